From an optimization exercise on the open Yosys and OpenROAD flow, aimed at small area and a short achievable clock period; shortcuts taken in it are not production practice.
Where RTL was checked, it was by simulation tests only, not by an equivalence proof against the original.
Runs are listed by start time; runs that overlapped did not see each other's results, and the first one shown may already differ from the original design.
The series may have gaps, and a smaller design here may also do less where the tests do not look.
The RTL of runs 2 and 3 was laid out without a check of its function.
No driver is modelled on the clock port, so clocking that relies on it looks cheaper here than on a real chip.
No activity file was given, so power comes from the tool's default toggle rates.

==> design/flow/design.v <==
module rv32i_sc (
	input  logic        clk, rst_n,
	output logic [31:0] imem_addr,
	input  logic [31:0] imem_rdata,
	output logic [31:0] dmem_addr,
	output logic [31:0] dmem_wdata,
	output logic        dmem_we,
	input  logic [31:0] dmem_rdata,
	input  logic        SW_Src,
	input  logic [7:0]  io,
	output logic [31:0] out_read
);
logic [31:0] ins;
assign ins = imem_rdata;
logic [4:0] rs1, rs2, rd;
logic [2:0] f3;
assign rs1 = ins[19:15];
assign rs2 = ins[24:20];
assign rd  = ins[11:7];
assign f3  = ins[14:12];
logic b6, b5, b4, b3, b2;
assign {b6, b5, b4, b3, b2} = ins[6:2];
logic is_store, is_load, is_branch, is_jal, is_jalr, is_op;
assign is_store  = ~b6 &  b5 & ~b4;
assign is_load   = ~b6 & ~b5 & ~b4;
assign is_branch =  b6 & ~b2;
assign is_jal    =  b6 &  b2 &  b3;
assign is_jalr   =  b6 &  b2 & ~b3;
assign is_op     = ~b6 &  b5 &  b4 & ~b2;
logic reg_we;
assign reg_we = ~(is_store | is_branch);
logic [31:0] imm_i, imm_b, imm_j, imm_u, imm_agu, imm_pc;
assign imm_i   = {{20{ins[31]}}, ins[31:20]};
assign imm_b   = {{20{ins[31]}}, ins[7], ins[30:25], ins[11:8], 1'b0};
assign imm_j   = {{12{ins[31]}}, ins[19:12], ins[20], ins[30:21], 1'b0};
assign imm_u   = {ins[31:12], 12'h000};
assign imm_agu = {imm_i[31:5], (~b6 & b5) ? ins[11:7] : ins[24:20]};
assign imm_pc  = ~b6 ? imm_u : (b2 ? imm_j : imm_b);
logic [31:0] pc;
logic [31:0] regs [1:31];
logic [31:1] valid;
logic [31:0] wd;
logic [31:1] wsel, sel1, sel2;
always_ff @(posedge clk or negedge rst_n)
	if (~rst_n) valid <= '0;
	else        valid <= valid | wsel;
genvar gi;
generate
	for (gi = 1; gi < 32; gi++) begin : g_rf
		assign wsel[gi] = reg_we & (rd == gi);
		assign sel1[gi] = valid[gi] & (rs1 == gi);
		assign sel2[gi] = valid[gi] & (rs2 == gi);
		always_ff @(posedge clk)
			if (wsel[gi]) regs[gi] <= wd;
	end
endgenerate
logic [31:0] rd1, rd2;
always_comb begin
	rd1 = '0;
	rd2 = '0;
	for (int i = 1; i < 32; i++) begin
		rd1 = rd1 | ({32{sel1[i]}} & regs[i]);
		rd2 = rd2 | ({32{sel2[i]}} & regs[i]);
	end
end
logic [31:0] agu;
assign agu = rd1 + imm_agu;
assign dmem_addr  = SW_Src ? {24'h0, io} : agu;
assign dmem_we    = is_store;
assign dmem_wdata = f3[1] ? rd2 : (f3[0] ? {{16{rd2[15]}}, rd2[15:0]} : {{24{rd2[7]}}, rd2[7:0]});
logic [31:0] opb;
logic        sub;
assign opb = (b5 & ~b2) ? rd2 : imm_i;         
assign sub = b6 | (~f3[2] & (f3[1] | (b5 & ins[30])));
logic [32:0] diff;
assign diff = {1'b0, rd1} + {1'b0, opb ^ {32{sub}}} + {32'b0, sub};
logic ltu, lt, eq;
assign ltu = ~diff[32];
assign lt  = (rd1[31] ^ opb[31]) ? rd1[31] : diff[31];
assign eq  = (rd1 == opb);
logic [31:0] sh_in, sh_r, sh_out;
logic        fill;
logic [4:0]  shamt;
logic [31:0] t1, t2, t4, t8;
assign shamt = opb[4:0];
always_comb
	for (int i = 0; i < 32; i++) sh_in[i] = f3[2] ? rd1[i] : rd1[31 - i];
assign fill = ins[30] & f3[2] & sh_in[31];
assign t1   = shamt[0] ? {fill, sh_in[31:1]} : sh_in;
assign t2   = shamt[1] ? {{2{fill}}, t1[31:2]} : t1;
assign t4   = shamt[2] ? {{4{fill}}, t2[31:4]} : t2;
assign t8   = shamt[3] ? {{8{fill}}, t4[31:8]} : t4;
assign sh_r = shamt[4] ? {{16{fill}}, t8[31:16]} : t8;
always_comb
	for (int i = 0; i < 32; i++) sh_out[i] = f3[2] ? sh_r[i] : sh_r[31 - i];
logic [31:0] alu;
always_comb
	case (f3)
		3'b000: alu = diff[31:0];
		3'b001: alu = sh_out;
		3'b010: alu = {31'b0, lt};
		3'b011: alu = {31'b0, ltu};
		3'b100: alu = rd1 ^ opb;
		3'b101: alu = sh_out;
		3'b110: alu = rd1 | opb;
		default: alu = rd1 & opb;
	endcase
logic [31:0] pc4, pct;
assign pc4 = {pc[31:2] + 30'd1, pc[1:0]};
assign pct = pc + imm_pc;
logic taken;
assign taken = ((f3[2] ? (f3[1] ? ltu : lt) : eq) ^ f3[0]);
logic [31:0] pc_next;
always_comb
	if (is_jalr)                          pc_next = {agu[31:1], 1'b0};
	else if (is_jal | (is_branch & taken)) pc_next = pct;
	else                                   pc_next = pc4;
always_ff @(posedge clk or negedge rst_n)
	if (~rst_n) pc <= '0;
	else        pc <= pc_next;
assign imem_addr = pc;
logic [31:0] ld;
always_comb
	case (f3[1:0])
		2'b00:   ld = {{24{dmem_rdata[7] & ~f3[2]}}, dmem_rdata[7:0]};
		2'b01:   ld = {{16{dmem_rdata[15] & ~f3[2]}}, dmem_rdata[15:0]};
		default: ld = dmem_rdata;
	endcase
always_comb
	if (b6)            wd = pc4;
	else if (~b4)      wd = ld;
	else if (~b2)      wd = alu;
	else if (~b5)      wd = pct;
	else               wd = imm_u;
always_ff @(posedge clk or negedge rst_n)
	if (~rst_n)      out_read <= '0;
	else if (SW_Src) out_read <= dmem_rdata;
endmodule
==> design/flow/run.sh <==
#!/bin/bash
# synth_recipe.tcl (not shown) runs the flow's synth.tcl, then flattens the netlist and writes it again
# the make line also repeats each setting of config.mk as NAME=value (left out here)
make -C /OpenROAD-flow-scripts/flow DESIGN_CONFIG=/design/flow/config.mk WORK_HOME=/design/flow/orfs CLKGATE_MAP_FILE= SYNTH_SCRIPT=/design/flow/synth_recipe.tcl finish
==> design/flow/config.mk <==
export PLATFORM = sky130hd
export DESIGN_NAME = rv32i_sc
export DESIGN_NICKNAME = rv32i_sc
export VERILOG_FILES = /design/flow/design.v
export SDC_FILE = /design/flow/constraint.sdc
export NUM_CORES = 4
export LEC_CHECK = 0
export CAP_MARGIN = 20
export CORE_MARGIN = 2
export CORE_UTILIZATION = 30
export SLEW_MARGIN = 20
==> design/flow/constraint.sdc <==
create_clock -name core_clock -period 18.0 [get_ports {clk}]
set_input_delay 3.6000 -clock core_clock [delete_from_list [all_inputs] [get_ports {clk}]]
set_output_delay 3.6000 -clock core_clock [all_outputs]
set_load 0.01 [all_outputs]
==> impl_results.md, run 1 <==
* Internal Power at 5210 µW
* HP Class: register to register
* Initial core utilization at 30.1%
* Area Overhead vs Synth at 16.1%
* CP Max Fanout at 31
* H-tree levels at 3
* DR WL/cell at 40.6 µm
* Clock latency on the worst-skew pair at 810 ps
* Sink Count at 1086
* Fillers at 19854
* HPWL after DPL at 203000 µm
* Initial antenna violation count at 25
* Global route total overflow at 0
* DRT antenna net count at 0
* Chip height at 454 µm
* First-pass GRT wire length at 459000 µm
* Post-cts resize count at 0
* # setup viols final at 0
* Hold Startpoint: valid[1]$_DFF_PN0_
* Ports at 204
* Status: timing/DRC/antenna clean
* RePlAce Congestion at 1.04
* FF+latch count, synth at 1086
* FMAX at 63.9 MHz
* Post-Syn Instances at 5597
* Crit path cell chain: buf_2 -> buf_4 -> and3b_2 -> buf_4 -> nand3_1 -> nand4_1 -> nor4_1 -> nand3_1 -> ha_1 -> o21ai_0 -> a21oi_1 -> o21bai_1 -> a311oi_1 -> a211oi_1 -> nor4b_1 -> a211oi_1 -> a2111oi_0 -> nor2_1 -> a21oi_1 -> xor2_1 -> nor2b_1 -> clkdlybuf4s50_1
* WL met3 at 63500 µm
* Cell Area, Synth at 60700 µm²
* Largest net degree at the start of global routing at 114
* Setup TNS Final at 0 ps
* Relative slew margins at 15.0%
* Post-synth EDFFs at 992
* Worst flop-to-flop path endpoint: pc[18]$_DFF_PN0_
* R2R Setup Slk at 9200 ps
* WL final at 346000 µm
* Met2 wire len at 134000 µm
* Worst Path Required at 14400 ps
* Clock power frac at 30.6%
* Nets@finish at 5948
* PortBufs at 200
* Slowest-stage cell, CP: nand3_1
* Type of origin of the critical path: input port
* CP Depth at 22
* # DRC at 0
* Count of cell types in the netlist at 114
* RSZ-0062 raised after global routing: no
* CP bufs+invs at 4
* Vias at 60972
* Drt first pass iters at 28
* Crit path max-delay family: simple AND/OR/NAND/NOR gates
* Final worst setup slack at 2350 ps
* Multi-input logic area at 26900 µm²
* WL met1 at 111000 µm
* Overall Global Routing Usage at 32.0%
* Hold endpoint: valid[1]$_DFF_PN0_
* Clock root buffer: clkbuf_16
* Die width at 454 µm
* Post-CTS Setup Inserts at 0
* Number of global-route vias before repair at 54959
* Die Area at 206000 µm²
* Switching power total at 3000 µW
* Rows at 165
* Vias per Instance at 7.16
* Pwr dens at 116 nW/µm²
* CTS max path bufs at 3
* Top sig layer: met5
* Crit path launch: imem_rdata[15]
* VDD IR max at 0.110 mV
* Reg area at 32100 µm²
* Sw frac at 36.5%
* Final period util at 87.0%
* Avg Inst Size Synth at 10.9 µm²
* Ys async rst share at 8.66%
* LEAKAGE at 0.0246 µW
* Reg2Reg Launch Point: valid[27]$_DFF_PN0_
* Combinational share of power at 30.6%
* Worst EP arrival at 12050 ps
* Starting DRC count in detailed routing at 14045
* CTS clk-pin slew, worst paths at 60 ps
* # hold bufs at CTS at 0
* CTS Buf Count at 113
* CTS tree: built
* Sequential power share at 38.8%
* Min-Delay Path Depth at 1
* Placed cell count at 8270
* Post-layout minimum cycle time at 15650 ps
* R2R depth at 24
* Max incr delay on CP at 760 ps
* Setup Skew at 107 ps
* Crit path kind: input port to output pin
* CP Capture Type: output pin
* Core ar. at 202000 µm²
* Predominant post-synthesis flop cell: edfxtp_1
* Worst-Margin Slew at 1260 ps
* Sequential area share after synthesis at 52.9%
* Max Slew Vio Count at 0
* Final Hold Fails at 0
* Max cap viols at 0
* YS warnings at 2
* Fin cells at 8514
* Layout cells sized above 1 at 11.9%
* Setup slack at placement at 2960 ps
cell families after synthesis:
| family | Yosys count | synth area share (%) |
|---|---|---|
| AND/OR/NAND/NOR | 2220 | 19.2 |
| AO/OA/AOI/OAI | 1261 | 15.3 |
| flip-flops | 1086 | 52.9 |
| buffers and inverters | 546 | 3.88 |
| multiplexers | 185 | 3.30 |
| adder cells (fa/ha/maj) | 160 | 3.33 |
| XOR/XNOR | 138 | 1.99 |
| other | 1 | 0.00617 |
sequential cells by signal, indices dropped and copies added, names as in the netlist:
register  count
pc           31
out_read     32
regs        992
valid        31
power by group through the flow:
stage | sequential, µW | combinational (µW) | clock, µW
final | 3180 | 2520 | 2510
after global routing | 3180 | 2550 | 2590
after CTS | 3170 | 2360 | 2490
after detailed placement | 3220 | 2350 | 0
after global placement | 3220 | 2330 | 0
after floorplan | 3190 | 1240 | 0
Yosys cell counts, drive strengths merged, types with 18 or more instances:
cell type / instances / area [µm²]
edfxtp: 992 / 29800
nand3: 885 / 4440
a22oi: 289 / 2170
nand2: 282 / 1070
nor2: 262 / 991
nand4: 250 / 1560
clkbuf: 241 / 905
buf: 194 / 1030
a21oi: 184 / 921
ha: 157 / 1960
o21ai: 151 / 756
mux2i: 133 / 1330
and3: 110 / 693
inv: 107 / 404
a22o: 101 / 885
nor4: 97 / 607
dfrtp: 94 / 2350
xnor2: 92 / 806
a221oi: 79 / 728
a21o: 66 / 495
nor3: 64 / 320
o21a: 54 / 405
a222oi: 49 / 490
a211oi: 48 / 365
and2: 47 / 297
xor2: 46 / 403
mux2: 45 / 510
or2: 36 / 225
and4: 27 / 239
o211ai: 27 / 208
and3b: 26 / 228
nand2b: 26 / 163
nor2b: 25 / 164
nor3b: 25 / 238
a32o: 21 / 210
o21bai: 21 / 169
a2111oi: 19 / 168
a31oi: 18 / 113
or3: 18 / 113
worst max path at each step:
stage / end / slack (ps)
after floorplan: dmem_addr[31] / 6420
after global placement: dmem_addr[30] / 2380
after detailed placement: dmem_addr[30] / 2960
after CTS: dmem_addr[30] / 2920
after global routing: dmem_addr[30] / 2400
final: dmem_addr[30] / 2350
final cells by class:
class	count	area share (%)
Clock inverter	77	1.31
Clock buffer	137	4.24
Tap cell	2672	4.74
Inverter	111	0.594
Multi-Input combinational cell	3965	38.1
Sequential cell	1086	45.6
Timing Repair Buffer	436	5.34
Antenna cell	30	0.106
metal layers:
metal | track usage, % | up-vias
li1 | - | 22356
met1 | 37.0 | 28904
met2 | 44.5 | 7284
met3 | 16.7 | 2406
met4 | 24.5 | 22
met5 | 0.140 | -
cell usage in the layout (no fill, tap or decap), drive strengths merged, types with 92 or more instances in the layout:
cell	count
dfrtp	94
and3	110
nand2	282
inv	110
edfxtp	992
nand4	250
nand3	885
a22o	101
clkdlybuf4s50	191
ha	157
o21ai	151
clkbuf	137
xnor2	92
buf	245
nor4	97
mux2i	133
a21oi	184
nor2	262
a22oi	289
per-stage QoR:
stage,hold WS [ps],cell area [µm²],util [%],total power (µW)
CTS,487,70400,34.9,8020
global route,504,70400,34.9,8320
detailed placement,471,66500,33.0,5570
finish,490,70500,35.0,8210
global placement,462,66500,33.0,5560
floorplan,446,60700,-,4430
==> inputs of run 2 (changes only) <==
--- a/design/flow/design.v
+++ b/design/flow/design.v
@@ -37,7 +37,7 @@
 assign imm_agu = {imm_i[31:5], (~b6 & b5) ? ins[11:7] : ins[24:20]};
 assign imm_pc  = ~b6 ? imm_u : (b2 ? imm_j : imm_b);
 logic [31:0] pc;
-logic [31:0] regs [1:31];
+logic [31:1][31:0] regs;
 logic [31:1] valid;
 logic [31:0] wd;
 logic [31:1] wsel, sel1, sel2;
@@ -55,14 +55,8 @@
 	end
 endgenerate
 logic [31:0] rd1, rd2;
-always_comb begin
-	rd1 = '0;
-	rd2 = '0;
-	for (int i = 1; i < 32; i++) begin
-		rd1 = rd1 | ({32{sel1[i]}} & regs[i]);
-		rd2 = rd2 | ({32{sel2[i]}} & regs[i]);
-	end
-end
+rf_read rp1 (.sel(sel1), .regs(regs), .q(rd1));
+rf_read rp2 (.sel(sel2), .regs(regs), .q(rd2));
 logic [31:0] agu;
 assign agu = rd1 + imm_agu;
 assign dmem_addr  = SW_Src ? {24'h0, io} : agu;
@@ -136,3 +130,44 @@
 	if (~rst_n)      out_read <= '0;
 	else if (SW_Src) out_read <= dmem_rdata;
 endmodule
+module rf_read (
+	input  logic [31:1]       sel,
+	input  logic [31:1][31:0] regs,
+	output logic [31:0]       q
+);
+logic [32:0] s;
+assign s = {1'b0, sel, 1'b0};
+genvar b, k;
+generate
+	for (b = 0; b < 32; b++) begin : g_bit
+		logic [32:0] d;
+		logic [10:0] n;
+		logic [2:0]  m;
+		assign d[0]  = 1'b0;
+		assign d[32] = 1'b0;
+		for (k = 1; k < 32; k++) begin : g_d
+			assign d[k] = regs[k][b];
+		end
+		for (k = 0; k < 11; k++) begin : g_aoi
+			rf_aoi222 u (.a(s[3*k]), .b(d[3*k]), .c(s[3*k+1]), .d(d[3*k+1]),
+			             .e(s[3*k+2]), .f(d[3*k+2]), .y(n[k]));
+		end
+		rf_nand4 u0 (.a(n[0]), .b(n[1]), .c(n[2]),  .d(n[3]), .y(m[0]));
+		rf_nand4 u1 (.a(n[4]), .b(n[5]), .c(n[6]),  .d(n[7]), .y(m[1]));
+		rf_nand4 u2 (.a(n[8]), .b(n[9]), .c(n[10]), .d(1'b1), .y(m[2]));
+		assign q[b] = |m;
+	end
+endgenerate
+endmodule
+module rf_aoi222 (
+	input  logic a, b, c, d, e, f,
+	output logic y
+);
+assign y = ~((a & b) | (c & d) | (e & f));
+endmodule
+module rf_nand4 (
+	input  logic a, b, c, d,
+	output logic y
+);
+assign y = ~(a & b & c & d);
+endmodule
--- a/design/flow/config.mk
+++ b/design/flow/config.mk
@@ -7,5 +7,7 @@
 export LEC_CHECK = 0
 export CAP_MARGIN = 20
 export CORE_MARGIN = 2
-export CORE_UTILIZATION = 30
+export CORE_UTILIZATION = 55
+export SETUP_SLACK_MARGIN = 5
 export SLEW_MARGIN = 20
+export SYNTH_HIERARCHICAL = 1
==> run 2 against run 1 <==
First-iteration DRC count decreased by 10%; final area decreased by 7.3%; non-clock buffer count decreased by 50; worst setup slack improved by 2400 ps; area after synthesis decreased by 8.7%; register-to-register slack improved by 720 ps; clock skew decreased by 43 ps; clock power decreased by 8.8%; critical path depth decreased by 2; total power decreased by 7.8%.
==> impl_results.md, run 2 <==
* Vias at 49653 (-19%)
* Post-Syn Instances at 4261 (-24%)
* PortBufs at 200 (unchanged)
* RSZ-0062 raised after global routing: yes
* Post-synth EDFFs at 992 (unchanged)
* CP Capture Type: output pin
* Final period util at 73.6% (-13 points)
* DR WL/cell at 40.5 µm (-0.45%)
* HP Class: register to register
* Crit path cell chain: buf_4 -> nor2b_1 -> and2_1 -> and3_1 -> buf_4 -> a222oi_1 -> nand4_1 -> or3_1 -> buf_4 -> fa_1 -> a21o_1 -> a211oi_1 -> o211ai_1 -> a31oi_1 -> o21ai_0 -> o41ai_2 -> o21a_1 -> xor2_2 -> nor2_1 -> clkdlybuf4s50_1
* Most frequent cells in the layout: 992 x edfxtp_1, 705 x a222oi_1, 321 x conb_1
* Sw frac at 33.8% (-2.7 points)
* Internal Power at 5010 µW (-3.9%)
* LEAKAGE at 0.0229 µW (-7.1%)
* FMAX at 75.5 MHz (+18%)
* Slowest-stage cell, CP: nand4_1
* Placed cell count at 6109 (-26%)
* Switching power total at 2560 µW (-15%)
* CP Max Fanout at 32 (+3.2%)
* Combinational share of power at 28.1% (-2.5 points)
* Area Overhead vs Synth at 17.8%
* Most common cell in the synthesized netlist: edfxtp_1
* Multi-input logic area at 24100 µm² (-10%)
* First-pass GRT wire length at 343000 µm (-25%)
* Commonest non-fill, non-tap cell in the layout: edfxtp_1
* Layout cells sized above 1 at 11.7% (-0.20 points)
* Synth top area share at 53.7% (+4.7 points)
* Clock latency on the worst-skew pair at 740 ps (-70 ps)
* Finished Core Util at 65.4% (+30 points)
* Sink Count at 1086 (unchanged)
* Nets@finish at 5170 (-13%)
* HPWL after DPL at 164000 µm (-19%)
* Worst EP arrival at 9650 ps (-2400 ps)
* Max incr delay on CP at 560 ps (-200 ps)
* # setup viols final at 0 (unchanged)
* DRT antenna net count at 0 (unchanged)
* Core ar. at 100000 µm² (-50%)
* YS warnings at 7 (+5)
* R2R Setup Slk at 9920 ps (+720 ps)
* WL final at 256000 µm (-26%)
* Rows at 116 (-30%)
* Worst flop-to-flop path endpoint: regs[736]$_DFFE_PP_
* Clock power frac at 30.2% (-0.4 points)
* VDD IR max at 0.0938 mV (-15%)
* Fillers at 7488 (-62%)
* Sequential power share at 41.7% (+2.9 points)
* Fin cells at 6336 (-26%)
* Die width at 322 µm (-29%)
* H-tree levels at 3 (unchanged)
* Final Hold Fails at 0 (unchanged)
* Chip height at 322 µm (-29%)
* Setup Skew at 63.5 ps (-43.4 ps)
* Crit path kind: input port to output pin
* Vias per Instance at 7.84 (+9.4%)
* Max cap viols at 0 (unchanged)
* RePlAce Congestion at 1.11 (+6.3%)
* CTS Buf Count at 107 (-5.3%)
* CTS clk-pin slew, worst paths at 60 ps (about the same)
* # hold bufs at CTS at 0 (unchanged)
* Ports at 204 (unchanged)
* Reg2Reg Launch Point: valid[2]$_DFF_PN0_
* # DRC at 0 (unchanged)
* Post-synth top area cell: edfxtp_1
* Reg area at 32100 µm² (unchanged)
* R2R depth at 18 (-25%)
* Sequential area share after synthesis at 57.9% (+5.0 points)
* Initial antenna violation count at 33 (+32%)
* Max reg flops at 992 (unchanged)
* Status: timing/DRC/antenna clean
* Predominant post-synthesis flop cell: edfxtp_1
* Synth top area cells: edfxtp_1 54%, a222oi_1 13%, dfrtp_1 4.2%, ha_1 3.6%, nand4_1 2.3%
* Worst Path Required at 14400 ps (about the same)
* Type of origin of the critical path: input port
* Crit path to: dmem_addr[20]
* Drt first pass iters at 13 (-54%)
* Starting DRC count in detailed routing at 12621 (-10%)
* Worst-Margin Slew at 1240 ps (-22.2 ps)
* Setup TNS Final at 0 ps (unchanged)
* FF+latch count, synth at 1086 (unchanged)
* Commonest cells in the netlist: 992 x edfxtp_1, 705 x a222oi_1, 233 x a21oi_1
* CTS max path bufs at 3 (unchanged)
* Ys async rst share at 8.66% (unchanged)
* Largest net degree at the start of global routing at 70 (-39%)
* Pwr dens at 116 nW/µm² (-0.57%)
* CTS tree: built
* Hold_ws at 481 ps (-8.62 ps)
* Relative slew margins at 17.3% (+2.3 points)
* Overall Global Routing Usage at 47.9% (+16 points)
* Biggest regs: regs (992), out_read (32)
* Cell Area, Synth at 55500 µm² (-8.7%)
* Number of global-route vias before repair at 44078 (-20%)
* Die Area at 103000 µm² (-50%)
* Most frequent CP cell: buf_4
* Count of cell types in the netlist at 98 (-14%)
* Biggest register: regs
* Avg Inst Size Synth at 13.0 µm² (+20%)
* Max Slew Vio Count at 0 (unchanged)
* Global route total overflow at 0 (unchanged)
* Clock root buffer: clkbuf_16
* Post-layout minimum cycle time at 13250 ps (-2400 ps)
* Initial core utilization at 55.5% (+25 points)
* Crit path launch: imem_rdata[19]
==> run 2: worst min-delay path by stage <==
stage                             start  cells past startpoint  slack (ps)                   to
finish              valid[26]$_DFF_PN0_                      1         480  valid[26]$_DFF_PN0_
global route         valid[3]$_DFF_PN0_                      1         500   valid[3]$_DFF_PN0_
CTS                 valid[26]$_DFF_PN0_                      1         480  valid[26]$_DFF_PN0_
detailed placement  valid[26]$_DFF_PN0_                      1         460  valid[26]$_DFF_PN0_
global placement    valid[13]$_DFF_PN0_                      1         460  valid[13]$_DFF_PN0_
floorplan           valid[10]$_DFF_PN0_                      1         450  valid[10]$_DFF_PN0_
==> run 2: final cells by class <==
type / instances / area share [%]
clock inverters: 59 / 1.03
inverters: 111 / 0.641
multi-input cells: 3241 / 36.9
diodes: 20 / 0.0766
clock buffers: 135 / 4.41
well taps: 1298 / 2.48
repair buffers: 386 / 5.25
flip-flops and latches: 1086 / 49.2
==> run 2: kinds of logic after synthesis <==
logic type / Yosys count / share of synthesized area (%)
xor gates and xnor gates: 139 / 2.19
muxes: 163 / 3.44
adders and majority gates: 162 / 3.69
other: 5 / 0.0338
AOI/OAI and AO/OA: 1451 / 21.4
DFF: 1086 / 57.9
buffers and inverters: 252 / 1.86
and+or+nand+nor: 1003 / 9.41
==> run 2: modules after synthesis, one instance, submodules excluded <==
module	flops+latches	cells inside
rv32i_sc	1086	3297
rf_read	0	34
rf_aoi222	0	1
rf_nand4	0	1
==> run 2: power groups by stage <==
stage / sequential [µW] / clock (µW) / combinational (µW)
detailed placement: 3200 / 0 / 1980
finish: 3150 / 2290 / 2130
floorplan: 3190 / 0 / 1030
global route: 3160 / 2380 / 2170
CTS: 3140 / 2280 / 2000
global placement: 3190 / 0 / 1970
==> run 2: critical path, delay by kind of cell <==
kind / cells / cell delay, ps
adders and majority gates: 1 / 470
xor gates and xnor gates: 1 / 320
and+or+nand+nor: 6 / 1770
AOI/OAI and AO/OA: 8 / 2210
buffers and inverters: 4 / 1240
==> run 2: metrics by stage <==
| step | setup slack (ps) | area, µm² | total power, µW |
|---|---|---|---|
| global route | 4820 | 65300 | 7710 |
| floorplan | 6710 | 56700 | 4220 |
| finish | 4750 | 65400 | 7570 |
| global placement | 3640 | 61400 | 5170 |
| CTS | 5000 | 65100 | 7420 |
| detailed placement | 3630 | 61400 | 5180 |
==> run 2: what timing repair did <==
action	4_1_cts	5_1_grt
setup endpoints to repair	27	28
pin swaps	11	20
cloned	0	2
resized for setup	58	29
buffers inserted	7	3
==> run 2: routing by layer <==
layer  GRT usage [%]  up-vias  wire, µm
li1                -    19756         -
met1            61.3    24017     85000
met2            66.5     4931    102000
met3            18.8      933     45600
met4            33.1       16     23200
met5           0.284        -        95
==> inputs of run 3 (changes only) <==
==> design/flow/flow/run.sh (new file) <==
#!/bin/bash
# Standard ORFS layout with a tighter setup target for timing repair.
# Every tool's output goes to standard.log here; ORFS keeps its per-step logs under orfs/logs.
set -euo pipefail
bash standard.sh SETUP_SLACK_MARGIN=${MARGIN:-7} finish > standard.log 2>&1
==> design/flow/standard.sh (new file) <==
#!/bin/bash
# synth_recipe.tcl (not shown) runs the flow's synth.tcl, then flattens the netlist and writes it again
# the make line also repeats each setting of config.mk as NAME=value (left out here)
make -C /OpenROAD-flow-scripts/flow DESIGN_CONFIG=/design/flow/config.mk WORK_HOME=/design/flow/orfs CLKGATE_MAP_FILE= SYNTH_SCRIPT=/design/flow/synth_recipe.tcl "${@:-finish}"
--- a/design/flow/config.mk
+++ b/design/flow/config.mk
@@ -8,6 +8,5 @@
 export CAP_MARGIN = 20
 export CORE_MARGIN = 2
 export CORE_UTILIZATION = 55
-export SETUP_SLACK_MARGIN = 5
 export SLEW_MARGIN = 20
 export SYNTH_HIERARCHICAL = 1
removed: design/flow/run.sh
==> run 3 against run 2 <==
Sequential power is essentially flat; combinational power grew 7%; via count grew 5.2%; still clean; final area grew 6.1%; global-route usage grew 2.5 points; worst setup slack gained 830 ps; core utilization grew 4.0 points; total power grew 2.5%.
==> impl_results.md, run 3 <==
* Reg2Reg Launch Point: valid[9]$_DFF_PN0_
* CTS clk-pin slew, worst paths at 60 ps (about the same)
* Avg Inst Size Synth at 13.0 µm² (unchanged)
* Commonest non-fill, non-tap cell in the layout: edfxtp_1
* Number of global-route vias before repair at 47312 (+7.3%)
* H-tree levels at 3 (unchanged)
* Sequential power share at 41.0% (-0.7 points)
* FF+latch count, synth at 1086 (unchanged)
* Worst EP arrival at 8820 ps (-830 ps)
* Chip height at 322 µm (unchanged)
* R2R depth at 20 (+2)
* # DRC at 0 (unchanged)
* Post-layout minimum cycle time at 12420 ps (-831 ps)
* Post-Syn Instances at 4261 (unchanged)
* Slowest-stage cell, CP: or3_4
* Biggest register: regs
* CTS max path bufs at 3 (unchanged)
* Relative slew margins at 16.8% (-0.47 points)
* Total power at 7750 µW (+2.5%)
* PortBufs at 200 (unchanged)
* Worst Path Required at 14400 ps (about the same)
* Switching power total at 2640 µW (+3.0%)
* Placed cell count at 6103 (-0.098%)
* Die Area at 103000 µm² (unchanged)
* Nets@finish at 5410 (+4.6%)
* Worst-Margin Slew at 1250 ps (+7.03 ps)
* Initial antenna violation count at 38 (+15%)
* Sink Count at 1086 (unchanged)
* Layout cells sized above 1 at 19.1% (+7.5 points)
* Post-synth EDFFs at 992 (unchanged)
* Predominant post-synthesis flop cell: edfxtp_1
* Ys async rst share at 8.66% (unchanged)
* Synth top area cells: edfxtp_1 54%, a222oi_1 13%, dfrtp_1 4.2%, ha_1 3.6%, nand4_1 2.3%
* Vias at 52214 (+5.2%)
* Biggest regs: regs (992), out_read (32)
* Max incr delay on CP at 670 ps (+110 ps)
* Largest net degree at the start of global routing at 70 (unchanged)
* Clock power frac at 29.8% (-0.4 points)
* CP Capture Type: output pin
* Rows at 116 (unchanged)
* Min-Delay Path Depth at 1 (unchanged)
* YS warnings at 7 (unchanged)
* Final Hold Fails at 0 (unchanged)
* Clock latency on the worst-skew pair at 730 ps (about the same)
* LEAKAGE at 0.0245 µW (+7.4%)
* DR WL/cell at 41.0 µm (+1.5%)
* WL final at 271000 µm (+5.5%)
* FMAX at 80.5 MHz (+6.7%)
* CP Max Fanout at 16 (-50%)
* CTS Buf Count at 109 (+1.9%)
* RePlAce Congestion at 1.11 (about the same)
* Fillers at 7160 (-4.4%)
* Crit path kind: input port to output pin
* HP Class: register to register
* CTS tree: built
* # setup viols final at 0 (unchanged)
* Setup TNS Final at 0 ps (unchanged)
* Core ar. at 100000 µm² (unchanged)
* Type of origin of the critical path: input port
* Max cap viols at 0 (unchanged)
* Vias per Instance at 7.92 (+1.1%)
* Overall Global Routing Usage at 50.3% (+2.5 points)
* VDD IR max at 0.105 mV (+12%)
* Global route total overflow at 0 (unchanged)
* Initial core utilization at 55.5% (unchanged)
* Count of cell types in the netlist at 98 (unchanged)
* Post-synth top area cell: edfxtp_1
* Commonest cells in the netlist: 992 x edfxtp_1, 705 x a222oi_1, 233 x a21oi_1
* Ports at 204 (unchanged)
* HPWL after DPL at 163000 µm (-0.41%)
* Cell Area, Synth at 55500 µm² (unchanged)
* Most common cell in the synthesized netlist: edfxtp_1
* # hold bufs at CTS at 0 (unchanged)
* Sequential area share after synthesis at 57.9% (unchanged)
* Area Overhead vs Synth at 25.0%
* Synth top area share at 53.7% (unchanged)
* Status: timing/DRC/antenna clean
* DRT antenna net count at 0 (unchanged)
* Hold Startpoint: valid[24]$_DFF_PN0_
* Drt first pass iters at 14 (+1)
* First-pass GRT wire length at 362000 µm (+5.5%)
* RSZ-0062 raised after global routing: yes
* Max reg flops at 992 (unchanged)
* Starting DRC count in detailed routing at 14187 (+12%)
* Most frequent CP cell: buf_4
* Max Slew Vio Count at 0 (unchanged)
* Clock root buffer: clkbuf_16
* Final period util at 69.0% (-4.6 points)
* Most frequent cells in the layout: 992 x edfxtp_1, 705 x a222oi_1, 321 x conb_1
* Combinational share of power at 29.2% (+1.1 points)
* Crit path launch: imem_rdata[17]
* Sw frac at 34.0% (+0.19 points)
* Setup Skew at 33.8 ps (-29.7 ps)
* Internal Power at 5120 µW (+2.2%)
* Pwr dens at 112 nW/µm² (-3.4%)
* Crit path cell chain: buf_12 -> nor2b_4 -> buf_8 -> buf_4 -> and3_4 -> a222oi_1 -> nand4_1 -> or3_4 -> ha_4 -> fa_2 -> a21o_1 -> a211oi_2 -> o211ai_1 -> a31oi_2 -> o21ai_2 -> o41ai_2 -> buf_4 -> o21a_4 -> xor2_4 -> nor2_1 -> buf_2
* Fin cells at 6591 (+4.0%)
* Die width at 322 µm (unchanged)
run 3: changes by cell type in the layout (fill, tap and decap cells not counted), moves of 29 or more:
cell / delta
buf_6: +29
and3_4: +41
buf_4: +120
buf_12: +50
and3_1: -38
clkdlybuf4s50_1: -50
run 3: path summary, 6_finish.rpt:
path	endpoint	slack [ps]
max	dmem_addr[20]	5580
min in group asynchronous	pc[12]$_DFF_PN0_	2890
max in group asynchronous	valid[3]$_DFF_PN0_	13810
max reg2reg	regs[56]$_DFFE_PP_	10300
min reg2reg	valid[24]$_DFF_PN0_	490
min	valid[24]$_DFF_PN0_	490
run 3: area by class of cell:
cell class,instances,area (µm²),area share (%)
multi-input cells,3259,25500,36.8
diodes,29,72.6,0.105
flip-flops and latches,1086,32100,46.4
clock inverters,58,684,0.987
well taps,1298,1620,2.34
inverters,111,437,0.630
clock buffers,144,2900,4.18
repair buffers,606,5970,8.61
run 3: repair_timing:
item	CTS	global route
hold endpoints to repair	0	0
gates resized for setup	488	102
pin swaps	175	97
setup endpoints to repair	276	271
setup buffers	160	65
gates cloned	25	6
run 3: metal layers:
| metal | GRT usage (%) | vias to the layer above | share of wire [%] |
|---|---|---|---|
| li1 | - | 20298 | - |
| met1 | 63.0 | 25035 | 32 |
| met2 | 68.8 | 5522 | 40 |
| met3 | 20.4 | 1335 | 18 |
| met4 | 39.9 | 24 | 10 |
| met5 | 0.189 | - | 0.081 |
run 3: cells by family (layout without fill, tap and decap cells):
kind of cell             after synthesis  after routing  share of synthesized area [%]
XOR/XNOR                             139            139                           2.19
adder cells (fa/ha/maj)              162            162                           3.69
multiplexers                         163            163                           3.44
AO/OA/AOI/OAI                       1451           1452                           21.4
other                                  5            350                         0.0338
buffers and inverters                252            919                           1.86
AND/OR/NAND/NOR                     1003           1022                           9.41
flip-flops                          1086           1086                           57.9
run 3: critical path, delay by kind of cell:
family                   cells  cell delay (ps)
buffers and inverters        5              780
AND/OR/NAND/NOR              5             1720
AO/OA/AOI/OAI                8             1930
adder cells (fa/ha/maj)      2              540
XOR/XNOR                     1              210
run 3: power groups by stage:
stage | Clock (µW) | Sequential (µW) | Combinational [µW]
finish | 2310 | 3180 | 2270
global route | 2400 | 3180 | 2300
CTS | 2300 | 3160 | 2070
detailed placement | 0 | 3200 | 1940
global placement | 0 | 3200 | 1920
floorplan | 0 | 3190 | 1040
run 3: per-module statistics from Yosys, one instance, submodules excluded:
module	cell area, µm²	flops+latches	cells inside	copies in the design
rv32i_sc	46800	1086	3297	1
rf_read	208	0	34	2
rf_nand4	6.26	0	1	192
rf_aoi222	10.0	0	1	704
run 3: metrics by stage:
stage / area, µm² / util (%) / hold slack, ps / worst slack (ps)
floorplan: 56800 / - / 445 / 7000
global placement: 61500 / 61.5 / 459 / 3450
detailed placement: 61500 / 61.5 / 462 / 3440
CTS: 68200 / 68.2 / 484 / 6100
global route: 69300 / 69.3 / 505 / 5660
finish: 69300 / 69.3 / 488 / 5580
==> inputs of run 4 (changes only) <==
--- a/design/flow/design.v
+++ b/design/flow/design.v
@@ -55,11 +55,15 @@
 	end
 endgenerate
 logic [31:0] rd1, rd2;
-rf_read rp1 (.sel(sel1), .regs(regs), .q(rd1));
-rf_read rp2 (.sel(sel2), .regs(regs), .q(rd2));
+logic [31:0][10:0] n1, n2;
+rf_read   rp1 (.sel(sel1), .regs(regs), .n(n1));
+rf_read   rp2 (.sel(sel2), .regs(regs), .n(n2));
+rf_reduce rr2 (.n(n2), .q(rd2));
 logic [31:0] agu;
-assign agu = rd1 + imm_agu;
-assign dmem_addr  = SW_Src ? {24'h0, io} : agu;
+logic [31:0] rd1_n, agu_n;
+agu_unit u_agu (.n(n1), .imm_n(~imm_agu), .sw_src(SW_Src), .io_n(~io), .rd1_n(rd1_n), .sum_n(agu_n), .addr(dmem_addr));
+assign rd1 = ~rd1_n;
+assign agu = ~agu_n;
 assign dmem_we    = is_store;
 assign dmem_wdata = f3[1] ? rd2 : (f3[0] ? {{16{rd2[15]}}, rd2[15:0]} : {{24{rd2[7]}}, rd2[7:0]});
 logic [31:0] opb;
@@ -133,7 +137,7 @@
 module rf_read (
 	input  logic [31:1]       sel,
 	input  logic [31:1][31:0] regs,
-	output logic [31:0]       q
+	output logic [31:0][10:0] n
 );
 logic [32:0] s;
 assign s = {1'b0, sel, 1'b0};
@@ -141,8 +145,6 @@
 generate
 	for (b = 0; b < 32; b++) begin : g_bit
 		logic [32:0] d;
-		logic [10:0] n;
-		logic [2:0]  m;
 		assign d[0]  = 1'b0;
 		assign d[32] = 1'b0;
 		for (k = 1; k < 32; k++) begin : g_d
@@ -150,24 +152,468 @@
 		end
 		for (k = 0; k < 11; k++) begin : g_aoi
 			rf_aoi222 u (.a(s[3*k]), .b(d[3*k]), .c(s[3*k+1]), .d(d[3*k+1]),
-			             .e(s[3*k+2]), .f(d[3*k+2]), .y(n[k]));
+			             .e(s[3*k+2]), .f(d[3*k+2]), .y(n[b][k]));
 		end
-		rf_nand4 u0 (.a(n[0]), .b(n[1]), .c(n[2]),  .d(n[3]), .y(m[0]));
-		rf_nand4 u1 (.a(n[4]), .b(n[5]), .c(n[6]),  .d(n[7]), .y(m[1]));
-		rf_nand4 u2 (.a(n[8]), .b(n[9]), .c(n[10]), .d(1'b1), .y(m[2]));
-		assign q[b] = |m;
 	end
 endgenerate
 endmodule
+module rf_reduce (
+	input  logic [31:0][10:0] n,
+	output logic [31:0]       q
+);
+always_comb
+	for (int b = 0; b < 32; b++) q[b] = ~&n[b];
+endmodule
+module agu_unit (
+	input  logic [31:0][10:0] n,       
+	input  logic [31:0]       imm_n,   
+	input  logic              sw_src,
+	input  logic [7:0]        io_n,    
+	output logic [31:0]       rd1_n,   
+	output logic [31:0]       sum_n,   
+	output logic [31:0]       addr
+);
+logic [31:0][2:0] m;
+genvar b;
+generate
+	for (b = 0; b < 32; b++) begin : g_rd
+		g_nand4 u0 (.a(n[b][0]), .b(n[b][1]), .c(n[b][2]),  .d(n[b][3]), .y(m[b][0]));
+		g_nand4 u1 (.a(n[b][4]), .b(n[b][5]), .c(n[b][6]),  .d(n[b][7]), .y(m[b][1]));
+		g_nand3 u2 (.a(n[b][8]), .b(n[b][9]), .c(n[b][10]), .y(m[b][2]));
+		g_nor3  u3 (.a(m[b][0]), .b(m[b][1]), .c(m[b][2]), .y(rd1_n[b]));
+	end
+endgenerate
+logic [31:0] g0, p0, x;
+generate
+	for (b = 0; b < 32; b++) begin : g_l0
+		g_nor2  ug (.a(rd1_n[b]), .b(imm_n[b]), .y(g0[b]));
+		g_nand2 up (.a(rd1_n[b]), .b(imm_n[b]), .y(p0[b]));
+		g_xor2  ux (.a(rd1_n[b]), .b(imm_n[b]), .y(x[b]));
+	end
+endgenerate
+logic [31:0] g1, p1;
+g_inv   u_g1_0 (.a(g0[0]), .y(g1[0]));
+assign p1[0] = 1'b0;
+g_aoi21 u_g1_1 (.a(p0[1]), .b(g0[0]), .c(g0[1]), .y(g1[1]));
+assign p1[1] = 1'b0;
+g_aoi21 u_g1_2 (.a(p0[2]), .b(g0[1]), .c(g0[2]), .y(g1[2]));
+g_nand2 u_p1_2 (.a(p0[2]), .b(p0[1]), .y(p1[2]));
+g_aoi21 u_g1_3 (.a(p0[3]), .b(g0[2]), .c(g0[3]), .y(g1[3]));
+g_nand2 u_p1_3 (.a(p0[3]), .b(p0[2]), .y(p1[3]));
+g_aoi21 u_g1_4 (.a(p0[4]), .b(g0[3]), .c(g0[4]), .y(g1[4]));
+g_nand2 u_p1_4 (.a(p0[4]), .b(p0[3]), .y(p1[4]));
+g_aoi21 u_g1_5 (.a(p0[5]), .b(g0[4]), .c(g0[5]), .y(g1[5]));
+g_nand2 u_p1_5 (.a(p0[5]), .b(p0[4]), .y(p1[5]));
+g_aoi21 u_g1_6 (.a(p0[6]), .b(g0[5]), .c(g0[6]), .y(g1[6]));
+g_nand2 u_p1_6 (.a(p0[6]), .b(p0[5]), .y(p1[6]));
+g_aoi21 u_g1_7 (.a(p0[7]), .b(g0[6]), .c(g0[7]), .y(g1[7]));
+g_nand2 u_p1_7 (.a(p0[7]), .b(p0[6]), .y(p1[7]));
+g_aoi21 u_g1_8 (.a(p0[8]), .b(g0[7]), .c(g0[8]), .y(g1[8]));
+g_nand2 u_p1_8 (.a(p0[8]), .b(p0[7]), .y(p1[8]));
+g_aoi21 u_g1_9 (.a(p0[9]), .b(g0[8]), .c(g0[9]), .y(g1[9]));
+g_nand2 u_p1_9 (.a(p0[9]), .b(p0[8]), .y(p1[9]));
+g_aoi21 u_g1_10 (.a(p0[10]), .b(g0[9]), .c(g0[10]), .y(g1[10]));
+g_nand2 u_p1_10 (.a(p0[10]), .b(p0[9]), .y(p1[10]));
+g_aoi21 u_g1_11 (.a(p0[11]), .b(g0[10]), .c(g0[11]), .y(g1[11]));
+g_nand2 u_p1_11 (.a(p0[11]), .b(p0[10]), .y(p1[11]));
+g_aoi21 u_g1_12 (.a(p0[12]), .b(g0[11]), .c(g0[12]), .y(g1[12]));
+g_nand2 u_p1_12 (.a(p0[12]), .b(p0[11]), .y(p1[12]));
+g_aoi21 u_g1_13 (.a(p0[13]), .b(g0[12]), .c(g0[13]), .y(g1[13]));
+g_nand2 u_p1_13 (.a(p0[13]), .b(p0[12]), .y(p1[13]));
+g_aoi21 u_g1_14 (.a(p0[14]), .b(g0[13]), .c(g0[14]), .y(g1[14]));
+g_nand2 u_p1_14 (.a(p0[14]), .b(p0[13]), .y(p1[14]));
+g_aoi21 u_g1_15 (.a(p0[15]), .b(g0[14]), .c(g0[15]), .y(g1[15]));
+g_nand2 u_p1_15 (.a(p0[15]), .b(p0[14]), .y(p1[15]));
+g_aoi21 u_g1_16 (.a(p0[16]), .b(g0[15]), .c(g0[16]), .y(g1[16]));
+g_nand2 u_p1_16 (.a(p0[16]), .b(p0[15]), .y(p1[16]));
+g_aoi21 u_g1_17 (.a(p0[17]), .b(g0[16]), .c(g0[17]), .y(g1[17]));
+g_nand2 u_p1_17 (.a(p0[17]), .b(p0[16]), .y(p1[17]));
+g_aoi21 u_g1_18 (.a(p0[18]), .b(g0[17]), .c(g0[18]), .y(g1[18]));
+g_nand2 u_p1_18 (.a(p0[18]), .b(p0[17]), .y(p1[18]));
+g_aoi21 u_g1_19 (.a(p0[19]), .b(g0[18]), .c(g0[19]), .y(g1[19]));
+g_nand2 u_p1_19 (.a(p0[19]), .b(p0[18]), .y(p1[19]));
+g_aoi21 u_g1_20 (.a(p0[20]), .b(g0[19]), .c(g0[20]), .y(g1[20]));
+g_nand2 u_p1_20 (.a(p0[20]), .b(p0[19]), .y(p1[20]));
+g_aoi21 u_g1_21 (.a(p0[21]), .b(g0[20]), .c(g0[21]), .y(g1[21]));
+g_nand2 u_p1_21 (.a(p0[21]), .b(p0[20]), .y(p1[21]));
+g_aoi21 u_g1_22 (.a(p0[22]), .b(g0[21]), .c(g0[22]), .y(g1[22]));
+g_nand2 u_p1_22 (.a(p0[22]), .b(p0[21]), .y(p1[22]));
+g_aoi21 u_g1_23 (.a(p0[23]), .b(g0[22]), .c(g0[23]), .y(g1[23]));
+g_nand2 u_p1_23 (.a(p0[23]), .b(p0[22]), .y(p1[23]));
+g_aoi21 u_g1_24 (.a(p0[24]), .b(g0[23]), .c(g0[24]), .y(g1[24]));
+g_nand2 u_p1_24 (.a(p0[24]), .b(p0[23]), .y(p1[24]));
+g_aoi21 u_g1_25 (.a(p0[25]), .b(g0[24]), .c(g0[25]), .y(g1[25]));
+g_nand2 u_p1_25 (.a(p0[25]), .b(p0[24]), .y(p1[25]));
+g_aoi21 u_g1_26 (.a(p0[26]), .b(g0[25]), .c(g0[26]), .y(g1[26]));
+g_nand2 u_p1_26 (.a(p0[26]), .b(p0[25]), .y(p1[26]));
+g_aoi21 u_g1_27 (.a(p0[27]), .b(g0[26]), .c(g0[27]), .y(g1[27]));
+g_nand2 u_p1_27 (.a(p0[27]), .b(p0[26]), .y(p1[27]));
+g_aoi21 u_g1_28 (.a(p0[28]), .b(g0[27]), .c(g0[28]), .y(g1[28]));
+g_nand2 u_p1_28 (.a(p0[28]), .b(p0[27]), .y(p1[28]));
+g_aoi21 u_g1_29 (.a(p0[29]), .b(g0[28]), .c(g0[29]), .y(g1[29]));
+g_nand2 u_p1_29 (.a(p0[29]), .b(p0[28]), .y(p1[29]));
+g_aoi21 u_g1_30 (.a(p0[30]), .b(g0[29]), .c(g0[30]), .y(g1[30]));
+g_nand2 u_p1_30 (.a(p0[30]), .b(p0[29]), .y(p1[30]));
+g_aoi21 u_g1_31 (.a(p0[31]), .b(g0[30]), .c(g0[31]), .y(g1[31]));
+g_nand2 u_p1_31 (.a(p0[31]), .b(p0[30]), .y(p1[31]));
+logic [31:0] g2, p2;
+g_inv   u_g2_0 (.a(g1[0]), .y(g2[0]));
+assign p2[0] = 1'b0;
+g_inv   u_g2_1 (.a(g1[1]), .y(g2[1]));
+assign p2[1] = 1'b0;
+g_oai21 u_g2_2 (.a(p1[2]), .b(g1[0]), .c(g1[2]), .y(g2[2]));
+assign p2[2] = 1'b0;
+g_oai21 u_g2_3 (.a(p1[3]), .b(g1[1]), .c(g1[3]), .y(g2[3]));
+assign p2[3] = 1'b0;
+g_oai21 u_g2_4 (.a(p1[4]), .b(g1[2]), .c(g1[4]), .y(g2[4]));
+g_nor2  u_p2_4 (.a(p1[4]), .b(p1[2]), .y(p2[4]));
+g_oai21 u_g2_5 (.a(p1[5]), .b(g1[3]), .c(g1[5]), .y(g2[5]));
+g_nor2  u_p2_5 (.a(p1[5]), .b(p1[3]), .y(p2[5]));
+g_oai21 u_g2_6 (.a(p1[6]), .b(g1[4]), .c(g1[6]), .y(g2[6]));
+g_nor2  u_p2_6 (.a(p1[6]), .b(p1[4]), .y(p2[6]));
+g_oai21 u_g2_7 (.a(p1[7]), .b(g1[5]), .c(g1[7]), .y(g2[7]));
+g_nor2  u_p2_7 (.a(p1[7]), .b(p1[5]), .y(p2[7]));
+g_oai21 u_g2_8 (.a(p1[8]), .b(g1[6]), .c(g1[8]), .y(g2[8]));
+g_nor2  u_p2_8 (.a(p1[8]), .b(p1[6]), .y(p2[8]));
+g_oai21 u_g2_9 (.a(p1[9]), .b(g1[7]), .c(g1[9]), .y(g2[9]));
+g_nor2  u_p2_9 (.a(p1[9]), .b(p1[7]), .y(p2[9]));
+g_oai21 u_g2_10 (.a(p1[10]), .b(g1[8]), .c(g1[10]), .y(g2[10]));
+g_nor2  u_p2_10 (.a(p1[10]), .b(p1[8]), .y(p2[10]));
+g_oai21 u_g2_11 (.a(p1[11]), .b(g1[9]), .c(g1[11]), .y(g2[11]));
+g_nor2  u_p2_11 (.a(p1[11]), .b(p1[9]), .y(p2[11]));
+g_oai21 u_g2_12 (.a(p1[12]), .b(g1[10]), .c(g1[12]), .y(g2[12]));
+g_nor2  u_p2_12 (.a(p1[12]), .b(p1[10]), .y(p2[12]));
+g_oai21 u_g2_13 (.a(p1[13]), .b(g1[11]), .c(g1[13]), .y(g2[13]));
+g_nor2  u_p2_13 (.a(p1[13]), .b(p1[11]), .y(p2[13]));
+g_oai21 u_g2_14 (.a(p1[14]), .b(g1[12]), .c(g1[14]), .y(g2[14]));
+g_nor2  u_p2_14 (.a(p1[14]), .b(p1[12]), .y(p2[14]));
+g_oai21 u_g2_15 (.a(p1[15]), .b(g1[13]), .c(g1[15]), .y(g2[15]));
+g_nor2  u_p2_15 (.a(p1[15]), .b(p1[13]), .y(p2[15]));
+g_oai21 u_g2_16 (.a(p1[16]), .b(g1[14]), .c(g1[16]), .y(g2[16]));
+g_nor2  u_p2_16 (.a(p1[16]), .b(p1[14]), .y(p2[16]));
+g_oai21 u_g2_17 (.a(p1[17]), .b(g1[15]), .c(g1[17]), .y(g2[17]));
+g_nor2  u_p2_17 (.a(p1[17]), .b(p1[15]), .y(p2[17]));
+g_oai21 u_g2_18 (.a(p1[18]), .b(g1[16]), .c(g1[18]), .y(g2[18]));
+g_nor2  u_p2_18 (.a(p1[18]), .b(p1[16]), .y(p2[18]));
+g_oai21 u_g2_19 (.a(p1[19]), .b(g1[17]), .c(g1[19]), .y(g2[19]));
+g_nor2  u_p2_19 (.a(p1[19]), .b(p1[17]), .y(p2[19]));
+g_oai21 u_g2_20 (.a(p1[20]), .b(g1[18]), .c(g1[20]), .y(g2[20]));
+g_nor2  u_p2_20 (.a(p1[20]), .b(p1[18]), .y(p2[20]));
+g_oai21 u_g2_21 (.a(p1[21]), .b(g1[19]), .c(g1[21]), .y(g2[21]));
+g_nor2  u_p2_21 (.a(p1[21]), .b(p1[19]), .y(p2[21]));
+g_oai21 u_g2_22 (.a(p1[22]), .b(g1[20]), .c(g1[22]), .y(g2[22]));
+g_nor2  u_p2_22 (.a(p1[22]), .b(p1[20]), .y(p2[22]));
+g_oai21 u_g2_23 (.a(p1[23]), .b(g1[21]), .c(g1[23]), .y(g2[23]));
+g_nor2  u_p2_23 (.a(p1[23]), .b(p1[21]), .y(p2[23]));
+g_oai21 u_g2_24 (.a(p1[24]), .b(g1[22]), .c(g1[24]), .y(g2[24]));
+g_nor2  u_p2_24 (.a(p1[24]), .b(p1[22]), .y(p2[24]));
+g_oai21 u_g2_25 (.a(p1[25]), .b(g1[23]), .c(g1[25]), .y(g2[25]));
+g_nor2  u_p2_25 (.a(p1[25]), .b(p1[23]), .y(p2[25]));
+g_oai21 u_g2_26 (.a(p1[26]), .b(g1[24]), .c(g1[26]), .y(g2[26]));
+g_nor2  u_p2_26 (.a(p1[26]), .b(p1[24]), .y(p2[26]));
+g_oai21 u_g2_27 (.a(p1[27]), .b(g1[25]), .c(g1[27]), .y(g2[27]));
+g_nor2  u_p2_27 (.a(p1[27]), .b(p1[25]), .y(p2[27]));
+g_oai21 u_g2_28 (.a(p1[28]), .b(g1[26]), .c(g1[28]), .y(g2[28]));
+g_nor2  u_p2_28 (.a(p1[28]), .b(p1[26]), .y(p2[28]));
+g_oai21 u_g2_29 (.a(p1[29]), .b(g1[27]), .c(g1[29]), .y(g2[29]));
+g_nor2  u_p2_29 (.a(p1[29]), .b(p1[27]), .y(p2[29]));
+g_oai21 u_g2_30 (.a(p1[30]), .b(g1[28]), .c(g1[30]), .y(g2[30]));
+g_nor2  u_p2_30 (.a(p1[30]), .b(p1[28]), .y(p2[30]));
+g_oai21 u_g2_31 (.a(p1[31]), .b(g1[29]), .c(g1[31]), .y(g2[31]));
+g_nor2  u_p2_31 (.a(p1[31]), .b(p1[29]), .y(p2[31]));
+logic [31:0] g3, p3;
+g_inv   u_g3_0 (.a(g2[0]), .y(g3[0]));
+assign p3[0] = 1'b0;
+g_inv   u_g3_1 (.a(g2[1]), .y(g3[1]));
+assign p3[1] = 1'b0;
+g_inv   u_g3_2 (.a(g2[2]), .y(g3[2]));
+assign p3[2] = 1'b0;
+g_inv   u_g3_3 (.a(g2[3]), .y(g3[3]));
+assign p3[3] = 1'b0;
+g_aoi21 u_g3_4 (.a(p2[4]), .b(g2[0]), .c(g2[4]), .y(g3[4]));
+assign p3[4] = 1'b0;
+g_aoi21 u_g3_5 (.a(p2[5]), .b(g2[1]), .c(g2[5]), .y(g3[5]));
+assign p3[5] = 1'b0;
+g_aoi21 u_g3_6 (.a(p2[6]), .b(g2[2]), .c(g2[6]), .y(g3[6]));
+assign p3[6] = 1'b0;
+g_aoi21 u_g3_7 (.a(p2[7]), .b(g2[3]), .c(g2[7]), .y(g3[7]));
+assign p3[7] = 1'b0;
+g_aoi21 u_g3_8 (.a(p2[8]), .b(g2[4]), .c(g2[8]), .y(g3[8]));
+g_nand2 u_p3_8 (.a(p2[8]), .b(p2[4]), .y(p3[8]));
+g_aoi21 u_g3_9 (.a(p2[9]), .b(g2[5]), .c(g2[9]), .y(g3[9]));
+g_nand2 u_p3_9 (.a(p2[9]), .b(p2[5]), .y(p3[9]));
+g_aoi21 u_g3_10 (.a(p2[10]), .b(g2[6]), .c(g2[10]), .y(g3[10]));
+g_nand2 u_p3_10 (.a(p2[10]), .b(p2[6]), .y(p3[10]));
+g_aoi21 u_g3_11 (.a(p2[11]), .b(g2[7]), .c(g2[11]), .y(g3[11]));
+g_nand2 u_p3_11 (.a(p2[11]), .b(p2[7]), .y(p3[11]));
+g_aoi21 u_g3_12 (.a(p2[12]), .b(g2[8]), .c(g2[12]), .y(g3[12]));
+g_nand2 u_p3_12 (.a(p2[12]), .b(p2[8]), .y(p3[12]));
+g_aoi21 u_g3_13 (.a(p2[13]), .b(g2[9]), .c(g2[13]), .y(g3[13]));
+g_nand2 u_p3_13 (.a(p2[13]), .b(p2[9]), .y(p3[13]));
+g_aoi21 u_g3_14 (.a(p2[14]), .b(g2[10]), .c(g2[14]), .y(g3[14]));
+g_nand2 u_p3_14 (.a(p2[14]), .b(p2[10]), .y(p3[14]));
+g_aoi21 u_g3_15 (.a(p2[15]), .b(g2[11]), .c(g2[15]), .y(g3[15]));
+g_nand2 u_p3_15 (.a(p2[15]), .b(p2[11]), .y(p3[15]));
+g_aoi21 u_g3_16 (.a(p2[16]), .b(g2[12]), .c(g2[16]), .y(g3[16]));
+g_nand2 u_p3_16 (.a(p2[16]), .b(p2[12]), .y(p3[16]));
+g_aoi21 u_g3_17 (.a(p2[17]), .b(g2[13]), .c(g2[17]), .y(g3[17]));
+g_nand2 u_p3_17 (.a(p2[17]), .b(p2[13]), .y(p3[17]));
+g_aoi21 u_g3_18 (.a(p2[18]), .b(g2[14]), .c(g2[18]), .y(g3[18]));
+g_nand2 u_p3_18 (.a(p2[18]), .b(p2[14]), .y(p3[18]));
+g_aoi21 u_g3_19 (.a(p2[19]), .b(g2[15]), .c(g2[19]), .y(g3[19]));
+g_nand2 u_p3_19 (.a(p2[19]), .b(p2[15]), .y(p3[19]));
+g_aoi21 u_g3_20 (.a(p2[20]), .b(g2[16]), .c(g2[20]), .y(g3[20]));
+g_nand2 u_p3_20 (.a(p2[20]), .b(p2[16]), .y(p3[20]));
+g_aoi21 u_g3_21 (.a(p2[21]), .b(g2[17]), .c(g2[21]), .y(g3[21]));
+g_nand2 u_p3_21 (.a(p2[21]), .b(p2[17]), .y(p3[21]));
+g_aoi21 u_g3_22 (.a(p2[22]), .b(g2[18]), .c(g2[22]), .y(g3[22]));
+g_nand2 u_p3_22 (.a(p2[22]), .b(p2[18]), .y(p3[22]));
+g_aoi21 u_g3_23 (.a(p2[23]), .b(g2[19]), .c(g2[23]), .y(g3[23]));
+g_nand2 u_p3_23 (.a(p2[23]), .b(p2[19]), .y(p3[23]));
+g_aoi21 u_g3_24 (.a(p2[24]), .b(g2[20]), .c(g2[24]), .y(g3[24]));
+g_nand2 u_p3_24 (.a(p2[24]), .b(p2[20]), .y(p3[24]));
+g_aoi21 u_g3_25 (.a(p2[25]), .b(g2[21]), .c(g2[25]), .y(g3[25]));
+g_nand2 u_p3_25 (.a(p2[25]), .b(p2[21]), .y(p3[25]));
+g_aoi21 u_g3_26 (.a(p2[26]), .b(g2[22]), .c(g2[26]), .y(g3[26]));
+g_nand2 u_p3_26 (.a(p2[26]), .b(p2[22]), .y(p3[26]));
+g_aoi21 u_g3_27 (.a(p2[27]), .b(g2[23]), .c(g2[27]), .y(g3[27]));
+g_nand2 u_p3_27 (.a(p2[27]), .b(p2[23]), .y(p3[27]));
+g_aoi21 u_g3_28 (.a(p2[28]), .b(g2[24]), .c(g2[28]), .y(g3[28]));
+g_nand2 u_p3_28 (.a(p2[28]), .b(p2[24]), .y(p3[28]));
+g_aoi21 u_g3_29 (.a(p2[29]), .b(g2[25]), .c(g2[29]), .y(g3[29]));
+g_nand2 u_p3_29 (.a(p2[29]), .b(p2[25]), .y(p3[29]));
+g_aoi21 u_g3_30 (.a(p2[30]), .b(g2[26]), .c(g2[30]), .y(g3[30]));
+g_nand2 u_p3_30 (.a(p2[30]), .b(p2[26]), .y(p3[30]));
+g_aoi21 u_g3_31 (.a(p2[31]), .b(g2[27]), .c(g2[31]), .y(g3[31]));
+g_nand2 u_p3_31 (.a(p2[31]), .b(p2[27]), .y(p3[31]));
+logic [31:0] g4, p4;
+g_inv   u_g4_0 (.a(g3[0]), .y(g4[0]));
+assign p4[0] = 1'b0;
+g_inv   u_g4_1 (.a(g3[1]), .y(g4[1]));
+assign p4[1] = 1'b0;
+g_inv   u_g4_2 (.a(g3[2]), .y(g4[2]));
+assign p4[2] = 1'b0;
+g_inv   u_g4_3 (.a(g3[3]), .y(g4[3]));
+assign p4[3] = 1'b0;
+g_inv   u_g4_4 (.a(g3[4]), .y(g4[4]));
+assign p4[4] = 1'b0;
+g_inv   u_g4_5 (.a(g3[5]), .y(g4[5]));
+assign p4[5] = 1'b0;
+g_inv   u_g4_6 (.a(g3[6]), .y(g4[6]));
+assign p4[6] = 1'b0;
+g_inv   u_g4_7 (.a(g3[7]), .y(g4[7]));
+assign p4[7] = 1'b0;
+g_oai21 u_g4_8 (.a(p3[8]), .b(g3[0]), .c(g3[8]), .y(g4[8]));
+assign p4[8] = 1'b0;
+g_oai21 u_g4_9 (.a(p3[9]), .b(g3[1]), .c(g3[9]), .y(g4[9]));
+assign p4[9] = 1'b0;
+g_oai21 u_g4_10 (.a(p3[10]), .b(g3[2]), .c(g3[10]), .y(g4[10]));
+assign p4[10] = 1'b0;
+g_oai21 u_g4_11 (.a(p3[11]), .b(g3[3]), .c(g3[11]), .y(g4[11]));
+assign p4[11] = 1'b0;
+g_oai21 u_g4_12 (.a(p3[12]), .b(g3[4]), .c(g3[12]), .y(g4[12]));
+assign p4[12] = 1'b0;
+g_oai21 u_g4_13 (.a(p3[13]), .b(g3[5]), .c(g3[13]), .y(g4[13]));
+assign p4[13] = 1'b0;
+g_oai21 u_g4_14 (.a(p3[14]), .b(g3[6]), .c(g3[14]), .y(g4[14]));
+assign p4[14] = 1'b0;
+g_oai21 u_g4_15 (.a(p3[15]), .b(g3[7]), .c(g3[15]), .y(g4[15]));
+assign p4[15] = 1'b0;
+g_oai21 u_g4_16 (.a(p3[16]), .b(g3[8]), .c(g3[16]), .y(g4[16]));
+g_nor2  u_p4_16 (.a(p3[16]), .b(p3[8]), .y(p4[16]));
+g_oai21 u_g4_17 (.a(p3[17]), .b(g3[9]), .c(g3[17]), .y(g4[17]));
+g_nor2  u_p4_17 (.a(p3[17]), .b(p3[9]), .y(p4[17]));
+g_oai21 u_g4_18 (.a(p3[18]), .b(g3[10]), .c(g3[18]), .y(g4[18]));
+g_nor2  u_p4_18 (.a(p3[18]), .b(p3[10]), .y(p4[18]));
+g_oai21 u_g4_19 (.a(p3[19]), .b(g3[11]), .c(g3[19]), .y(g4[19]));
+g_nor2  u_p4_19 (.a(p3[19]), .b(p3[11]), .y(p4[19]));
+g_oai21 u_g4_20 (.a(p3[20]), .b(g3[12]), .c(g3[20]), .y(g4[20]));
+g_nor2  u_p4_20 (.a(p3[20]), .b(p3[12]), .y(p4[20]));
+g_oai21 u_g4_21 (.a(p3[21]), .b(g3[13]), .c(g3[21]), .y(g4[21]));
+g_nor2  u_p4_21 (.a(p3[21]), .b(p3[13]), .y(p4[21]));
+g_oai21 u_g4_22 (.a(p3[22]), .b(g3[14]), .c(g3[22]), .y(g4[22]));
+g_nor2  u_p4_22 (.a(p3[22]), .b(p3[14]), .y(p4[22]));
+g_oai21 u_g4_23 (.a(p3[23]), .b(g3[15]), .c(g3[23]), .y(g4[23]));
+g_nor2  u_p4_23 (.a(p3[23]), .b(p3[15]), .y(p4[23]));
+g_oai21 u_g4_24 (.a(p3[24]), .b(g3[16]), .c(g3[24]), .y(g4[24]));
+g_nor2  u_p4_24 (.a(p3[24]), .b(p3[16]), .y(p4[24]));
+g_oai21 u_g4_25 (.a(p3[25]), .b(g3[17]), .c(g3[25]), .y(g4[25]));
+g_nor2  u_p4_25 (.a(p3[25]), .b(p3[17]), .y(p4[25]));
+g_oai21 u_g4_26 (.a(p3[26]), .b(g3[18]), .c(g3[26]), .y(g4[26]));
+g_nor2  u_p4_26 (.a(p3[26]), .b(p3[18]), .y(p4[26]));
+g_oai21 u_g4_27 (.a(p3[27]), .b(g3[19]), .c(g3[27]), .y(g4[27]));
+g_nor2  u_p4_27 (.a(p3[27]), .b(p3[19]), .y(p4[27]));
+g_oai21 u_g4_28 (.a(p3[28]), .b(g3[20]), .c(g3[28]), .y(g4[28]));
+g_nor2  u_p4_28 (.a(p3[28]), .b(p3[20]), .y(p4[28]));
+g_oai21 u_g4_29 (.a(p3[29]), .b(g3[21]), .c(g3[29]), .y(g4[29]));
+g_nor2  u_p4_29 (.a(p3[29]), .b(p3[21]), .y(p4[29]));
+g_oai21 u_g4_30 (.a(p3[30]), .b(g3[22]), .c(g3[30]), .y(g4[30]));
+g_nor2  u_p4_30 (.a(p3[30]), .b(p3[22]), .y(p4[30]));
+g_oai21 u_g4_31 (.a(p3[31]), .b(g3[23]), .c(g3[31]), .y(g4[31]));
+g_nor2  u_p4_31 (.a(p3[31]), .b(p3[23]), .y(p4[31]));
+logic [31:0] g5, p5;
+g_inv   u_g5_0 (.a(g4[0]), .y(g5[0]));
+assign p5[0] = 1'b0;
+g_inv   u_g5_1 (.a(g4[1]), .y(g5[1]));
+assign p5[1] = 1'b0;
+g_inv   u_g5_2 (.a(g4[2]), .y(g5[2]));
+assign p5[2] = 1'b0;
+g_inv   u_g5_3 (.a(g4[3]), .y(g5[3]));
+assign p5[3] = 1'b0;
+g_inv   u_g5_4 (.a(g4[4]), .y(g5[4]));
+assign p5[4] = 1'b0;
+g_inv   u_g5_5 (.a(g4[5]), .y(g5[5]));
+assign p5[5] = 1'b0;
+g_inv   u_g5_6 (.a(g4[6]), .y(g5[6]));
+assign p5[6] = 1'b0;
+g_inv   u_g5_7 (.a(g4[7]), .y(g5[7]));
+assign p5[7] = 1'b0;
+g_inv   u_g5_8 (.a(g4[8]), .y(g5[8]));
+assign p5[8] = 1'b0;
+g_inv   u_g5_9 (.a(g4[9]), .y(g5[9]));
+assign p5[9] = 1'b0;
+g_inv   u_g5_10 (.a(g4[10]), .y(g5[10]));
+assign p5[10] = 1'b0;
+g_inv   u_g5_11 (.a(g4[11]), .y(g5[11]));
+assign p5[11] = 1'b0;
+g_inv   u_g5_12 (.a(g4[12]), .y(g5[12]));
+assign p5[12] = 1'b0;
+g_inv   u_g5_13 (.a(g4[13]), .y(g5[13]));
+assign p5[13] = 1'b0;
+g_inv   u_g5_14 (.a(g4[14]), .y(g5[14]));
+assign p5[14] = 1'b0;
+g_inv   u_g5_15 (.a(g4[15]), .y(g5[15]));
+assign p5[15] = 1'b0;
+g_aoi21 u_g5_16 (.a(p4[16]), .b(g4[0]), .c(g4[16]), .y(g5[16]));
+assign p5[16] = 1'b0;
+g_aoi21 u_g5_17 (.a(p4[17]), .b(g4[1]), .c(g4[17]), .y(g5[17]));
+assign p5[17] = 1'b0;
+g_aoi21 u_g5_18 (.a(p4[18]), .b(g4[2]), .c(g4[18]), .y(g5[18]));
+assign p5[18] = 1'b0;
+g_aoi21 u_g5_19 (.a(p4[19]), .b(g4[3]), .c(g4[19]), .y(g5[19]));
+assign p5[19] = 1'b0;
+g_aoi21 u_g5_20 (.a(p4[20]), .b(g4[4]), .c(g4[20]), .y(g5[20]));
+assign p5[20] = 1'b0;
+g_aoi21 u_g5_21 (.a(p4[21]), .b(g4[5]), .c(g4[21]), .y(g5[21]));
+assign p5[21] = 1'b0;
+g_aoi21 u_g5_22 (.a(p4[22]), .b(g4[6]), .c(g4[22]), .y(g5[22]));
+assign p5[22] = 1'b0;
+g_aoi21 u_g5_23 (.a(p4[23]), .b(g4[7]), .c(g4[23]), .y(g5[23]));
+assign p5[23] = 1'b0;
+g_aoi21 u_g5_24 (.a(p4[24]), .b(g4[8]), .c(g4[24]), .y(g5[24]));
+assign p5[24] = 1'b0;
+g_aoi21 u_g5_25 (.a(p4[25]), .b(g4[9]), .c(g4[25]), .y(g5[25]));
+assign p5[25] = 1'b0;
+g_aoi21 u_g5_26 (.a(p4[26]), .b(g4[10]), .c(g4[26]), .y(g5[26]));
+assign p5[26] = 1'b0;
+g_aoi21 u_g5_27 (.a(p4[27]), .b(g4[11]), .c(g4[27]), .y(g5[27]));
+assign p5[27] = 1'b0;
+g_aoi21 u_g5_28 (.a(p4[28]), .b(g4[12]), .c(g4[28]), .y(g5[28]));
+assign p5[28] = 1'b0;
+g_aoi21 u_g5_29 (.a(p4[29]), .b(g4[13]), .c(g4[29]), .y(g5[29]));
+assign p5[29] = 1'b0;
+g_aoi21 u_g5_30 (.a(p4[30]), .b(g4[14]), .c(g4[30]), .y(g5[30]));
+assign p5[30] = 1'b0;
+g_aoi21 u_g5_31 (.a(p4[31]), .b(g4[15]), .c(g4[31]), .y(g5[31]));
+assign p5[31] = 1'b0;
+g_inv u_s0 (.a(x[0]), .y(sum_n[0]));
+g_xor2 u_s1 (.a(x[1]), .b(g5[0]), .y(sum_n[1]));
+g_xor2 u_s2 (.a(x[2]), .b(g5[1]), .y(sum_n[2]));
+g_xor2 u_s3 (.a(x[3]), .b(g5[2]), .y(sum_n[3]));
+g_xor2 u_s4 (.a(x[4]), .b(g5[3]), .y(sum_n[4]));
+g_xor2 u_s5 (.a(x[5]), .b(g5[4]), .y(sum_n[5]));
+g_xor2 u_s6 (.a(x[6]), .b(g5[5]), .y(sum_n[6]));
+g_xor2 u_s7 (.a(x[7]), .b(g5[6]), .y(sum_n[7]));
+g_xor2 u_s8 (.a(x[8]), .b(g5[7]), .y(sum_n[8]));
+g_xor2 u_s9 (.a(x[9]), .b(g5[8]), .y(sum_n[9]));
+g_xor2 u_s10 (.a(x[10]), .b(g5[9]), .y(sum_n[10]));
+g_xor2 u_s11 (.a(x[11]), .b(g5[10]), .y(sum_n[11]));
+g_xor2 u_s12 (.a(x[12]), .b(g5[11]), .y(sum_n[12]));
+g_xor2 u_s13 (.a(x[13]), .b(g5[12]), .y(sum_n[13]));
+g_xor2 u_s14 (.a(x[14]), .b(g5[13]), .y(sum_n[14]));
+g_xor2 u_s15 (.a(x[15]), .b(g5[14]), .y(sum_n[15]));
+g_xor2 u_s16 (.a(x[16]), .b(g5[15]), .y(sum_n[16]));
+g_xor2 u_s17 (.a(x[17]), .b(g5[16]), .y(sum_n[17]));
+g_xor2 u_s18 (.a(x[18]), .b(g5[17]), .y(sum_n[18]));
+g_xor2 u_s19 (.a(x[19]), .b(g5[18]), .y(sum_n[19]));
+g_xor2 u_s20 (.a(x[20]), .b(g5[19]), .y(sum_n[20]));
+g_xor2 u_s21 (.a(x[21]), .b(g5[20]), .y(sum_n[21]));
+g_xor2 u_s22 (.a(x[22]), .b(g5[21]), .y(sum_n[22]));
+g_xor2 u_s23 (.a(x[23]), .b(g5[22]), .y(sum_n[23]));
+g_xor2 u_s24 (.a(x[24]), .b(g5[23]), .y(sum_n[24]));
+g_xor2 u_s25 (.a(x[25]), .b(g5[24]), .y(sum_n[25]));
+g_xor2 u_s26 (.a(x[26]), .b(g5[25]), .y(sum_n[26]));
+g_xor2 u_s27 (.a(x[27]), .b(g5[26]), .y(sum_n[27]));
+g_xor2 u_s28 (.a(x[28]), .b(g5[27]), .y(sum_n[28]));
+g_xor2 u_s29 (.a(x[29]), .b(g5[28]), .y(sum_n[29]));
+g_xor2 u_s30 (.a(x[30]), .b(g5[29]), .y(sum_n[30]));
+g_xor2 u_s31 (.a(x[31]), .b(g5[30]), .y(sum_n[31]));
+g_mux2i u_a0 (.a0(sum_n[0]), .a1(io_n[0]), .s(sw_src), .y(addr[0]));
+g_mux2i u_a1 (.a0(sum_n[1]), .a1(io_n[1]), .s(sw_src), .y(addr[1]));
+g_mux2i u_a2 (.a0(sum_n[2]), .a1(io_n[2]), .s(sw_src), .y(addr[2]));
+g_mux2i u_a3 (.a0(sum_n[3]), .a1(io_n[3]), .s(sw_src), .y(addr[3]));
+g_mux2i u_a4 (.a0(sum_n[4]), .a1(io_n[4]), .s(sw_src), .y(addr[4]));
+g_mux2i u_a5 (.a0(sum_n[5]), .a1(io_n[5]), .s(sw_src), .y(addr[5]));
+g_mux2i u_a6 (.a0(sum_n[6]), .a1(io_n[6]), .s(sw_src), .y(addr[6]));
+g_mux2i u_a7 (.a0(sum_n[7]), .a1(io_n[7]), .s(sw_src), .y(addr[7]));
+g_nor2  u_a8 (.a(sum_n[8]), .b(sw_src), .y(addr[8]));
+g_nor2  u_a9 (.a(sum_n[9]), .b(sw_src), .y(addr[9]));
+g_nor2  u_a10 (.a(sum_n[10]), .b(sw_src), .y(addr[10]));
+g_nor2  u_a11 (.a(sum_n[11]), .b(sw_src), .y(addr[11]));
+g_nor2  u_a12 (.a(sum_n[12]), .b(sw_src), .y(addr[12]));
+g_nor2  u_a13 (.a(sum_n[13]), .b(sw_src), .y(addr[13]));
+g_nor2  u_a14 (.a(sum_n[14]), .b(sw_src), .y(addr[14]));
+g_nor2  u_a15 (.a(sum_n[15]), .b(sw_src), .y(addr[15]));
+g_nor2  u_a16 (.a(sum_n[16]), .b(sw_src), .y(addr[16]));
+g_nor2  u_a17 (.a(sum_n[17]), .b(sw_src), .y(addr[17]));
+g_nor2  u_a18 (.a(sum_n[18]), .b(sw_src), .y(addr[18]));
+g_nor2  u_a19 (.a(sum_n[19]), .b(sw_src), .y(addr[19]));
+g_nor2  u_a20 (.a(sum_n[20]), .b(sw_src), .y(addr[20]));
+g_nor2  u_a21 (.a(sum_n[21]), .b(sw_src), .y(addr[21]));
+g_nor2  u_a22 (.a(sum_n[22]), .b(sw_src), .y(addr[22]));
+g_nor2  u_a23 (.a(sum_n[23]), .b(sw_src), .y(addr[23]));
+g_nor2  u_a24 (.a(sum_n[24]), .b(sw_src), .y(addr[24]));
+g_nor2  u_a25 (.a(sum_n[25]), .b(sw_src), .y(addr[25]));
+g_nor2  u_a26 (.a(sum_n[26]), .b(sw_src), .y(addr[26]));
+g_nor2  u_a27 (.a(sum_n[27]), .b(sw_src), .y(addr[27]));
+g_nor2  u_a28 (.a(sum_n[28]), .b(sw_src), .y(addr[28]));
+g_nor2  u_a29 (.a(sum_n[29]), .b(sw_src), .y(addr[29]));
+g_nor2  u_a30 (.a(sum_n[30]), .b(sw_src), .y(addr[30]));
+g_nor2  u_a31 (.a(sum_n[31]), .b(sw_src), .y(addr[31]));
+endmodule
+module g_inv (input logic a, output logic y);
+assign y = ~a;
+endmodule
+module g_nand2 (input logic a, b, output logic y);
+assign y = ~(a & b);
+endmodule
+module g_nor2 (input logic a, b, output logic y);
+assign y = ~(a | b);
+endmodule
+module g_xor2 (input logic a, b, output logic y);
+assign y = a ^ b;
+endmodule
+module g_nand3 (input logic a, b, c, output logic y);
+assign y = ~(a & b & c);
+endmodule
+module g_nor3 (input logic a, b, c, output logic y);
+assign y = ~(a | b | c);
+endmodule
+module g_nand4 (input logic a, b, c, d, output logic y);
+assign y = ~(a & b & c & d);
+endmodule
+module g_aoi21 (input logic a, b, c, output logic y);
+assign y = ~((a & b) | c);
+endmodule
+module g_oai21 (input logic a, b, c, output logic y);
+assign y = ~((a | b) & c);
+endmodule
+module g_mux2i (input logic a0, a1, s, output logic y);
+assign y = ~(s ? a1 : a0);
+endmodule
 module rf_aoi222 (
 	input  logic a, b, c, d, e, f,
 	output logic y
 );
 assign y = ~((a & b) | (c & d) | (e & f));
 endmodule
-module rf_nand4 (
-	input  logic a, b, c, d,
-	output logic y
-);
-assign y = ~(a & b & c & d);
-endmodule
==> design/flow/flow/run.sh (replaced) <==
#!/bin/bash
# Standard ORFS layout with a tighter setup target for timing repair.
# make's output goes to standard.log here; ORFS keeps each step's log under orfs/logs.
set -euo pipefail
bash standard.sh SETUP_SLACK_MARGIN=7 finish > standard.log 2>&1
==> run 4 against run 3 <==
Total power down 0.13%; combinational power up 3%; worst setup slack better by 1300 ps; routed wire length decreased by 4.3%; flip-flop and latch count stayed put; critical path type unchanged; cell count is 1.1% lower; critical endpoint is now dmem_addr[12]; core utilization decreased by 2.8 points.
==> impl_results.md, run 4 <==
* # hold bufs at CTS at 0 (unchanged)
* Die width at 323 µm (+0.42%)
* Worst EP arrival at 7510 ps (-1310 ps)
* Multi-input logic area at 24700 µm² (-3.2%)
* Number of global-route vias before repair at 47158 (-0.33%)
* Ports at 204 (unchanged)
* Post-Syn Instances at 4377 (+2.7%)
* Predominant post-synthesis flop cell: edfxtp_1
* Final worst setup slack at 6890 ps (+1310 ps)
* Most frequent cells in the layout: 992 x edfxtp_1, 704 x a222oi_1, 257 x conb_1
* Biggest regs: regs (992), out_read (32)
* Vias at 50909 (-2.5%)
* H-tree levels at 3 (unchanged)
* Reg area at 32100 µm² (unchanged)
* Nets@finish at 5257 (-2.8%)
* Post-synth EDFFs at 992 (unchanged)
* HP Class: register to register
* Clock root buffer: clkbuf_16
* Drt first pass iters at 13 (-1)
* Max reg flops at 992 (unchanged)
* # DRC at 0 (unchanged)
* Avg Inst Size Synth at 12.8 µm² (-1.8%)
* Worst Path Required at 14400 ps (about the same)
* Post-synth top area cell: edfxtp_1
* Sequential area share after synthesis at 57.4% (-0.49 points)
* Area Overhead vs Synth at 19.4%
* CTS max path bufs at 3 (unchanged)
* DR WL/cell at 39.7 µm (-3.3%)
* CP Max Fanout at 32 (+16)
* Biggest register: regs
* Synth top area share at 53.2% (-0.45 points)
* Post-layout minimum cycle time at 11110 ps (-1310 ps)
* Pwr dens at 116 nW/µm² (+3.7%)
* DRT antenna net count at 0 (unchanged)
* Status: timing/DRC/antenna clean
* HPWL after DPL at 155000 µm (-4.9%)
* CTS tree: built
* Setup Skew at 47.8 ps (+14.0 ps)
* Initial antenna violation count at 19 (-50%)
* Crit path kind: input port to output pin
* Relative slew margins at 17.6% (+0.83 points)
* Starting DRC count in detailed routing at 12972 (-8.6%)
* PortBufs at 200 (unchanged)
* RePlAce Congestion at 1.05 (-5.5%)
* Vias per Instance at 7.81 (-1.4%)
* Setup TNS Final at 0 ps (unchanged)
* Worst-Margin Slew at 1230 ps (-15.1 ps)
* Max Slew Vio Count at 0 (unchanged)
* # setup viols final at 0 (unchanged)
* Final Hold Fails at 0 (unchanged)
* Type of origin of the critical path: input port
* Hold_ws at 484 ps (-4.21 ps)
* VDD IR max at 0.151 mV (+43%)
* Global route total overflow at 0 (unchanged)
* LEAKAGE at 0.0237 µW (-3.3%)
* Layout cells sized above 1 at 15.9% (-3.2 points)
* Ys async rst share at 8.66% (unchanged)
* Initial core utilization at 55.7% (+0.23 points)
* CTS clk-pin slew, worst paths at 60 ps (about the same)
* Chip height at 323 µm (+0.42%)
* Core ar. at 100000 µm² (+0.43%)
* FMAX at 90.0 MHz (+12%)
* Finished Core Util at 66.5% (-2.8 points)
* Most common cell in the synthesized netlist: edfxtp_1
* Setup slack at placement at 5120 ps (+1680 ps)
* R2R Setup Slk at 10380 ps (+80 ps)
* Cell Area, Synth at 55900 µm² (+0.85%)
* Max cap viols at 0 (unchanged)
* Final period util at 61.7% (-7.3 points)
* Synth top area cells: edfxtp_1 53%, a222oi_1 13%, dfrtp_1 4.2%, ha_1 2.8%, a21oi_1 1.9%
* RSZ-0062 raised after global routing: yes
* Die Area at 104000 µm² (+0.84%)
* CP Capture Type: output pin
* Fillers at 7569 (+5.7%)
* Rows at 116 (unchanged)
* Overall Global Routing Usage at 48.3% (-2.0 points)
* FF+latch count, synth at 1086 (unchanged)
* YS warnings at 8 (+1)
* Sink Count at 1086 (unchanged)
* CTS Buf Count at 107 (-1.8%)
* First-pass GRT wire length at 349000 µm (-3.6%)
* Count of cell types in the netlist at 82 (-16%)
* WL final at 259000 µm (-4.3%)
* Largest net degree at the start of global routing at 65 (-7.1%)
* Total power at 7740 µW (-0.13%)
* Commonest cells in the netlist: 992 x edfxtp_1, 704 x a222oi_1, 274 x nor2_1
* Clock latency on the worst-skew pair at 730 ps (about the same)
* Commonest non-fill, non-tap cell in the layout: edfxtp_1
[run 4: cell count changes in the layout (fill, tap and decap cells not counted), moves of 39 or more]
cell	previous run	this run
a21oi_2	17	82
and3_4	44	0
buf_12	50	9
buf_4	295	163
conb_1	321	257
nand2_1	198	245
nand3_1	40	111
nand4_1	205	140
nor2_1	155	244
o21ai_1	9	55
xor2_1	36	75
[run 4: cell type report]
type                       count  share of cell area [%]
multi-input combinational   3278                    37.0
inverter                     138                   0.783
clock buffer                 141                    4.28
sequential                  1086                    48.1
timing repair buffer         443                    6.34
tap                         1357                    2.54
clock inverter                56                   0.894
antenna                       18                  0.0674
[run 4: final timing paths]
check,startpoint,end,cells past startpoint
hold reg to reg,valid[20]$_DFF_PN0_,valid[20]$_DFF_PN0_,1
setup / recovery,imem_rdata[19],dmem_addr[12],17
max in group asynchronous,rst_n,valid[4]$_DFF_PN0_,2
hold / removal,valid[20]$_DFF_PN0_,valid[20]$_DFF_PN0_,1
setup reg to reg,valid[6]$_DFF_PN0_,regs[256]$_DFFE_PP_,23
min in group asynchronous,rst_n,pc[12]$_DFF_PN0_,1
[run 4: timing repair]
| action | CTS | global route |
|---|---|---|
| endpoints found under the setup margin | 372 | 299 |
| buffers inserted | 31 | 26 |
| gates cloned | 1 | 1 |
| pin swaps | 45 | 37 |
| resized for setup | 189 | 75 |
[run 4: layer usage]
layer / vias to the layer above / routed length [µm] / global-route usage [%]
met5: - / 221 / 0
met4: 26 / 18100 / 28.5
met3: 1067 / 52400 / 26.3
met2: 5350 / 102000 / 64.6
met1: 24399 / 85600 / 61.3
li1: 20067 / - / -
[run 4: through the flow]
stage / cell area (µm²) / cells
6_report: 66800 / 6517
5_1_grt: 66800 / 6500
4_1_cts: 66300 / 6472
3_5_place_dp: 61900 / 6243
3_3_place_gp: 61900 / 6243
2_1_floorplan: 56900 / 4631
[run 4: modules after synthesis (local to each module, per instance), excerpt]
module     cells  times used  area, µm²  flip-flops and latches
rv32i_sc    3009           1      44900                    1086
rf_reduce    128           1        761                       0
g_nor3         1          32       10.0                       0
g_mux2i        1           8       10.0                       0
rf_aoi222      1         704       10.0                       0
g_aoi21        1          72       8.76                       0
g_xor2         1          63       8.76                       0
g_nand4        1          64       6.26                       0
g_oai21        1          52       5.00                       0
g_nand3        1          32       5.00                       0
rf_read        1           2       3.75                       0
g_inv          1          32       3.75                       0
g_nor2         1          97       3.75                       0
[run 4: power breakdown]
part / leakage (µW) / switching, µW / internal [µW] / total [µW]
clock: 0.00168 / 1000 / 1250 / 2250
sequential: 0.00997 / 116 / 3040 / 3160
combinational: 0.0121 / 1560 / 779 / 2330
total: 0.0237 / 2670 / 5070 / 7740
[run 4: kinds of logic after synthesis]
kind of cell               share of synthesized area, %
other                                            0.0201
xor gates and xnor gates                           2.76
adders and majority gates                          2.89
DFF                                                57.4
and+or+nand+nor                                    9.66
buffers and inverters                              1.89
AOI/OAI and AO/OA                                  21.8
muxes                                              3.53
[run 4: critical path, stage by stage]
cell and delay [ps]:
buf_6 180, and3b_2 280, and3_2 230, buf_8 250, a222oi_1 420, nand4_1 280
nor3_4 270, buf_12 170, nand2_1 110, a21oi_2 210, o21ai_1 140, a21oi_2 170
o21ai_1 160, inv_1 140, xor2_2 300, nor2_1 70, clkdlybuf4s50_1 510
==> inputs of run 5 (changes only) <==
--- a/design/flow/design.v
+++ b/design/flow/design.v
@@ -58,7 +58,10 @@
 logic [31:0][10:0] n1, n2;
 rf_read   rp1 (.sel(sel1), .regs(regs), .n(n1));
 rf_read   rp2 (.sel(sel2), .regs(regs), .n(n2));
-rf_reduce rr2 (.n(n2), .q(rd2));
+logic [31:0] rd2_n, rda_n;
+rf_red    rr2 (.n(n2), .q_n(rd2_n));
+rf_red    rra (.n(n1), .q_n(rda_n));       
+assign rd2 = ~rd2_n;
 logic [31:0] agu;
 logic [31:0] rd1_n, agu_n;
 agu_unit u_agu (.n(n1), .imm_n(~imm_agu), .sw_src(SW_Src), .io_n(~io), .rd1_n(rd1_n), .sum_n(agu_n), .addr(dmem_addr));
@@ -71,7 +74,7 @@
 assign opb = (b5 & ~b2) ? rd2 : imm_i;         
 assign sub = b6 | (~f3[2] & (f3[1] | (b5 & ins[30])));
 logic [32:0] diff;
-assign diff = {1'b0, rd1} + {1'b0, opb ^ {32{sub}}} + {32'b0, sub};
+alu_add u_add (.a_n(rda_n), .bn(~(opb ^ {32{sub}})), .cin(sub), .sum(diff[31:0]), .cout(diff[32]));
 logic ltu, lt, eq;
 assign ltu = ~diff[32];
 assign lt  = (rd1[31] ^ opb[31]) ? rd1[31] : diff[31];
@@ -139,30 +142,31 @@
 	input  logic [31:1][31:0] regs,
 	output logic [31:0][10:0] n
 );
-logic [32:0] s;
-assign s = {1'b0, sel, 1'b0};
 genvar b, k;
 generate
 	for (b = 0; b < 32; b++) begin : g_bit
-		logic [32:0] d;
-		assign d[0]  = 1'b0;
-		assign d[32] = 1'b0;
-		for (k = 1; k < 32; k++) begin : g_d
-			assign d[k] = regs[k][b];
-		end
-		for (k = 0; k < 11; k++) begin : g_aoi
-			rf_aoi222 u (.a(s[3*k]), .b(d[3*k]), .c(s[3*k+1]), .d(d[3*k+1]),
-			             .e(s[3*k+2]), .f(d[3*k+2]), .y(n[b][k]));
+		for (k = 0; k < 10; k++) begin : g_aoi
+			rf_aoi222 u (.a(sel[3*k+1]), .b(regs[3*k+1][b]), .c(sel[3*k+2]), .d(regs[3*k+2][b]),
+			             .e(sel[3*k+3]), .f(regs[3*k+3][b]), .y(n[b][k]));
 		end
+		g_nand2 u31 (.a(sel[31]), .b(regs[31][b]), .y(n[b][10]));
 	end
 endgenerate
 endmodule
-module rf_reduce (
+module rf_red (
 	input  logic [31:0][10:0] n,
-	output logic [31:0]       q
+	output logic [31:0]       q_n
 );
-always_comb
-	for (int b = 0; b < 32; b++) q[b] = ~&n[b];
+logic [31:0][2:0] m;
+genvar b;
+generate
+	for (b = 0; b < 32; b++) begin : g_rd
+		g_nand4 u0 (.a(n[b][0]), .b(n[b][1]), .c(n[b][2]),  .d(n[b][3]), .y(m[b][0]));
+		g_nand4 u1 (.a(n[b][4]), .b(n[b][5]), .c(n[b][6]),  .d(n[b][7]), .y(m[b][1]));
+		g_nand3 u2 (.a(n[b][8]), .b(n[b][9]), .c(n[b][10]), .y(m[b][2]));
+		g_nor3  u3 (.a(m[b][0]), .b(m[b][1]), .c(m[b][2]), .y(q_n[b]));
+	end
+endgenerate
 endmodule
 module agu_unit (
 	input  logic [31:0][10:0] n,       
@@ -611,6 +615,475 @@
 module g_mux2i (input logic a0, a1, s, output logic y);
 assign y = ~(s ? a1 : a0);
 endmodule
+module alu_add (
+	input  logic [31:0] a_n,
+	input  logic [31:0] bn,
+	input  logic        cin,
+	output logic [31:0] sum,
+	output logic        cout
+);
+logic [31:0] g0, p0, x;
+g_xor2  u_x0 (.a(a_n[0]), .b(bn[0]), .y(x[0]));
+g_nand2 u_p0 (.a(a_n[0]), .b(bn[0]), .y(p0[0]));
+g_maj3n u_g0 (.a(a_n[0]), .b(bn[0]), .c(cin), .y(g0[0]));
+g_xor2  u_x1 (.a(a_n[1]), .b(bn[1]), .y(x[1]));
+g_nand2 u_p1 (.a(a_n[1]), .b(bn[1]), .y(p0[1]));
+g_nor2  u_g1 (.a(a_n[1]), .b(bn[1]), .y(g0[1]));
+g_xor2  u_x2 (.a(a_n[2]), .b(bn[2]), .y(x[2]));
+g_nand2 u_p2 (.a(a_n[2]), .b(bn[2]), .y(p0[2]));
+g_nor2  u_g2 (.a(a_n[2]), .b(bn[2]), .y(g0[2]));
+g_xor2  u_x3 (.a(a_n[3]), .b(bn[3]), .y(x[3]));
+g_nand2 u_p3 (.a(a_n[3]), .b(bn[3]), .y(p0[3]));
+g_nor2  u_g3 (.a(a_n[3]), .b(bn[3]), .y(g0[3]));
+g_xor2  u_x4 (.a(a_n[4]), .b(bn[4]), .y(x[4]));
+g_nand2 u_p4 (.a(a_n[4]), .b(bn[4]), .y(p0[4]));
+g_nor2  u_g4 (.a(a_n[4]), .b(bn[4]), .y(g0[4]));
+g_xor2  u_x5 (.a(a_n[5]), .b(bn[5]), .y(x[5]));
+g_nand2 u_p5 (.a(a_n[5]), .b(bn[5]), .y(p0[5]));
+g_nor2  u_g5 (.a(a_n[5]), .b(bn[5]), .y(g0[5]));
+g_xor2  u_x6 (.a(a_n[6]), .b(bn[6]), .y(x[6]));
+g_nand2 u_p6 (.a(a_n[6]), .b(bn[6]), .y(p0[6]));
+g_nor2  u_g6 (.a(a_n[6]), .b(bn[6]), .y(g0[6]));
+g_xor2  u_x7 (.a(a_n[7]), .b(bn[7]), .y(x[7]));
+g_nand2 u_p7 (.a(a_n[7]), .b(bn[7]), .y(p0[7]));
+g_nor2  u_g7 (.a(a_n[7]), .b(bn[7]), .y(g0[7]));
+g_xor2  u_x8 (.a(a_n[8]), .b(bn[8]), .y(x[8]));
+g_nand2 u_p8 (.a(a_n[8]), .b(bn[8]), .y(p0[8]));
+g_nor2  u_g8 (.a(a_n[8]), .b(bn[8]), .y(g0[8]));
+g_xor2  u_x9 (.a(a_n[9]), .b(bn[9]), .y(x[9]));
+g_nand2 u_p9 (.a(a_n[9]), .b(bn[9]), .y(p0[9]));
+g_nor2  u_g9 (.a(a_n[9]), .b(bn[9]), .y(g0[9]));
+g_xor2  u_x10 (.a(a_n[10]), .b(bn[10]), .y(x[10]));
+g_nand2 u_p10 (.a(a_n[10]), .b(bn[10]), .y(p0[10]));
+g_nor2  u_g10 (.a(a_n[10]), .b(bn[10]), .y(g0[10]));
+g_xor2  u_x11 (.a(a_n[11]), .b(bn[11]), .y(x[11]));
+g_nand2 u_p11 (.a(a_n[11]), .b(bn[11]), .y(p0[11]));
+g_nor2  u_g11 (.a(a_n[11]), .b(bn[11]), .y(g0[11]));
+g_xor2  u_x12 (.a(a_n[12]), .b(bn[12]), .y(x[12]));
+g_nand2 u_p12 (.a(a_n[12]), .b(bn[12]), .y(p0[12]));
+g_nor2  u_g12 (.a(a_n[12]), .b(bn[12]), .y(g0[12]));
+g_xor2  u_x13 (.a(a_n[13]), .b(bn[13]), .y(x[13]));
+g_nand2 u_p13 (.a(a_n[13]), .b(bn[13]), .y(p0[13]));
+g_nor2  u_g13 (.a(a_n[13]), .b(bn[13]), .y(g0[13]));
+g_xor2  u_x14 (.a(a_n[14]), .b(bn[14]), .y(x[14]));
+g_nand2 u_p14 (.a(a_n[14]), .b(bn[14]), .y(p0[14]));
+g_nor2  u_g14 (.a(a_n[14]), .b(bn[14]), .y(g0[14]));
+g_xor2  u_x15 (.a(a_n[15]), .b(bn[15]), .y(x[15]));
+g_nand2 u_p15 (.a(a_n[15]), .b(bn[15]), .y(p0[15]));
+g_nor2  u_g15 (.a(a_n[15]), .b(bn[15]), .y(g0[15]));
+g_xor2  u_x16 (.a(a_n[16]), .b(bn[16]), .y(x[16]));
+g_nand2 u_p16 (.a(a_n[16]), .b(bn[16]), .y(p0[16]));
+g_nor2  u_g16 (.a(a_n[16]), .b(bn[16]), .y(g0[16]));
+g_xor2  u_x17 (.a(a_n[17]), .b(bn[17]), .y(x[17]));
+g_nand2 u_p17 (.a(a_n[17]), .b(bn[17]), .y(p0[17]));
+g_nor2  u_g17 (.a(a_n[17]), .b(bn[17]), .y(g0[17]));
+g_xor2  u_x18 (.a(a_n[18]), .b(bn[18]), .y(x[18]));
+g_nand2 u_p18 (.a(a_n[18]), .b(bn[18]), .y(p0[18]));
+g_nor2  u_g18 (.a(a_n[18]), .b(bn[18]), .y(g0[18]));
+g_xor2  u_x19 (.a(a_n[19]), .b(bn[19]), .y(x[19]));
+g_nand2 u_p19 (.a(a_n[19]), .b(bn[19]), .y(p0[19]));
+g_nor2  u_g19 (.a(a_n[19]), .b(bn[19]), .y(g0[19]));
+g_xor2  u_x20 (.a(a_n[20]), .b(bn[20]), .y(x[20]));
+g_nand2 u_p20 (.a(a_n[20]), .b(bn[20]), .y(p0[20]));
+g_nor2  u_g20 (.a(a_n[20]), .b(bn[20]), .y(g0[20]));
+g_xor2  u_x21 (.a(a_n[21]), .b(bn[21]), .y(x[21]));
+g_nand2 u_p21 (.a(a_n[21]), .b(bn[21]), .y(p0[21]));
+g_nor2  u_g21 (.a(a_n[21]), .b(bn[21]), .y(g0[21]));
+g_xor2  u_x22 (.a(a_n[22]), .b(bn[22]), .y(x[22]));
+g_nand2 u_p22 (.a(a_n[22]), .b(bn[22]), .y(p0[22]));
+g_nor2  u_g22 (.a(a_n[22]), .b(bn[22]), .y(g0[22]));
+g_xor2  u_x23 (.a(a_n[23]), .b(bn[23]), .y(x[23]));
+g_nand2 u_p23 (.a(a_n[23]), .b(bn[23]), .y(p0[23]));
+g_nor2  u_g23 (.a(a_n[23]), .b(bn[23]), .y(g0[23]));
+g_xor2  u_x24 (.a(a_n[24]), .b(bn[24]), .y(x[24]));
+g_nand2 u_p24 (.a(a_n[24]), .b(bn[24]), .y(p0[24]));
+g_nor2  u_g24 (.a(a_n[24]), .b(bn[24]), .y(g0[24]));
+g_xor2  u_x25 (.a(a_n[25]), .b(bn[25]), .y(x[25]));
+g_nand2 u_p25 (.a(a_n[25]), .b(bn[25]), .y(p0[25]));
+g_nor2  u_g25 (.a(a_n[25]), .b(bn[25]), .y(g0[25]));
+g_xor2  u_x26 (.a(a_n[26]), .b(bn[26]), .y(x[26]));
+g_nand2 u_p26 (.a(a_n[26]), .b(bn[26]), .y(p0[26]));
+g_nor2  u_g26 (.a(a_n[26]), .b(bn[26]), .y(g0[26]));
+g_xor2  u_x27 (.a(a_n[27]), .b(bn[27]), .y(x[27]));
+g_nand2 u_p27 (.a(a_n[27]), .b(bn[27]), .y(p0[27]));
+g_nor2  u_g27 (.a(a_n[27]), .b(bn[27]), .y(g0[27]));
+g_xor2  u_x28 (.a(a_n[28]), .b(bn[28]), .y(x[28]));
+g_nand2 u_p28 (.a(a_n[28]), .b(bn[28]), .y(p0[28]));
+g_nor2  u_g28 (.a(a_n[28]), .b(bn[28]), .y(g0[28]));
+g_xor2  u_x29 (.a(a_n[29]), .b(bn[29]), .y(x[29]));
+g_nand2 u_p29 (.a(a_n[29]), .b(bn[29]), .y(p0[29]));
+g_nor2  u_g29 (.a(a_n[29]), .b(bn[29]), .y(g0[29]));
+g_xor2  u_x30 (.a(a_n[30]), .b(bn[30]), .y(x[30]));
+g_nand2 u_p30 (.a(a_n[30]), .b(bn[30]), .y(p0[30]));
+g_nor2  u_g30 (.a(a_n[30]), .b(bn[30]), .y(g0[30]));
+g_xor2  u_x31 (.a(a_n[31]), .b(bn[31]), .y(x[31]));
+g_nand2 u_p31 (.a(a_n[31]), .b(bn[31]), .y(p0[31]));
+g_nor2  u_g31 (.a(a_n[31]), .b(bn[31]), .y(g0[31]));
+logic [31:0] g1, p1;
+g_inv   u_g1_0 (.a(g0[0]), .y(g1[0]));
+assign p1[0] = 1'b0;
+g_aoi21 u_g1_1 (.a(p0[1]), .b(g0[0]), .c(g0[1]), .y(g1[1]));
+assign p1[1] = 1'b0;
+g_aoi21 u_g1_2 (.a(p0[2]), .b(g0[1]), .c(g0[2]), .y(g1[2]));
+g_nand2 u_p1_2 (.a(p0[2]), .b(p0[1]), .y(p1[2]));
+g_aoi21 u_g1_3 (.a(p0[3]), .b(g0[2]), .c(g0[3]), .y(g1[3]));
+g_nand2 u_p1_3 (.a(p0[3]), .b(p0[2]), .y(p1[3]));
+g_aoi21 u_g1_4 (.a(p0[4]), .b(g0[3]), .c(g0[4]), .y(g1[4]));
+g_nand2 u_p1_4 (.a(p0[4]), .b(p0[3]), .y(p1[4]));
+g_aoi21 u_g1_5 (.a(p0[5]), .b(g0[4]), .c(g0[5]), .y(g1[5]));
+g_nand2 u_p1_5 (.a(p0[5]), .b(p0[4]), .y(p1[5]));
+g_aoi21 u_g1_6 (.a(p0[6]), .b(g0[5]), .c(g0[6]), .y(g1[6]));
+g_nand2 u_p1_6 (.a(p0[6]), .b(p0[5]), .y(p1[6]));
+g_aoi21 u_g1_7 (.a(p0[7]), .b(g0[6]), .c(g0[7]), .y(g1[7]));
+g_nand2 u_p1_7 (.a(p0[7]), .b(p0[6]), .y(p1[7]));
+g_aoi21 u_g1_8 (.a(p0[8]), .b(g0[7]), .c(g0[8]), .y(g1[8]));
+g_nand2 u_p1_8 (.a(p0[8]), .b(p0[7]), .y(p1[8]));
+g_aoi21 u_g1_9 (.a(p0[9]), .b(g0[8]), .c(g0[9]), .y(g1[9]));
+g_nand2 u_p1_9 (.a(p0[9]), .b(p0[8]), .y(p1[9]));
+g_aoi21 u_g1_10 (.a(p0[10]), .b(g0[9]), .c(g0[10]), .y(g1[10]));
+g_nand2 u_p1_10 (.a(p0[10]), .b(p0[9]), .y(p1[10]));
+g_aoi21 u_g1_11 (.a(p0[11]), .b(g0[10]), .c(g0[11]), .y(g1[11]));
+g_nand2 u_p1_11 (.a(p0[11]), .b(p0[10]), .y(p1[11]));
+g_aoi21 u_g1_12 (.a(p0[12]), .b(g0[11]), .c(g0[12]), .y(g1[12]));
+g_nand2 u_p1_12 (.a(p0[12]), .b(p0[11]), .y(p1[12]));
+g_aoi21 u_g1_13 (.a(p0[13]), .b(g0[12]), .c(g0[13]), .y(g1[13]));
+g_nand2 u_p1_13 (.a(p0[13]), .b(p0[12]), .y(p1[13]));
+g_aoi21 u_g1_14 (.a(p0[14]), .b(g0[13]), .c(g0[14]), .y(g1[14]));
+g_nand2 u_p1_14 (.a(p0[14]), .b(p0[13]), .y(p1[14]));
+g_aoi21 u_g1_15 (.a(p0[15]), .b(g0[14]), .c(g0[15]), .y(g1[15]));
+g_nand2 u_p1_15 (.a(p0[15]), .b(p0[14]), .y(p1[15]));
+g_aoi21 u_g1_16 (.a(p0[16]), .b(g0[15]), .c(g0[16]), .y(g1[16]));
+g_nand2 u_p1_16 (.a(p0[16]), .b(p0[15]), .y(p1[16]));
+g_aoi21 u_g1_17 (.a(p0[17]), .b(g0[16]), .c(g0[17]), .y(g1[17]));
+g_nand2 u_p1_17 (.a(p0[17]), .b(p0[16]), .y(p1[17]));
+g_aoi21 u_g1_18 (.a(p0[18]), .b(g0[17]), .c(g0[18]), .y(g1[18]));
+g_nand2 u_p1_18 (.a(p0[18]), .b(p0[17]), .y(p1[18]));
+g_aoi21 u_g1_19 (.a(p0[19]), .b(g0[18]), .c(g0[19]), .y(g1[19]));
+g_nand2 u_p1_19 (.a(p0[19]), .b(p0[18]), .y(p1[19]));
+g_aoi21 u_g1_20 (.a(p0[20]), .b(g0[19]), .c(g0[20]), .y(g1[20]));
+g_nand2 u_p1_20 (.a(p0[20]), .b(p0[19]), .y(p1[20]));
+g_aoi21 u_g1_21 (.a(p0[21]), .b(g0[20]), .c(g0[21]), .y(g1[21]));
+g_nand2 u_p1_21 (.a(p0[21]), .b(p0[20]), .y(p1[21]));
+g_aoi21 u_g1_22 (.a(p0[22]), .b(g0[21]), .c(g0[22]), .y(g1[22]));
+g_nand2 u_p1_22 (.a(p0[22]), .b(p0[21]), .y(p1[22]));
+g_aoi21 u_g1_23 (.a(p0[23]), .b(g0[22]), .c(g0[23]), .y(g1[23]));
+g_nand2 u_p1_23 (.a(p0[23]), .b(p0[22]), .y(p1[23]));
+g_aoi21 u_g1_24 (.a(p0[24]), .b(g0[23]), .c(g0[24]), .y(g1[24]));
+g_nand2 u_p1_24 (.a(p0[24]), .b(p0[23]), .y(p1[24]));
+g_aoi21 u_g1_25 (.a(p0[25]), .b(g0[24]), .c(g0[25]), .y(g1[25]));
+g_nand2 u_p1_25 (.a(p0[25]), .b(p0[24]), .y(p1[25]));
+g_aoi21 u_g1_26 (.a(p0[26]), .b(g0[25]), .c(g0[26]), .y(g1[26]));
+g_nand2 u_p1_26 (.a(p0[26]), .b(p0[25]), .y(p1[26]));
+g_aoi21 u_g1_27 (.a(p0[27]), .b(g0[26]), .c(g0[27]), .y(g1[27]));
+g_nand2 u_p1_27 (.a(p0[27]), .b(p0[26]), .y(p1[27]));
+g_aoi21 u_g1_28 (.a(p0[28]), .b(g0[27]), .c(g0[28]), .y(g1[28]));
+g_nand2 u_p1_28 (.a(p0[28]), .b(p0[27]), .y(p1[28]));
+g_aoi21 u_g1_29 (.a(p0[29]), .b(g0[28]), .c(g0[29]), .y(g1[29]));
+g_nand2 u_p1_29 (.a(p0[29]), .b(p0[28]), .y(p1[29]));
+g_aoi21 u_g1_30 (.a(p0[30]), .b(g0[29]), .c(g0[30]), .y(g1[30]));
+g_nand2 u_p1_30 (.a(p0[30]), .b(p0[29]), .y(p1[30]));
+g_aoi21 u_g1_31 (.a(p0[31]), .b(g0[30]), .c(g0[31]), .y(g1[31]));
+g_nand2 u_p1_31 (.a(p0[31]), .b(p0[30]), .y(p1[31]));
+logic [31:0] g2, p2;
+g_inv   u_g2_0 (.a(g1[0]), .y(g2[0]));
+assign p2[0] = 1'b0;
+g_inv   u_g2_1 (.a(g1[1]), .y(g2[1]));
+assign p2[1] = 1'b0;
+g_oai21 u_g2_2 (.a(p1[2]), .b(g1[0]), .c(g1[2]), .y(g2[2]));
+assign p2[2] = 1'b0;
+g_oai21 u_g2_3 (.a(p1[3]), .b(g1[1]), .c(g1[3]), .y(g2[3]));
+assign p2[3] = 1'b0;
+g_oai21 u_g2_4 (.a(p1[4]), .b(g1[2]), .c(g1[4]), .y(g2[4]));
+g_nor2  u_p2_4 (.a(p1[4]), .b(p1[2]), .y(p2[4]));
+g_oai21 u_g2_5 (.a(p1[5]), .b(g1[3]), .c(g1[5]), .y(g2[5]));
+g_nor2  u_p2_5 (.a(p1[5]), .b(p1[3]), .y(p2[5]));
+g_oai21 u_g2_6 (.a(p1[6]), .b(g1[4]), .c(g1[6]), .y(g2[6]));
+g_nor2  u_p2_6 (.a(p1[6]), .b(p1[4]), .y(p2[6]));
+g_oai21 u_g2_7 (.a(p1[7]), .b(g1[5]), .c(g1[7]), .y(g2[7]));
+g_nor2  u_p2_7 (.a(p1[7]), .b(p1[5]), .y(p2[7]));
+g_oai21 u_g2_8 (.a(p1[8]), .b(g1[6]), .c(g1[8]), .y(g2[8]));
+g_nor2  u_p2_8 (.a(p1[8]), .b(p1[6]), .y(p2[8]));
+g_oai21 u_g2_9 (.a(p1[9]), .b(g1[7]), .c(g1[9]), .y(g2[9]));
+g_nor2  u_p2_9 (.a(p1[9]), .b(p1[7]), .y(p2[9]));
+g_oai21 u_g2_10 (.a(p1[10]), .b(g1[8]), .c(g1[10]), .y(g2[10]));
+g_nor2  u_p2_10 (.a(p1[10]), .b(p1[8]), .y(p2[10]));
+g_oai21 u_g2_11 (.a(p1[11]), .b(g1[9]), .c(g1[11]), .y(g2[11]));
+g_nor2  u_p2_11 (.a(p1[11]), .b(p1[9]), .y(p2[11]));
+g_oai21 u_g2_12 (.a(p1[12]), .b(g1[10]), .c(g1[12]), .y(g2[12]));
+g_nor2  u_p2_12 (.a(p1[12]), .b(p1[10]), .y(p2[12]));
+g_oai21 u_g2_13 (.a(p1[13]), .b(g1[11]), .c(g1[13]), .y(g2[13]));
+g_nor2  u_p2_13 (.a(p1[13]), .b(p1[11]), .y(p2[13]));
+g_oai21 u_g2_14 (.a(p1[14]), .b(g1[12]), .c(g1[14]), .y(g2[14]));
+g_nor2  u_p2_14 (.a(p1[14]), .b(p1[12]), .y(p2[14]));
+g_oai21 u_g2_15 (.a(p1[15]), .b(g1[13]), .c(g1[15]), .y(g2[15]));
+g_nor2  u_p2_15 (.a(p1[15]), .b(p1[13]), .y(p2[15]));
+g_oai21 u_g2_16 (.a(p1[16]), .b(g1[14]), .c(g1[16]), .y(g2[16]));
+g_nor2  u_p2_16 (.a(p1[16]), .b(p1[14]), .y(p2[16]));
+g_oai21 u_g2_17 (.a(p1[17]), .b(g1[15]), .c(g1[17]), .y(g2[17]));
+g_nor2  u_p2_17 (.a(p1[17]), .b(p1[15]), .y(p2[17]));
+g_oai21 u_g2_18 (.a(p1[18]), .b(g1[16]), .c(g1[18]), .y(g2[18]));
+g_nor2  u_p2_18 (.a(p1[18]), .b(p1[16]), .y(p2[18]));
+g_oai21 u_g2_19 (.a(p1[19]), .b(g1[17]), .c(g1[19]), .y(g2[19]));
+g_nor2  u_p2_19 (.a(p1[19]), .b(p1[17]), .y(p2[19]));
+g_oai21 u_g2_20 (.a(p1[20]), .b(g1[18]), .c(g1[20]), .y(g2[20]));
+g_nor2  u_p2_20 (.a(p1[20]), .b(p1[18]), .y(p2[20]));
+g_oai21 u_g2_21 (.a(p1[21]), .b(g1[19]), .c(g1[21]), .y(g2[21]));
+g_nor2  u_p2_21 (.a(p1[21]), .b(p1[19]), .y(p2[21]));
+g_oai21 u_g2_22 (.a(p1[22]), .b(g1[20]), .c(g1[22]), .y(g2[22]));
+g_nor2  u_p2_22 (.a(p1[22]), .b(p1[20]), .y(p2[22]));
+g_oai21 u_g2_23 (.a(p1[23]), .b(g1[21]), .c(g1[23]), .y(g2[23]));
+g_nor2  u_p2_23 (.a(p1[23]), .b(p1[21]), .y(p2[23]));
+g_oai21 u_g2_24 (.a(p1[24]), .b(g1[22]), .c(g1[24]), .y(g2[24]));
+g_nor2  u_p2_24 (.a(p1[24]), .b(p1[22]), .y(p2[24]));
+g_oai21 u_g2_25 (.a(p1[25]), .b(g1[23]), .c(g1[25]), .y(g2[25]));
+g_nor2  u_p2_25 (.a(p1[25]), .b(p1[23]), .y(p2[25]));
+g_oai21 u_g2_26 (.a(p1[26]), .b(g1[24]), .c(g1[26]), .y(g2[26]));
+g_nor2  u_p2_26 (.a(p1[26]), .b(p1[24]), .y(p2[26]));
+g_oai21 u_g2_27 (.a(p1[27]), .b(g1[25]), .c(g1[27]), .y(g2[27]));
+g_nor2  u_p2_27 (.a(p1[27]), .b(p1[25]), .y(p2[27]));
+g_oai21 u_g2_28 (.a(p1[28]), .b(g1[26]), .c(g1[28]), .y(g2[28]));
+g_nor2  u_p2_28 (.a(p1[28]), .b(p1[26]), .y(p2[28]));
+g_oai21 u_g2_29 (.a(p1[29]), .b(g1[27]), .c(g1[29]), .y(g2[29]));
+g_nor2  u_p2_29 (.a(p1[29]), .b(p1[27]), .y(p2[29]));
+g_oai21 u_g2_30 (.a(p1[30]), .b(g1[28]), .c(g1[30]), .y(g2[30]));
+g_nor2  u_p2_30 (.a(p1[30]), .b(p1[28]), .y(p2[30]));
+g_oai21 u_g2_31 (.a(p1[31]), .b(g1[29]), .c(g1[31]), .y(g2[31]));
+g_nor2  u_p2_31 (.a(p1[31]), .b(p1[29]), .y(p2[31]));
+logic [31:0] g3, p3;
+g_inv   u_g3_0 (.a(g2[0]), .y(g3[0]));
+assign p3[0] = 1'b0;
+g_inv   u_g3_1 (.a(g2[1]), .y(g3[1]));
+assign p3[1] = 1'b0;
+g_inv   u_g3_2 (.a(g2[2]), .y(g3[2]));
+assign p3[2] = 1'b0;
+g_inv   u_g3_3 (.a(g2[3]), .y(g3[3]));
+assign p3[3] = 1'b0;
+g_aoi21 u_g3_4 (.a(p2[4]), .b(g2[0]), .c(g2[4]), .y(g3[4]));
+assign p3[4] = 1'b0;
+g_aoi21 u_g3_5 (.a(p2[5]), .b(g2[1]), .c(g2[5]), .y(g3[5]));
+assign p3[5] = 1'b0;
+g_aoi21 u_g3_6 (.a(p2[6]), .b(g2[2]), .c(g2[6]), .y(g3[6]));
+assign p3[6] = 1'b0;
+g_aoi21 u_g3_7 (.a(p2[7]), .b(g2[3]), .c(g2[7]), .y(g3[7]));
+assign p3[7] = 1'b0;
+g_aoi21 u_g3_8 (.a(p2[8]), .b(g2[4]), .c(g2[8]), .y(g3[8]));
+g_nand2 u_p3_8 (.a(p2[8]), .b(p2[4]), .y(p3[8]));
+g_aoi21 u_g3_9 (.a(p2[9]), .b(g2[5]), .c(g2[9]), .y(g3[9]));
+g_nand2 u_p3_9 (.a(p2[9]), .b(p2[5]), .y(p3[9]));
+g_aoi21 u_g3_10 (.a(p2[10]), .b(g2[6]), .c(g2[10]), .y(g3[10]));
+g_nand2 u_p3_10 (.a(p2[10]), .b(p2[6]), .y(p3[10]));
+g_aoi21 u_g3_11 (.a(p2[11]), .b(g2[7]), .c(g2[11]), .y(g3[11]));
+g_nand2 u_p3_11 (.a(p2[11]), .b(p2[7]), .y(p3[11]));
+g_aoi21 u_g3_12 (.a(p2[12]), .b(g2[8]), .c(g2[12]), .y(g3[12]));
+g_nand2 u_p3_12 (.a(p2[12]), .b(p2[8]), .y(p3[12]));
+g_aoi21 u_g3_13 (.a(p2[13]), .b(g2[9]), .c(g2[13]), .y(g3[13]));
+g_nand2 u_p3_13 (.a(p2[13]), .b(p2[9]), .y(p3[13]));
+g_aoi21 u_g3_14 (.a(p2[14]), .b(g2[10]), .c(g2[14]), .y(g3[14]));
+g_nand2 u_p3_14 (.a(p2[14]), .b(p2[10]), .y(p3[14]));
+g_aoi21 u_g3_15 (.a(p2[15]), .b(g2[11]), .c(g2[15]), .y(g3[15]));
+g_nand2 u_p3_15 (.a(p2[15]), .b(p2[11]), .y(p3[15]));
+g_aoi21 u_g3_16 (.a(p2[16]), .b(g2[12]), .c(g2[16]), .y(g3[16]));
+g_nand2 u_p3_16 (.a(p2[16]), .b(p2[12]), .y(p3[16]));
+g_aoi21 u_g3_17 (.a(p2[17]), .b(g2[13]), .c(g2[17]), .y(g3[17]));
+g_nand2 u_p3_17 (.a(p2[17]), .b(p2[13]), .y(p3[17]));
+g_aoi21 u_g3_18 (.a(p2[18]), .b(g2[14]), .c(g2[18]), .y(g3[18]));
+g_nand2 u_p3_18 (.a(p2[18]), .b(p2[14]), .y(p3[18]));
+g_aoi21 u_g3_19 (.a(p2[19]), .b(g2[15]), .c(g2[19]), .y(g3[19]));
+g_nand2 u_p3_19 (.a(p2[19]), .b(p2[15]), .y(p3[19]));
+g_aoi21 u_g3_20 (.a(p2[20]), .b(g2[16]), .c(g2[20]), .y(g3[20]));
+g_nand2 u_p3_20 (.a(p2[20]), .b(p2[16]), .y(p3[20]));
+g_aoi21 u_g3_21 (.a(p2[21]), .b(g2[17]), .c(g2[21]), .y(g3[21]));
+g_nand2 u_p3_21 (.a(p2[21]), .b(p2[17]), .y(p3[21]));
+g_aoi21 u_g3_22 (.a(p2[22]), .b(g2[18]), .c(g2[22]), .y(g3[22]));
+g_nand2 u_p3_22 (.a(p2[22]), .b(p2[18]), .y(p3[22]));
+g_aoi21 u_g3_23 (.a(p2[23]), .b(g2[19]), .c(g2[23]), .y(g3[23]));
+g_nand2 u_p3_23 (.a(p2[23]), .b(p2[19]), .y(p3[23]));
+g_aoi21 u_g3_24 (.a(p2[24]), .b(g2[20]), .c(g2[24]), .y(g3[24]));
+g_nand2 u_p3_24 (.a(p2[24]), .b(p2[20]), .y(p3[24]));
+g_aoi21 u_g3_25 (.a(p2[25]), .b(g2[21]), .c(g2[25]), .y(g3[25]));
+g_nand2 u_p3_25 (.a(p2[25]), .b(p2[21]), .y(p3[25]));
+g_aoi21 u_g3_26 (.a(p2[26]), .b(g2[22]), .c(g2[26]), .y(g3[26]));
+g_nand2 u_p3_26 (.a(p2[26]), .b(p2[22]), .y(p3[26]));
+g_aoi21 u_g3_27 (.a(p2[27]), .b(g2[23]), .c(g2[27]), .y(g3[27]));
+g_nand2 u_p3_27 (.a(p2[27]), .b(p2[23]), .y(p3[27]));
+g_aoi21 u_g3_28 (.a(p2[28]), .b(g2[24]), .c(g2[28]), .y(g3[28]));
+g_nand2 u_p3_28 (.a(p2[28]), .b(p2[24]), .y(p3[28]));
+g_aoi21 u_g3_29 (.a(p2[29]), .b(g2[25]), .c(g2[29]), .y(g3[29]));
+g_nand2 u_p3_29 (.a(p2[29]), .b(p2[25]), .y(p3[29]));
+g_aoi21 u_g3_30 (.a(p2[30]), .b(g2[26]), .c(g2[30]), .y(g3[30]));
+g_nand2 u_p3_30 (.a(p2[30]), .b(p2[26]), .y(p3[30]));
+g_aoi21 u_g3_31 (.a(p2[31]), .b(g2[27]), .c(g2[31]), .y(g3[31]));
+g_nand2 u_p3_31 (.a(p2[31]), .b(p2[27]), .y(p3[31]));
+logic [31:0] g4, p4;
+g_inv   u_g4_0 (.a(g3[0]), .y(g4[0]));
+assign p4[0] = 1'b0;
+g_inv   u_g4_1 (.a(g3[1]), .y(g4[1]));
+assign p4[1] = 1'b0;
+g_inv   u_g4_2 (.a(g3[2]), .y(g4[2]));
+assign p4[2] = 1'b0;
+g_inv   u_g4_3 (.a(g3[3]), .y(g4[3]));
+assign p4[3] = 1'b0;
+g_inv   u_g4_4 (.a(g3[4]), .y(g4[4]));
+assign p4[4] = 1'b0;
+g_inv   u_g4_5 (.a(g3[5]), .y(g4[5]));
+assign p4[5] = 1'b0;
+g_inv   u_g4_6 (.a(g3[6]), .y(g4[6]));
+assign p4[6] = 1'b0;
+g_inv   u_g4_7 (.a(g3[7]), .y(g4[7]));
+assign p4[7] = 1'b0;
+g_oai21 u_g4_8 (.a(p3[8]), .b(g3[0]), .c(g3[8]), .y(g4[8]));
+assign p4[8] = 1'b0;
+g_oai21 u_g4_9 (.a(p3[9]), .b(g3[1]), .c(g3[9]), .y(g4[9]));
+assign p4[9] = 1'b0;
+g_oai21 u_g4_10 (.a(p3[10]), .b(g3[2]), .c(g3[10]), .y(g4[10]));
+assign p4[10] = 1'b0;
+g_oai21 u_g4_11 (.a(p3[11]), .b(g3[3]), .c(g3[11]), .y(g4[11]));
+assign p4[11] = 1'b0;
+g_oai21 u_g4_12 (.a(p3[12]), .b(g3[4]), .c(g3[12]), .y(g4[12]));
+assign p4[12] = 1'b0;
+g_oai21 u_g4_13 (.a(p3[13]), .b(g3[5]), .c(g3[13]), .y(g4[13]));
+assign p4[13] = 1'b0;
+g_oai21 u_g4_14 (.a(p3[14]), .b(g3[6]), .c(g3[14]), .y(g4[14]));
+assign p4[14] = 1'b0;
+g_oai21 u_g4_15 (.a(p3[15]), .b(g3[7]), .c(g3[15]), .y(g4[15]));
+assign p4[15] = 1'b0;
+g_oai21 u_g4_16 (.a(p3[16]), .b(g3[8]), .c(g3[16]), .y(g4[16]));
+g_nor2  u_p4_16 (.a(p3[16]), .b(p3[8]), .y(p4[16]));
+g_oai21 u_g4_17 (.a(p3[17]), .b(g3[9]), .c(g3[17]), .y(g4[17]));
+g_nor2  u_p4_17 (.a(p3[17]), .b(p3[9]), .y(p4[17]));
+g_oai21 u_g4_18 (.a(p3[18]), .b(g3[10]), .c(g3[18]), .y(g4[18]));
+g_nor2  u_p4_18 (.a(p3[18]), .b(p3[10]), .y(p4[18]));
+g_oai21 u_g4_19 (.a(p3[19]), .b(g3[11]), .c(g3[19]), .y(g4[19]));
+g_nor2  u_p4_19 (.a(p3[19]), .b(p3[11]), .y(p4[19]));
+g_oai21 u_g4_20 (.a(p3[20]), .b(g3[12]), .c(g3[20]), .y(g4[20]));
+g_nor2  u_p4_20 (.a(p3[20]), .b(p3[12]), .y(p4[20]));
+g_oai21 u_g4_21 (.a(p3[21]), .b(g3[13]), .c(g3[21]), .y(g4[21]));
+g_nor2  u_p4_21 (.a(p3[21]), .b(p3[13]), .y(p4[21]));
+g_oai21 u_g4_22 (.a(p3[22]), .b(g3[14]), .c(g3[22]), .y(g4[22]));
+g_nor2  u_p4_22 (.a(p3[22]), .b(p3[14]), .y(p4[22]));
+g_oai21 u_g4_23 (.a(p3[23]), .b(g3[15]), .c(g3[23]), .y(g4[23]));
+g_nor2  u_p4_23 (.a(p3[23]), .b(p3[15]), .y(p4[23]));
+g_oai21 u_g4_24 (.a(p3[24]), .b(g3[16]), .c(g3[24]), .y(g4[24]));
+g_nor2  u_p4_24 (.a(p3[24]), .b(p3[16]), .y(p4[24]));
+g_oai21 u_g4_25 (.a(p3[25]), .b(g3[17]), .c(g3[25]), .y(g4[25]));
+g_nor2  u_p4_25 (.a(p3[25]), .b(p3[17]), .y(p4[25]));
+g_oai21 u_g4_26 (.a(p3[26]), .b(g3[18]), .c(g3[26]), .y(g4[26]));
+g_nor2  u_p4_26 (.a(p3[26]), .b(p3[18]), .y(p4[26]));
+g_oai21 u_g4_27 (.a(p3[27]), .b(g3[19]), .c(g3[27]), .y(g4[27]));
+g_nor2  u_p4_27 (.a(p3[27]), .b(p3[19]), .y(p4[27]));
+g_oai21 u_g4_28 (.a(p3[28]), .b(g3[20]), .c(g3[28]), .y(g4[28]));
+g_nor2  u_p4_28 (.a(p3[28]), .b(p3[20]), .y(p4[28]));
+g_oai21 u_g4_29 (.a(p3[29]), .b(g3[21]), .c(g3[29]), .y(g4[29]));
+g_nor2  u_p4_29 (.a(p3[29]), .b(p3[21]), .y(p4[29]));
+g_oai21 u_g4_30 (.a(p3[30]), .b(g3[22]), .c(g3[30]), .y(g4[30]));
+g_nor2  u_p4_30 (.a(p3[30]), .b(p3[22]), .y(p4[30]));
+g_oai21 u_g4_31 (.a(p3[31]), .b(g3[23]), .c(g3[31]), .y(g4[31]));
+g_nor2  u_p4_31 (.a(p3[31]), .b(p3[23]), .y(p4[31]));
+logic [31:0] g5, p5;
+g_inv   u_g5_0 (.a(g4[0]), .y(g5[0]));
+assign p5[0] = 1'b0;
+g_inv   u_g5_1 (.a(g4[1]), .y(g5[1]));
+assign p5[1] = 1'b0;
+g_inv   u_g5_2 (.a(g4[2]), .y(g5[2]));
+assign p5[2] = 1'b0;
+g_inv   u_g5_3 (.a(g4[3]), .y(g5[3]));
+assign p5[3] = 1'b0;
+g_inv   u_g5_4 (.a(g4[4]), .y(g5[4]));
+assign p5[4] = 1'b0;
+g_inv   u_g5_5 (.a(g4[5]), .y(g5[5]));
+assign p5[5] = 1'b0;
+g_inv   u_g5_6 (.a(g4[6]), .y(g5[6]));
+assign p5[6] = 1'b0;
+g_inv   u_g5_7 (.a(g4[7]), .y(g5[7]));
+assign p5[7] = 1'b0;
+g_inv   u_g5_8 (.a(g4[8]), .y(g5[8]));
+assign p5[8] = 1'b0;
+g_inv   u_g5_9 (.a(g4[9]), .y(g5[9]));
+assign p5[9] = 1'b0;
+g_inv   u_g5_10 (.a(g4[10]), .y(g5[10]));
+assign p5[10] = 1'b0;
+g_inv   u_g5_11 (.a(g4[11]), .y(g5[11]));
+assign p5[11] = 1'b0;
+g_inv   u_g5_12 (.a(g4[12]), .y(g5[12]));
+assign p5[12] = 1'b0;
+g_inv   u_g5_13 (.a(g4[13]), .y(g5[13]));
+assign p5[13] = 1'b0;
+g_inv   u_g5_14 (.a(g4[14]), .y(g5[14]));
+assign p5[14] = 1'b0;
+g_inv   u_g5_15 (.a(g4[15]), .y(g5[15]));
+assign p5[15] = 1'b0;
+g_aoi21 u_g5_16 (.a(p4[16]), .b(g4[0]), .c(g4[16]), .y(g5[16]));
+assign p5[16] = 1'b0;
+g_aoi21 u_g5_17 (.a(p4[17]), .b(g4[1]), .c(g4[17]), .y(g5[17]));
+assign p5[17] = 1'b0;
+g_aoi21 u_g5_18 (.a(p4[18]), .b(g4[2]), .c(g4[18]), .y(g5[18]));
+assign p5[18] = 1'b0;
+g_aoi21 u_g5_19 (.a(p4[19]), .b(g4[3]), .c(g4[19]), .y(g5[19]));
+assign p5[19] = 1'b0;
+g_aoi21 u_g5_20 (.a(p4[20]), .b(g4[4]), .c(g4[20]), .y(g5[20]));
+assign p5[20] = 1'b0;
+g_aoi21 u_g5_21 (.a(p4[21]), .b(g4[5]), .c(g4[21]), .y(g5[21]));
+assign p5[21] = 1'b0;
+g_aoi21 u_g5_22 (.a(p4[22]), .b(g4[6]), .c(g4[22]), .y(g5[22]));
+assign p5[22] = 1'b0;
+g_aoi21 u_g5_23 (.a(p4[23]), .b(g4[7]), .c(g4[23]), .y(g5[23]));
+assign p5[23] = 1'b0;
+g_aoi21 u_g5_24 (.a(p4[24]), .b(g4[8]), .c(g4[24]), .y(g5[24]));
+assign p5[24] = 1'b0;
+g_aoi21 u_g5_25 (.a(p4[25]), .b(g4[9]), .c(g4[25]), .y(g5[25]));
+assign p5[25] = 1'b0;
+g_aoi21 u_g5_26 (.a(p4[26]), .b(g4[10]), .c(g4[26]), .y(g5[26]));
+assign p5[26] = 1'b0;
+g_aoi21 u_g5_27 (.a(p4[27]), .b(g4[11]), .c(g4[27]), .y(g5[27]));
+assign p5[27] = 1'b0;
+g_aoi21 u_g5_28 (.a(p4[28]), .b(g4[12]), .c(g4[28]), .y(g5[28]));
+assign p5[28] = 1'b0;
+g_aoi21 u_g5_29 (.a(p4[29]), .b(g4[13]), .c(g4[29]), .y(g5[29]));
+assign p5[29] = 1'b0;
+g_aoi21 u_g5_30 (.a(p4[30]), .b(g4[14]), .c(g4[30]), .y(g5[30]));
+assign p5[30] = 1'b0;
+g_aoi21 u_g5_31 (.a(p4[31]), .b(g4[15]), .c(g4[31]), .y(g5[31]));
+assign p5[31] = 1'b0;
+g_xor2 u_s0 (.a(x[0]), .b(cin), .y(sum[0]));
+g_xnor2 u_s1 (.a(x[1]), .b(g5[0]), .y(sum[1]));
+g_xnor2 u_s2 (.a(x[2]), .b(g5[1]), .y(sum[2]));
+g_xnor2 u_s3 (.a(x[3]), .b(g5[2]), .y(sum[3]));
+g_xnor2 u_s4 (.a(x[4]), .b(g5[3]), .y(sum[4]));
+g_xnor2 u_s5 (.a(x[5]), .b(g5[4]), .y(sum[5]));
+g_xnor2 u_s6 (.a(x[6]), .b(g5[5]), .y(sum[6]));
+g_xnor2 u_s7 (.a(x[7]), .b(g5[6]), .y(sum[7]));
+g_xnor2 u_s8 (.a(x[8]), .b(g5[7]), .y(sum[8]));
+g_xnor2 u_s9 (.a(x[9]), .b(g5[8]), .y(sum[9]));
+g_xnor2 u_s10 (.a(x[10]), .b(g5[9]), .y(sum[10]));
+g_xnor2 u_s11 (.a(x[11]), .b(g5[10]), .y(sum[11]));
+g_xnor2 u_s12 (.a(x[12]), .b(g5[11]), .y(sum[12]));
+g_xnor2 u_s13 (.a(x[13]), .b(g5[12]), .y(sum[13]));
+g_xnor2 u_s14 (.a(x[14]), .b(g5[13]), .y(sum[14]));
+g_xnor2 u_s15 (.a(x[15]), .b(g5[14]), .y(sum[15]));
+g_xnor2 u_s16 (.a(x[16]), .b(g5[15]), .y(sum[16]));
+g_xnor2 u_s17 (.a(x[17]), .b(g5[16]), .y(sum[17]));
+g_xnor2 u_s18 (.a(x[18]), .b(g5[17]), .y(sum[18]));
+g_xnor2 u_s19 (.a(x[19]), .b(g5[18]), .y(sum[19]));
+g_xnor2 u_s20 (.a(x[20]), .b(g5[19]), .y(sum[20]));
+g_xnor2 u_s21 (.a(x[21]), .b(g5[20]), .y(sum[21]));
+g_xnor2 u_s22 (.a(x[22]), .b(g5[21]), .y(sum[22]));
+g_xnor2 u_s23 (.a(x[23]), .b(g5[22]), .y(sum[23]));
+g_xnor2 u_s24 (.a(x[24]), .b(g5[23]), .y(sum[24]));
+g_xnor2 u_s25 (.a(x[25]), .b(g5[24]), .y(sum[25]));
+g_xnor2 u_s26 (.a(x[26]), .b(g5[25]), .y(sum[26]));
+g_xnor2 u_s27 (.a(x[27]), .b(g5[26]), .y(sum[27]));
+g_xnor2 u_s28 (.a(x[28]), .b(g5[27]), .y(sum[28]));
+g_xnor2 u_s29 (.a(x[29]), .b(g5[28]), .y(sum[29]));
+g_xnor2 u_s30 (.a(x[30]), .b(g5[29]), .y(sum[30]));
+g_xnor2 u_s31 (.a(x[31]), .b(g5[30]), .y(sum[31]));
+g_inv u_co (.a(g5[31]), .y(cout));
+endmodule
+module g_xnor2 (input logic a, b, output logic y);
+assign y = ~(a ^ b);
+endmodule
+module g_maj3n (input logic a, b, c, output logic y);
+assign y = (~a & ~b) | ((~a | ~b) & c);
+endmodule
 module rf_aoi222 (
 	input  logic a, b, c, d, e, f,
 	output logic y
==> design/flow/flow/run.sh (replaced) <==
#!/bin/bash
# The standard ORFS layout (standard.sh) with two changes: timing
# repair aims for 7 ns of setup slack, and ports are buffered with buf_2.
# make's output goes to standard.log here; ORFS keeps each step's log under orfs/logs.
set -euo pipefail
bash standard.sh SETUP_SLACK_MARGIN=7 "BUFFER_PORTS_ARGS=-buffer_cell sky130_fd_sc_hd__buf_2" finish > standard.log 2>&1
--- a/design/flow/config.mk
+++ b/design/flow/config.mk
@@ -8,5 +8,6 @@
 export CAP_MARGIN = 20
 export CORE_MARGIN = 2
 export CORE_UTILIZATION = 55
+export CTS_BUF_LIST = sky130_fd_sc_hd__clkbuf_8
 export SLEW_MARGIN = 20
 export SYNTH_HIERARCHICAL = 1
==> run 5 against run 4 <==
Still clean; clock power shrank 7%; sequential share of layout area is 0.17 points lower; clock skew grew 40 ps; first-iteration DRC count decreased by 0.51%; largest power group unchanged; highest routed layer unchanged.
==> impl_results.md, run 5 <==
* Chip height at 328 µm (+1.5%)
* Worst flop-to-flop path endpoint: pc[27]$_DFF_PN0_
* PortBufs at 200 (unchanged)
* Setup Skew at 88.1 ps (+40.3 ps)
* Clock latency on the worst-skew pair at 950 ps (+220 ps)
* Sequential area share after synthesis at 55.8% (-1.7 points)
* Clock root buffer: clkbuf_8
* Sequential power share at 40.7% (about the same)
* Setup slack at placement at 5820 ps (+700 ps)
* Post-layout minimum cycle time at 11170 ps (+62.6 ps)
* LEAKAGE at 0.0245 µW (+3.4%)
* Sink Count at 1086 (unchanged)
* Cell Area, Synth at 57600 µm² (+3.0%)
* Synth top area share at 51.7% (-1.6 points)
* Finished Core Util at 64.6% (-1.9 points)
* Area Overhead vs Synth at 16.3%
* # setup viols final at 0 (unchanged)
* Overall Global Routing Usage at 48.8% (+0.47 points)
* Rows at 118 (+1.7%)
* DRT antenna net count at 0 (unchanged)
* # hold bufs at CTS at 0 (unchanged)
* CP Max Fanout at 32 (unchanged)
* Crit path kind: input port to register
* Max reg flops at 992 (unchanged)
* Internal Power at 4800 µW (-5.3%)
* Synth top area cells: edfxtp_1 52%, a222oi_1 11%, dfrtp_1 4.1%, nand2_1 2.5%, a21oi_2 2.2%
* Commonest cells in the netlist: 992 x edfxtp_1, 645 x a222oi_1, 387 x nand2_1
* Reg area at 32100 µm² (unchanged)
* Most frequent cells in the layout: 992 x edfxtp_1, 645 x a222oi_1, 385 x nand2_1
* Layout cells sized above 1 at 23.6% (+7.7 points)
* Biggest regs: regs (992), out_read (32)
* Avg Inst Size Synth at 12.2 µm² (-4.6%)
* Biggest register: regs
* Worst EP arrival at 11910 ps (+4400 ps)
* R2R Setup Slk at 9900 ps (-480 ps)
* Post-synth EDFFs at 992 (unchanged)
* RSZ-0062 raised after global routing: yes
* Max Slew Vio Count at 0 (unchanged)
* Die Area at 107000 µm² (+3.0%)
* Setup TNS Final at 0 ps (unchanged)
* # DRC at 0 (unchanged)
* Most common cell in the synthesized netlist: edfxtp_1
* Pwr dens at 115 nW/µm² (-0.88%)
* Reg2Reg Launch Point: valid[24]$_DFF_PN0_
* Clock power frac at 27.2% (-1.9 points)
* Final Hold Fails at 0 (unchanged)
* CTS clk-pin slew, worst paths at 60 ps (about the same)
* Number of global-route vias before repair at 49704 (+5.4%)
* Worst Path Required at 18740 ps (+4340 ps)
* Type of origin of the critical path: input port
* Global route total overflow at 0 (unchanged)
* YS warnings at 7 (-1)
* VDD IR max at 0.0909 mV (-40%)
* H-tree levels at 4 (+1)
* First-pass GRT wire length at 366000 µm (+4.9%)
* Initial antenna violation count at 13 (-6)
* FF+latch count, synth at 1086 (unchanged)
* Placed cell count at 6355 (+1.8%)
* Core ar. at 104000 µm² (+3.3%)
* CP Capture Type: register
* Die width at 328 µm (+1.5%)
* Vias per Instance at 7.83 (+0.18%)
* HP Class: register to register
* Relative slew margins at 9.79% (-7.8 points)
* Fillers at 8081 (+6.8%)
* WL final at 271000 µm (+4.6%)
* Drt first pass iters at 15 (+2)
* Vias at 53601 (+5.3%)
* Largest net degree at the start of global routing at 65 (unchanged)
* Max cap viols at 0 (unchanged)
* Count of cell types in the netlist at 84 (+2.4%)
* Predominant post-synthesis flop cell: edfxtp_1
* Status: timing/DRC/antenna clean
* Final worst setup slack at 6830 ps (-62.6 ps)
* CTS tree: built
* CTS max path bufs at 3 (unchanged)
* Hold_ws at 482 ps (-2.33 ps)
* HPWL after DPL at 174000 µm (+12%)
* Ports at 204 (unchanged)
* Combinational share of power at 32.1% (+1.9 points)
* Starting DRC count in detailed routing at 12906 (-0.51%)
* R2R depth at 41 (+78%)
* Nets@finish at 5496 (+4.5%)
* Ys async rst share at 8.66% (unchanged)
* RePlAce Congestion at 1.03 (-1.4%)
* Worst-Margin Slew at 1350 ps (+113 ps)
* Switching power total at 2900 µW (+8.6%)
* Fin cells at 6849 (+5.1%)
* Min-Delay Path Depth at 1 (unchanged)
* CTS Buf Count at 174 (+63%)
* Hold Startpoint: valid[17]$_DFF_PN0_
* Post-synth top area cell: edfxtp_1
* FMAX at 89.5 MHz (-0.56%)
* Commonest non-fill, non-tap cell in the layout: edfxtp_1
* Multi-input logic area at 25200 µm² (+2.1%)
* Hold endpoint: valid[17]$_DFF_PN0_
* Post-Syn Instances at 4725 (+8.0%)
* DR WL/cell at 39.5 µm (-0.47%)
* Initial core utilization at 55.5% (-0.17 points)
* Final period util at 62.0% (+0.35 points)
* Sw frac at 37.7% (+3.2 points)
[run 5: cell types whose count changed in the layout (fill, tap and decap cells not counted), moves of 62 or more]
cell and change:
clkdlybuf4s50_1 -159, clkbuf_16 -109, a21oi_2 +66, nand4_1 +65, buf_4 +141, nor2_1 +62
inv_1 +98, conb_1 -256, nand2_1 +140, clkbuf_8 +174, buf_2 +187
[run 5: final cells by class]
| type | count | area share, % |
|---|---|---|
| Antenna cell | 7 | 0.0261 |
| Clock buffer | 178 | 3.65 |
| Clock inverter | 133 | 1.37 |
| Inverter | 172 | 0.980 |
| Multi-Input combinational cell | 3344 | 37.6 |
| Sequential cell | 1086 | 47.9 |
| Tap cell | 1380 | 2.58 |
| Timing Repair Buffer | 549 | 5.81 |
[run 5: repair_timing]
action                     4_1_cts  5_1_grt
buffers inserted               134       36
gates cloned                     0        3
setup endpoints to repair       61       81
gates resized for setup         76       88
pin swaps                       63       98
[run 5: kinds of logic (layout without fill, tap and decap cells)]
logic type / after synthesis / after routing / synth area share, %
AO/OA/AOI/OAI: 1492 / 1492 / 21.0
AND/OR/NAND/NOR: 1366 / 1369 / 12.0
flip-flops: 1086 / 1086 / 55.8
buffers and inverters: 298 / 1032 / 2.06
XOR/XNOR: 212 / 212 / 3.22
multiplexers: 175 / 175 / 3.82
adder cells (fa/ha/maj): 95 / 95 / 2.07
other: 1 / 8 / 0.00651
[run 5: power by group through the flow]
stage          sequential, µW  clock [µW]  combinational (µW)
6_report                 3130        2090                2470
5_1_grt                  3140        2200                2530
4_1_cts                  3120        2090                2300
3_5_place_dp             3170           0                2250
3_3_place_gp             3170           0                2240
2_1_floorplan            3160           0                1260
[run 5: how the worst max path moves through the flow]
stage	start	end	slack, ps	cells after the start
2_1_floorplan	imem_rdata[19]	dmem_addr[31]	7730	14
3_3_place_gp	imem_rdata[19]	dmem_addr[17]	5840	16
3_5_place_dp	imem_rdata[19]	dmem_addr[17]	5820	16
4_1_cts	imem_rdata[16]	dmem_addr[17]	6940	16
5_1_grt	imem_rdata[18]	dmem_addr[17]	6940	18
6_report	imem_rdata[24]	pc[27]$_DFF_PN0_	6830	26
[run 5: layer usage]
metal / up-vias / global-route usage [%] / part of all wire [%] / wire length [µm]
met3: 1324 / 20.9 / 17 / 46800
met1: 25726 / 59.3 / 32 / 87700
met4: 18 / 34.7 / 9.4 / 25500
li1: 21184 / - / - / -
met5: - / 1.02 / 0.11 / 285
met2: 5349 / 69.8 / 41 / 110000
[run 5: worst max-delay path, stage by stage]
cell and delay [ps]:
buf_2 330, clkinvlp_4 420, nor3_1 690, and3_2 1020
a222oi_1 270, nand4_1 450, nor3_2 260, o21ai_0 790
xnor2_1 270, nand2_1 190, nand2_1 130, nor2_1 260
nand2_1 130, o21ai_1 240, a21oi_2 110, xnor2_1 170
nor2_1 130, nor3_1 70, o21a_1 280, or3_1 370
nand3_1 110, buf_4 350, inv_1 220, nor2_2 640
a221o_1 240, o21ai_0 80
[run 5: metrics by stage]
step	area (µm²)	power, µW
CTS	66300	7510
global route	67000	7870
detailed placement	61600	5430
finish	67000	7700
floorplan	57600	4430
global placement	61600	5420
[run 5: modules after synthesis, one instance, submodules excluded, a selection]
module,cells,flip-flops and latches,copies in the design,cell area (µm²)
g_aoi21,1,0,147,8.76
g_inv,1,0,64,3.75
g_maj3n,3,0,1,18.8
g_nand3,1,0,96,5.00
g_nand4,1,0,192,6.26
g_nor3,1,0,96,10.0
g_oai21,1,0,106,5.00
g_xnor2,1,0,31,8.76
g_xor2,1,0,96,8.76
==> inputs of run 6 (changes only) <==
--- a/design/flow/design.v
+++ b/design/flow/design.v
@@ -48,12 +48,12 @@
 generate
 	for (gi = 1; gi < 32; gi++) begin : g_rf
 		assign wsel[gi] = reg_we & (rd == gi);
-		assign sel1[gi] = valid[gi] & (rs1 == gi);
-		assign sel2[gi] = valid[gi] & (rs2 == gi);
 		always_ff @(posedge clk)
 			if (wsel[gi]) regs[gi] <= wd;
 	end
 endgenerate
+rf_dec d1 (.a(rs1), .valid(valid), .sel(sel1));
+rf_dec d2 (.a(rs2), .valid(valid), .sel(sel2));
 logic [31:0] rd1, rd2;
 logic [31:0][10:0] n1, n2;
 rf_read   rp1 (.sel(sel1), .regs(regs), .n(n1));
@@ -61,11 +61,11 @@
 logic [31:0] rd2_n, rda_n;
 rf_red    rr2 (.n(n2), .q_n(rd2_n));
 rf_red    rra (.n(n1), .q_n(rda_n));       
+assign rd1 = ~rda_n;
 assign rd2 = ~rd2_n;
 logic [31:0] agu;
-logic [31:0] rd1_n, agu_n;
-agu_unit u_agu (.n(n1), .imm_n(~imm_agu), .sw_src(SW_Src), .io_n(~io), .rd1_n(rd1_n), .sum_n(agu_n), .addr(dmem_addr));
-assign rd1 = ~rd1_n;
+logic [31:0] agu_n;
+agu_unit u_agu (.n(n1), .imm_n(~imm_agu), .sw_src(SW_Src), .io_n(~io), .sum_n(agu_n), .addr(dmem_addr));
 assign agu = ~agu_n;
 assign dmem_we    = is_store;
 assign dmem_wdata = f3[1] ? rd2 : (f3[0] ? {{16{rd2[15]}}, rd2[15:0]} : {{24{rd2[7]}}, rd2[7:0]});
@@ -153,6 +153,32 @@
 	end
 endgenerate
 endmodule
+module rf_dec (
+	input  logic [4:0]  a,
+	input  logic [31:1] valid,
+	output logic [31:1] sel
+);
+logic [4:0] an;
+logic [7:0] lo_n;
+logic [3:0] hi_n;
+genvar i;
+generate
+	for (i = 0; i < 5; i++) begin : g_an
+		g_inv u (.a(a[i]), .y(an[i]));
+	end
+	for (i = 0; i < 8; i++) begin : g_lo
+		g_nand3 u (.a(i[0] ? a[0] : an[0]), .b(i[1] ? a[1] : an[1]), .c(i[2] ? a[2] : an[2]), .y(lo_n[i]));
+	end
+	for (i = 0; i < 4; i++) begin : g_hi
+		g_nand2 u (.a(i[0] ? a[3] : an[3]), .b(i[1] ? a[4] : an[4]), .y(hi_n[i]));
+	end
+	for (i = 1; i < 32; i++) begin : g_sel
+		logic vn;
+		g_inv  uv (.a(valid[i]), .y(vn));
+		g_nor3 u  (.a(lo_n[i % 8]), .b(hi_n[i / 8]), .c(vn), .y(sel[i]));
+	end
+endgenerate
+endmodule
 module rf_red (
 	input  logic [31:0][10:0] n,
 	output logic [31:0]       q_n
@@ -173,11 +199,11 @@
 	input  logic [31:0]       imm_n,   
 	input  logic              sw_src,
 	input  logic [7:0]        io_n,    
-	output logic [31:0]       rd1_n,   
 	output logic [31:0]       sum_n,   
 	output logic [31:0]       addr
 );
 logic [31:0][2:0] m;
+logic [31:0]      rd1_n;   
 genvar b;
 generate
 	for (b = 0; b < 32; b++) begin : g_rd
--- a/design/flow/config.mk
+++ b/design/flow/config.mk
@@ -8,6 +8,8 @@
 export CAP_MARGIN = 20
 export CORE_MARGIN = 2
 export CORE_UTILIZATION = 55
-export CTS_BUF_LIST = sky130_fd_sc_hd__clkbuf_8
+export CTS_BUF_LIST = sky130_fd_sc_hd__clkbuf_16
+export CTS_CLUSTER_DIAMETER = 120
+export CTS_CLUSTER_SIZE = 24
 export SLEW_MARGIN = 20
 export SYNTH_HIERARCHICAL = 1
==> run 6 against run 5 <==
Core utilization decreased by 1.3 points; final area is 1.0% lower; worst hold slack improved by 21 ps; critical path type is now input port to output pin; largest cell class unchanged.
==> impl_results.md, run 6 <==
* Status: timing/DRC/antenna clean
* Biggest register: regs
* Max reg flops at 992 (unchanged)
* Worst Path Required at 14400 ps (-4340 ps)
* Post-layout minimum cycle time at 11140 ps (-25.2 ps)
* Global route total overflow at 0 (unchanged)
* Starting DRC count in detailed routing at 12113 (-6.1%)
* Initial core utilization at 55.3% (-0.25 points)
* Multi-input logic area at 26000 µm² (+3.1%)
* Vias at 51302 (-4.3%)
* Worst EP arrival at 7540 ps (-4370 ps)
* DRT antenna net count at 0 (unchanged)
* Sequential area share after synthesis at 55.5% (-0.30 points)
* Hold Startpoint: valid[22]$_DFF_PN0_
* Rows at 119 (+0.85%)
* Most frequent cells in the layout: 992 x edfxtp_1, 643 x a222oi_1, 359 x nand2_1
* Biggest regs: regs (992), out_read (32)
* Max Slew Vio Count at 0 (unchanged)
* Min-Delay Path Depth at 1 (unchanged)
* Overall Global Routing Usage at 46.7% (-2.1 points)
* Commonest non-fill, non-tap cell in the layout: edfxtp_1
* Type of origin of the critical path: input port
* Final Hold Fails at 0 (unchanged)
* WL final at 262000 µm (-3.4%)
* Ports at 204 (unchanged)
* Commonest cells in the netlist: 992 x edfxtp_1, 643 x a222oi_1, 370 x nand2_1
* Reg area at 32100 µm² (unchanged)
* CTS Buf Count at 53 (-70%)
* Die width at 329 µm (+0.26%)
* Total power at 7050 µW (-8.5%)
* Max cap viols at 0 (unchanged)
* LEAKAGE at 0.0240 µW (-2.2%)
* First-pass GRT wire length at 352000 µm (-3.8%)
* RSZ-0062 raised after global routing: yes
* Cell Area, Synth at 57900 µm² (+0.54%)
* HP Class: register to register
* Ys async rst share at 8.66% (unchanged)
* Drt first pass iters at 13 (-2)
* Number of global-route vias before repair at 46492 (-6.5%)
* RePlAce Congestion at 1.07 (+3.3%)
* CP Max Fanout at 8 (-75%)
* Post-Syn Instances at 4774 (+1.0%)
* # DRC at 0 (unchanged)
* VDD IR max at 0.0947 mV (+4.2%)
* Synth top area share at 51.4% (-0.28 points)
* Area Overhead vs Synth at 14.5%
* Avg Inst Size Synth at 12.1 µm² (-0.50%)
* Placed cell count at 6427 (+1.1%)
* CTS tree: built
* Hold endpoint: valid[22]$_DFF_PN0_
* Nets@finish at 5392 (-1.9%)
* Pwr dens at 106 nW/µm² (-7.5%)
* Core ar. at 105000 µm² (+0.99%)
* Fin cells at 6641 (-3.0%)
* Relative slew margins at 22.0% (+12 points)
* R2R Setup Slk at 10570 ps (+670 ps)
* CP Capture Type: output pin
* YS warnings at 7 (unchanged)
* Chip height at 329 µm (+0.26%)
* Most common cell in the synthesized netlist: edfxtp_1
* Worst flop-to-flop path endpoint: regs[27]$_DFFE_PP_
* FF+latch count, synth at 1086 (unchanged)
* Largest net degree at the start of global routing at 72 (+11%)
* # setup viols final at 0 (unchanged)
* Count of cell types in the netlist at 85 (+1.2%)
* Setup TNS Final at 0 ps (unchanged)
* PortBufs at 200 (unchanged)
* Reg2Reg Launch Point: valid[16]$_DFF_PN0_
* Post-synth EDFFs at 992 (unchanged)
* R2R depth at 17 (-59%)
* Clock latency on the worst-skew pair at 720 ps (-230 ps)
* Crit path kind: input port to output pin
* Worst-Margin Slew at 1160 ps (-188 ps)
* Vias per Instance at 7.73 (-1.3%)
* Fillers at 8304 (+2.8%)
* Die Area at 108000 µm² (+0.53%)
* DR WL/cell at 39.4 µm (-0.32%)
* Clock root buffer: clkbuf_16
* HPWL after DPL at 170000 µm (-2.3%)
* CTS max path bufs at 3 (unchanged)
* FMAX at 89.7 MHz (+0.23%)
* Sink Count at 1086 (unchanged)
* H-tree levels at 2 (-2)
* Synth top area cells: edfxtp_1 51%, a222oi_1 11%, dfrtp_1 4.1%, nor3_2 2.7%, nand2_1 2.4%
* Setup Skew at 38.2 ps (-49.9 ps)
* Post-synth top area cell: edfxtp_1
* CTS clk-pin slew, worst paths at 110 ps (+50 ps)
* Initial antenna violation count at 11 (-2)
* Final period util at 61.9% (-0.14 points)
* Layout cells sized above 1 at 22.1% (-1.5 points)
* Predominant post-synthesis flop cell: edfxtp_1
## run 6: cell types whose count changed after synthesis, sizes merged, moves of 9 or more
| cell | before | now |
|---|---|---|
| o211ai | 35 | 25 |
| a22oi | 21 | 30 |
| nor3 | 130 | 188 |
| a211oi | 38 | 29 |
| nor2 | 341 | 324 |
| o21ai | 239 | 250 |
| xnor2 | 84 | 93 |
| a21o | 54 | 45 |
| a21oi | 320 | 341 |
| nand3 | 128 | 146 |
| nand2 | 387 | 371 |
| inv | 168 | 239 |
| and3 | 71 | 16 |
## run 6: logic make-up after synthesis
logic type / count (synthesis) / synth area share, %
xor gates and xnor gates: 218 / 3.29
and+or+nand+nor: 1340 / 12.2
other: 1 / 0.00647
muxes: 173 / 3.71
DFF: 1086 / 55.5
adders and majority gates: 95 / 2.06
buffers and inverters: 365 / 2.48
AOI/OAI and AO/OA: 1496 / 20.8
## run 6: what timing repair did
item,CTS,global route
hold buffers,0,0
hold endpoints to repair,0,0
gates resized for setup,98,120
gates cloned,0,7
pin swaps,59,148
endpoints found under the setup margin,47,60
setup buffers,60,64
## run 6: per-stage QoR
step | setup slack (ps) | area, µm² | hold WS [ps] | utilization (%)
after floorplan | 7580 | 57900 | 463 | -
after global placement | 5850 | 62400 | 479 | 59.5
after detailed placement | 5800 | 62400 | 481 | 59.5
after CTS | 6980 | 65100 | 505 | 62.1
after global routing | 6820 | 66300 | 520 | 63.3
final | 6860 | 66400 | 503 | 63.3
## run 6: cell type report
type	instances	share of cell area [%]
inverter	240	1.38
sequential	1086	48.4
tap	1391	2.62
antenna	9	0.0339
clock inverter	20	0.292
clock buffer	53	2.00
timing repair buffer	519	6.06
multi-input combinational	3323	39.2
## run 6: where the power goes
part | internal, µW | leakage, µW | switching (µW)
Clock | 559 | 0.000789 | 816
Sequential | 3020 | 0.0101 | 112
Combinational | 774 | 0.0132 | 1770
## run 6: layer usage
| layer | global-route usage, % | vias to the layer above | wire [µm] |
|---|---|---|---|
| met1 | 56.8 | 24916 | 83500 |
| met2 | 69.9 | 4555 | 112000 |
| met3 | 12.7 | 995 | 38500 |
| li1 | - | 20832 | - |
| met5 | 0 | - | 34 |
| met4 | 38.5 | 4 | 27400 |
## run 6: critical path, stage by stage
cell	delay, ps
buf_12	120
clkinvlp_4	210
nand3_4	240
nor3_4	130
buf_12	190
a222oi_1	470
nand4_1	630
nor3_4	380
buf_6	160
nand2_1	100
a21oi_2	230
buf_4	130
o21ai_2	70
a21oi_2	150
o21ai_1	90
a21oi_2	160
xor2_2	220
nor2_1	60
buf_2	170
## run 6: modules after synthesis, one instance, submodules excluded, a selection
| module | cells | cell area (µm²) | times used |
|---|---|---|---|
| rv32i_sc | 2734 | 43100 | 1 |
| g_maj3n | 3 | 18.8 | 1 |
| g_mux2i | 1 | 10.0 | 8 |
| g_nor3 | 1 | 10.0 | 158 |
| rf_aoi222 | 1 | 10.0 | 640 |
| g_aoi21 | 1 | 8.76 | 147 |
| g_xnor2 | 1 | 8.76 | 31 |
| g_xor2 | 1 | 8.76 | 96 |
| g_nand4 | 1 | 6.26 | 192 |
| g_nand3 | 1 | 5.00 | 112 |
| g_oai21 | 1 | 5.00 | 106 |
| g_inv | 1 | 3.75 | 136 |
| g_nand2 | 1 | 3.75 | 239 |
| g_nor2 | 1 | 3.75 | 172 |
## run 6: worst max-delay path by stage
stage          cells past startpoint            from             endpoint  slack [ps]
6_report                          19  imem_rdata[16]        dmem_addr[18]        6860
5_1_grt                           18  imem_rdata[19]        dmem_addr[31]        6820
4_1_cts                           18  imem_rdata[17]        dmem_addr[21]        6980
3_5_place_dp                      17  imem_rdata[18]        dmem_addr[17]        5800
3_3_place_gp                      17  imem_rdata[18]        dmem_addr[17]        5850
2_1_floorplan                     25  imem_rdata[23]  regs[102]$_DFFE_PP_        7580
==> inputs of run 7 (changes only) <==
--- a/design/flow/design.v
+++ b/design/flow/design.v
@@ -78,7 +78,7 @@
 logic ltu, lt, eq;
 assign ltu = ~diff[32];
 assign lt  = (rd1[31] ^ opb[31]) ? rd1[31] : diff[31];
-assign eq  = (rd1 == opb);
+assign eq  = ~|diff[31:0];             
 logic [31:0] sh_in, sh_r, sh_out;
 logic        fill;
 logic [4:0]  shamt;
@@ -746,363 +746,396 @@
 g_nand2 u_p31 (.a(a_n[31]), .b(bn[31]), .y(p0[31]));
 g_nor2  u_g31 (.a(a_n[31]), .b(bn[31]), .y(g0[31]));
 logic [31:0] g1, p1;
-g_inv   u_g1_0 (.a(g0[0]), .y(g1[0]));
-assign p1[0] = 1'b0;
 g_aoi21 u_g1_1 (.a(p0[1]), .b(g0[0]), .c(g0[1]), .y(g1[1]));
 assign p1[1] = 1'b0;
-g_aoi21 u_g1_2 (.a(p0[2]), .b(g0[1]), .c(g0[2]), .y(g1[2]));
-g_nand2 u_p1_2 (.a(p0[2]), .b(p0[1]), .y(p1[2]));
 g_aoi21 u_g1_3 (.a(p0[3]), .b(g0[2]), .c(g0[3]), .y(g1[3]));
 g_nand2 u_p1_3 (.a(p0[3]), .b(p0[2]), .y(p1[3]));
-g_aoi21 u_g1_4 (.a(p0[4]), .b(g0[3]), .c(g0[4]), .y(g1[4]));
-g_nand2 u_p1_4 (.a(p0[4]), .b(p0[3]), .y(p1[4]));
 g_aoi21 u_g1_5 (.a(p0[5]), .b(g0[4]), .c(g0[5]), .y(g1[5]));
 g_nand2 u_p1_5 (.a(p0[5]), .b(p0[4]), .y(p1[5]));
-g_aoi21 u_g1_6 (.a(p0[6]), .b(g0[5]), .c(g0[6]), .y(g1[6]));
-g_nand2 u_p1_6 (.a(p0[6]), .b(p0[5]), .y(p1[6]));
 g_aoi21 u_g1_7 (.a(p0[7]), .b(g0[6]), .c(g0[7]), .y(g1[7]));
 g_nand2 u_p1_7 (.a(p0[7]), .b(p0[6]), .y(p1[7]));
-g_aoi21 u_g1_8 (.a(p0[8]), .b(g0[7]), .c(g0[8]), .y(g1[8]));
-g_nand2 u_p1_8 (.a(p0[8]), .b(p0[7]), .y(p1[8]));
 g_aoi21 u_g1_9 (.a(p0[9]), .b(g0[8]), .c(g0[9]), .y(g1[9]));
 g_nand2 u_p1_9 (.a(p0[9]), .b(p0[8]), .y(p1[9]));
-g_aoi21 u_g1_10 (.a(p0[10]), .b(g0[9]), .c(g0[10]), .y(g1[10]));
-g_nand2 u_p1_10 (.a(p0[10]), .b(p0[9]), .y(p1[10]));
 g_aoi21 u_g1_11 (.a(p0[11]), .b(g0[10]), .c(g0[11]), .y(g1[11]));
 g_nand2 u_p1_11 (.a(p0[11]), .b(p0[10]), .y(p1[11]));
-g_aoi21 u_g1_12 (.a(p0[12]), .b(g0[11]), .c(g0[12]), .y(g1[12]));
-g_nand2 u_p1_12 (.a(p0[12]), .b(p0[11]), .y(p1[12]));
 g_aoi21 u_g1_13 (.a(p0[13]), .b(g0[12]), .c(g0[13]), .y(g1[13]));
 g_nand2 u_p1_13 (.a(p0[13]), .b(p0[12]), .y(p1[13]));
-g_aoi21 u_g1_14 (.a(p0[14]), .b(g0[13]), .c(g0[14]), .y(g1[14]));
-g_nand2 u_p1_14 (.a(p0[14]), .b(p0[13]), .y(p1[14]));
 g_aoi21 u_g1_15 (.a(p0[15]), .b(g0[14]), .c(g0[15]), .y(g1[15]));
 g_nand2 u_p1_15 (.a(p0[15]), .b(p0[14]), .y(p1[15]));
-g_aoi21 u_g1_16 (.a(p0[16]), .b(g0[15]), .c(g0[16]), .y(g1[16]));
-g_nand2 u_p1_16 (.a(p0[16]), .b(p0[15]), .y(p1[16]));
 g_aoi21 u_g1_17 (.a(p0[17]), .b(g0[16]), .c(g0[17]), .y(g1[17]));
 g_nand2 u_p1_17 (.a(p0[17]), .b(p0[16]), .y(p1[17]));
-g_aoi21 u_g1_18 (.a(p0[18]), .b(g0[17]), .c(g0[18]), .y(g1[18]));
-g_nand2 u_p1_18 (.a(p0[18]), .b(p0[17]), .y(p1[18]));
 g_aoi21 u_g1_19 (.a(p0[19]), .b(g0[18]), .c(g0[19]), .y(g1[19]));
 g_nand2 u_p1_19 (.a(p0[19]), .b(p0[18]), .y(p1[19]));
-g_aoi21 u_g1_20 (.a(p0[20]), .b(g0[19]), .c(g0[20]), .y(g1[20]));
-g_nand2 u_p1_20 (.a(p0[20]), .b(p0[19]), .y(p1[20]));
 g_aoi21 u_g1_21 (.a(p0[21]), .b(g0[20]), .c(g0[21]), .y(g1[21]));
 g_nand2 u_p1_21 (.a(p0[21]), .b(p0[20]), .y(p1[21]));
-g_aoi21 u_g1_22 (.a(p0[22]), .b(g0[21]), .c(g0[22]), .y(g1[22]));
-g_nand2 u_p1_22 (.a(p0[22]), .b(p0[21]), .y(p1[22]));
 g_aoi21 u_g1_23 (.a(p0[23]), .b(g0[22]), .c(g0[23]), .y(g1[23]));
 g_nand2 u_p1_23 (.a(p0[23]), .b(p0[22]), .y(p1[23]));
-g_aoi21 u_g1_24 (.a(p0[24]), .b(g0[23]), .c(g0[24]), .y(g1[24]));
-g_nand2 u_p1_24 (.a(p0[24]), .b(p0[23]), .y(p1[24]));
 g_aoi21 u_g1_25 (.a(p0[25]), .b(g0[24]), .c(g0[25]), .y(g1[25]));
 g_nand2 u_p1_25 (.a(p0[25]), .b(p0[24]), .y(p1[25]));
-g_aoi21 u_g1_26 (.a(p0[26]), .b(g0[25]), .c(g0[26]), .y(g1[26]));
-g_nand2 u_p1_26 (.a(p0[26]), .b(p0[25]), .y(p1[26]));
 g_aoi21 u_g1_27 (.a(p0[27]), .b(g0[26]), .c(g0[27]), .y(g1[27]));
 g_nand2 u_p1_27 (.a(p0[27]), .b(p0[26]), .y(p1[27]));
-g_aoi21 u_g1_28 (.a(p0[28]), .b(g0[27]), .c(g0[28]), .y(g1[28]));
-g_nand2 u_p1_28 (.a(p0[28]), .b(p0[27]), .y(p1[28]));
 g_aoi21 u_g1_29 (.a(p0[29]), .b(g0[28]), .c(g0[29]), .y(g1[29]));
 g_nand2 u_p1_29 (.a(p0[29]), .b(p0[28]), .y(p1[29]));
-g_aoi21 u_g1_30 (.a(p0[30]), .b(g0[29]), .c(g0[30]), .y(g1[30]));
-g_nand2 u_p1_30 (.a(p0[30]), .b(p0[29]), .y(p1[30]));
 g_aoi21 u_g1_31 (.a(p0[31]), .b(g0[30]), .c(g0[31]), .y(g1[31]));
 g_nand2 u_p1_31 (.a(p0[31]), .b(p0[30]), .y(p1[31]));
+assign g1[0] = 1'b0;
+assign p1[0] = 1'b0;
+assign g1[2] = 1'b0;
+assign p1[2] = 1'b0;
+assign g1[4] = 1'b0;
+assign p1[4] = 1'b0;
+assign g1[6] = 1'b0;
+assign p1[6] = 1'b0;
+assign g1[8] = 1'b0;
+assign p1[8] = 1'b0;
+assign g1[10] = 1'b0;
+assign p1[10] = 1'b0;
+assign g1[12] = 1'b0;
+assign p1[12] = 1'b0;
+assign g1[14] = 1'b0;
+assign p1[14] = 1'b0;
+assign g1[16] = 1'b0;
+assign p1[16] = 1'b0;
+assign g1[18] = 1'b0;
+assign p1[18] = 1'b0;
+assign g1[20] = 1'b0;
+assign p1[20] = 1'b0;
+assign g1[22] = 1'b0;
+assign p1[22] = 1'b0;
+assign g1[24] = 1'b0;
+assign p1[24] = 1'b0;
+assign g1[26] = 1'b0;
+assign p1[26] = 1'b0;
+assign g1[28] = 1'b0;
+assign p1[28] = 1'b0;
+assign g1[30] = 1'b0;
+assign p1[30] = 1'b0;
 logic [31:0] g2, p2;
-g_inv   u_g2_0 (.a(g1[0]), .y(g2[0]));
-assign p2[0] = 1'b0;
 g_inv   u_g2_1 (.a(g1[1]), .y(g2[1]));
 assign p2[1] = 1'b0;
-g_oai21 u_g2_2 (.a(p1[2]), .b(g1[0]), .c(g1[2]), .y(g2[2]));
-assign p2[2] = 1'b0;
 g_oai21 u_g2_3 (.a(p1[3]), .b(g1[1]), .c(g1[3]), .y(g2[3]));
 assign p2[3] = 1'b0;
-g_oai21 u_g2_4 (.a(p1[4]), .b(g1[2]), .c(g1[4]), .y(g2[4]));
-g_nor2  u_p2_4 (.a(p1[4]), .b(p1[2]), .y(p2[4]));
 g_oai21 u_g2_5 (.a(p1[5]), .b(g1[3]), .c(g1[5]), .y(g2[5]));
 g_nor2  u_p2_5 (.a(p1[5]), .b(p1[3]), .y(p2[5]));
-g_oai21 u_g2_6 (.a(p1[6]), .b(g1[4]), .c(g1[6]), .y(g2[6]));
-g_nor2  u_p2_6 (.a(p1[6]), .b(p1[4]), .y(p2[6]));
 g_oai21 u_g2_7 (.a(p1[7]), .b(g1[5]), .c(g1[7]), .y(g2[7]));
 g_nor2  u_p2_7 (.a(p1[7]), .b(p1[5]), .y(p2[7]));
-g_oai21 u_g2_8 (.a(p1[8]), .b(g1[6]), .c(g1[8]), .y(g2[8]));
-g_nor2  u_p2_8 (.a(p1[8]), .b(p1[6]), .y(p2[8]));
 g_oai21 u_g2_9 (.a(p1[9]), .b(g1[7]), .c(g1[9]), .y(g2[9]));
 g_nor2  u_p2_9 (.a(p1[9]), .b(p1[7]), .y(p2[9]));
-g_oai21 u_g2_10 (.a(p1[10]), .b(g1[8]), .c(g1[10]), .y(g2[10]));
-g_nor2  u_p2_10 (.a(p1[10]), .b(p1[8]), .y(p2[10]));
 g_oai21 u_g2_11 (.a(p1[11]), .b(g1[9]), .c(g1[11]), .y(g2[11]));
 g_nor2  u_p2_11 (.a(p1[11]), .b(p1[9]), .y(p2[11]));
-g_oai21 u_g2_12 (.a(p1[12]), .b(g1[10]), .c(g1[12]), .y(g2[12]));
-g_nor2  u_p2_12 (.a(p1[12]), .b(p1[10]), .y(p2[12]));
 g_oai21 u_g2_13 (.a(p1[13]), .b(g1[11]), .c(g1[13]), .y(g2[13]));
 g_nor2  u_p2_13 (.a(p1[13]), .b(p1[11]), .y(p2[13]));
-g_oai21 u_g2_14 (.a(p1[14]), .b(g1[12]), .c(g1[14]), .y(g2[14]));
-g_nor2  u_p2_14 (.a(p1[14]), .b(p1[12]), .y(p2[14]));
 g_oai21 u_g2_15 (.a(p1[15]), .b(g1[13]), .c(g1[15]), .y(g2[15]));
 g_nor2  u_p2_15 (.a(p1[15]), .b(p1[13]), .y(p2[15]));
-g_oai21 u_g2_16 (.a(p1[16]), .b(g1[14]), .c(g1[16]), .y(g2[16]));
-g_nor2  u_p2_16 (.a(p1[16]), .b(p1[14]), .y(p2[16]));
 g_oai21 u_g2_17 (.a(p1[17]), .b(g1[15]), .c(g1[17]), .y(g2[17]));
 g_nor2  u_p2_17 (.a(p1[17]), .b(p1[15]), .y(p2[17]));
-g_oai21 u_g2_18 (.a(p1[18]), .b(g1[16]), .c(g1[18]), .y(g2[18]));
-g_nor2  u_p2_18 (.a(p1[18]), .b(p1[16]), .y(p2[18]));
 g_oai21 u_g2_19 (.a(p1[19]), .b(g1[17]), .c(g1[19]), .y(g2[19]));
 g_nor2  u_p2_19 (.a(p1[19]), .b(p1[17]), .y(p2[19]));
-g_oai21 u_g2_20 (.a(p1[20]), .b(g1[18]), .c(g1[20]), .y(g2[20]));
-g_nor2  u_p2_20 (.a(p1[20]), .b(p1[18]), .y(p2[20]));
 g_oai21 u_g2_21 (.a(p1[21]), .b(g1[19]), .c(g1[21]), .y(g2[21]));
 g_nor2  u_p2_21 (.a(p1[21]), .b(p1[19]), .y(p2[21]));
-g_oai21 u_g2_22 (.a(p1[22]), .b(g1[20]), .c(g1[22]), .y(g2[22]));
-g_nor2  u_p2_22 (.a(p1[22]), .b(p1[20]), .y(p2[22]));
 g_oai21 u_g2_23 (.a(p1[23]), .b(g1[21]), .c(g1[23]), .y(g2[23]));
 g_nor2  u_p2_23 (.a(p1[23]), .b(p1[21]), .y(p2[23]));
-g_oai21 u_g2_24 (.a(p1[24]), .b(g1[22]), .c(g1[24]), .y(g2[24]));
-g_nor2  u_p2_24 (.a(p1[24]), .b(p1[22]), .y(p2[24]));
 g_oai21 u_g2_25 (.a(p1[25]), .b(g1[23]), .c(g1[25]), .y(g2[25]));
 g_nor2  u_p2_25 (.a(p1[25]), .b(p1[23]), .y(p2[25]));
-g_oai21 u_g2_26 (.a(p1[26]), .b(g1[24]), .c(g1[26]), .y(g2[26]));
-g_nor2  u_p2_26 (.a(p1[26]), .b(p1[24]), .y(p2[26]));
 g_oai21 u_g2_27 (.a(p1[27]), .b(g1[25]), .c(g1[27]), .y(g2[27]));
 g_nor2  u_p2_27 (.a(p1[27]), .b(p1[25]), .y(p2[27]));
-g_oai21 u_g2_28 (.a(p1[28]), .b(g1[26]), .c(g1[28]), .y(g2[28]));
-g_nor2  u_p2_28 (.a(p1[28]), .b(p1[26]), .y(p2[28]));
 g_oai21 u_g2_29 (.a(p1[29]), .b(g1[27]), .c(g1[29]), .y(g2[29]));
 g_nor2  u_p2_29 (.a(p1[29]), .b(p1[27]), .y(p2[29]));
-g_oai21 u_g2_30 (.a(p1[30]), .b(g1[28]), .c(g1[30]), .y(g2[30]));
-g_nor2  u_p2_30 (.a(p1[30]), .b(p1[28]), .y(p2[30]));
 g_oai21 u_g2_31 (.a(p1[31]), .b(g1[29]), .c(g1[31]), .y(g2[31]));
 g_nor2  u_p2_31 (.a(p1[31]), .b(p1[29]), .y(p2[31]));
+assign g2[0] = 1'b0;
+assign p2[0] = 1'b0;
+assign g2[2] = 1'b0;
+assign p2[2] = 1'b0;
+assign g2[4] = 1'b0;
+assign p2[4] = 1'b0;
+assign g2[6] = 1'b0;
+assign p2[6] = 1'b0;
+assign g2[8] = 1'b0;
+assign p2[8] = 1'b0;
+assign g2[10] = 1'b0;
+assign p2[10] = 1'b0;
+assign g2[12] = 1'b0;
+assign p2[12] = 1'b0;
+assign g2[14] = 1'b0;
+assign p2[14] = 1'b0;
+assign g2[16] = 1'b0;
+assign p2[16] = 1'b0;
+assign g2[18] = 1'b0;
+assign p2[18] = 1'b0;
+assign g2[20] = 1'b0;
+assign p2[20] = 1'b0;
+assign g2[22] = 1'b0;
+assign p2[22] = 1'b0;
+assign g2[24] = 1'b0;
+assign p2[24] = 1'b0;
+assign g2[26] = 1'b0;
+assign p2[26] = 1'b0;
+assign g2[28] = 1'b0;
+assign p2[28] = 1'b0;
+assign g2[30] = 1'b0;
+assign p2[30] = 1'b0;
 logic [31:0] g3, p3;
-g_inv   u_g3_0 (.a(g2[0]), .y(g3[0]));
-assign p3[0] = 1'b0;
 g_inv   u_g3_1 (.a(g2[1]), .y(g3[1]));
 assign p3[1] = 1'b0;
-g_inv   u_g3_2 (.a(g2[2]), .y(g3[2]));
-assign p3[2] = 1'b0;
 g_inv   u_g3_3 (.a(g2[3]), .y(g3[3]));
 assign p3[3] = 1'b0;
-g_aoi21 u_g3_4 (.a(p2[4]), .b(g2[0]), .c(g2[4]), .y(g3[4]));
-assign p3[4] = 1'b0;
 g_aoi21 u_g3_5 (.a(p2[5]), .b(g2[1]), .c(g2[5]), .y(g3[5]));
 assign p3[5] = 1'b0;
-g_aoi21 u_g3_6 (.a(p2[6]), .b(g2[2]), .c(g2[6]), .y(g3[6]));
-assign p3[6] = 1'b0;
 g_aoi21 u_g3_7 (.a(p2[7]), .b(g2[3]), .c(g2[7]), .y(g3[7]));
 assign p3[7] = 1'b0;
-g_aoi21 u_g3_8 (.a(p2[8]), .b(g2[4]), .c(g2[8]), .y(g3[8]));
-g_nand2 u_p3_8 (.a(p2[8]), .b(p2[4]), .y(p3[8]));
 g_aoi21 u_g3_9 (.a(p2[9]), .b(g2[5]), .c(g2[9]), .y(g3[9]));
 g_nand2 u_p3_9 (.a(p2[9]), .b(p2[5]), .y(p3[9]));
-g_aoi21 u_g3_10 (.a(p2[10]), .b(g2[6]), .c(g2[10]), .y(g3[10]));
-g_nand2 u_p3_10 (.a(p2[10]), .b(p2[6]), .y(p3[10]));
 g_aoi21 u_g3_11 (.a(p2[11]), .b(g2[7]), .c(g2[11]), .y(g3[11]));
 g_nand2 u_p3_11 (.a(p2[11]), .b(p2[7]), .y(p3[11]));
-g_aoi21 u_g3_12 (.a(p2[12]), .b(g2[8]), .c(g2[12]), .y(g3[12]));
-g_nand2 u_p3_12 (.a(p2[12]), .b(p2[8]), .y(p3[12]));
 g_aoi21 u_g3_13 (.a(p2[13]), .b(g2[9]), .c(g2[13]), .y(g3[13]));
 g_nand2 u_p3_13 (.a(p2[13]), .b(p2[9]), .y(p3[13]));
-g_aoi21 u_g3_14 (.a(p2[14]), .b(g2[10]), .c(g2[14]), .y(g3[14]));
-g_nand2 u_p3_14 (.a(p2[14]), .b(p2[10]), .y(p3[14]));
 g_aoi21 u_g3_15 (.a(p2[15]), .b(g2[11]), .c(g2[15]), .y(g3[15]));
 g_nand2 u_p3_15 (.a(p2[15]), .b(p2[11]), .y(p3[15]));
-g_aoi21 u_g3_16 (.a(p2[16]), .b(g2[12]), .c(g2[16]), .y(g3[16]));
-g_nand2 u_p3_16 (.a(p2[16]), .b(p2[12]), .y(p3[16]));
 g_aoi21 u_g3_17 (.a(p2[17]), .b(g2[13]), .c(g2[17]), .y(g3[17]));
 g_nand2 u_p3_17 (.a(p2[17]), .b(p2[13]), .y(p3[17]));
-g_aoi21 u_g3_18 (.a(p2[18]), .b(g2[14]), .c(g2[18]), .y(g3[18]));
-g_nand2 u_p3_18 (.a(p2[18]), .b(p2[14]), .y(p3[18]));
 g_aoi21 u_g3_19 (.a(p2[19]), .b(g2[15]), .c(g2[19]), .y(g3[19]));
 g_nand2 u_p3_19 (.a(p2[19]), .b(p2[15]), .y(p3[19]));
-g_aoi21 u_g3_20 (.a(p2[20]), .b(g2[16]), .c(g2[20]), .y(g3[20]));
-g_nand2 u_p3_20 (.a(p2[20]), .b(p2[16]), .y(p3[20]));
 g_aoi21 u_g3_21 (.a(p2[21]), .b(g2[17]), .c(g2[21]), .y(g3[21]));
 g_nand2 u_p3_21 (.a(p2[21]), .b(p2[17]), .y(p3[21]));
-g_aoi21 u_g3_22 (.a(p2[22]), .b(g2[18]), .c(g2[22]), .y(g3[22]));
-g_nand2 u_p3_22 (.a(p2[22]), .b(p2[18]), .y(p3[22]));
 g_aoi21 u_g3_23 (.a(p2[23]), .b(g2[19]), .c(g2[23]), .y(g3[23]));
 g_nand2 u_p3_23 (.a(p2[23]), .b(p2[19]), .y(p3[23]));
-g_aoi21 u_g3_24 (.a(p2[24]), .b(g2[20]), .c(g2[24]), .y(g3[24]));
-g_nand2 u_p3_24 (.a(p2[24]), .b(p2[20]), .y(p3[24]));
 g_aoi21 u_g3_25 (.a(p2[25]), .b(g2[21]), .c(g2[25]), .y(g3[25]));
 g_nand2 u_p3_25 (.a(p2[25]), .b(p2[21]), .y(p3[25]));
-g_aoi21 u_g3_26 (.a(p2[26]), .b(g2[22]), .c(g2[26]), .y(g3[26]));
-g_nand2 u_p3_26 (.a(p2[26]), .b(p2[22]), .y(p3[26]));
 g_aoi21 u_g3_27 (.a(p2[27]), .b(g2[23]), .c(g2[27]), .y(g3[27]));
 g_nand2 u_p3_27 (.a(p2[27]), .b(p2[23]), .y(p3[27]));
-g_aoi21 u_g3_28 (.a(p2[28]), .b(g2[24]), .c(g2[28]), .y(g3[28]));
-g_nand2 u_p3_28 (.a(p2[28]), .b(p2[24]), .y(p3[28]));
 g_aoi21 u_g3_29 (.a(p2[29]), .b(g2[25]), .c(g2[29]), .y(g3[29]));
 g_nand2 u_p3_29 (.a(p2[29]), .b(p2[25]), .y(p3[29]));
-g_aoi21 u_g3_30 (.a(p2[30]), .b(g2[26]), .c(g2[30]), .y(g3[30]));
-g_nand2 u_p3_30 (.a(p2[30]), .b(p2[26]), .y(p3[30]));
 g_aoi21 u_g3_31 (.a(p2[31]), .b(g2[27]), .c(g2[31]), .y(g3[31]));
 g_nand2 u_p3_31 (.a(p2[31]), .b(p2[27]), .y(p3[31]));
+assign g3[0] = 1'b0;
+assign p3[0] = 1'b0;
+assign g3[2] = 1'b0;
+assign p3[2] = 1'b0;
+assign g3[4] = 1'b0;
+assign p3[4] = 1'b0;
+assign g3[6] = 1'b0;
+assign p3[6] = 1'b0;
+assign g3[8] = 1'b0;
+assign p3[8] = 1'b0;
+assign g3[10] = 1'b0;
+assign p3[10] = 1'b0;
+assign g3[12] = 1'b0;
+assign p3[12] = 1'b0;
+assign g3[14] = 1'b0;
+assign p3[14] = 1'b0;
+assign g3[16] = 1'b0;
+assign p3[16] = 1'b0;
+assign g3[18] = 1'b0;
+assign p3[18] = 1'b0;
+assign g3[20] = 1'b0;
+assign p3[20] = 1'b0;
+assign g3[22] = 1'b0;
+assign p3[22] = 1'b0;
+assign g3[24] = 1'b0;
+assign p3[24] = 1'b0;
+assign g3[26] = 1'b0;
+assign p3[26] = 1'b0;
+assign g3[28] = 1'b0;
+assign p3[28] = 1'b0;
+assign g3[30] = 1'b0;
+assign p3[30] = 1'b0;
 logic [31:0] g4, p4;
-g_inv   u_g4_0 (.a(g3[0]), .y(g4[0]));
-assign p4[0] = 1'b0;
 g_inv   u_g4_1 (.a(g3[1]), .y(g4[1]));
 assign p4[1] = 1'b0;
-g_inv   u_g4_2 (.a(g3[2]), .y(g4[2]));
-assign p4[2] = 1'b0;
 g_inv   u_g4_3 (.a(g3[3]), .y(g4[3]));
 assign p4[3] = 1'b0;
-g_inv   u_g4_4 (.a(g3[4]), .y(g4[4]));
-assign p4[4] = 1'b0;
 g_inv   u_g4_5 (.a(g3[5]), .y(g4[5]));
 assign p4[5] = 1'b0;
-g_inv   u_g4_6 (.a(g3[6]), .y(g4[6]));
-assign p4[6] = 1'b0;
 g_inv   u_g4_7 (.a(g3[7]), .y(g4[7]));
 assign p4[7] = 1'b0;
-g_oai21 u_g4_8 (.a(p3[8]), .b(g3[0]), .c(g3[8]), .y(g4[8]));
-assign p4[8] = 1'b0;
 g_oai21 u_g4_9 (.a(p3[9]), .b(g3[1]), .c(g3[9]), .y(g4[9]));
 assign p4[9] = 1'b0;
-g_oai21 u_g4_10 (.a(p3[10]), .b(g3[2]), .c(g3[10]), .y(g4[10]));
-assign p4[10] = 1'b0;
 g_oai21 u_g4_11 (.a(p3[11]), .b(g3[3]), .c(g3[11]), .y(g4[11]));
 assign p4[11] = 1'b0;
-g_oai21 u_g4_12 (.a(p3[12]), .b(g3[4]), .c(g3[12]), .y(g4[12]));
-assign p4[12] = 1'b0;
 g_oai21 u_g4_13 (.a(p3[13]), .b(g3[5]), .c(g3[13]), .y(g4[13]));
 assign p4[13] = 1'b0;
-g_oai21 u_g4_14 (.a(p3[14]), .b(g3[6]), .c(g3[14]), .y(g4[14]));
-assign p4[14] = 1'b0;
 g_oai21 u_g4_15 (.a(p3[15]), .b(g3[7]), .c(g3[15]), .y(g4[15]));
 assign p4[15] = 1'b0;
-g_oai21 u_g4_16 (.a(p3[16]), .b(g3[8]), .c(g3[16]), .y(g4[16]));
-g_nor2  u_p4_16 (.a(p3[16]), .b(p3[8]), .y(p4[16]));
 g_oai21 u_g4_17 (.a(p3[17]), .b(g3[9]), .c(g3[17]), .y(g4[17]));
 g_nor2  u_p4_17 (.a(p3[17]), .b(p3[9]), .y(p4[17]));
-g_oai21 u_g4_18 (.a(p3[18]), .b(g3[10]), .c(g3[18]), .y(g4[18]));
-g_nor2  u_p4_18 (.a(p3[18]), .b(p3[10]), .y(p4[18]));
 g_oai21 u_g4_19 (.a(p3[19]), .b(g3[11]), .c(g3[19]), .y(g4[19]));
 g_nor2  u_p4_19 (.a(p3[19]), .b(p3[11]), .y(p4[19]));
-g_oai21 u_g4_20 (.a(p3[20]), .b(g3[12]), .c(g3[20]), .y(g4[20]));
-g_nor2  u_p4_20 (.a(p3[20]), .b(p3[12]), .y(p4[20]));
 g_oai21 u_g4_21 (.a(p3[21]), .b(g3[13]), .c(g3[21]), .y(g4[21]));
 g_nor2  u_p4_21 (.a(p3[21]), .b(p3[13]), .y(p4[21]));
-g_oai21 u_g4_22 (.a(p3[22]), .b(g3[14]), .c(g3[22]), .y(g4[22]));
-g_nor2  u_p4_22 (.a(p3[22]), .b(p3[14]), .y(p4[22]));
 g_oai21 u_g4_23 (.a(p3[23]), .b(g3[15]), .c(g3[23]), .y(g4[23]));
 g_nor2  u_p4_23 (.a(p3[23]), .b(p3[15]), .y(p4[23]));
-g_oai21 u_g4_24 (.a(p3[24]), .b(g3[16]), .c(g3[24]), .y(g4[24]));
-g_nor2  u_p4_24 (.a(p3[24]), .b(p3[16]), .y(p4[24]));
 g_oai21 u_g4_25 (.a(p3[25]), .b(g3[17]), .c(g3[25]), .y(g4[25]));
 g_nor2  u_p4_25 (.a(p3[25]), .b(p3[17]), .y(p4[25]));
-g_oai21 u_g4_26 (.a(p3[26]), .b(g3[18]), .c(g3[26]), .y(g4[26]));
-g_nor2  u_p4_26 (.a(p3[26]), .b(p3[18]), .y(p4[26]));
 g_oai21 u_g4_27 (.a(p3[27]), .b(g3[19]), .c(g3[27]), .y(g4[27]));
 g_nor2  u_p4_27 (.a(p3[27]), .b(p3[19]), .y(p4[27]));
-g_oai21 u_g4_28 (.a(p3[28]), .b(g3[20]), .c(g3[28]), .y(g4[28]));
-g_nor2  u_p4_28 (.a(p3[28]), .b(p3[20]), .y(p4[28]));
 g_oai21 u_g4_29 (.a(p3[29]), .b(g3[21]), .c(g3[29]), .y(g4[29]));
 g_nor2  u_p4_29 (.a(p3[29]), .b(p3[21]), .y(p4[29]));
-g_oai21 u_g4_30 (.a(p3[30]), .b(g3[22]), .c(g3[30]), .y(g4[30]));
-g_nor2  u_p4_30 (.a(p3[30]), .b(p3[22]), .y(p4[30]));
 g_oai21 u_g4_31 (.a(p3[31]), .b(g3[23]), .c(g3[31]), .y(g4[31]));
 g_nor2  u_p4_31 (.a(p3[31]), .b(p3[23]), .y(p4[31]));
+assign g4[0] = 1'b0;
+assign p4[0] = 1'b0;
+assign g4[2] = 1'b0;
+assign p4[2] = 1'b0;
+assign g4[4] = 1'b0;
+assign p4[4] = 1'b0;
+assign g4[6] = 1'b0;
+assign p4[6] = 1'b0;
+assign g4[8] = 1'b0;
+assign p4[8] = 1'b0;
+assign g4[10] = 1'b0;
+assign p4[10] = 1'b0;
+assign g4[12] = 1'b0;
+assign p4[12] = 1'b0;
+assign g4[14] = 1'b0;
+assign p4[14] = 1'b0;
+assign g4[16] = 1'b0;
+assign p4[16] = 1'b0;
+assign g4[18] = 1'b0;
+assign p4[18] = 1'b0;
+assign g4[20] = 1'b0;
+assign p4[20] = 1'b0;
+assign g4[22] = 1'b0;
+assign p4[22] = 1'b0;
+assign g4[24] = 1'b0;
+assign p4[24] = 1'b0;
+assign g4[26] = 1'b0;
+assign p4[26] = 1'b0;
+assign g4[28] = 1'b0;
+assign p4[28] = 1'b0;
+assign g4[30] = 1'b0;
+assign p4[30] = 1'b0;
 logic [31:0] g5, p5;
-g_inv   u_g5_0 (.a(g4[0]), .y(g5[0]));
-assign p5[0] = 1'b0;
 g_inv   u_g5_1 (.a(g4[1]), .y(g5[1]));
 assign p5[1] = 1'b0;
-g_inv   u_g5_2 (.a(g4[2]), .y(g5[2]));
-assign p5[2] = 1'b0;
 g_inv   u_g5_3 (.a(g4[3]), .y(g5[3]));
 assign p5[3] = 1'b0;
-g_inv   u_g5_4 (.a(g4[4]), .y(g5[4]));
-assign p5[4] = 1'b0;
 g_inv   u_g5_5 (.a(g4[5]), .y(g5[5]));
 assign p5[5] = 1'b0;
-g_inv   u_g5_6 (.a(g4[6]), .y(g5[6]));
-assign p5[6] = 1'b0;
 g_inv   u_g5_7 (.a(g4[7]), .y(g5[7]));
 assign p5[7] = 1'b0;
-g_inv   u_g5_8 (.a(g4[8]), .y(g5[8]));
-assign p5[8] = 1'b0;
 g_inv   u_g5_9 (.a(g4[9]), .y(g5[9]));
 assign p5[9] = 1'b0;
-g_inv   u_g5_10 (.a(g4[10]), .y(g5[10]));
-assign p5[10] = 1'b0;
 g_inv   u_g5_11 (.a(g4[11]), .y(g5[11]));
 assign p5[11] = 1'b0;
-g_inv   u_g5_12 (.a(g4[12]), .y(g5[12]));
-assign p5[12] = 1'b0;
 g_inv   u_g5_13 (.a(g4[13]), .y(g5[13]));
 assign p5[13] = 1'b0;
-g_inv   u_g5_14 (.a(g4[14]), .y(g5[14]));
-assign p5[14] = 1'b0;
 g_inv   u_g5_15 (.a(g4[15]), .y(g5[15]));
 assign p5[15] = 1'b0;
-g_aoi21 u_g5_16 (.a(p4[16]), .b(g4[0]), .c(g4[16]), .y(g5[16]));
-assign p5[16] = 1'b0;
 g_aoi21 u_g5_17 (.a(p4[17]), .b(g4[1]), .c(g4[17]), .y(g5[17]));
 assign p5[17] = 1'b0;
-g_aoi21 u_g5_18 (.a(p4[18]), .b(g4[2]), .c(g4[18]), .y(g5[18]));
-assign p5[18] = 1'b0;
 g_aoi21 u_g5_19 (.a(p4[19]), .b(g4[3]), .c(g4[19]), .y(g5[19]));
 assign p5[19] = 1'b0;
-g_aoi21 u_g5_20 (.a(p4[20]), .b(g4[4]), .c(g4[20]), .y(g5[20]));
-assign p5[20] = 1'b0;
 g_aoi21 u_g5_21 (.a(p4[21]), .b(g4[5]), .c(g4[21]), .y(g5[21]));
 assign p5[21] = 1'b0;
-g_aoi21 u_g5_22 (.a(p4[22]), .b(g4[6]), .c(g4[22]), .y(g5[22]));
-assign p5[22] = 1'b0;
 g_aoi21 u_g5_23 (.a(p4[23]), .b(g4[7]), .c(g4[23]), .y(g5[23]));
 assign p5[23] = 1'b0;
-g_aoi21 u_g5_24 (.a(p4[24]), .b(g4[8]), .c(g4[24]), .y(g5[24]));
-assign p5[24] = 1'b0;
 g_aoi21 u_g5_25 (.a(p4[25]), .b(g4[9]), .c(g4[25]), .y(g5[25]));
 assign p5[25] = 1'b0;
-g_aoi21 u_g5_26 (.a(p4[26]), .b(g4[10]), .c(g4[26]), .y(g5[26]));
-assign p5[26] = 1'b0;
 g_aoi21 u_g5_27 (.a(p4[27]), .b(g4[11]), .c(g4[27]), .y(g5[27]));
 assign p5[27] = 1'b0;
-g_aoi21 u_g5_28 (.a(p4[28]), .b(g4[12]), .c(g4[28]), .y(g5[28]));
-assign p5[28] = 1'b0;
 g_aoi21 u_g5_29 (.a(p4[29]), .b(g4[13]), .c(g4[29]), .y(g5[29]));
 assign p5[29] = 1'b0;
-g_aoi21 u_g5_30 (.a(p4[30]), .b(g4[14]), .c(g4[30]), .y(g5[30]));
-assign p5[30] = 1'b0;
 g_aoi21 u_g5_31 (.a(p4[31]), .b(g4[15]), .c(g4[31]), .y(g5[31]));
 assign p5[31] = 1'b0;
+assign g5[0] = 1'b0;
+assign p5[0] = 1'b0;
+assign g5[2] = 1'b0;
+assign p5[2] = 1'b0;
+assign g5[4] = 1'b0;
+assign p5[4] = 1'b0;
+assign g5[6] = 1'b0;
+assign p5[6] = 1'b0;
+assign g5[8] = 1'b0;
+assign p5[8] = 1'b0;
+assign g5[10] = 1'b0;
+assign p5[10] = 1'b0;
+assign g5[12] = 1'b0;
+assign p5[12] = 1'b0;
+assign g5[14] = 1'b0;
+assign p5[14] = 1'b0;
+assign g5[16] = 1'b0;
+assign p5[16] = 1'b0;
+assign g5[18] = 1'b0;
+assign p5[18] = 1'b0;
+assign g5[20] = 1'b0;
+assign p5[20] = 1'b0;
+assign g5[22] = 1'b0;
+assign p5[22] = 1'b0;
+assign g5[24] = 1'b0;
+assign p5[24] = 1'b0;
+assign g5[26] = 1'b0;
+assign p5[26] = 1'b0;
+assign g5[28] = 1'b0;
+assign p5[28] = 1'b0;
+assign g5[30] = 1'b0;
+assign p5[30] = 1'b0;
+logic [31:0] g6;
+g_inv   u_g6_0 (.a(g0[0]), .y(g6[0]));
+assign g6[1] = g5[1];
+g_aoi21n u_g6_2 (.a(p0[2]), .b(g5[1]), .c(g0[2]), .y(g6[2]));
+assign g6[3] = g5[3];
+g_aoi21n u_g6_4 (.a(p0[4]), .b(g5[3]), .c(g0[4]), .y(g6[4]));
+assign g6[5] = g5[5];
+g_aoi21n u_g6_6 (.a(p0[6]), .b(g5[5]), .c(g0[6]), .y(g6[6]));
+assign g6[7] = g5[7];
+g_aoi21n u_g6_8 (.a(p0[8]), .b(g5[7]), .c(g0[8]), .y(g6[8]));
+assign g6[9] = g5[9];
+g_aoi21n u_g6_10 (.a(p0[10]), .b(g5[9]), .c(g0[10]), .y(g6[10]));
+assign g6[11] = g5[11];
+g_aoi21n u_g6_12 (.a(p0[12]), .b(g5[11]), .c(g0[12]), .y(g6[12]));
+assign g6[13] = g5[13];
+g_aoi21n u_g6_14 (.a(p0[14]), .b(g5[13]), .c(g0[14]), .y(g6[14]));
+assign g6[15] = g5[15];
+g_aoi21n u_g6_16 (.a(p0[16]), .b(g5[15]), .c(g0[16]), .y(g6[16]));
+assign g6[17] = g5[17];
+g_aoi21n u_g6_18 (.a(p0[18]), .b(g5[17]), .c(g0[18]), .y(g6[18]));
+assign g6[19] = g5[19];
+g_aoi21n u_g6_20 (.a(p0[20]), .b(g5[19]), .c(g0[20]), .y(g6[20]));
+assign g6[21] = g5[21];
+g_aoi21n u_g6_22 (.a(p0[22]), .b(g5[21]), .c(g0[22]), .y(g6[22]));
+assign g6[23] = g5[23];
+g_aoi21n u_g6_24 (.a(p0[24]), .b(g5[23]), .c(g0[24]), .y(g6[24]));
+assign g6[25] = g5[25];
+g_aoi21n u_g6_26 (.a(p0[26]), .b(g5[25]), .c(g0[26]), .y(g6[26]));
+assign g6[27] = g5[27];
+g_aoi21n u_g6_28 (.a(p0[28]), .b(g5[27]), .c(g0[28]), .y(g6[28]));
+assign g6[29] = g5[29];
+g_aoi21n u_g6_30 (.a(p0[30]), .b(g5[29]), .c(g0[30]), .y(g6[30]));
+assign g6[31] = g5[31];
 g_xor2 u_s0 (.a(x[0]), .b(cin), .y(sum[0]));
-g_xnor2 u_s1 (.a(x[1]), .b(g5[0]), .y(sum[1]));
-g_xnor2 u_s2 (.a(x[2]), .b(g5[1]), .y(sum[2]));
-g_xnor2 u_s3 (.a(x[3]), .b(g5[2]), .y(sum[3]));
-g_xnor2 u_s4 (.a(x[4]), .b(g5[3]), .y(sum[4]));
-g_xnor2 u_s5 (.a(x[5]), .b(g5[4]), .y(sum[5]));
-g_xnor2 u_s6 (.a(x[6]), .b(g5[5]), .y(sum[6]));
-g_xnor2 u_s7 (.a(x[7]), .b(g5[6]), .y(sum[7]));
-g_xnor2 u_s8 (.a(x[8]), .b(g5[7]), .y(sum[8]));
-g_xnor2 u_s9 (.a(x[9]), .b(g5[8]), .y(sum[9]));
-g_xnor2 u_s10 (.a(x[10]), .b(g5[9]), .y(sum[10]));
-g_xnor2 u_s11 (.a(x[11]), .b(g5[10]), .y(sum[11]));
-g_xnor2 u_s12 (.a(x[12]), .b(g5[11]), .y(sum[12]));
-g_xnor2 u_s13 (.a(x[13]), .b(g5[12]), .y(sum[13]));
-g_xnor2 u_s14 (.a(x[14]), .b(g5[13]), .y(sum[14]));
-g_xnor2 u_s15 (.a(x[15]), .b(g5[14]), .y(sum[15]));
-g_xnor2 u_s16 (.a(x[16]), .b(g5[15]), .y(sum[16]));
-g_xnor2 u_s17 (.a(x[17]), .b(g5[16]), .y(sum[17]));
-g_xnor2 u_s18 (.a(x[18]), .b(g5[17]), .y(sum[18]));
-g_xnor2 u_s19 (.a(x[19]), .b(g5[18]), .y(sum[19]));
-g_xnor2 u_s20 (.a(x[20]), .b(g5[19]), .y(sum[20]));
-g_xnor2 u_s21 (.a(x[21]), .b(g5[20]), .y(sum[21]));
-g_xnor2 u_s22 (.a(x[22]), .b(g5[21]), .y(sum[22]));
-g_xnor2 u_s23 (.a(x[23]), .b(g5[22]), .y(sum[23]));
-g_xnor2 u_s24 (.a(x[24]), .b(g5[23]), .y(sum[24]));
-g_xnor2 u_s25 (.a(x[25]), .b(g5[24]), .y(sum[25]));
-g_xnor2 u_s26 (.a(x[26]), .b(g5[25]), .y(sum[26]));
-g_xnor2 u_s27 (.a(x[27]), .b(g5[26]), .y(sum[27]));
-g_xnor2 u_s28 (.a(x[28]), .b(g5[27]), .y(sum[28]));
-g_xnor2 u_s29 (.a(x[29]), .b(g5[28]), .y(sum[29]));
-g_xnor2 u_s30 (.a(x[30]), .b(g5[29]), .y(sum[30]));
-g_xnor2 u_s31 (.a(x[31]), .b(g5[30]), .y(sum[31]));
-g_inv u_co (.a(g5[31]), .y(cout));
+g_xnor2 u_s1 (.a(x[1]), .b(g6[0]), .y(sum[1]));
+g_xnor2 u_s2 (.a(x[2]), .b(g6[1]), .y(sum[2]));
+g_xnor2 u_s3 (.a(x[3]), .b(g6[2]), .y(sum[3]));
+g_xnor2 u_s4 (.a(x[4]), .b(g6[3]), .y(sum[4]));
+g_xnor2 u_s5 (.a(x[5]), .b(g6[4]), .y(sum[5]));
+g_xnor2 u_s6 (.a(x[6]), .b(g6[5]), .y(sum[6]));
+g_xnor2 u_s7 (.a(x[7]), .b(g6[6]), .y(sum[7]));
+g_xnor2 u_s8 (.a(x[8]), .b(g6[7]), .y(sum[8]));
+g_xnor2 u_s9 (.a(x[9]), .b(g6[8]), .y(sum[9]));
+g_xnor2 u_s10 (.a(x[10]), .b(g6[9]), .y(sum[10]));
+g_xnor2 u_s11 (.a(x[11]), .b(g6[10]), .y(sum[11]));
+g_xnor2 u_s12 (.a(x[12]), .b(g6[11]), .y(sum[12]));
+g_xnor2 u_s13 (.a(x[13]), .b(g6[12]), .y(sum[13]));
+g_xnor2 u_s14 (.a(x[14]), .b(g6[13]), .y(sum[14]));
+g_xnor2 u_s15 (.a(x[15]), .b(g6[14]), .y(sum[15]));
+g_xnor2 u_s16 (.a(x[16]), .b(g6[15]), .y(sum[16]));
+g_xnor2 u_s17 (.a(x[17]), .b(g6[16]), .y(sum[17]));
+g_xnor2 u_s18 (.a(x[18]), .b(g6[17]), .y(sum[18]));
+g_xnor2 u_s19 (.a(x[19]), .b(g6[18]), .y(sum[19]));
+g_xnor2 u_s20 (.a(x[20]), .b(g6[19]), .y(sum[20]));
+g_xnor2 u_s21 (.a(x[21]), .b(g6[20]), .y(sum[21]));
+g_xnor2 u_s22 (.a(x[22]), .b(g6[21]), .y(sum[22]));
+g_xnor2 u_s23 (.a(x[23]), .b(g6[22]), .y(sum[23]));
+g_xnor2 u_s24 (.a(x[24]), .b(g6[23]), .y(sum[24]));
+g_xnor2 u_s25 (.a(x[25]), .b(g6[24]), .y(sum[25]));
+g_xnor2 u_s26 (.a(x[26]), .b(g6[25]), .y(sum[26]));
+g_xnor2 u_s27 (.a(x[27]), .b(g6[26]), .y(sum[27]));
+g_xnor2 u_s28 (.a(x[28]), .b(g6[27]), .y(sum[28]));
+g_xnor2 u_s29 (.a(x[29]), .b(g6[28]), .y(sum[29]));
+g_xnor2 u_s30 (.a(x[30]), .b(g6[29]), .y(sum[30]));
+g_xnor2 u_s31 (.a(x[31]), .b(g6[30]), .y(sum[31]));
+g_inv u_co (.a(g6[31]), .y(cout));
 endmodule
 module g_xnor2 (input logic a, b, output logic y);
 assign y = ~(a ^ b);
@@ -1110,6 +1143,9 @@
 module g_maj3n (input logic a, b, c, output logic y);
 assign y = (~a & ~b) | ((~a | ~b) & c);
 endmodule
+module g_aoi21n (input logic a, b, c, output logic y);
+assign y = ~((a & ~b) | c);
+endmodule
 module rf_aoi222 (
 	input  logic a, b, c, d, e, f,
 	output logic y
==> run 7 against run 6 <==
Cell count down 0.95%; worst hold slack better by 1.2 ps; flip-flop and latch count unchanged.
==> impl_results.md, run 7 <==
* Max Slew Vio Count at 0 (unchanged)
* CTS max path bufs at 3 (unchanged)
* Max reg flops at 992 (unchanged)
* Chip height at 326 µm (-0.64%)
* Hold_ws at 504 ps (+1.25 ps)
* Relative slew margins at 14.1% (-7.9 points)
* Starting DRC count in detailed routing at 14282 (+18%)
* R2R Setup Slk at 10170 ps (-400 ps)
* CTS Buf Count at 52 (-1.9%)
* Reg area at 32100 µm² (unchanged)
* Fillers at 8087 (-2.6%)
* Area Overhead vs Synth at 15.6%
* Vias per Instance at 7.93 (+2.7%)
* Setup Skew at 68.2 ps (+30.0 ps)
* Nets@finish at 5331 (-1.1%)
* Rows at 118 (-0.84%)
* Core ar. at 103000 µm² (-1.4%)
* Global route total overflow at 0 (unchanged)
* Biggest register: regs
* Max incr delay on CP at 770 ps (+140 ps)
* YS warnings at 7 (unchanged)
* Largest net degree at the start of global routing at 65 (-9.7%)
* WL final at 273000 µm (+4.4%)
* H-tree levels at 2 (unchanged)
* Worst Path Required at 14400 ps (about the same)
* Post-layout minimum cycle time at 11200 ps (+55.4 ps)
* Worst flop-to-flop path endpoint: pc[30]$_DFF_PN0_
* Sequential area share after synthesis at 56.2% (+0.72 points)
* Final period util at 62.2% (+0.31 points)
* PortBufs at 200 (unchanged)
* Number of global-route vias before repair at 46334 (-0.34%)
* Avg Inst Size Synth at 12.2 µm² (+0.63%)
* Overall Global Routing Usage at 48.4% (+1.7 points)
* Final Hold Fails at 0 (unchanged)
* HP Class: register to register
* RSZ-0062 raised after global routing: yes
* Multi-input logic area at 25300 µm² (-2.8%)
* Vias at 52170 (+1.7%)
* Pwr dens at 107 nW/µm² (+0.71%)
* Commonest non-fill, non-tap cell in the layout: edfxtp_1
* CP Max Fanout at 7 (-1)
* LEAKAGE at 0.0238 µW (-0.87%)
* Reg2Reg Launch Point: valid[22]$_DFF_PN0_
* Die Area at 107000 µm² (-1.3%)
* Max cap viols at 0 (unchanged)
* Ys async rst share at 8.66% (unchanged)
* Post-synth EDFFs at 992 (unchanged)
* First-pass GRT wire length at 359000 µm (+2.0%)
* RePlAce Congestion at 1.08 (+1.2%)
* Most common cell in the synthesized netlist: edfxtp_1
* Setup TNS Final at 0 ps (unchanged)
* Crit path max-delay family: simple AND/OR/NAND/NOR gates
* Ports at 204 (unchanged)
* Synth top area share at 52.1% (+0.67 points)
* Drt first pass iters at 15 (+2)
* Post-synth top area cell: edfxtp_1
* DRT antenna net count at 0 (unchanged)
* Synth top area cells: edfxtp_1 52%, a222oi_1 11%, dfrtp_1 4.1%, nor3_2 2.8%, nand4_1 2.3%
* Status: timing/DRC/antenna clean
* Worst-Margin Slew at 1280 ps (+117 ps)
* CP Capture Type: output pin
* Crit path launch: imem_rdata[17]
* CTS clk-pin slew, worst paths at 100 ps (about the same)
* CP bufs+invs at 8 (+2)
* Layout cells sized above 1 at 22.1% (about the same)
* FF+latch count, synth at 1086 (unchanged)
* VDD IR max at 0.103 mV (+8.6%)
* Die width at 326 µm (-0.64%)
* Crit path to: dmem_addr[27]
* Initial core utilization at 55.3% (+0.064 points)
* Clock root buffer: clkbuf_16
* Slowest-stage cell, CP: nand4_1
* Most frequent cells in the layout: 992 x edfxtp_1, 645 x a222oi_1, 331 x nand2_1
* DR WL/cell at 41.5 µm (+5.4%)
* CTS tree: built
* Count of cell types in the netlist at 85 (unchanged)
* Post-Syn Instances at 4683 (-1.9%)
* # DRC at 0 (unchanged)
* CP Depth at 21 (+2)
* Type of origin of the critical path: input port
* FMAX at 89.3 MHz (-0.49%)
* Crit path kind: input port to output pin
* Worst EP arrival at 7600 ps (+60 ps)
* Clock latency on the worst-skew pair at 770 ps (+50 ps)
* Predominant post-synthesis flop cell: edfxtp_1
* Crit path cell chain: buf_12 -> buf_4 -> buf_4 -> nand3_4 -> nor3_4 -> buf_12 -> a222oi_1 -> nand4_1 -> nor3_4 -> buf_6 -> nand2_4 -> a21oi_4 -> o21ai_4 -> a21oi_2 -> buf_4 -> o21ai_2 -> a21oi_2 -> xor2_2 -> buf_6 -> nor2_4 -> buf_6
* Biggest regs: regs (992), out_read (32)
* # setup viols final at 0 (unchanged)
* # hold bufs at CTS at 0 (unchanged)
* R2R depth at 28 (+11)
* Initial antenna violation count at 18 (+7)
* HPWL after DPL at 174000 µm (+2.3%)
* Commonest cells in the netlist: 992 x edfxtp_1, 645 x a222oi_1, 342 x nand2_1
* Sink Count at 1086 (unchanged)
* Cell Area, Synth at 57200 µm² (-1.3%)
==> run 7: cell count changes after synthesis, sizes merged, moves of 8 or more <==
cell / change
o21ai: -37
mux2i: -24
nand2: -29
nor2: -18
a211oi: +8
a21o: -11
a21oi: -17
a22oi: -9
a221oi: +12
mux4: -9
o211ai: +22
==> run 7: worst min-delay path by stage <==
| stage | startpoint | to | slack [ps] | cells after the start |
|---|---|---|---|---|
| final | valid[28]$_DFF_PN0_ | valid[28]$_DFF_PN0_ | 500 | 1 |
| after detailed placement | valid[1]$_DFF_PN0_ | valid[1]$_DFF_PN0_ | 480 | 1 |
| after floorplan | valid[10]$_DFF_PN0_ | valid[10]$_DFF_PN0_ | 460 | 1 |
| after global placement | valid[10]$_DFF_PN0_ | valid[10]$_DFF_PN0_ | 480 | 1 |
| after CTS | valid[9]$_DFF_PN0_ | valid[9]$_DFF_PN0_ | 500 | 1 |
| after global routing | valid[9]$_DFF_PN0_ | valid[9]$_DFF_PN0_ | 520 | 1 |
==> run 7: modules after synthesis (local to each module, per instance), excerpt <==
| module | times used | cell area (µm²) | flip-flops and latches | cells inside |
|---|---|---|---|---|
| g_nand3 | 112 | 5.00 | 0 | 1 |
| g_nand2 | 212 | 3.75 | 0 | 1 |
| rf_aoi222 | 640 | 10.0 | 0 | 1 |
| g_nand4 | 192 | 6.26 | 0 | 1 |
| g_mux2i | 8 | 10.0 | 0 | 1 |
| g_maj3n | 1 | 18.8 | 0 | 3 |
==> run 7: layout make-up <==
type / instances / area share, %
Sequential cell: 1086 / 48.6
Tap cell: 1380 / 2.61
Antenna cell: 20 / 0.0757
Inverter: 249 / 1.44
Clock buffer: 52 / 1.97
Clock inverter: 19 / 0.273
Multi-Input combinational cell: 3225 / 38.2
Timing Repair Buffer: 547 / 6.79
==> run 7: timing repair <==
action | 4_1_cts | 5_1_grt
pin swaps | 64 | 113
hold endpoints to repair | 0 | 0
setup endpoints to repair | 83 | 82
setup buffers | 48 | 95
cloned | 0 | 13
resized for setup | 104 | 118
==> run 7: per-layer routing <==
metal,up-vias,global-route usage [%],part of all wire (%)
li1,20599,-,-
met1,25144,57.9,31
met2,5226,70.9,42
met3,1195,16.9,16
met4,6,39.4,11
met5,-,0.355,0.060
==> run 7: kinds of logic after synthesis <==
group	count (synthesis)	share of synthesized area (%)
muxes	138	2.98
AOI/OAI and AO/OA	1468	20.8
buffers and inverters	372	2.52
adders and majority gates	96	2.11
and+or+nand+nor	1308	12.2
xor gates and xnor gates	214	3.28
DFF	1086	56.2
other	1	0.00656
==> run 7: stage by stage <==
| step | std cells | cell area (µm²) | setup WS, ps | total power, µW | utilization (%) |
|---|---|---|---|---|---|
| floorplan | 4683 | 57200 | 7860 | 4440 | - |
| global placement | 6331 | 61700 | 5920 | 5480 | 59.7 |
| detailed placement | 6331 | 61700 | 5900 | 5490 | 59.7 |
| CTS | 6450 | 64400 | 7000 | 6850 | 62.3 |
| global route | 6560 | 66100 | 6760 | 7200 | 63.9 |
| finish | 6578 | 66100 | 6800 | 7070 | 64.0 |
==> run 7: power by group <==
group / switching, µW / internal [µW]
combinational: 1810 / 756
sequential: 120 / 3040
clock: 820 / 534
==> inputs of run 8 (changes only) <==
==> design/flow/flow/run.sh (replaced) <==
#!/bin/bash
# The standard ORFS layout (standard.sh) with these changes: timing
# repair aims for 7 ns of setup slack, ports are buffered with buf_2, and after
# CTS one more setup repair runs to the same target with more iterations.
# Each tool's output goes to its own log here; ORFS keeps each step's log under orfs/logs.
set -euo pipefail
ARGS=(SETUP_SLACK_MARGIN=7 "BUFFER_PORTS_ARGS=-buffer_cell sky130_fd_sc_hd__buf_2")
bash standard.sh "${ARGS[@]}" cts > standard_cts.log 2>&1
openroad -no_init -exit flow/repair.tcl > repair.log 2>&1
bash standard.sh "${ARGS[@]}" finish > standard.log 2>&1
==> design/flow/flow/repair.tcl (new file) <==
# Extra setup repair after CTS: the same target as the flow's own repair
# (7 ns of setup slack), with more iterations; then legalize and save.
set base orfs/results/sky130hd/rv32i_sc/base
read_liberty $::env(FLOW_HOME)/platforms/sky130hd/lib/sky130_fd_sc_hd__tt_025C_1v80.lib
read_db $base/4_cts.odb
read_sdc $base/4_cts.sdc
source $::env(FLOW_HOME)/platforms/sky130hd/setRC.tcl
set_dont_use [list sky130_fd_sc_hd__probe_p_8 sky130_fd_sc_hd__probec_p_8 sky130_fd_sc_hd__lpflow_*]
estimate_parasitics -placement
report_worst_slack -max
report_design_area
repair_timing -setup -setup_margin 7 -repair_tns 100 -max_iterations 3000 -match_cell_footprint -verbose
detailed_placement
check_placement -verbose
estimate_parasitics -placement
report_worst_slack -max
report_design_area
write_db $base/4_cts.odb
==> run 8 against run 7 <==
First-iteration DRC count decreased by 5.6%; still clean on timing, DRC and antenna; fmax decreased by 0.26%; die area unchanged; worst setup slack got worse by 29 ps; critical path depth decreased by 2; critical path type unchanged; combinational power about the same; flip-flop and latch count unchanged; non-clock buffer count increased by 20; sequential power about the same.
==> impl_results.md, run 8 <==
* Post-layout minimum cycle time at 11230 ps (+28.7 ps)
* Pwr dens at 106 nW/µm² (-0.44%)
* Clock root buffer: clkbuf_16
* DR WL/cell at 41.6 µm (+0.15%)
* Predominant post-synthesis flop cell: edfxtp_1
* Worst EP arrival at 7630 ps (+30 ps)
* LEAKAGE at 0.0240 µW (+0.74%)
* Setup Skew at 68.9 ps (+0.774 ps)
* CTS max path bufs at 3 (unchanged)
* First-pass GRT wire length at 360000 µm (+0.11%)
* Number of global-route vias before repair at 46443 (+0.24%)
* Area after DPL at 61700 µm² (unchanged)
* Top sig layer: met5
* VDD IR max at 0.102 mV (-0.58%)
* YS warnings at 7 (unchanged)
* Initial core utilization at 55.3% (unchanged)
* Sink Count at 1086 (unchanged)
* Rows at 118 (unchanged)
* Type of origin of the critical path: input port
* Relative slew margins at 13.8% (-0.25 points)
* Worst-Margin Slew at 1280 ps (+3.72 ps)
* Total power at 7090 µW (+0.23%)
* Largest net degree at the start of global routing at 65 (unchanged)
* FF+latch count, synth at 1086 (unchanged)
* Die Area at 107000 µm² (unchanged)
* Crit path kind: input port to output pin
* Count of cell types in the netlist at 85 (unchanged)
* PortBufs at 200 (unchanged)
* Max cap viols at 0 (unchanged)
* Final Cell Area at 66600 µm² (+0.67%)
* Cell Area, Synth at 57200 µm² (unchanged)
* Drt first pass iters at 14 (-1)
* Min-Delay Path Depth at 1 (unchanged)
* Most frequent cells in the layout: 992 x edfxtp_1, 645 x a222oi_1, 320 x nand2_1
* CTS Buf Count at 52 (unchanged)
* WL final at 274000 µm (+0.27%)
* Overall Global Routing Usage at 48.5% (about the same)
* HP Class: register to register
* Area Overhead vs Synth at 16.4%
* CTS clk-pin slew, worst paths at 100 ps (about the same)
* Synth top area cells: edfxtp_1 52%, a222oi_1 11%, dfrtp_1 4.1%, nor3_2 2.8%, nand4_1 2.3%
* Chip height at 326 µm (unchanged)
* RSZ-0062 raised after global routing: yes
* WL met3 at 44500 µm (+0.56%)
* Final Hold Fails at 0 (unchanged)
* Biggest register: regs
* Vias per Instance at 7.95 (+0.21%)
* Setup slack at placement at 5900 ps (unchanged)
* Fillers at 8010 (-0.95%)
* Avg Inst Size Synth at 12.2 µm² (unchanged)
* Multi-input logic area at 25400 µm² (+0.46%)
* WL met1 at 84900 µm (-0.36%)
* FMAX at 89.1 MHz (-0.26%)
* Vias at 52341 (+0.33%)
* Worst Path Required at 14400 ps (about the same)
* Post-synth top area cell: edfxtp_1
* Status: timing/DRC/antenna clean
* Commonest cells in the netlist: 992 x edfxtp_1, 645 x a222oi_1, 342 x nand2_1
* DRT antenna net count at 0 (unchanged)
* Reg area at 32100 µm² (unchanged)
* # setup viols final at 0 (unchanged)
* Final worst setup slack at 6770 ps (-28.7 ps)
* Synth top area share at 52.1% (unchanged)
* Ports at 204 (unchanged)
* CP Capture Type: output pin
* Clock latency on the worst-skew pair at 780 ps (about the same)
* Final period util at 62.4% (+0.16 points)
* R2R depth at 30 (+7.1%)
* # hold bufs at CTS at 0 (unchanged)
* CTS tree: built
* Met2 wire len at 113000 µm (-0.46%)
* H-tree levels at 2 (unchanged)
* Max reg flops at 992 (unchanged)
* Post-Syn Instances at 4683 (unchanged)
* Post-synth EDFFs at 992 (unchanged)
* # DRC at 0 (unchanged)
* Die width at 326 µm (unchanged)
* Starting DRC count in detailed routing at 13477 (-5.6%)
* Commonest non-fill, non-tap cell in the layout: edfxtp_1
* CP Max Fanout at 16 (+9)
* Sequential area share after synthesis at 56.2% (unchanged)
* HPWL after DPL at 174000 µm (unchanged)
* Global route total overflow at 0 (unchanged)
* Max Slew Vio Count at 0 (unchanged)
* Nets@finish at 5351 (+0.38%)
* Layout cells sized above 1 at 23.0% (+0.82 points)
* Most common cell in the synthesized netlist: edfxtp_1
* Ys async rst share at 8.66% (unchanged)
* RePlAce Congestion at 1.08 (unchanged)
* Core ar. at 103000 µm² (unchanged)
* Initial antenna violation count at 11 (-7)
* Setup TNS Final at 0 ps (unchanged)
* Biggest regs: regs (992), out_read (32)
## run 8: what timing repair did
action / 4_1_cts / 5_1_grt
pin swaps: 64 / 129
setup endpoints to repair: 83 / 81
cloned: 0 / 15
resized for setup: 104 / 161
hold endpoints to repair: 0 / 0
setup buffers: 48 / 107
## run 8: cell type report
| type | instances | area share, % |
|---|---|---|
| Timing Repair Buffer | 567 | 7.28 |
| Clock buffer | 52 | 1.95 |
| Sequential cell | 1086 | 48.3 |
| Tap cell | 1380 | 2.59 |
| Clock inverter | 19 | 0.271 |
| Antenna cell | 8 | 0.0301 |
| Multi-Input combinational cell | 3225 | 38.1 |
| Inverter | 249 | 1.43 |
## run 8: per-layer routing
layer | GRT usage (%) | up-vias
met5 | 0.355 | -
met4 | 39.4 | 10
li1 | - | 20614
met2 | 71.2 | 5174
met1 | 58.1 | 25277
met3 | 16.5 | 1266
## run 8: cells by family (layout without fill, tap and decap cells)
kind of cell / Yosys count / in the layout / share of synthesized area, %
AOI/OAI and AO/OA: 1468 / 1468 / 20.8
xor gates and xnor gates: 214 / 214 / 3.28
adders and majority gates: 96 / 96 / 2.11
buffers and inverters: 372 / 887 / 2.52
DFF: 1086 / 1086 / 56.2
muxes: 138 / 138 / 2.98
other: 1 / 9 / 0.00656
and+or+nand+nor: 1308 / 1308 / 12.2
## run 8: path summary, 6_finish.rpt
| kind | start | endpoint | slack (ps) |
|---|---|---|---|
| max reg2reg | valid[22]$_DFF_PN0_ | pc[30]$_DFF_PN0_ | 10220 |
| min reg2reg | valid[28]$_DFF_PN0_ | valid[28]$_DFF_PN0_ | 510 |
| max in group asynchronous | rst_n | pc[17]$_DFF_PN0_ | 13940 |
| min in group asynchronous | rst_n | out_read[3]$_DFFE_PN0P_ | 2920 |
| max | imem_rdata[16] | dmem_addr[25] | 6770 |
| min | valid[28]$_DFF_PN0_ | valid[28]$_DFF_PN0_ | 510 |
## run 8: worst max-delay path: stages
cell and delay [ps]:
buf_12 100, clkinvlp_4 150, nand3_4 200, buf_6 130, nor3_4 40, buf_4 200, clkbuf_16 230, a222oi_1 400
nand4_1 510, nor3_4 460, nand2_2 130, a21oi_2 250, o21ai_1 160, a21oi_2 170, o21ai_2 100, a21oi_2 240
xor2_2 280, nor2_1 70, buf_2 170
## run 8: Yosys stat by module, one instance, submodules excluded, excerpt
module,flip-flops and latches,area (µm²)
g_aoi21,0,8.76
g_aoi21n,0,12.5
g_inv,0,3.75
g_maj3n,0,18.8
g_mux2i,0,10.0
g_nand2,0,3.75
g_nand3,0,5.00
g_nand4,0,6.26
g_nor2,0,3.75
g_nor3,0,10.0
g_oai21,0,5.00
g_xnor2,0,8.76
g_xor2,0,8.76
rf_aoi222,0,10.0
rv32i_sc,1086,42900
## run 8: power by group
group          switching, µW  internal (µW)
clock                    826            533
sequential               119           3040
combinational           1810            761
total                   2760           4330
## run 8: through the flow
stage | hold slack (ps) | util [%] | std cells
3_5_place_dp | 480 | 59.7 | 6331
5_1_grt | 516 | 64.4 | 6580
3_3_place_gp | 478 | 59.7 | 6331
6_report | 508 | 64.4 | 6586
2_1_floorplan | 463 | - | 4683
4_1_cts | 504 | 62.3 | 6450

what the ideal ports hide:
In the flow no input, the clock included, has a driving cell. The finished layouts below were timed again as built, in two steps.
Step 1 sets driving cells, clkbuf_16 on the clock port and buf_2 on the other inputs (assumed; they add their load-dependent delay and slew).
Step 2, shift: input delay + t, output delay - t, t = (earliest + latest rising clock arrival at the registers) / 2. This alone moves slack from input paths to output paths.
a / b / c = no drivers / after step 1 / after step 2; a / b = the first two.
run | shift t [ns] | setup slack, ns | worst hold slack (ns) | cell pins on the clock port's net
run 1 | 0.839 | 2.349 / 2.327 / 2.327 | 0.490 / 0.490 / 0.490 | 1
run 2 | 0.789 | 4.751 / 4.724 / 4.724 | 0.481 / 0.481 / 0.481 | 1
run 3 | 0.787 | 5.581 / 5.528 / 5.528 | 0.488 / 0.488 / 0.488 | 1
run 4 | 0.786 | 6.894 / 6.854 / 6.381 | 0.484 / 0.484 / 0.484 | 1
run 5 | 0.972 | 6.832 / 6.808 / 5.898 | 0.482 / 0.482 / 0.482 | 1
run 6 | 0.775 | 6.857 / 6.763 / 6.382 | 0.503 / 0.503 / 0.503 | 1
run 7 | 0.799 | 6.802 / 6.668 / 6.109 | 0.504 / 0.504 / 0.504 | 1
run 8 | 0.815 | 6.773 / 6.625 / 6.210 | 0.508 / 0.508 / 0.508 | 1
After both steps setup and hold are still met in every run listed. The setup slack of run 5, which loses most, moves by -0.024 ns with the drivers and by -0.934 ns with both steps.
